Source: an optimization exercise on an open RTL-to-GDS flow (aim: small area). Production flows keep margins and buffers that such runs may drop. At most, simulation tests tie the RTL to the original design; equivalence was not proved. The runs stand in the order in which they began. Some may have run side by side, so a run need not build on the results above it, and the first need not be the original design. The series may have gaps, and a smaller design here may also do less where the tests do not look. Function not checked in runs 9 and 15: the RTL went through the layout flow alone. The clock cells of runs 8 to 18 come from the design's own scripts or RTL, not from TritonCTS. The clock port is modelled as an ideal driver, which makes a skipped or thinned clock tree look cheaper than it is; a real chip needs a root buffer or a tree.

==> flow/design.v <==
`timescale 1ns / 1ps
module Elevator(input CLK,
					input rst,
					input [1:0] mode,
					input [3:0] request,
					output reg[3:0] currentFloor1,
					output reg[3:0] currentFloor2,
					output reg doorOpen1, 
					output reg doorOpen2, 
					output reg [3:0] listingLeds,
					output reg listBusy,
					output reg state);
integer taskCount; 
integer listIndex; 
integer i,j; 
reg [3:0]tasks[7:0]; 
integer task1,task2; 
integer isInList,deleted;
always@(posedge CLK)
begin
if(rst)
begin
	currentFloor1[3:0] = 1;
	currentFloor2[3:0] = 1;
	doorOpen1=1;
	doorOpen2=1;
	listingLeds=4'b0000;
	listBusy = 0;
	state = 0;
	for(i=0;i < 8;i=i+1) tasks[i]=4'b0000; 
	taskCount=0;
	task1=0;
	task2=0;
	listIndex=0;
end
else
begin
	if(mode==2'b00 && !listBusy) 
	begin
		isInList=0;
		if(taskCount!=8)
		begin
			for(j=0;j<8;j=j+1)
			begin
				if(tasks[j]==request)
				begin
					isInList=1;
				end
			end
			if(!isInList)
			begin
				tasks[taskCount]=request;
				taskCount=taskCount+1;
			end
		end
	end
	if(mode==2'b01 || listBusy) 
	begin
		listBusy=1; 
		if(listIndex==taskCount)
		begin
			listingLeds=4'b0000;
			listIndex=0;
			listBusy=0; 
		end
		else
		begin
			listingLeds=tasks[listIndex];
			listIndex=listIndex+1;
		end
	end
	if(mode==2'b10 && !listBusy) 
	begin
		j=0;
		deleted=0;
		for(i=0;i<8;i=i+1)  
		begin
			if(tasks[i]==request && request!=4'b0000)
			begin 
				j=i; 
				deleted=1;
				taskCount=taskCount-1;
			end
		end
		if(deleted)
		begin
		for(i=0;i<7;i=i+1)
		begin
				if(i>=j) tasks[i]=tasks[i+1];
		end
		tasks[7]=4'b0000;
		end
		i=0; 
	end
	if(mode==2'b11 && !listBusy) 
	begin
		state=1; 
		if(doorOpen1 && doorOpen2 && tasks[0]==0000)
		begin
			state=0;
		end
		else
		begin
			if(doorOpen1) 
			begin
				if(tasks[0]!=4'b0000) 
				begin
					task1=tasks[0];
					for(i=0;i<7;i=i+1) tasks[i]=tasks[i+1];
					tasks[7]=4'b0000;
					doorOpen1=0;
					taskCount=taskCount-1;
				end
			end
			if(!doorOpen1) 
			begin
				if(currentFloor1==task1 || currentFloor1==task1+1 || currentFloor1==task1-1) 
				begin
					doorOpen1=1;
				end
				if(currentFloor1!=task1) 
				begin
					currentFloor1=(task1>currentFloor1)? currentFloor1+1 : currentFloor1-1;
				end
			end
			if(doorOpen2) 
			begin
				if(tasks[0]!=4'b0000) 
				begin
					task2=tasks[0];
					for(i=0;i<7;i=i+1) tasks[i]=tasks[i+1];
					tasks[7]=4'b0000;
					doorOpen2=0;
					taskCount=taskCount-1;
				end
			end
			if(!doorOpen2) 
			begin
				if(currentFloor2==task2 || currentFloor2==task2+1 || currentFloor2==task2-1) 
				begin
					doorOpen2=1;
				end
				if(currentFloor2!=task2) 
				begin
					currentFloor2=(task2>currentFloor2)? currentFloor2+1 : currentFloor2-1;
				end
			end
		end
	end
end
end
endmodule
==> flow/run.sh <==
#!/bin/bash
# synth_recipe.tcl (not shown) runs the flow's synth.tcl, then flattens the netlist and writes it again
# the make line also repeats each setting of config.mk as NAME=value (left out here)
make -C /OpenROAD-flow-scripts/flow DESIGN_CONFIG=/design/flow/config.mk WORK_HOME=/design/flow/orfs CLKGATE_MAP_FILE= SYNTH_SCRIPT=/design/flow/synth_recipe.tcl finish
==> flow/config.mk <==
export PLATFORM = sky130hd
export DESIGN_NAME = Elevator
export DESIGN_NICKNAME = Elevator
export VERILOG_FILES = /design/flow/design.v
export SDC_FILE = /design/flow/constraint.sdc
export NUM_CORES = 4
export LEC_CHECK = 0
export CAP_MARGIN = 20
export CORE_MARGIN = 2
export CORE_UTILIZATION = 40
export SLEW_MARGIN = 20
==> flow/constraint.sdc <==
create_clock -name core_clock -period 18.0 [get_ports {CLK}]
set_input_delay 3.6000 -clock core_clock [delete_from_list [all_inputs] [get_ports {CLK}]]
set_output_delay 3.6000 -clock core_clock [all_outputs]
set_load 0.01 [all_outputs]
==> results of run 1 <==
-- state kept, by name (all words and copies together), names as in the netlist --
| register | count |
|---|---|
| currentFloor2 | 4 |
| listBusy | 1 |
| currentFloor1 | 4 |
| doorOpen2 | 1 |
| state | 1 |
| task1 | 32 |
| listingLeds | 4 |
| taskCount | 32 |
| listIndex | 32 |
| task2 | 32 |
| tasks | 32 |
| doorOpen1 | 1 |
-- metrics by stage --
stage / hold slack, ns / cells
floorplan: 0.460 / 3163
global placement: 0.440 / 3832
detailed placement: 0.447 / 3832
CTS: 0.465 / 3862
global route: 0.510 / 3862
finish: 0.464 / 3862
-- path summary, 6_finish.rpt --
kind / start / endpoint / depth (start not counted)
setup / recovery: request[3] / taskCount[28] / 47
hold / removal: listingLeds[3] / listingLeds[3] / 2
setup reg to reg: taskCount[0] / taskCount[28] / 49
hold reg to reg: listingLeds[3] / listingLeds[3] / 2
-- layer usage --
metal	track usage (%)	part of all wire, %
met5	0	0.014
met4	7.35	2.1
met3	3.95	6.6
met1	37.0	47
met2	42.1	45
-- critical path: cells and delay by family --
family	cells	cell delay [ns]
compound gates	16	4.50
xor+xnor	6	1.26
fa+ha+maj	4	1.23
buf+inv	5	1.58
mux	1	0.17
simple gates	15	5.05
-- area by class of cell --
class,count,area share [%]
clock inverters,11,0.353
clock buffers,19,1.80
repair buffers,53,1.89
flip-flops and latches,176,14.6
inverters,67,1.04
multi-input cells,2780,76.4
well taps,756,3.93
-- cell usage in the layout (no fill, tap or decap), drive strengths merged, types with 39 or more instances in the layout --
| cell type | instances |
|---|---|
| nand2 | 240 |
| nor4 | 106 |
| xnor2 | 272 |
| nor2 | 387 |
| a21oi | 149 |
| nor3 | 123 |
| o211ai | 39 |
| and3 | 52 |
| nand3 | 153 |
| o22ai | 41 |
| dfxtp | 176 |
| inv | 68 |
| and2 | 99 |
| nand4 | 86 |
| o21ai | 148 |
| or3 | 40 |
| a211oi | 52 |
| xor2 | 150 |
| mux2i | 62 |
-- logic make-up (layout without fill, tap and decap cells) --
family	after synthesis	in the layout
flip-flops	176	176
AND/OR/NAND/NOR	1502	1502
multiplexers	84	84
XOR/XNOR	427	427
buffers and inverters	207	150
adder cells (fa/ha/maj)	41	41
AO/OA/AOI/OAI	726	726
==> impl_metrics.py, run 1 <==
metrics = {
    "status": {
        "run_status": "no timing/DRC/antenna violations",
    },
    "placement": {
        "dpl.hpwl_um": 63200,
        "dp_slack_ns": 0.683,
        "gp_congestion": 0.974,
        "placed_area_mm2": 0.0235,
        "port_buffers": 23,
    },
    "worst_setup_path": {
        "cp_data_arrival_time_ns": 17.44,
        "slowest_delay_ns": 0.83,
        "critPathMaxFanout": 18,
        "crit_slowest_cell": "clkdlybuf4s50_1",
        "rrSetupSlack_ns": 4.21,
        "critical_path_class": "primary input to flop",
        "cpMostUsedCell": "a31oi_1",
        "required_ns": 18.33,
        "end_kind": "flop",
        "setup.worst_path.start_class": "primary input",
    },
    "clock_tree": {
        "htreeDepth": 4,
        "cts_setup_buffers": 0,
        "ctsResizeCount": 0,
        "clock_latency_ns": 0.48,
        "tritoncts": "done",
        "postCtsHoldBufs": 0,
        "path_clk_slew_ns": 0.07,
        "clock_path_buffers": 2,
        "root_buffer": "clkbuf_16",
        "numCtsBuffers": 17,
        "clock_sink_count": 176,
    },
    "floorplanning": {
        "dieArea_mm2": 0.0588,
        "die_h_um": 242,
        "rows": 87,
        "die_w_um": 242,
        "core_area_mm2": 0.0563,
        "floorplan.initialDensity_pct": 40.4,
        "io_pins": 24,
    },
    "synthesis": {
        "synthMuxAreaShare_pct": 3.82,
        "ys_seq_elements": 176,
        "ys_warn_count": 2,
        "synth_flop_cell": "dfxtp_1",
        "synth.area.top_cells": "dfxtp_1 (15%), xnor2_1 (10%), nor2_1 (6.4%), xor2_1 (5.7%), nand2_1 (3.9%)",
        "synth_simple_gate_area_share_pct": 35.4,
        "netlist_instances": 3163,
        "synth_compound_area_share_pct": 22.1,
        "yosysMostFrequentCell": "nor2_1",
        "syn-cell-area_mm2": 0.0228,
        "syn_nets": 3211,
        "synth_top_cell_area_share_pct": 15.5,
        "synth_edf_count": 0,
        "synthAdderAreaFrac_pct": 2.31,
        "synth_top_family_by_area": "simple AND/OR/NAND/NOR gates",
        "synth_common_cells": "nor2_1 (385), xnor2_1 (268), nand2_1 (239)",
        "yosysSeqAreaShare_pct": 15.5,
        "syn_area_per_cell_um2": 7.19,
        "yosys.area_share.xor_xnor_pct": 17.0,
        "synth.distinct_cells": 125,
        "async_reset_ff_share_pct": 0,
        "synth.largest_area_cell": "dfxtp_1",
    },
    "finish": {
        "area_growth_pct": 5.83,
        "layout-drive-gt1-share_pct": 6.15,
        "multi_input_area_mm2": 0.0184,
        "postLayoutCellArea_mm2": 0.0241,
        "fill_cells": 5791,
        "final_nets": 3143,
        "regArea_mm2": 0.00352,
        "antenna_cells": 0,
        "fin_util_pct": 42.8,
    },
    "sta": {
        "fin_ws_ns": 0.888,
        "hold_viol_final": 0,
        "drv_slew": 0,
        "rsz0062_at_grt": "false",
        "skew_ns": 0.0130,
        "setup_violations": 0,
        "setup_tns_ns": 0,
        "final.min_clock_period_ns": 17.11,
        "max_freq_mhz": 58.4,
        "fin_crit_sh_pct": 95.1,
        "max_slew_margin_pct": 23.2,
        "tightest_slew_ns": 1.15,
    },
    "global_route": {
        "grt_antenna_before_repair": 2,
        "grt_usage_pct": 26.5,
        "grt_max_degree": 86,
        "gr-total-overflow": 0,
        "grt_pass1_vias": 22500,
        "grt_first_pass_wirelength_um": 127000,
    },
    "route": {
        "routed_wl_um": 79700,
        "avgViaCountPerCell": 6.24,
        "drtIter0Drc": 2591,
        "route.detailed.wl_per_inst_um": 20.6,
        "post-route-drc-count": 0,
        "final_antenna_net_count": 0,
        "drtPass1Iterations": 6,
        "vias": 24100,
    },
    "min_path": {
        "hp-class": "flop to flop",
    },
    "job": {
        "cap_violations": 0,
    },
}
Power of run 1 is not shown: the default activity estimate is doubtful for this run.
==> inputs of run 2 (changes only) <==
==> flow/design.v (replaced) <==
`timescale 1ns / 1ps
module Elevator(input CLK,
					input rst,
					input [1:0] mode,
					input [3:0] request,
					output reg[3:0] currentFloor1,
					output reg[3:0] currentFloor2,
					output reg doorOpen1,
					output reg doorOpen2,
					output [3:0] listingLeds,
					output reg listBusy,
					output reg state);
reg [3:0] t0, t1, t2, t3, t4, t5, t6, t7;
reg [2:0] cur;
reg [3:0] tgt1, tgt2;
wire [7:0] e = {t7 == 0, t6 == 0, t5 == 0, t4 == 0,
                t3 == 0, t2 == 0, t1 == 0, t0 == 0};
wire [7:0] m = {t7 == request, t6 == request, t5 == request, t4 == request,
                t3 == request, t2 == request, t1 == request, t0 == request};
reg [3:0] shown;
always @* begin
	case (cur)
	3'd0: shown = t0; 3'd1: shown = t1; 3'd2: shown = t2; 3'd3: shown = t3;
	3'd4: shown = t4; 3'd5: shown = t5; 3'd6: shown = t6; default: shown = t7;
	endcase
end
assign listingLeds = listBusy ? shown : 4'd0;
wire [8:0] ex = {1'b1, e};
wire lastShown = ex[cur + 4'd1];
wire listAct = mode == 2'd1 || listBusy;
wire busyN = listBusy ? !lastShown : (mode == 2'd1 && !e[0]);
wire idle = !busyN;
wire addC = mode == 2'd0 && !listBusy && e[7] && m == 8'd0;
wire [7:0] fe = e & ~{e[6:0], 1'b0};
wire delC = mode == 2'd2 && idle && request != 4'd0;
wire [7:0] mp = {|m[7:0], |m[6:0], |m[5:0], |m[4:0], |m[3:0], |m[2:0], |m[1:0], m[0]};
wire [7:0] dsh = delC ? mp : 8'd0;
wire workC = mode == 2'd3 && idle;
wire stop = doorOpen1 && doorOpen2 && e[0];
wire take1 = workC && !stop && doorOpen1 && !e[0];
wire take2 = workC && !stop && doorOpen2 && (take1 ? !e[1] : !e[0]);
wire sh2 = take1 && take2;
wire sh1 = take1 ^ take2;
wire [3:0] tn1 = take1 ? t0 : tgt1;
wire [3:0] tn2 = take2 ? (take1 ? t1 : t0) : tgt2;
wire door1c = !doorOpen1 || take1;
wire door2c = !doorOpen2 || take2;
wire [4:0] d1 = {1'b0, tn1} - {1'b0, currentFloor1};
wire [4:0] d2 = {1'b0, tn2} - {1'b0, currentFloor2};
wire near1 = d1 == 5'd0 || d1 == 5'd1 || d1 == 5'h1f;
wire near2 = d2 == 5'd0 || d2 == 5'd1 || d2 == 5'h1f;
wire mv1 = workC && !stop && door1c && d1 != 5'd0;
wire mv2 = workC && !stop && door2c && d2 != 5'd0;
function [3:0] nxt;
	input [3:0] cur_, n1, n2;
	input s1, s2, add;
	begin
		nxt = s2 ? n2 : s1 ? n1 : add ? request : cur_;
	end
endfunction
always @(posedge CLK) begin
	if (rst) begin
		{t0, t1, t2, t3, t4, t5, t6, t7} <= 32'd0;
		cur <= 3'd0;
		listBusy <= 1'b0;
		tgt1 <= 4'd0;
		tgt2 <= 4'd0;
		currentFloor1 <= 4'd1;
		currentFloor2 <= 4'd1;
		doorOpen1 <= 1'b1;
		doorOpen2 <= 1'b1;
		state <= 1'b0;
	end else begin
		t0 <= nxt(t0, t1, t2, sh1 | dsh[0], sh2, addC & fe[0]);
		t1 <= nxt(t1, t2, t3, sh1 | dsh[1], sh2, addC & fe[1]);
		t2 <= nxt(t2, t3, t4, sh1 | dsh[2], sh2, addC & fe[2]);
		t3 <= nxt(t3, t4, t5, sh1 | dsh[3], sh2, addC & fe[3]);
		t4 <= nxt(t4, t5, t6, sh1 | dsh[4], sh2, addC & fe[4]);
		t5 <= nxt(t5, t6, t7, sh1 | dsh[5], sh2, addC & fe[5]);
		t6 <= nxt(t6, t7, 4'd0, sh1 | dsh[6], sh2, addC & fe[6]);
		t7 <= nxt(t7, 4'd0, 4'd0, sh1 | dsh[7], sh2, addC & fe[7]);
		listBusy <= busyN;
		if (listAct) cur <= listBusy ? cur + 3'd1 : 3'd0;
		if (workC) state <= !stop;
		if (take1) tgt1 <= t0;
		if (take2) tgt2 <= take1 ? t1 : t0;
		if (workC && !stop) begin
			doorOpen1 <= !door1c || near1;
			doorOpen2 <= !door2c || near2;
		end
		if (mv1) currentFloor1 <= d1[4] ? currentFloor1 - 4'd1 : currentFloor1 + 4'd1;
		if (mv2) currentFloor2 <= d2[4] ? currentFloor2 - 4'd1 : currentFloor2 + 4'd1;
	end
end
endmodule
==> impl_metrics.py, run 2 <==
metrics = {
    "clock_tree": {
        "root_buffer": "clkbuf_8",
        "clock_latency_ns": 0.32,
        "path_clk_slew_ns": 0.10,
        "tritoncts": "done",
        "postCtsHoldBufs": 0,
        "htreeDepth": 2,
        "clock_path_buffers": 2,
        "cts_setup_buffers": 0,
        "numCtsBuffers": 5,
        "clock_sink_count": 55,
        "ctsResizeCount": 0,
    },
    "floorplanning": {
        "core_area_mm2": 0.0104,
        "rows": 37,
        "io_pins": 24,
        "die_w_um": 108,
        "die_h_um": 108,
        "dieArea_mm2": 0.0116,
        "floorplan.initialDensity_pct": 41.5,
    },
    "synthesis": {
        "synth.distinct_cells": 66,
        "syn-cell-area_mm2": 0.00431,
        "synth_edf_count": 0,
        "ys_warn_count": 1,
        "synth_common_cells": "dfxtp_1 (55), nor2_1 (35), nand2_1 (34)",
        "yosysSeqAreaShare_pct": 25.6,
        "synth.area.top_cells": "dfxtp_1 (26%), ha_1 (5.2%), xnor2_1 (4.9%), xor2_1 (3.7%), nor2_1 (3.1%)",
        "syn_area_per_cell_um2": 8.41,
        "syn_nets": 542,
        "yosysMostFrequentCell": "dfxtp_1",
        "async_reset_ff_share_pct": 0,
        "synth.largest_area_cell": "dfxtp_1",
        "ys_seq_elements": 55,
        "synth_flop_cell": "dfxtp_1",
        "synth_top_cell_area_share_pct": 25.6,
        "netlist_instances": 512,
    },
    "finish": {
        "fin_util_pct": 44.9,
        "area_growth_pct": 8.20,
        "final_nets": 538,
        "mostFrequentLayoutCell": "dfxtp_1",
        "postLayoutCellArea_mm2": 0.00466,
        "antenna_cells": 0,
        "final_cell_mix": "dfxtp_1 (55), nor2_1 (35), nand2_1 (34)",
        "layout-drive-gt1-share_pct": 8.64,
    },
    "sta": {
        "drv_slew": 0,
        "setup_violations": 0,
        "tightest_slew_ns": 1.01,
        "hold_viol_final": 0,
        "setup_tns_ns": 0,
        "rsz0062_at_grt": "false",
        "skew_ns": 0.0124,
        "max_freq_mhz": 141,
        "final.min_clock_period_ns": 7.11,
        "timing.hold.ws_ns": 0.510,
        "max_slew_margin_pct": 32.8,
        "fin_crit_sh_pct": 39.5,
    },
    "worst_setup_path": {
        "critPathMaxFanout": 9,
        "required_ns": 18.25,
        "setup.worst_path.start_class": "primary input",
        "reg2reg_depth": 18,
        "rrSetupSlack_ns": 13.17,
        "critical_path_class": "primary input to flop",
        "end_kind": "flop",
        "rr_endpoint": "currentFloor2[3]",
        "reg2reg_from": "t3[1]",
        "cp_data_arrival_time_ns": 7.36,
    },
    "placement": {
        "port_buffers": 23,
        "placed_area_mm2": 0.00456,
        "gp_congestion": 0.837,
        "dpl.hpwl_um": 8660,
    },
    "min_path": {
        "hp-start": "currentFloor1[3]",
        "worstHoldPathCells": 2,
        "hp-class": "flop to flop",
        "holdPathEnd": "currentFloor1[3]",
    },
    "route": {
        "drtIter0Drc": 341,
        "vias": 3979,
        "final_antenna_net_count": 0,
        "post-route-drc-count": 0,
        "route.detailed.wl_per_inst_um": 19.1,
        "routed_wl_um": 12300,
        "avgViaCountPerCell": 6.17,
        "drtPass1Iterations": 8,
    },
    "global_route": {
        "grt_antenna_before_repair": 0,
        "top_usage_layer": "met2",
        "grt_pass1_vias": 3941,
        "grt_util_met1_pct": 28.7,
        "grt_usage_pct": 22.2,
        "use_met2_pct": 37.9,
        "grt_max_degree": 45,
        "globalRouteMet3Util_pct": 3.63,
        "grt_first_pass_wirelength_um": 20500,
        "gr-total-overflow": 0,
    },
    "job": {
        "cap_violations": 0,
    },
    "status": {
        "run_status": "no timing/DRC/antenna violations",
    },
}
==> run 2: changes by cell type in the layout (fill, tap and decap cells not counted), sizes merged, moves of 132 or more <==
cell / change
nor2: -351
xor2: -132
nand2: -206
xnor2: -248
o21ai: -138
nand3: -134
==> run 2: area by class of cell <==
class	instances	area (um^2)
fill	1039	5710
multi-input combinational	388	2920
sequential	55	1100
timing repair buffer	27	260
tap	136	170
inverter	31	116
clock buffer	7	86.3
clock inverter	1	8.76
==> run 2: cells by family after synthesis <==
logic type,after synthesis,share of synthesized area [%]
compound gates,117,21.7
xor+xnor,42,8.54
fa+ha+maj,22,7.09
buf+inv,69,6.71
flops,55,25.6
mux,22,5.52
simple gates,185,24.8
==> run 2: per-layer routing <==
layer / share of wire [%] / wire (um)
met1: 44 / 5460
met2: 47 / 5780
met3: 6.1 / 750
met4: 2.5 / 305
met5: 0 / 0
==> run 2: worst max-delay path by stage <==
stage | from | cells past startpoint | to
global placement | mode[0] | 17 | currentFloor2[3]
CTS | mode[0] | 17 | currentFloor2[3]
floorplan | mode[0] | 16 | currentFloor2[3]
finish | mode[0] | 17 | currentFloor2[3]
global route | mode[0] | 17 | currentFloor2[3]
detailed placement | mode[0] | 17 | currentFloor2[3]
==> run 2: through the flow <==
stage                     instances  setup WS, ns
after CTS                       645         10.90
after global placement          637         10.72
after floorplan                 512         11.51
after global routing            645         10.59
final                           645         10.89
after detailed placement        637         10.56
==> run 2: worst max-delay path, stage by stage <==
cell,delay [ns]
clkdlybuf4s50_1,0.52
nand2_1,0.10
a21oi_4,0.28
nand4_1,0.35
mux2i_1,0.22
ha_1,0.22
fa_1,0.40
nor2b_1,0.12
o21ai_0,0.08
nand2b_1,0.18
inv_1,0.10
ha_1,0.28
a21o_1,0.18
a21oi_1,0.17
xnor2_1,0.10
or3_1,0.31
a21oi_1,0.14
Power of run 2 is not shown: the default activity estimate is doubtful for this run.
==> inputs of run 3 (changes only) <==
--- a/flow/design.v
+++ b/flow/design.v
@@ -27,7 +27,6 @@
 assign listingLeds = listBusy ? shown : 4'd0;
 wire [8:0] ex = {1'b1, e};
 wire lastShown = ex[cur + 4'd1];
-wire listAct = mode == 2'd1 || listBusy;
 wire busyN = listBusy ? !lastShown : (mode == 2'd1 && !e[0]);
 wire idle = !busyN;
 wire addC = mode == 2'd0 && !listBusy && e[7] && m == 8'd0;
@@ -37,20 +36,18 @@
 wire [7:0] dsh = delC ? mp : 8'd0;
 wire workC = mode == 2'd3 && idle;
 wire stop = doorOpen1 && doorOpen2 && e[0];
-wire take1 = workC && !stop && doorOpen1 && !e[0];
-wire take2 = workC && !stop && doorOpen2 && (take1 ? !e[1] : !e[0]);
+wire take1 = workC && doorOpen1 && !e[0];
+wire take2 = workC && doorOpen2 && (doorOpen1 ? !e[1] : !e[0]);
 wire sh2 = take1 && take2;
 wire sh1 = take1 ^ take2;
-wire [3:0] tn1 = take1 ? t0 : tgt1;
-wire [3:0] tn2 = take2 ? (take1 ? t1 : t0) : tgt2;
-wire door1c = !doorOpen1 || take1;
-wire door2c = !doorOpen2 || take2;
-wire [4:0] d1 = {1'b0, tn1} - {1'b0, currentFloor1};
-wire [4:0] d2 = {1'b0, tn2} - {1'b0, currentFloor2};
-wire near1 = d1 == 5'd0 || d1 == 5'd1 || d1 == 5'h1f;
-wire near2 = d2 == 5'd0 || d2 == 5'd1 || d2 == 5'h1f;
-wire mv1 = workC && !stop && door1c && d1 != 5'd0;
-wire mv2 = workC && !stop && door2c && d2 != 5'd0;
+wire [3:0] tn1 = doorOpen1 ? t0 : tgt1;
+wire [3:0] tn2 = doorOpen2 ? (doorOpen1 ? t1 : t0) : tgt2;
+wire en1 = workC && !(doorOpen1 && e[0]);
+wire en2 = workC && !(doorOpen2 && (doorOpen1 ? e[1] : e[0]));
+wire up1 = tn1 > currentFloor1;
+wire up2 = tn2 > currentFloor2;
+wire [3:0] fn1 = tn1 == currentFloor1 ? currentFloor1 : up1 ? currentFloor1 + 4'd1 : currentFloor1 - 4'd1;
+wire [3:0] fn2 = tn2 == currentFloor2 ? currentFloor2 : up2 ? currentFloor2 + 4'd1 : currentFloor2 - 4'd1;
 function [3:0] nxt;
 	input [3:0] cur_, n1, n2;
 	input s1, s2, add;
@@ -59,12 +56,13 @@
 	end
 endfunction
 always @(posedge CLK) begin
+	tgt1 <= tn1;
+	tgt2 <= tn2;
+	if (!listBusy) cur <= 3'd0;
+	else cur <= cur + 3'd1;
 	if (rst) begin
 		{t0, t1, t2, t3, t4, t5, t6, t7} <= 32'd0;
-		cur <= 3'd0;
 		listBusy <= 1'b0;
-		tgt1 <= 4'd0;
-		tgt2 <= 4'd0;
 		currentFloor1 <= 4'd1;
 		currentFloor2 <= 4'd1;
 		doorOpen1 <= 1'b1;
@@ -80,16 +78,15 @@
 		t6 <= nxt(t6, t7, 4'd0, sh1 | dsh[6], sh2, addC & fe[6]);
 		t7 <= nxt(t7, 4'd0, 4'd0, sh1 | dsh[7], sh2, addC & fe[7]);
 		listBusy <= busyN;
-		if (listAct) cur <= listBusy ? cur + 3'd1 : 3'd0;
 		if (workC) state <= !stop;
-		if (take1) tgt1 <= t0;
-		if (take2) tgt2 <= take1 ? t1 : t0;
-		if (workC && !stop) begin
-			doorOpen1 <= !door1c || near1;
-			doorOpen2 <= !door2c || near2;
+		if (en1) begin
+			doorOpen1 <= fn1 == tn1;
+			currentFloor1 <= fn1;
 		end
-		if (mv1) currentFloor1 <= d1[4] ? currentFloor1 - 4'd1 : currentFloor1 + 4'd1;
-		if (mv2) currentFloor2 <= d2[4] ? currentFloor2 - 4'd1 : currentFloor2 + 4'd1;
+		if (en2) begin
+			doorOpen2 <= fn2 == tn2;
+			currentFloor2 <= fn2;
+		end
 	end
 end
 endmodule
==> flow/flow/run.sh (new file) <==
#!/bin/bash
# Standard ORFS flow, except that synthesis maps the logic with an
# area-oriented ABC script (flow/abc_area.script) and without the full-adder
# extraction; the synthesis script itself (synth_recipe.tcl) is unchanged.
set -euo pipefail
rm -rf scripts_area
cp -r "$FLOW_HOME/scripts" scripts_area
cp flow/abc_area.script scripts_area/abc_area.script
bash standard.sh SCRIPTS_DIR="$PWD/scripts_area" ABC_AREA=1 ADDER_MAP_FILE= synth > synth.log 2>&1
bash standard.sh > layout.log 2>&1
==> flow/flow/abc_area.script (new file) <==
strash
&get -n
&st
&deepsyn -T 60
&dch -f
&nf -a
&put
==> flow/standard.sh (new file) <==
#!/bin/bash
# synth_recipe.tcl (not shown) runs the flow's synth.tcl, then flattens the netlist and writes it again
# the make line also repeats each setting of config.mk as NAME=value (left out here)
make -C /OpenROAD-flow-scripts/flow DESIGN_CONFIG=/design/flow/config.mk WORK_HOME=/design/flow/orfs CLKGATE_MAP_FILE= SYNTH_SCRIPT=/design/flow/synth_recipe.tcl "${@:-finish}"
removed: flow/run.sh
==> impl_metrics.py, run 3 <==
metrics = {
    "synthesis": {
        "synth_top_cell_area_share_pct": 32.8,
        "syn_nets": 428,
        "synth.largest_area_cell": "dfxtp_1",
        "synth_edf_count": 0,
        "synth_common_cells": "dfxtp_1 (55), nand2_1 (47), nor2_1 (32)",
        "synth.area.top_cells": "dfxtp_1 (33%), xor2_1 (7.1%), nand2_1 (5.3%), a21oi_1 (4.3%), a22oi_1 (3.6%)",
        "syn_area_per_cell_um2": 7.98,
        "yosysSeqAreaShare_pct": 32.8,
        "ys_warn_count": 1,
        "synth_flop_cell": "dfxtp_1",
        "synth.distinct_cells": 51,
        "ys_seq_elements": 55,
        "syn-cell-area_mm2": 0.00335,
        "yosysMostFrequentCell": "dfxtp_1",
        "netlist_instances": 420,
        "async_reset_ff_share_pct": 0,
    },
    "sta": {
        "fin_ws_ns": 10.89,
        "final.min_clock_period_ns": 7.11,
        "setup_tns_ns": 0,
        "tightest_slew_ns": 1.11,
        "skew_ns": 0.00943,
        "drv_slew": 0,
        "max_slew_margin_pct": 25.2,
        "rsz0062_at_grt": "false",
        "hold_viol_final": 0,
        "fin_crit_sh_pct": 39.5,
        "setup_violations": 0,
        "max_freq_mhz": 141,
        "timing.hold.ws_ns": 0.499,
    },
    "finish": {
        "layout-drive-gt1-share_pct": 3.49,
        "antenna_cells": 0,
        "final_nets": 465,
        "mostFrequentLayoutCell": "dfxtp_1",
        "multi_input_area_mm2": 0.00220,
        "final_cell_mix": "dfxtp_1 (55), nand2_1 (47), nor2_1 (31)",
        "area_growth_pct": 15.5,
        "fill_cells": 840,
        "fin_util_pct": 47.3,
        "regArea_mm2": 0.00110,
    },
    "job": {
        "cap_violations": 0,
    },
    "clock_tree": {
        "clock_sink_count": 55,
        "numCtsBuffers": 5,
        "cts_setup_buffers": 0,
        "path_clk_slew_ns": 0.10,
        "postCtsHoldBufs": 0,
        "root_buffer": "clkbuf_8",
        "clock_latency_ns": 0.32,
        "ctsResizeCount": 0,
        "clock_path_buffers": 2,
        "htreeDepth": 2,
        "tritoncts": "done",
    },
    "worst_setup_path": {
        "critPathMaxFanout": 16,
        "setup.worst_path.start_class": "primary input",
        "required_ns": 18.25,
        "rrSetupSlack_ns": 13.77,
        "end_kind": "flop",
        "cp_data_arrival_time_ns": 7.35,
        "reg2reg_depth": 9,
        "critical_path_class": "primary input to flop",
    },
    "route": {
        "route.detailed.wl_per_inst_um": 19.4,
        "avgViaCountPerCell": 6.38,
        "routed_wl_um": 10900,
        "vias": 3590,
        "final_antenna_net_count": 0,
        "post-route-drc-count": 0,
        "drtPass1Iterations": 5,
        "drtIter0Drc": 396,
    },
    "global_route": {
        "grt_max_degree": 28,
        "grt_first_pass_wirelength_um": 17400,
        "grt_usage_pct": 24.4,
        "gr-total-overflow": 0,
        "grt_antenna_before_repair": 0,
        "grt_pass1_vias": 3302,
    },
    "floorplanning": {
        "die_h_um": 95.5,
        "io_pins": 24,
        "die_w_um": 95.5,
        "rows": 33,
        "core_area_mm2": 0.00818,
        "dieArea_mm2": 0.00913,
        "floorplan.initialDensity_pct": 41.0,
    },
    "min_path": {
        "hp-class": "flop to flop",
        "worstHoldPathCells": 2,
    },
    "placement": {
        "gp_congestion": 0.936,
        "dpl.hpwl_um": 7460,
        "port_buffers": 23,
        "dp_slack_ns": 10.70,
    },
    "status": {
        "run_status": "no timing/DRC/antenna violations",
    },
}
[run 3: cell types whose count changed in the layout (fill, tap and decap cells not counted), sizes merged, moves of 11 or more]
cell    delta
mux2      -14
a22oi     +11
xnor2     -13
inv       -31
ha        -18
clkinv    +17
nand2     +13
[run 3: per-layer routing]
| layer | vias to the layer above | global-route usage [%] | wire length, um |
|---|---|---|---|
| li1 | 1687 | - | - |
| met1 | 1714 | 32.1 | 4910 |
| met2 | 155 | 39.8 | 4950 |
| met3 | 34 | 3.95 | 736 |
| met4 | 0 | 9.88 | 341 |
| met5 | - | 0 | 0 |
[run 3: kinds of logic after synthesis]
| kind of cell | count (synthesis) | share of synthesized area, % |
|---|---|---|
| mux | 7 | 2.09 |
| compound gates | 132 | 27.6 |
| xor+xnor | 38 | 9.93 |
| flops | 55 | 32.8 |
| simple gates | 170 | 25.3 |
| fa+ha+maj | 1 | 0.299 |
| buf+inv | 17 | 1.90 |
[run 3: worst max-delay path, stage by stage]
cell and delay (ns):
clkdlybuf4s50_1 1.07, xor2_1 0.20, nor4_1 0.11, or3_1 0.43
nor3_1 0.34, nand3_1 0.21, nor4_1 0.76, nor2b_1 0.23
a2bb2oi_1 0.21, mux2i_1 0.19
[run 3: cell type report]
class | instances | share of cell area (%)
multi-input combinational | 348 | 56.7
sequential | 55 | 28.5
timing repair buffer | 30 | 7.31
tap | 105 | 3.39
clock buffer | 7 | 2.23
inverter | 17 | 1.65
clock inverter | 1 | 0.226
[run 3: final timing paths]
kind,from,end
worst max register to register,t3[0],t2[1]
worst min-delay path,tgt1[0],tgt1[0]
worst max-delay path,request[1],t1[1]
worst min register to register,tgt1[0],tgt1[0]
[run 3: metrics by stage]
step	area [um^2]	std cells
4_1_cts	3870	563
6_report	3870	563
3_5_place_dp	3770	555
2_1_floorplan	3350	420
3_3_place_gp	3770	555
5_1_grt	3870	563
Power of run 3 is not shown: the default activity estimate is doubtful for this run.
==> inputs of run 4 (changes only) <==
==> flow/flow/run.sh (replaced) <==
#!/bin/bash
# Standard ORFS flow (standard.sh) with three changes:
#  - synthesis maps the logic with an area-oriented ABC script
#    (flow/abc_area.script) and without full-adder extraction; the synthesis
#    script itself (synth_recipe.tcl) is unchanged, so are the registers;
#  - ports are buffered with the smallest buffer (buf_1);
#  - the clock tree is built from small clock buffers, without dummy loads.
set -euo pipefail
rm -rf scripts_area
cp -r "$FLOW_HOME/scripts" scripts_area
cp flow/abc_area.script scripts_area/abc_area.script
bash standard.sh SCRIPTS_DIR="$PWD/scripts_area" ABC_AREA=1 ADDER_MAP_FILE= synth > synth.log 2>&1
bash standard.sh \
  "BUFFER_PORTS_ARGS=-buffer_cell sky130_fd_sc_hd__buf_1" \
  "CTS_ARGS=-sink_clustering_enable -repair_clock_nets -dont_use_dummy_load -root_buf sky130_fd_sc_hd__clkbuf_8 -buf_list sky130_fd_sc_hd__clkbuf_8" \
  > layout.log 2>&1
--- a/flow/config.mk
+++ b/flow/config.mk
@@ -7,5 +7,6 @@
 export LEC_CHECK = 0
 export CAP_MARGIN = 20
 export CORE_MARGIN = 2
-export CORE_UTILIZATION = 40
+export CORE_UTILIZATION = 70
+export PLACE_DENSITY = 0.85
 export SLEW_MARGIN = 20
==> impl_metrics.py, run 4 <==
metrics = {
    "synthesis": {
        "synth_flop_cell": "dfxtp_1",
        "yosysSeqAreaShare_pct": 32.8,
        "synth_edf_count": 0,
        "yosysMostFrequentCell": "nand2_1",
        "synth.largest_area_cell": "dfxtp_1",
        "syn_nets": 439,
        "synth_common_cells": "nand2_1 (56), dfxtp_1 (55), nor2_1 (43)",
        "synth.distinct_cells": 52,
        "synth.area.top_cells": "dfxtp_1 (33%), nand2_1 (6.3%), xnor2_1 (5.2%), nor2_1 (4.8%), a32oi_1 (3.9%)",
        "ys_warn_count": 1,
        "async_reset_ff_share_pct": 0,
        "synth_top_cell_area_share_pct": 32.8,
        "syn_area_per_cell_um2": 7.80,
        "syn-cell-area_mm2": 0.00336,
        "ys_seq_elements": 55,
        "netlist_instances": 431,
    },
    "clock_tree": {
        "path_clk_slew_ns": 0.10,
        "postCtsHoldBufs": 0,
        "clock_path_buffers": 2,
        "tritoncts": "done",
        "root_buffer": "clkbuf_8",
        "numCtsBuffers": 5,
        "clock_latency_ns": 0.32,
        "cts_setup_buffers": 0,
        "ctsResizeCount": 0,
        "htreeDepth": 2,
        "clock_sink_count": 55,
    },
    "route": {
        "avgViaCountPerCell": 7.28,
        "final_antenna_net_count": 0,
        "vias": 3780,
        "routed_wl_um": 10700,
        "drtIter0Drc": 405,
        "drtPass1Iterations": 6,
        "route.detailed.wl_per_inst_um": 20.5,
        "post-route-drc-count": 0,
    },
    "global_route": {
        "grt_first_pass_wirelength_um": 17000,
        "top_usage_layer": "met2",
        "grt_usage_pct": 41.1,
        "globalRouteMet3Util_pct": 7.00,
        "grt_util_met1_pct": 53.3,
        "grt_antenna_before_repair": 0,
        "gr-total-overflow": 0,
        "grt_max_degree": 28,
        "use_met2_pct": 63.2,
        "grt_pass1_vias": 3488,
    },
    "floorplanning": {
        "core_area_mm2": 0.00466,
        "die_w_um": 73.3,
        "rows": 25,
        "io_pins": 24,
        "dieArea_mm2": 0.00537,
        "floorplan.initialDensity_pct": 72.1,
        "die_h_um": 73.3,
    },
    "sta": {
        "drv_slew": 0,
        "setup_violations": 0,
        "max_slew_margin_pct": 30.8,
        "setup_tns_ns": 0,
        "fin_crit_sh_pct": 37.4,
        "tightest_slew_ns": 1.03,
        "hold_viol_final": 0,
        "skew_ns": 0.0190,
        "rsz0062_at_grt": "false",
        "final.min_clock_period_ns": 6.73,
        "max_freq_mhz": 148,
    },
    "worst_setup_path": {
        "critPathMaxFanout": 15,
        "crit_slowest_cell": "nor3_1",
        "slowest_delay_ns": 0.83,
        "setup.worst_path.start_class": "primary input",
        "end_kind": "flop",
        "cp_data_arrival_time_ns": 6.98,
        "startpoint": "request[0]",
        "required_ns": 18.25,
        "reg2reg_from": "t6[3]",
        "critical_path_class": "primary input to flop",
        "crit_family": "simple AND/OR/NAND/NOR gates",
        "cpMostUsedCell": "nor3_1",
        "crit_chain": "buf_1, xor2_1, nor4_1, nor3_1, nand3_1, nand3b_1, nor3_1, buf_4, nor2b_1, a22o_1",
        "critical_path_buf_inv_count": 2,
    },
    "finish": {
        "regArea_mm2": 0.00110,
        "final_nets": 475,
        "mostFrequentLayoutCell": "nand2_1",
        "final_cell_mix": "nand2_1 (56), dfxtp_1 (55), nor2_1 (42)",
        "postLayoutCellArea_mm2": 0.00363,
        "area_growth_pct": 8.04,
        "fin_cells": 519,
        "fin_util_pct": 77.9,
        "fill_cells": 355,
        "multi_input_area_mm2": 0.00220,
        "layout-drive-gt1-share_pct": 2.58,
        "antenna_cells": 0,
    },
    "job": {
        "cap_violations": 0,
    },
    "min_path": {
        "hp-start": "state",
        "hp-class": "flop to flop",
    },
    "placement": {
        "gp_congestion": 0.967,
        "port_buffers": 23,
        "place_inst": 514,
        "placed_area_mm2": 0.00356,
        "dpl.hpwl_um": 7570,
    },
    "status": {
        "run_status": "no timing/DRC/antenna violations",
    },
}
[run 4: kinds of logic (layout without fill, tap and decap cells)]
logic type,count (synthesis),count (layout),share of synthesized area [%]
flops,55,55,32.8
mux,7,7,2.12
fa+ha+maj,1,1,0.298
simple gates,193,193,27.8
compound gates,125,125,26.3
xor+xnor,34,34,8.86
buf+inv,16,50,1.79
[run 4: final timing paths]
| path | cells after the start | to | slack [ns] |
|---|---|---|---|
| max | 10 | t7[0] | 11.27 |
| min | 2 | state | 0.47 |
| max reg2reg | 9 | t0[3] | 13.78 |
| min reg2reg | 2 | state | 0.47 |
[run 4: metrics by stage]
step | setup slack [ns] | hold slack, ns
3_5_place_dp | 11.13 | 0.447
5_1_grt | 11.07 | 0.502
2_1_floorplan | 12.08 | 0.455
4_1_cts | 11.31 | 0.470
3_3_place_gp | 11.38 | 0.437
6_report | 11.27 | 0.472
[run 4: final cells by class]
type | count | share of cell area, %
clock buffer | 5 | 1.90
multi-input combinational | 360 | 60.6
tap | 54 | 1.86
timing repair buffer | 29 | 3.62
sequential | 55 | 30.3
inverter | 16 | 1.65
[run 4: layer usage]
layer,vias up,part of all wire (%)
met5,-,0
met4,0,7.1
met3,81,11
met2,294,44
met1,1694,38
li1,1711,-
[run 4: worst register-to-register path: stages (launching register included)]
cell	delay, ns
dfxtp_1	0.41
nor4_1	0.66
o22ai_1	0.18
o21ai_0	0.56
o211ai_1	0.33
nor2_1	0.43
nand4_1	0.50
nor2_2	0.79
a22oi_1	0.20
nand2_1	0.11
Power of run 4 is not shown: the default activity estimate is doubtful for this run.
==> inputs of run 5 (changes only) <==
--- a/flow/config.mk
+++ b/flow/config.mk
@@ -5,8 +5,9 @@
 export SDC_FILE = /design/flow/constraint.sdc
 export NUM_CORES = 4
 export LEC_CHECK = 0
-export CAP_MARGIN = 20
+export CAP_MARGIN = 0
 export CORE_MARGIN = 2
 export CORE_UTILIZATION = 70
+export GPL_TIMING_DRIVEN = 0
 export PLACE_DENSITY = 0.85
-export SLEW_MARGIN = 20
+export SLEW_MARGIN = 0
==> impl_metrics.py, run 5 <==
metrics = {
    "status": {
        "run_status": "no timing/DRC/antenna violations",
    },
    "clock_tree": {
        "clock_sink_count": 55,
        "htreeDepth": 2,
        "clock_latency_ns": 0.31,
        "ctsResizeCount": 0,
        "root_buffer": "clkbuf_8",
        "cts_setup_buffers": 0,
        "clock_path_buffers": 2,
        "postCtsHoldBufs": 0,
        "numCtsBuffers": 5,
        "tritoncts": "done",
        "path_clk_slew_ns": 0.10,
    },
    "synthesis": {
        "synth_common_cells": "nand2_1 (56), dfxtp_1 (55), nor2_1 (43)",
        "syn_nets": 439,
        "synth_flop_cell": "dfxtp_1",
        "syn_area_per_cell_um2": 7.80,
        "synth.distinct_cells": 52,
        "synth.area.top_cells": "dfxtp_1 (33%), nand2_1 (6.3%), xnor2_1 (5.2%), nor2_1 (4.8%), a32oi_1 (3.9%)",
        "yosysMostFrequentCell": "nand2_1",
        "synth.largest_area_cell": "dfxtp_1",
        "async_reset_ff_share_pct": 0,
        "ys_seq_elements": 55,
        "synth_top_cell_area_share_pct": 32.8,
        "yosysSeqAreaShare_pct": 32.8,
        "syn-cell-area_mm2": 0.00336,
        "synth_edf_count": 0,
        "netlist_instances": 431,
        "ys_warn_count": 1,
    },
    "sta": {
        "hold_viol_final": 0,
        "setup_tns_ns": 0,
        "fin_crit_sh_pct": 37.9,
        "max_slew_margin_pct": 6.66,
        "setup_violations": 0,
        "max_freq_mhz": 147,
        "rsz0062_at_grt": "false",
        "tightest_slew_ns": 1.40,
        "final.min_clock_period_ns": 6.82,
        "skew_ns": 0.0150,
        "drv_slew": 0,
    },
    "floorplanning": {
        "die_w_um": 73.3,
        "dieArea_mm2": 0.00537,
        "rows": 25,
        "core_area_mm2": 0.00466,
        "die_h_um": 73.3,
        "io_pins": 24,
        "floorplan.initialDensity_pct": 72.1,
    },
    "finish": {
        "antenna_cells": 0,
        "mostFrequentLayoutCell": "nand2_1",
        "final_cell_mix": "nand2_1 (56), dfxtp_1 (55), nor2_1 (43)",
        "fill_cells": 365,
        "final_nets": 470,
        "area_growth_pct": 7.11,
        "fin_cells": 514,
        "postLayoutCellArea_mm2": 0.00360,
        "layout-drive-gt1-share_pct": 1.52,
    },
    "job": {
        "cap_violations": 0,
    },
    "worst_setup_path": {
        "critPathMaxFanout": 17,
        "required_ns": 18.24,
        "end_kind": "flop",
        "cp_data_arrival_time_ns": 7.06,
        "setup.worst_path.start_class": "primary input",
        "critical_path_class": "primary input to flop",
    },
    "global_route": {
        "globalRouteMet3Util_pct": 6.72,
        "grt_antenna_before_repair": 0,
        "grt_pass1_vias": 3374,
        "use_met2_pct": 62.3,
        "gr-total-overflow": 0,
        "top_usage_layer": "met2",
        "grt_max_degree": 28,
        "grt_util_met1_pct": 49.6,
        "grt_first_pass_wirelength_um": 16100,
        "grt_usage_pct": 38.3,
    },
    "route": {
        "final_antenna_net_count": 0,
        "vias": 3680,
        "route.detailed.wl_per_inst_um": 19.5,
        "drtPass1Iterations": 7,
        "post-route-drc-count": 0,
        "drtIter0Drc": 616,
        "routed_wl_um": 10000,
        "avgViaCountPerCell": 7.16,
    },
    "placement": {
        "port_buffers": 23,
        "dpl.hpwl_um": 6800,
        "gp_congestion": 0.959,
        "placed_area_mm2": 0.00353,
        "place_inst": 509,
    },
    "min_path": {
        "hp-class": "flop to flop",
    },
}
==> run 5: cell count changes in the layout (fill, tap and decap cells not counted), sizes merged <==
| cell | delta |
|---|---|
| buf | -5 |
==> run 5: cells by family (layout without fill, tap and decap cells) <==
kind of cell | count (synthesis) | count (layout) | share of synthesized area (%)
DFF | 55 | 55 | 32.8
buffers and inverters | 16 | 45 | 1.79
xor gates and xnor gates | 34 | 34 | 8.86
and+or+nand+nor | 193 | 193 | 27.8
adders and majority gates | 1 | 1 | 0.298
AOI/OAI and AO/OA | 125 | 125 | 26.3
muxes | 7 | 7 | 2.12
==> run 5: worst paths after layout <==
| kind | slack [ns] | cells past startpoint | start | endpoint |
|---|---|---|---|---|
| max | 11.18 | 11 | request[3] | t6[1] |
| min | 0.46 | 2 | state | state |
| max reg2reg | 13.62 | 9 | t2[1] | t0[3] |
| min reg2reg | 0.46 | 2 | state | state |
==> run 5: area by class of cell <==
class	count	area (um^2)	share of cell area [%]
flip-flops and latches	55	1100	30.6
repair buffers	24	97.6	2.71
well taps	54	67.6	1.88
clock buffers	5	68.8	1.91
inverters	16	60.1	1.67
multi-input cells	360	2200	61.2
==> run 5: stage by stage <==
step                      util (%)  worst slack, ns  hold slack, ns
after global routing          77.2            11.09           0.500
after global placement        75.4            10.36           0.439
final                         77.2            11.18           0.464
after detailed placement      75.8            11.14           0.445
after CTS                     77.2            11.43           0.467
after floorplan                  -            12.08           0.455
==> run 5: worst max-delay path: stages <==
cell and delay, ns:
buf_1 0.83, xor2_1 0.19, nor4_1 0.10, nor3_1 0.51
nand3_1 0.25, nand3b_1 0.32, nor3_2 0.57, buf_6 0.23
and3b_1 0.22, nand2_1 0.08, nand3_1 0.14
==> run 5: layer usage <==
layer	wire, um	vias to the layer above	share of wire (%)
li1	-	1695	-
met1	3860	1694	39
met2	4690	243	47
met3	1090	48	11
met4	378	0	3.8
met5	0	-	0
Power of run 5 is not shown: the default activity estimate is doubtful for this run.
==> inputs of run 6 (changes only) <==
==> flow/flow/abc_area.script (replaced) <==
strash
&get -n
&st
&deepsyn -T 60
&dch -f
&nf -a -R 1000 -C 32 -F 8 -A 8
&put
==> impl_metrics.py, run 6 <==
metrics = {
    "status": {
        "run_status": "no timing/DRC/antenna violations",
    },
    "worst_setup_path": {
        "cp_data_arrival_time_ns": 7.86,
        "required_ns": 18.23,
        "end_kind": "flop",
        "setup.worst_path.start_class": "primary input",
        "critical_path_class": "primary input to flop",
        "critPathMaxFanout": 17,
    },
    "sta": {
        "max_freq_mhz": 131,
        "tightest_slew_ns": 1.14,
        "rsz0062_at_grt": "false",
        "fin_crit_sh_pct": 42.4,
        "max_slew_margin_pct": 24.3,
        "setup_tns_ns": 0,
        "drv_slew": 0,
        "hold_viol_final": 0,
        "skew_ns": 0.0242,
        "final.min_clock_period_ns": 7.63,
        "setup_violations": 0,
    },
    "clock_tree": {
        "clock_sink_count": 55,
        "cts_setup_buffers": 0,
        "clock_path_buffers": 2,
        "root_buffer": "clkbuf_8",
        "path_clk_slew_ns": 0.11,
        "clock_latency_ns": 0.32,
        "numCtsBuffers": 5,
        "tritoncts": "done",
        "htreeDepth": 2,
        "postCtsHoldBufs": 0,
        "ctsResizeCount": 0,
    },
    "finish": {
        "postLayoutCellArea_mm2": 0.00349,
        "multi_input_area_mm2": 0.00209,
        "antenna_cells": 0,
        "final_nets": 454,
        "layout-drive-gt1-share_pct": 1.58,
        "final_cell_mix": "nand2_1 (55), dfxtp_1 (55), nor2_1 (46)",
        "fill_cells": 357,
        "regArea_mm2": 0.00110,
        "area_growth_pct": 6.94,
    },
    "route": {
        "vias": 3545,
        "final_antenna_net_count": 0,
        "post-route-drc-count": 0,
        "avgViaCountPerCell": 7.15,
        "drtPass1Iterations": 9,
        "route.detailed.wl_per_inst_um": 18.8,
        "routed_wl_um": 9320,
        "drtIter0Drc": 679,
    },
    "floorplanning": {
        "die_h_um": 72.3,
        "core_area_mm2": 0.00441,
        "die_w_um": 72.3,
        "dieArea_mm2": 0.00522,
        "io_pins": 24,
        "rows": 24,
        "floorplan.initialDensity_pct": 73.9,
    },
    "global_route": {
        "gr-total-overflow": 0,
        "grt_usage_pct": 36.2,
        "grt_first_pass_wirelength_um": 15000,
        "grt_pass1_vias": 3181,
        "grt_antenna_before_repair": 0,
        "grt_max_degree": 33,
    },
    "synthesis": {
        "synth_common_cells": "dfxtp_1 (55), nand2_1 (55), nor2_1 (46)",
        "synth.distinct_cells": 44,
        "synth.area.top_cells": "dfxtp_1 (34%), a222oi_1 (7.1%), xnor2_1 (7.0%), nand2_1 (6.3%), a21oi_1 (5.7%)",
        "ys_warn_count": 1,
        "ys_seq_elements": 55,
        "netlist_instances": 416,
        "syn_area_per_cell_um2": 7.84,
        "synth_edf_count": 0,
        "syn_nets": 424,
        "synth.largest_area_cell": "dfxtp_1",
        "synth_flop_cell": "dfxtp_1",
        "async_reset_ff_share_pct": 0,
        "yosysSeqAreaShare_pct": 33.8,
        "syn-cell-area_mm2": 0.00326,
        "synth_top_cell_area_share_pct": 33.8,
    },
    "placement": {
        "dpl.hpwl_um": 6430,
        "gp_congestion": 0.948,
        "port_buffers": 23,
        "placed_area_mm2": 0.00342,
    },
    "job": {
        "cap_violations": 0,
    },
    "min_path": {
        "hp-class": "flop to flop",
    },
}
-- run 6: metal layers --
metal / GRT usage [%] / vias up / share of wire [%]
met1: 48.4 / 1630 / 40
met4: 15.3 / 0 / 3.3
li1: - / 1635 / -
met5: 0 / - / 0
met3: 7.64 / 38 / 11
met2: 56.5 / 242 / 46
-- run 6: through the flow --
stage / hold WS [ns] / util, % / setup WS (ns) / cells
final: 0.506 / 79.0 / 10.37 / 496
after CTS: 0.504 / 79.0 / 10.59 / 496
after floorplan: 0.450 / - / 11.83 / 416
after detailed placement: 0.476 / 77.5 / 10.27 / 491
after global routing: 0.529 / 79.0 / 10.17 / 496
after global placement: 0.478 / 77.3 / 10.38 / 491
-- run 6: cells by family after synthesis --
logic type	synth area share, %
AO/OA/AOI/OAI	29.0
XOR/XNOR	9.93
adder cells (fa/ha/maj)	0.307
buffers and inverters	2.30
flip-flops	33.8
multiplexers	1.84
AND/OR/NAND/NOR	22.9
-- run 6: critical path: stages --
cell	delay, ns
buf_1	0.81
xor2_1	0.22
nor4_1	0.09
a41o_1	0.23
a41o_1	0.22
a41o_1	0.23
a41oi_1	0.26
o41ai_1	0.16
a41o_1	0.26
nor3_1	0.57
nor3b_1	0.65
a21oi_1	0.15
a21oi_1	0.21
nand3_1	0.10
o21ai_0	0.09
-- run 6: final timing paths --
path / start / end / slack [ns] / cells after the start
hold reg to reg: tgt1[0] / tgt1[0] / 0.51 / 2
setup / recovery: request[0] / t1[1] / 10.37 / 15
setup reg to reg: t3[3] / t5[0] / 13.32 / 12
hold / removal: tgt1[0] / tgt1[0] / 0.51 / 2
-- run 6: layout make-up --
cell class              instances  share of cell area [%]
clock buffers                   5                    1.97
well taps                      52                    1.87
repair buffers                 23                    2.51
multi-input cells             341                    59.9
inverters                      20                    2.15
flip-flops and latches         55                    31.6
Power of run 6 is not shown: the default activity estimate is doubtful for this run.
==> inputs of run 7 (changes only) <==
--- a/flow/design.v
+++ b/flow/design.v
@@ -49,19 +49,27 @@
 wire [3:0] fn1 = tn1 == currentFloor1 ? currentFloor1 : up1 ? currentFloor1 + 4'd1 : currentFloor1 - 4'd1;
 wire [3:0] fn2 = tn2 == currentFloor2 ? currentFloor2 : up2 ? currentFloor2 + 4'd1 : currentFloor2 - 4'd1;
 function [3:0] nxt;
+	input r;
 	input [3:0] cur_, n1, n2;
 	input s1, s2, add;
 	begin
-		nxt = s2 ? n2 : s1 ? n1 : add ? request : cur_;
+		nxt = {4{!r}} & (({4{!s1 && !s2}} & (cur_ | {4{add}} & request)) | ({4{s1}} & n1) | ({4{s2}} & n2));
 	end
 endfunction
 always @(posedge CLK) begin
 	tgt1 <= tn1;
+	t0 <= nxt(rst, t0, t1, t2, sh1 | dsh[0], sh2, addC & fe[0]);
+	t1 <= nxt(rst, t1, t2, t3, sh1 | dsh[1], sh2, addC & fe[1]);
+	t2 <= nxt(rst, t2, t3, t4, sh1 | dsh[2], sh2, addC & fe[2]);
+	t3 <= nxt(rst, t3, t4, t5, sh1 | dsh[3], sh2, addC & fe[3]);
+	t4 <= nxt(rst, t4, t5, t6, sh1 | dsh[4], sh2, addC & fe[4]);
+	t5 <= nxt(rst, t5, t6, t7, sh1 | dsh[5], sh2, addC & fe[5]);
+	t6 <= nxt(rst, t6, t7, 4'd0, sh1 | dsh[6], sh2, addC & fe[6]);
+	t7 <= nxt(rst, t7, 4'd0, 4'd0, sh1 | dsh[7], sh2, addC & fe[7]);
 	tgt2 <= tn2;
 	if (!listBusy) cur <= 3'd0;
 	else cur <= cur + 3'd1;
 	if (rst) begin
-		{t0, t1, t2, t3, t4, t5, t6, t7} <= 32'd0;
 		listBusy <= 1'b0;
 		currentFloor1 <= 4'd1;
 		currentFloor2 <= 4'd1;
@@ -69,14 +77,6 @@
 		doorOpen2 <= 1'b1;
 		state <= 1'b0;
 	end else begin
-		t0 <= nxt(t0, t1, t2, sh1 | dsh[0], sh2, addC & fe[0]);
-		t1 <= nxt(t1, t2, t3, sh1 | dsh[1], sh2, addC & fe[1]);
-		t2 <= nxt(t2, t3, t4, sh1 | dsh[2], sh2, addC & fe[2]);
-		t3 <= nxt(t3, t4, t5, sh1 | dsh[3], sh2, addC & fe[3]);
-		t4 <= nxt(t4, t5, t6, sh1 | dsh[4], sh2, addC & fe[4]);
-		t5 <= nxt(t5, t6, t7, sh1 | dsh[5], sh2, addC & fe[5]);
-		t6 <= nxt(t6, t7, 4'd0, sh1 | dsh[6], sh2, addC & fe[6]);
-		t7 <= nxt(t7, 4'd0, 4'd0, sh1 | dsh[7], sh2, addC & fe[7]);
 		listBusy <= busyN;
 		if (workC) state <= !stop;
 		if (en1) begin
==> impl_metrics.py, run 7 <==
metrics = {
    "route": {
        "routed_wl_um": 8950,
        "final_antenna_net_count": 0,
        "post-route-drc-count": 0,
        "drtPass1Iterations": 11,
        "avgViaCountPerCell": 7.17,
        "vias": 3399,
        "route.detailed.wl_per_inst_um": 18.9,
        "drtIter0Drc": 648,
    },
    "clock_tree": {
        "path_clk_slew_ns": 0.10,
        "tritoncts": "done",
        "clock_path_buffers": 2,
        "root_buffer": "clkbuf_8",
        "htreeDepth": 2,
        "numCtsBuffers": 5,
        "clock_latency_ns": 0.31,
        "postCtsHoldBufs": 0,
        "ctsResizeCount": 0,
        "cts_setup_buffers": 0,
        "clock_sink_count": 55,
    },
    "synthesis": {
        "synth.largest_area_cell": "dfxtp_1",
        "synth.area.top_cells": "dfxtp_1 (35%), a222oi_1 (11%), nand2_1 (8.9%), xor2_1 (7.2%), a21oi_1 (3.8%)",
        "synth_flop_cell": "dfxtp_1",
        "yosysMostFrequentCell": "nand2_1",
        "syn_nets": 402,
        "ys_seq_elements": 55,
        "netlist_instances": 394,
        "synth_edf_count": 0,
        "synth_common_cells": "nand2_1 (75), dfxtp_1 (55), a222oi_1 (36)",
        "yosysSeqAreaShare_pct": 34.8,
        "synth_top_cell_area_share_pct": 34.8,
        "syn_area_per_cell_um2": 8.03,
        "async_reset_ff_share_pct": 0,
        "synth.distinct_cells": 41,
        "syn-cell-area_mm2": 0.00317,
        "ys_warn_count": 1,
    },
    "job": {
        "cap_violations": 0,
    },
    "finish": {
        "final_nets": 432,
        "fin_util_pct": 77.8,
        "area_growth_pct": 7.04,
        "mostFrequentLayoutCell": "nand2_1",
        "regArea_mm2": 0.00110,
        "antenna_cells": 0,
        "fill_cells": 325,
        "multi_input_area_mm2": 0.00199,
        "final_cell_mix": "nand2_1 (75), dfxtp_1 (55), a222oi_1 (36)",
        "layout-drive-gt1-share_pct": 1.42,
    },
    "worst_setup_path": {
        "required_ns": 18.23,
        "critPathMaxFanout": 18,
        "end_kind": "flop",
        "setup.worst_path.start_class": "primary input",
        "cp_data_arrival_time_ns": 7.92,
        "critical_path_class": "primary input to flop",
    },
    "global_route": {
        "grt_first_pass_wirelength_um": 14700,
        "gr-total-overflow": 0,
        "grt_pass1_vias": 3071,
        "grt_antenna_before_repair": 0,
        "grt_usage_pct": 35.7,
        "grt_max_degree": 25,
    },
    "sta": {
        "final.min_clock_period_ns": 7.69,
        "drv_slew": 0,
        "setup_violations": 0,
        "max_slew_margin_pct": 15.5,
        "fin_ws_ns": 10.31,
        "setup_tns_ns": 0,
        "rsz0062_at_grt": "false",
        "fin_crit_sh_pct": 42.7,
        "tightest_slew_ns": 1.26,
        "max_freq_mhz": 130,
        "skew_ns": 0.0237,
        "hold_viol_final": 0,
    },
    "min_path": {
        "hp-class": "flop to flop",
    },
    "status": {
        "run_status": "no timing/DRC/antenna violations",
    },
    "placement": {
        "dpl.hpwl_um": 6010,
        "gp_congestion": 0.905,
        "dp_slack_ns": 10.42,
        "port_buffers": 23,
    },
    "floorplanning": {
        "die_w_um": 71.2,
        "floorplan.initialDensity_pct": 72.7,
        "core_area_mm2": 0.00435,
        "dieArea_mm2": 0.00508,
        "rows": 24,
        "io_pins": 24,
        "die_h_um": 71.2,
    },
}
[run 7: logic make-up after synthesis]
logic type	after synthesis	share of synthesized area (%)
multiplexers	4	1.26
AND/OR/NAND/NOR	157	22.7
XOR/XNOR	39	10.8
flip-flops	55	34.8
AO/OA/AOI/OAI	117	27.6
buffers and inverters	21	2.49
adder cells (fa/ha/maj)	1	0.316
[run 7: final timing paths]
check | startpoint | end | slack (ns) | cells past startpoint
worst max-delay path | request[1] | t2[1] | 10.31 | 13
worst min-delay path | state | state | 0.51 | 2
worst max register to register | t1[3] | t6[3] | 13.76 | 11
worst min register to register | state | state | 0.51 | 2
[run 7: layout make-up]
class / count / area share (%)
Multi-Input combinational cell: 318 / 58.7
Sequential cell: 55 / 32.5
Timing Repair Buffer: 23 / 2.55
Inverter: 21 / 2.33
Clock buffer: 5 / 2.03
Tap cell: 52 / 1.92
[run 7: stage by stage]
| stage | std cells | hold slack [ns] | area (um^2) |
|---|---|---|---|
| after floorplan | 394 | 0.453 | 3170 |
| after global placement | 469 | 0.485 | 3320 |
| after detailed placement | 469 | 0.494 | 3320 |
| after CTS | 474 | 0.514 | 3390 |
| after global routing | 474 | 0.540 | 3390 |
| final | 474 | 0.510 | 3390 |
[run 7: layer usage]
layer / GRT usage, % / routed length (um) / part of all wire (%)
met1: 52.0 / 3680 / 41
met2: 53.5 / 3950 / 44
met3: 5.77 / 1080 / 12
met4: 13.2 / 240 / 2.7
met5: 0 / 0 / 0
[run 7: critical path: stages]
cell and delay, ns:
buf_1 0.85, xnor2_1 0.14, nand4_1 0.17, o41a_1 0.20
o41a_1 0.19, o41a_1 0.17, o41ai_1 0.09, a41oi_1 0.39
o41ai_1 0.22, nor4_1 1.04, nor3b_1 0.55, a222oi_1 0.18
nand2_1 0.11
Power of run 7 is not shown: the default activity estimate is doubtful for this run.
==> inputs of run 8 (changes only) <==
==> flow/flow/run.sh (replaced) <==
#!/bin/bash
# Standard ORFS flow (standard.sh) with these changes:
#  - synthesis maps the logic with an area-oriented ABC script
#    (flow/abc_area.script) and without full-adder extraction; the synthesis
#    script itself (synth_recipe.tcl) is unchanged, so are the registers;
#  - ports are buffered with the smallest buffer (buf_1);
#  - the clock is distributed by two clkbuf_16, each fed by the clock port
#    and driving one half of the registers (flow/clock_tree.tcl, run after
#    CTS), in place of the tree that CTS builds.
set -euo pipefail
rm -rf scripts_area
cp -r "$FLOW_HOME/scripts" scripts_area
cp flow/abc_area.script scripts_area/abc_area.script
bash standard.sh SCRIPTS_DIR="$PWD/scripts_area" ABC_AREA=1 ADDER_MAP_FILE= synth > synth.log 2>&1
CLOCK_CLUSTERS=2 CLOCK_BUFFER=sky130_fd_sc_hd__clkbuf_16 bash standard.sh \
  "BUFFER_PORTS_ARGS=-buffer_cell sky130_fd_sc_hd__buf_1" \
  "CTS_ARGS=-sink_clustering_enable -repair_clock_nets -dont_use_dummy_load -root_buf sky130_fd_sc_hd__clkbuf_8 -buf_list sky130_fd_sc_hd__clkbuf_8" \
  "POST_CTS_TCL=$PWD/flow/clock_tree.tcl"  \
  > layout.log 2>&1
==> flow/flow/clock_tree.tcl (new file) <==
# Post-CTS hook: replace the clock tree that CTS built with CLOCK_CLUSTERS
# buffers of type CLOCK_BUFFER, each driven by the clock port and driving the
# clock pins of one cluster of registers.
set block [ord::get_db_block]
set db [ord::get_db]
set master [$db findMaster $::env(CLOCK_BUFFER)]
set root_net [[$block findBTerm CLK] getNet]

proc is_clock_buffer { inst } {
  return [string match "sky130_fd_sc_hd__clkbuf_*" [[$inst getMaster] getName]]
}

# Walk the clock tree from the port: collect its buffers, nets and sinks.
set nets [list $root_net]
set bufs {}
set tree_nets {}
set sinks {}
while { [llength $nets] > 0 } {
  set net [lindex $nets 0]
  set nets [lrange $nets 1 end]
  foreach it [$net getITerms] {
    if { [$it isOutputSignal] } { continue }
    set inst [$it getInst]
    if { [is_clock_buffer $inst] } {
      lappend bufs $inst
      foreach o [$inst getITerms] {
        if { [$o isOutputSignal] && [$o getNet] != "NULL" } {
          lappend nets [$o getNet]
          lappend tree_nets [$o getNet]
        }
      }
    } else {
      lappend sinks $it
    }
  }
}
puts "clock_single: [llength $bufs] clock buffers, [llength $sinks] sinks"

# Split the sinks into clusters by position (k-means on x), one buffer each.
set pts {}
foreach it $sinks {
  set box [[$it getInst] getBBox]
  lappend pts [list $it [expr { ([$box xMin] + [$box xMax]) / 2 }] [expr { ([$box yMin] + [$box yMax]) / 2 }]]
}
set K $::env(CLOCK_CLUSTERS)
set cx {}
set cy {}
set sorted [lsort -real -index 1 $pts]
for { set k 0 } { $k < $K } { incr k } {
  set p [lindex $sorted [expr { int(($k + 0.5) * [llength $sorted] / $K) }]]
  lappend cx [lindex $p 1]
  lappend cy [lindex $p 2]
}
for { set iter 0 } { $iter < 20 } { incr iter } {
  set members {}
  for { set k 0 } { $k < $K } { incr k } { lappend members {} }
  foreach p $pts {
    set best 0
    set bd 1e30
    for { set k 0 } { $k < $K } { incr k } {
      set d [expr { abs([lindex $p 1] - [lindex $cx $k]) + abs([lindex $p 2] - [lindex $cy $k]) }]
      if { $d < $bd } { set bd $d; set best $k }
    }
    lset members $best [concat [lindex $members $best] [list $p]]
  }
  for { set k 0 } { $k < $K } { incr k } {
    set m [lindex $members $k]
    if { [llength $m] == 0 } { continue }
    set sx 0
    set sy 0
    foreach p $m { set sx [expr { $sx + [lindex $p 1] }]; set sy [expr { $sy + [lindex $p 2] }] }
    lset cx $k [expr { $sx / [llength $m] }]
    lset cy $k [expr { $sy / [llength $m] }]
  }
}
foreach b $bufs {
  odb::dbInst_destroy $b
}
foreach n $tree_nets {
  if { [llength [$n getITerms]] == 0 } {
    odb::dbNet_destroy $n
  }
}
for { set k 0 } { $k < $K } { incr k } {
  set m [lindex $members $k]
  if { [llength $m] == 0 } { continue }
  set leaf [odb::dbNet_create $block clknet_leaf_$k]
  $leaf setSigType CLOCK
  foreach p $m {
    set it [lindex $p 0]
    $it disconnect
    $it connect $leaf
  }
  set nb [odb::dbInst_create $block $master clkbuf_leaf_$k]
  [$nb findITerm A] connect $root_net
  [$nb findITerm X] connect $leaf
  $nb setLocation [expr { int([lindex $cx $k]) }] [expr { int([lindex $cy $k]) }]
  $nb setPlacementStatus PLACED
  puts "clock_single: buffer $k drives [llength $m] sinks"
}
global_connect
detailed_placement
check_placement -verbose
estimate_parasitics -placement
==> impl_metrics.py, run 8 <==
metrics = {
    "min_path": {
        "hp-class": "flop to flop",
        "hp-start": "state",
    },
    "synthesis": {
        "synth.largest_area_cell": "dfxtp_1",
        "async_reset_ff_share_pct": 0,
        "yosysSeqAreaShare_pct": 34.8,
        "synth_flop_cell": "dfxtp_1",
        "netlist_instances": 394,
        "ys_seq_elements": 55,
        "ys_warn_count": 1,
        "syn-cell-area_mm2": 0.00317,
        "syn_area_per_cell_um2": 8.03,
        "yosysMostFrequentCell": "nand2_1",
        "synth.distinct_cells": 41,
        "synth_edf_count": 0,
        "synth.area.top_cells": "dfxtp_1 (35%), a222oi_1 (11%), nand2_1 (8.9%), xor2_1 (7.2%), a21oi_1 (3.8%)",
        "synth_common_cells": "nand2_1 (75), dfxtp_1 (55), a222oi_1 (36)",
        "synth_top_cell_area_share_pct": 34.8,
        "syn_nets": 402,
    },
    "clock_tree": {
        "clock_latency_ns": 0.17,
        "clock_sink_count": 55,
        "path_clk_slew_ns": 0.10,
    },
    "route": {
        "drtPass1Iterations": 12,
        "route.detailed.wl_per_inst_um": 19.2,
        "routed_wl_um": 9040,
        "post-route-drc-count": 0,
        "final_antenna_net_count": 0,
        "drtIter0Drc": 636,
        "avgViaCountPerCell": 7.19,
        "vias": 3386,
    },
    "worst_setup_path": {
        "slowest_delay_ns": 1.02,
        "crit_slowest_cell": "nor4_1",
        "cpMostUsedCell": "o41a_1",
        "critical_path_buf_inv_count": 1,
        "required_ns": 18.11,
        "crit_chain": "buf_1, xnor2_1, nand4_1, o41a_1, o41a_1, o41a_1, o41ai_1, a41oi_1, o41ai_1, nor4_1, nor3b_1, a222oi_1, nand2_1",
        "cp_data_arrival_time_ns": 7.82,
        "end_kind": "flop",
        "critical_path_class": "primary input to flop",
        "critPathMaxFanout": 18,
        "crit_family": "simple AND/OR/NAND/NOR gates",
        "setup.worst_path.start_class": "primary input",
        "startpoint": "request[1]",
        "reg2reg_from": "t1[3]",
    },
    "finish": {
        "mostFrequentLayoutCell": "nand2_1",
        "antenna_cells": 0,
        "final_nets": 433,
        "multi_input_area_mm2": 0.00199,
        "fill_cells": 326,
        "regArea_mm2": 0.00110,
        "final_cell_mix": "nand2_1 (75), dfxtp_1 (55), a222oi_1 (36)",
        "area_growth_pct": 6.44,
        "layout-drive-gt1-share_pct": 0.716,
    },
    "global_route": {
        "gr-total-overflow": 0,
        "grt_first_pass_wirelength_um": 14800,
        "grt_usage_pct": 35.7,
        "grt_pass1_vias": 3081,
        "grt_antenna_before_repair": 0,
        "grt_max_degree": 29,
    },
    "sta": {
        "setup_tns_ns": 0,
        "rsz0062_at_grt": "false",
        "fin_crit_sh_pct": 42.8,
        "max_slew_margin_pct": 17.0,
        "max_freq_mhz": 130,
        "tightest_slew_ns": 1.23,
        "skew_ns": 0.00813,
        "hold_viol_final": 0,
        "drv_slew": 0,
        "setup_violations": 0,
        "final.min_clock_period_ns": 7.71,
    },
    "floorplanning": {
        "die_w_um": 71.2,
        "die_h_um": 71.2,
        "rows": 24,
        "core_area_mm2": 0.00435,
        "io_pins": 24,
        "floorplan.initialDensity_pct": 72.7,
        "dieArea_mm2": 0.00508,
    },
    "job": {
        "cap_violations": 0,
    },
    "placement": {
        "port_buffers": 23,
        "dpl.hpwl_um": 6010,
        "gp_congestion": 0.905,
    },
    "status": {
        "run_status": "no timing/DRC/antenna violations",
    },
}
-- run 8: cell counts after synthesis --
No cell type changed its count.
-- run 8: stage by stage --
step | setup slack, ns | utilization [%] | hold WS, ns | cells | cell area [um^2]
floorplan | 12.13 | - | 0.453 | 394 | 3170
global placement | 10.43 | 76.2 | 0.485 | 469 | 3320
detailed placement | 10.42 | 76.2 | 0.494 | 469 | 3320
global route | 10.15 | 77.4 | 0.555 | 471 | 3370
finish | 10.29 | 77.4 | 0.511 | 471 | 3370
-- run 8: routing by layer --
layer,global-route usage [%],part of all wire [%]
met5,0,0
met4,11.9,2.0
met3,6.33,12
met2,53.6,45
met1,52.1,41
-- run 8: worst register-to-register path, delay by kind of cell (launching register included) --
| kind | cells | cell delay, ns |
|---|---|---|
| and+or+nand+nor | 6 | 2.16 |
| DFF | 1 | 0.40 |
| AOI/OAI and AO/OA | 4 | 1.58 |
| buffers and inverters | 1 | 0.12 |
-- run 8: logic make-up (layout without fill, tap and decap cells) --
family                   after synthesis  count (layout)  synth area share, %
AO/OA/AOI/OAI                        117             117                 27.6
XOR/XNOR                              39              39                 10.8
adder cells (fa/ha/maj)                1               1                0.316
buffers and inverters                 21              46                 2.49
flip-flops                            55              55                 34.8
multiplexers                           4               4                 1.26
AND/OR/NAND/NOR                      157             157                 22.7
-- run 8: worst paths after layout --
kind | to | slack [ns] | cells after the start
worst min register to register | state | 0.51 | 2
worst max register to register | t6[1] | 13.63 | 11
worst min-delay path | state | 0.51 | 2
worst max-delay path | t2[3] | 10.29 | 13
-- run 8: cell type report --
type                            count  area share, %
Buffer                              2           1.49
Inverter                           21           2.34
Multi-Input combinational cell    318           59.0
Sequential cell                    55           32.7
Tap cell                           52           1.93
Timing Repair Buffer               23           2.56
Power of run 8 is not shown: the default activity estimate is doubtful for this run.
==> inputs of run 9 (changes only) <==
--- a/flow/design.v
+++ b/flow/design.v
@@ -29,9 +29,9 @@
 wire lastShown = ex[cur + 4'd1];
 wire busyN = listBusy ? !lastShown : (mode == 2'd1 && !e[0]);
 wire idle = !busyN;
-wire addC = mode == 2'd0 && !listBusy && e[7] && m == 8'd0;
+wire addC = mode == 2'd0 && !listBusy && m == 8'd0;
 wire [7:0] fe = e & ~{e[6:0], 1'b0};
-wire delC = mode == 2'd2 && idle && request != 4'd0;
+wire delC = mode == 2'd2 && idle;
 wire [7:0] mp = {|m[7:0], |m[6:0], |m[5:0], |m[4:0], |m[3:0], |m[2:0], |m[1:0], m[0]};
 wire [7:0] dsh = delC ? mp : 8'd0;
 wire workC = mode == 2'd3 && idle;
==> flow/flow/run.sh (replaced) <==
#!/bin/bash
# Standard ORFS flow (standard.sh) with these changes:
#  - synthesis maps the logic with an area-oriented ABC script (deepsyn, then
#    amap or nf) and without full-adder extraction. Several ABC random seeds
#    are tried, each in a synthesis run of its own (cand/N), and the seed with
#    the smallest cell area is used for the layout. The synthesis script
#    itself (synth_recipe.tcl) is unchanged, and so are the registers;
#  - ports are buffered with the smallest buffer (buf_1);
#  - the clock is distributed by two clkbuf_16, each fed by the clock port
#    and driving one half of the registers (flow/clock_tree.tcl, run after
#    CTS), in place of the tree that CTS builds.
set -euo pipefail

abc_script() {  # abc_script SEED MAPPER
  printf 'strash\n&get -n\n&st\n&deepsyn -T 60 -S %s\n' "$1"
  if [[ $2 == amap ]]; then
    printf '&put\namap\n'
  else
    printf '&dch -f\n&nf -a -R 1000 -C 32 -F 8 -A 8\n&put\n'
  fi
}

candidates=("0 amap" "1 amap" "2 amap" "3 amap" "4 amap" "5 amap" "0 nf" "1 nf")
rm -rf cand
mkdir -p cand
run_candidate() {
  local i=$1 d=$PWD/cand/$1
  mkdir -p "$d"
  cp -r "$FLOW_HOME/scripts" "$d/scripts"
  abc_script ${candidates[$i]} > "$d/scripts/abc_area.script"
  sed "s#WORK_HOME=[^ ]*#WORK_HOME=$d/orfs#" standard.sh > "$d/standard.sh"
  bash "$d/standard.sh" SCRIPTS_DIR="$d/scripts" ABC_AREA=1 ADDER_MAP_FILE= synth > "$d/synth.log" 2>&1 || true
}
for i in "${!candidates[@]}"; do
  run_candidate "$i" &
  if (( i % 4 == 3 )); then wait; fi
done
wait

best=""
best_area=""
for i in "${!candidates[@]}"; do
  stat=cand/$i/orfs/reports/sky130hd/Elevator/base/synth_stat.txt
  [[ -f $stat ]] || continue
  area=$(awk '/Chip area/ {print $NF}' "$stat")
  echo "candidate $i (${candidates[$i]}): $area" >> candidates.log
  if [[ -z $best ]] || awk -v a="$area" -v b="$best_area" 'BEGIN {exit !(a < b)}'; then
    best=$i
    best_area=$area
  fi
done
echo "best: candidate $best (${candidates[$best]}): $best_area" >> candidates.log

rm -rf scripts_area
cp -r "$FLOW_HOME/scripts" scripts_area
abc_script ${candidates[$best]} > scripts_area/abc_area.script
bash standard.sh SCRIPTS_DIR="$PWD/scripts_area" ABC_AREA=1 ADDER_MAP_FILE= synth > synth.log 2>&1
echo "layout synthesis: $(awk '/Chip area/ {print $NF}' orfs/reports/sky130hd/Elevator/base/synth_stat.txt)" >> candidates.log
rm -rf cand/*/scripts

CLOCK_CLUSTERS=2 CLOCK_BUFFER=sky130_fd_sc_hd__clkbuf_16 bash standard.sh \
  "BUFFER_PORTS_ARGS=-buffer_cell sky130_fd_sc_hd__buf_1" \
  "CTS_ARGS=-sink_clustering_enable -repair_clock_nets -dont_use_dummy_load -root_buf sky130_fd_sc_hd__clkbuf_8 -buf_list sky130_fd_sc_hd__clkbuf_8" \
  "POST_CTS_TCL=$PWD/flow/clock_tree.tcl" \
  > layout.log 2>&1
removed: flow/flow/abc_area.script
==> impl_metrics.py, run 9 <==
metrics = {
    "status": {
        "run_status": "no timing/DRC/antenna violations",
    },
    "global_route": {
        "grt_usage_pct": 39.7,
        "gr-total-overflow": 0,
        "grt_first_pass_wirelength_um": 16100,
        "grt_antenna_before_repair": 0,
        "grt_pass1_vias": 3450,
        "grt_max_degree": 34,
    },
    "worst_setup_path": {
        "critPathMaxFanout": 16,
        "cp_data_arrival_time_ns": 7.91,
        "end_kind": "flop",
        "critical_path_class": "primary input to flop",
        "reg2reg_depth": 12,
        "required_ns": 18.09,
        "setup.worst_path.start_class": "primary input",
    },
    "floorplanning": {
        "dieArea_mm2": 0.00502,
        "die_w_um": 70.9,
        "die_h_um": 70.9,
        "core_area_mm2": 0.00432,
        "floorplan.initialDensity_pct": 72.4,
        "rows": 24,
        "io_pins": 24,
    },
    "job": {
        "cap_violations": 0,
    },
    "placement": {
        "port_buffers": 23,
        "gp_congestion": 1.04,
        "dpl.hpwl_um": 7480,
    },
    "sta": {
        "final.min_clock_period_ns": 7.82,
        "skew_ns": 0.0196,
        "timing.hold.ws_ns": 0.470,
        "tightest_slew_ns": 0.995,
        "max_freq_mhz": 128,
        "rsz0062_at_grt": "false",
        "setup_tns_ns": 0,
        "max_slew_margin_pct": 33.6,
        "fin_crit_sh_pct": 43.5,
        "hold_viol_final": 0,
        "drv_slew": 0,
        "setup_violations": 0,
    },
    "synthesis": {
        "synth.area.top_cells": "dfxtp_1 (35%), a222oi_1 (10%), clkinv_1 (9.7%), o21ai_0 (8.2%), nor2_1 (6.4%)",
        "synth_edf_count": 0,
        "synth.distinct_cells": 31,
        "synth_common_cells": "clkinv_1 (81), dfxtp_1 (55), nor2_1 (53)",
        "syn-cell-area_mm2": 0.00313,
        "async_reset_ff_share_pct": 0,
        "syn_nets": 431,
        "syn_area_per_cell_um2": 7.40,
        "yosysMostFrequentCell": "clkinv_1",
        "synth_flop_cell": "dfxtp_1",
        "synth_top_cell_area_share_pct": 35.2,
        "netlist_instances": 423,
        "synth.largest_area_cell": "dfxtp_1",
        "ys_seq_elements": 55,
        "yosysSeqAreaShare_pct": 35.2,
        "ys_warn_count": 1,
    },
    "clock_tree": {
        "clock_latency_ns": 0.18,
        "clock_sink_count": 55,
        "path_clk_slew_ns": 0.10,
    },
    "route": {
        "routed_wl_um": 10200,
        "drtIter0Drc": 917,
        "vias": 3780,
        "post-route-drc-count": 0,
        "final_antenna_net_count": 0,
        "avgViaCountPerCell": 7.56,
        "route.detailed.wl_per_inst_um": 20.3,
        "drtPass1Iterations": 7,
    },
    "min_path": {
        "hp-class": "flop to flop",
        "worstHoldPathCells": 1,
    },
    "finish": {
        "antenna_cells": 0,
        "mostFrequentLayoutCell": "clkinv_1",
        "final_nets": 462,
        "layout-drive-gt1-share_pct": 0.670,
        "area_growth_pct": 6.52,
        "final_cell_mix": "clkinv_1 (81), dfxtp_1 (55), nor2_1 (52)",
    },
}
## run 9: changes by cell type after synthesis, sizes merged, moves of 25 or more
cell	before	now
nor2	28	53
nand2	75	23
o21ai	23	51
o22ai	1	28
xor2	26	0
clkinv	21	81
## run 9: cell type report
| cell class | instances | area (um^2) |
|---|---|---|
| timing repair buffer | 23 | 86.3 |
| sequential | 55 | 1100 |
| tap | 52 | 65.1 |
| inverter | 81 | 304 |
| buffer | 2 | 50.0 |
| fill | 327 | 991 |
| multi-input combinational | 287 | 1730 |
## run 9: kinds of logic after synthesis
kind of cell           after synthesis  synth area share (%)
and+or+nand+nor                    113                  16.2
buffers and inverters               81                  9.72
AOI/OAI and AO/OA                  174                  38.9
DFF                                 55                  35.2
## run 9: path summary, 6_finish.rpt
kind	start	to	slack, ns
setup / recovery	request[1]	t5[0]	10.18
hold / removal	cur[0]	cur[0]	0.47
setup reg to reg	t1[3]	t6[0]	13.97
hold reg to reg	cur[0]	cur[0]	0.47
## run 9: layer usage
| metal | vias to the layer above | share of wire (%) | GRT usage (%) | wire length (um) |
|---|---|---|---|---|
| li1 | 1682 | - | - | - |
| met1 | 1684 | 36 | 48.9 | 3690 |
| met2 | 332 | 46 | 65.7 | 4670 |
| met3 | 82 | 13 | 8.40 | 1300 |
| met4 | 0 | 5.1 | 19.9 | 518 |
| met5 | - | 0 | 0 | 0 |
## run 9: through the flow
| step | cell area [um^2] | worst slack [ns] | cells | utilization (%) |
|---|---|---|---|---|
| finish | 3330 | 10.18 | 500 | 77.1 |
| global route | 3330 | 10.04 | 500 | 77.1 |
| detailed placement | 3280 | 10.29 | 498 | 75.9 |
| global placement | 3280 | 10.44 | 498 | 75.9 |
| floorplan | 3130 | 12.02 | 423 | - |
## run 9: critical path, stage by stage
cell	delay (ns)
buf_1	0.64
clkinv_1	0.59
a22oi_1	0.30
or4_1	0.17
o41ai_1	0.11
a31oi_1	0.26
nand2_1	0.14
a31oi_1	0.26
o41ai_1	0.16
a31oi_1	0.22
nand2_1	0.11
or3_1	0.47
nor3b_1	0.54
a222oi_1	0.21
o21ai_0	0.12
Power of run 9 is not shown: the default activity estimate is doubtful for this run.
==> inputs of run 10 (changes only) <==
--- a/flow/design.v
+++ b/flow/design.v
@@ -5,14 +5,16 @@
 					input [3:0] request,
 					output reg[3:0] currentFloor1,
 					output reg[3:0] currentFloor2,
-					output reg doorOpen1,
-					output reg doorOpen2,
+					output doorOpen1,
+					output doorOpen2,
 					output [3:0] listingLeds,
 					output reg listBusy,
 					output reg state);
 reg [3:0] t0, t1, t2, t3, t4, t5, t6, t7;
 reg [2:0] cur;
 reg [3:0] tgt1, tgt2;
+assign doorOpen1 = currentFloor1 == tgt1;
+assign doorOpen2 = currentFloor2 == tgt2;
 wire [7:0] e = {t7 == 0, t6 == 0, t5 == 0, t4 == 0,
                 t3 == 0, t2 == 0, t1 == 0, t0 == 0};
 wire [7:0] m = {t7 == request, t6 == request, t5 == request, t4 == request,
@@ -57,7 +59,6 @@
 	end
 endfunction
 always @(posedge CLK) begin
-	tgt1 <= tn1;
 	t0 <= nxt(rst, t0, t1, t2, sh1 | dsh[0], sh2, addC & fe[0]);
 	t1 <= nxt(rst, t1, t2, t3, sh1 | dsh[1], sh2, addC & fe[1]);
 	t2 <= nxt(rst, t2, t3, t4, sh1 | dsh[2], sh2, addC & fe[2]);
@@ -66,25 +67,24 @@
 	t5 <= nxt(rst, t5, t6, t7, sh1 | dsh[5], sh2, addC & fe[5]);
 	t6 <= nxt(rst, t6, t7, 4'd0, sh1 | dsh[6], sh2, addC & fe[6]);
 	t7 <= nxt(rst, t7, 4'd0, 4'd0, sh1 | dsh[7], sh2, addC & fe[7]);
-	tgt2 <= tn2;
 	if (!listBusy) cur <= 3'd0;
 	else cur <= cur + 3'd1;
 	if (rst) begin
 		listBusy <= 1'b0;
 		currentFloor1 <= 4'd1;
 		currentFloor2 <= 4'd1;
-		doorOpen1 <= 1'b1;
-		doorOpen2 <= 1'b1;
+		tgt1 <= 4'd1;
+		tgt2 <= 4'd1;
 		state <= 1'b0;
 	end else begin
 		listBusy <= busyN;
 		if (workC) state <= !stop;
 		if (en1) begin
-			doorOpen1 <= fn1 == tn1;
+			tgt1 <= tn1;
 			currentFloor1 <= fn1;
 		end
 		if (en2) begin
-			doorOpen2 <= fn2 == tn2;
+			tgt2 <= tn2;
 			currentFloor2 <= fn2;
 		end
 	end
--- a/flow/flow/run.sh
+++ b/flow/flow/run.sh
@@ -20,7 +20,7 @@
   fi
 }
 
-candidates=("0 amap" "1 amap" "2 amap" "3 amap" "4 amap" "5 amap" "0 nf" "1 nf")
+candidates=("1 amap" "2 amap" "3 amap" "4 amap" "5 amap" "6 amap" "7 amap" "8 amap" "1 nf" "2 nf" "3 nf" "4 nf")
 rm -rf cand
 mkdir -p cand
 run_candidate() {
==> impl_metrics.py, run 10 <==
metrics = {
    "floorplanning": {
        "die_w_um": 70.6,
        "io_pins": 24,
        "dieArea_mm2": 0.00499,
        "core_area_mm2": 0.00432,
        "die_h_um": 70.6,
        "rows": 24,
        "floorplan.initialDensity_pct": 71.9,
    },
    "finish": {
        "multi_input_area_mm2": 0.00177,
        "mostFrequentLayoutCell": "clkinv_1",
        "antenna_cells": 0,
        "area_growth_pct": 7.20,
        "final_nets": 446,
        "regArea_mm2": 0.00106,
        "layout-drive-gt1-share_pct": 1.16,
        "final_cell_mix": "clkinv_1 (76), dfxtp_1 (53), o21ai_0 (46)",
        "fill_cells": 322,
    },
    "synthesis": {
        "synth_top_cell_area_share_pct": 34.1,
        "synth_flop_cell": "dfxtp_1",
        "syn_area_per_cell_um2": 7.66,
        "netlist_instances": 406,
        "synth.area.top_cells": "dfxtp_1 (34%), a222oi_1 (11%), clkinv_1 (9.2%), o21ai_0 (7.4%), o22ai_1 (6.4%)",
        "synth_common_cells": "clkinv_1 (76), dfxtp_1 (53), o21ai_0 (46)",
        "synth.largest_area_cell": "dfxtp_1",
        "yosysSeqAreaShare_pct": 34.1,
        "syn_nets": 414,
        "ys_seq_elements": 53,
        "yosysMostFrequentCell": "clkinv_1",
        "synth.distinct_cells": 40,
        "syn-cell-area_mm2": 0.00311,
        "async_reset_ff_share_pct": 0,
        "synth_edf_count": 0,
        "ys_warn_count": 1,
    },
    "global_route": {
        "use_met2_pct": 66.5,
        "grt_antenna_before_repair": 0,
        "grt_usage_pct": 42.2,
        "top_usage_layer": "met2",
        "grt_first_pass_wirelength_um": 17100,
        "globalRouteMet3Util_pct": 6.84,
        "grt_max_degree": 31,
        "gr-total-overflow": 0,
        "grt_util_met1_pct": 54.7,
        "grt_pass1_vias": 3560,
    },
    "route": {
        "avgViaCountPerCell": 7.84,
        "post-route-drc-count": 0,
        "vias": 3794,
        "final_antenna_net_count": 0,
        "drtPass1Iterations": 10,
        "route.detailed.wl_per_inst_um": 21.6,
        "drtIter0Drc": 658,
        "routed_wl_um": 10500,
    },
    "worst_setup_path": {
        "required_ns": 18.07,
        "slowest_delay_ns": 0.66,
        "critical_path_class": "primary input to flop",
        "crit_family": "compound AO/OA/AOI/OAI gates",
        "critPathMaxFanout": 17,
        "cp_data_arrival_time_ns": 8.19,
        "end_kind": "flop",
        "crit_chain": "buf_1, clkinv_1, a22oi_1, or4_1, o41ai_1, a31o_1, a31oi_1, o41a_1, o41ai_1, a31oi_1, nand2_1, or3_1, nor3b_1, a222oi_1, o21ai_0",
        "setup.worst_path.start_class": "primary input",
        "critical_path_buf_inv_count": 2,
        "crit_slowest_cell": "buf_1",
    },
    "placement": {
        "port_buffers": 23,
        "gp_congestion": 0.988,
        "dpl.hpwl_um": 7300,
    },
    "sta": {
        "rsz0062_at_grt": "false",
        "skew_ns": 0.0145,
        "drv_slew": 0,
        "hold_viol_final": 0,
        "max_slew_margin_pct": 28.2,
        "setup_tns_ns": 0,
        "final.min_clock_period_ns": 8.12,
        "max_freq_mhz": 123,
        "fin_crit_sh_pct": 45.1,
        "tightest_slew_ns": 1.07,
        "setup_violations": 0,
    },
    "status": {
        "run_status": "no timing/DRC/antenna violations",
    },
    "min_path": {
        "hp-class": "flop to flop",
    },
    "clock_tree": {
        "clock_sink_count": 53,
        "path_clk_slew_ns": 0.11,
        "clock_latency_ns": 0.17,
    },
    "job": {
        "cap_violations": 0,
    },
}
run 10: cell count changes after synthesis, sizes merged, moves of 3 or more:
cell    delta
a21oi      -4
a22oi      +9
a221oi     -3
a211oi     +3
o21ai      -5
o22ai      +4
clkinv     -5
nor3       -3
nand3      -4
nor3b      +4
nor2      -18
run 10: cell type report:
type,count,area share (%)
timing repair buffer,24,2.93
tap,52,1.95
sequential,53,31.8
buffer,2,1.50
inverter,76,8.56
multi-input combinational,277,53.2
run 10: layer usage:
metal	routed length, um	part of all wire [%]
met2	4540	43
met1	3800	36
met4	687	6.6
met5	0	0
met3	1440	14
run 10: through the flow:
stage          std cells  area [um^2]  setup slack [ns]  hold slack, ns  util, %
6_report             484         3330              9.88           0.482     77.1
3_5_place_dp         482         3280             10.16           0.456     75.8
3_3_place_gp         481         3260             10.24           0.449     75.4
5_1_grt              484         3330              9.79           0.501     77.1
2_1_floorplan        406         3110             11.90           0.430        -
run 10: final timing paths:
check	from	to	slack, ns	cells past startpoint
hold / removal	cur[0]	cur[0]	0.48	1
setup reg to reg	currentFloor1[2]	t6[1]	13.35	15
setup / recovery	request[3]	t2[0]	9.88	15
hold reg to reg	cur[0]	cur[0]	0.48	1
run 10: cells by family (layout without fill, tap and decap cells):
kind of cell           after synthesis  in the layout  synth area share, %
AO/OA/AOI/OAI                      187            187                 43.2
AND/OR/NAND/NOR                     90             90                 13.5
buffers and inverters               76            102                 9.17
flip-flops                          53             53                 34.1
Power of run 10 is not shown: the default activity estimate is doubtful for this run.
==> inputs of run 11 (changes only) <==
--- a/flow/flow/run.sh
+++ b/flow/flow/run.sh
@@ -6,8 +6,8 @@
 #    the smallest cell area is used for the layout. The synthesis script
 #    itself (synth_recipe.tcl) is unchanged, and so are the registers;
 #  - ports are buffered with the smallest buffer (buf_1);
-#  - the clock is distributed by two clkbuf_16, each fed by the clock port
-#    and driving one half of the registers (flow/clock_tree.tcl, run after
+#  - the clock is distributed by four clkbuf_8, each fed by the clock port
+#    and driving a quarter of the registers (flow/clock_tree.tcl, run after
 #    CTS), in place of the tree that CTS builds.
 set -euo pipefail
 
@@ -58,7 +58,7 @@
 echo "layout synthesis: $(awk '/Chip area/ {print $NF}' orfs/reports/sky130hd/Elevator/base/synth_stat.txt)" >> candidates.log
 rm -rf cand/*/scripts
 
-CLOCK_CLUSTERS=2 CLOCK_BUFFER=sky130_fd_sc_hd__clkbuf_16 bash standard.sh \
+CLOCK_CLUSTERS=4 CLOCK_BUFFER=sky130_fd_sc_hd__clkbuf_8 bash standard.sh \
   "BUFFER_PORTS_ARGS=-buffer_cell sky130_fd_sc_hd__buf_1" \
   "CTS_ARGS=-sink_clustering_enable -repair_clock_nets -dont_use_dummy_load -root_buf sky130_fd_sc_hd__clkbuf_8 -buf_list sky130_fd_sc_hd__clkbuf_8" \
   "POST_CTS_TCL=$PWD/flow/clock_tree.tcl" \
==> impl_metrics.py, run 11 <==
metrics = {
    "floorplanning": {
        "die_h_um": 70.6,
        "core_area_mm2": 0.00432,
        "rows": 24,
        "die_w_um": 70.6,
        "floorplan.initialDensity_pct": 71.9,
        "dieArea_mm2": 0.00499,
        "io_pins": 24,
    },
    "worst_setup_path": {
        "setup.worst_path.start_class": "primary input",
        "reg2reg_depth": 15,
        "slowest_delay_ns": 0.63,
        "required_ns": 18.06,
        "reg2reg_from": "currentFloor1[2]",
        "cp_data_arrival_time_ns": 8.11,
        "rrSetupSlack_ns": 13.38,
        "crit_chain": "buf_1, clkinv_1, o22ai_1, or4_1, o41ai_1, a31o_1, a31oi_1, o41a_1, o41ai_1, a31oi_1, nand2_1, or3_1, nor3b_1, a222oi_1, o21ai_0",
        "critical_path_class": "primary input to flop",
        "critPathMaxFanout": 15,
        "rr_endpoint": "t6[3]",
        "crit_slowest_cell": "clkinv_1",
        "end_kind": "flop",
    },
    "finish": {
        "final_cell_mix": "clkinv_1 (76), dfxtp_1 (53), o21ai_0 (46)",
        "mostFrequentLayoutCell": "clkinv_1",
        "area_growth_pct": 7.36,
        "fin_util_pct": 77.2,
        "fill_cells": 322,
        "regArea_mm2": 0.00106,
        "layout-drive-gt1-share_pct": 1.61,
        "multi_input_area_mm2": 0.00177,
        "antenna_cells": 0,
        "final_nets": 448,
    },
    "synthesis": {
        "synth.largest_area_cell": "dfxtp_1",
        "syn_nets": 414,
        "synth_top_cell_area_share_pct": 34.1,
        "async_reset_ff_share_pct": 0,
        "syn-cell-area_mm2": 0.00311,
        "yosysMostFrequentCell": "clkinv_1",
        "synth_edf_count": 0,
        "synth.area.top_cells": "dfxtp_1 (34%), a222oi_1 (11%), clkinv_1 (9.2%), o21ai_0 (7.4%), o22ai_1 (6.4%)",
        "syn_area_per_cell_um2": 7.66,
        "synth.distinct_cells": 40,
        "synth_common_cells": "clkinv_1 (76), dfxtp_1 (53), o21ai_0 (46)",
        "ys_seq_elements": 53,
        "synth_flop_cell": "dfxtp_1",
        "netlist_instances": 406,
        "ys_warn_count": 1,
        "yosysSeqAreaShare_pct": 34.1,
    },
    "clock_tree": {
        "clock_sink_count": 53,
        "clock_latency_ns": 0.16,
        "path_clk_slew_ns": 0.07,
    },
    "min_path": {
        "holdPathEnd": "cur[0]",
        "hp-class": "flop to flop",
        "hp-start": "cur[0]",
        "worstHoldPathCells": 1,
    },
    "sta": {
        "tightest_slew_ns": 1.08,
        "skew_ns": 0.0265,
        "max_slew_margin_pct": 27.5,
        "setup_tns_ns": 0,
        "rsz0062_at_grt": "false",
        "final.min_clock_period_ns": 8.06,
        "drv_slew": 0,
        "fin_crit_sh_pct": 44.8,
        "hold_viol_final": 0,
        "max_freq_mhz": 124,
        "setup_violations": 0,
    },
    "placement": {
        "port_buffers": 23,
        "dpl.hpwl_um": 7300,
        "gp_congestion": 0.988,
    },
    "route": {
        "highest_layer": "met4",
        "vias": 3764,
        "routed_wl_um": 10500,
        "wl_met3_um": 1400,
        "drtIter0Drc": 719,
        "avgViaCountPerCell": 7.74,
        "route.detailed.wl_per_inst_um": 21.6,
        "final_antenna_net_count": 0,
        "wl_met1_um": 3850,
        "post-route-drc-count": 0,
        "wl_met2_um": 4560,
        "drtPass1Iterations": 8,
    },
    "status": {
        "run_status": "no timing/DRC/antenna violations",
    },
    "job": {
        "cap_violations": 0,
    },
    "global_route": {
        "grt_usage_pct": 42.5,
        "grt_max_degree": 19,
        "grt_pass1_vias": 3568,
        "gr-total-overflow": 0,
        "grt_antenna_before_repair": 0,
        "grt_first_pass_wirelength_um": 17000,
    },
}
run 11: how the worst max path moves through the flow:
stage,startpoint,to,slack [ns],cells past startpoint
after detailed placement,request[2],t1[1],10.16,15
final,request[0],t3[0],9.94,15
after global placement,request[3],t3[1],10.24,15
after floorplan,mode[0],t0[1],11.90,7
after global routing,request[2],t5[0],9.81,15
run 11: layout make-up:
| cell class | count | area share [%] |
|---|---|---|
| timing repair buffer | 24 | 2.92 |
| sequential | 53 | 31.8 |
| tap | 52 | 1.95 |
| inverter | 76 | 8.55 |
| buffer | 4 | 1.65 |
| multi-input combinational | 277 | 53.1 |
run 11: cells by family (layout without fill, tap and decap cells):
family	count (synthesis)	in the layout	share of synthesized area, %
flip-flops	53	53	34.1
buffers and inverters	76	104	9.17
AND/OR/NAND/NOR	90	90	13.5
AO/OA/AOI/OAI	187	187	43.2
run 11: stage by stage:
step	cell area (um^2)	hold slack [ns]	setup WS [ns]	cells
finish	3340	0.476	9.94	486
global placement	3260	0.449	10.24	481
detailed placement	3280	0.456	10.16	482
global route	3340	0.497	9.81	486
floorplan	3110	0.430	11.90	406
run 11: critical path, delay by kind of cell:
family	cells	cell delay [ns]
buffers and inverters	2	1.25
and+or+nand+nor	4	1.35
AOI/OAI and AO/OA	9	1.92
run 11: per-layer routing:
| metal | vias to the layer above | global-route usage, % |
|---|---|---|
| met3 | 81 | 9.69 |
| met4 | 0 | 28.5 |
| li1 | 1674 | - |
| met2 | 339 | 65.3 |
| met5 | - | 0 |
| met1 | 1670 | 53.4 |
Power of run 11 is not shown: the default activity estimate is doubtful for this run.
==> inputs of run 12 (changes only) <==
--- a/flow/design.v
+++ b/flow/design.v
@@ -48,8 +48,10 @@
 wire en2 = workC && !(doorOpen2 && (doorOpen1 ? e[1] : e[0]));
 wire up1 = tn1 > currentFloor1;
 wire up2 = tn2 > currentFloor2;
-wire [3:0] fn1 = tn1 == currentFloor1 ? currentFloor1 : up1 ? currentFloor1 + 4'd1 : currentFloor1 - 4'd1;
-wire [3:0] fn2 = tn2 == currentFloor2 ? currentFloor2 : up2 ? currentFloor2 + 4'd1 : currentFloor2 - 4'd1;
+wire stay1 = doorOpen1 && t0 == currentFloor1;
+wire stay2 = doorOpen2 && (doorOpen1 ? t1 : t0) == currentFloor2;
+wire [3:0] fn1 = stay1 ? currentFloor1 : up1 ? currentFloor1 + 4'd1 : currentFloor1 - 4'd1;
+wire [3:0] fn2 = stay2 ? currentFloor2 : up2 ? currentFloor2 + 4'd1 : currentFloor2 - 4'd1;
 function [3:0] nxt;
 	input r;
 	input [3:0] cur_, n1, n2;
--- a/flow/flow/run.sh
+++ b/flow/flow/run.sh
@@ -6,8 +6,8 @@
 #    the smallest cell area is used for the layout. The synthesis script
 #    itself (synth_recipe.tcl) is unchanged, and so are the registers;
 #  - ports are buffered with the smallest buffer (buf_1);
-#  - the clock is distributed by four clkbuf_8, each fed by the clock port
-#    and driving a quarter of the registers (flow/clock_tree.tcl, run after
+#  - the clock is distributed by two clkbuf_16, each fed by the clock port
+#    and driving one half of the registers (flow/clock_tree.tcl, run after
 #    CTS), in place of the tree that CTS builds.
 set -euo pipefail
 
@@ -20,7 +20,7 @@
   fi
 }
 
-candidates=("1 amap" "2 amap" "3 amap" "4 amap" "5 amap" "6 amap" "7 amap" "8 amap" "1 nf" "2 nf" "3 nf" "4 nf")
+candidates=("1 amap" "2 amap" "3 amap" "4 amap" "5 amap" "6 amap" "7 amap" "8 amap" "9 amap" "10 amap" "1 nf" "2 nf" "3 nf" "4 nf" "5 nf" "6 nf")
 rm -rf cand
 mkdir -p cand
 run_candidate() {
@@ -58,7 +58,7 @@
 echo "layout synthesis: $(awk '/Chip area/ {print $NF}' orfs/reports/sky130hd/Elevator/base/synth_stat.txt)" >> candidates.log
 rm -rf cand/*/scripts
 
-CLOCK_CLUSTERS=4 CLOCK_BUFFER=sky130_fd_sc_hd__clkbuf_8 bash standard.sh \
+CLOCK_CLUSTERS=2 CLOCK_BUFFER=sky130_fd_sc_hd__clkbuf_16 bash standard.sh \
   "BUFFER_PORTS_ARGS=-buffer_cell sky130_fd_sc_hd__buf_1" \
   "CTS_ARGS=-sink_clustering_enable -repair_clock_nets -dont_use_dummy_load -root_buf sky130_fd_sc_hd__clkbuf_8 -buf_list sky130_fd_sc_hd__clkbuf_8" \
   "POST_CTS_TCL=$PWD/flow/clock_tree.tcl" \
==> impl_metrics.py, run 12 <==
metrics = {
    "status": {
        "run_status": "no timing/DRC/antenna violations",
    },
    "route": {
        "drtIter0Drc": 792,
        "post-route-drc-count": 0,
        "avgViaCountPerCell": 7.62,
        "vias": 3765,
        "final_antenna_net_count": 0,
        "route.detailed.wl_per_inst_um": 20.7,
        "routed_wl_um": 10200,
        "drtPass1Iterations": 10,
    },
    "synthesis": {
        "ys_warn_count": 1,
        "syn_nets": 424,
        "synth.largest_area_cell": "dfxtp_1",
        "async_reset_ff_share_pct": 0,
        "netlist_instances": 416,
        "yosysSeqAreaShare_pct": 34.2,
        "syn-cell-area_mm2": 0.00310,
        "synth.area.top_cells": "dfxtp_1 (34%), a222oi_1 (11%), clkinv_1 (10%), o21ai_0 (8.9%), o22ai_1 (6.5%)",
        "synth_common_cells": "clkinv_1 (85), o21ai_0 (55), dfxtp_1 (53)",
        "ys_seq_elements": 53,
        "synth_edf_count": 0,
        "syn_area_per_cell_um2": 7.45,
        "synth_flop_cell": "dfxtp_1",
        "synth_top_cell_area_share_pct": 34.2,
        "yosysMostFrequentCell": "clkinv_1",
        "synth.distinct_cells": 29,
    },
    "sta": {
        "setup_violations": 0,
        "hold_viol_final": 0,
        "max_freq_mhz": 130,
        "fin_ws_ns": 10.28,
        "fin_crit_sh_pct": 42.9,
        "setup_tns_ns": 0,
        "rsz0062_at_grt": "false",
        "skew_ns": 0.00748,
        "final.min_clock_period_ns": 7.72,
        "tightest_slew_ns": 1.30,
        "max_slew_margin_pct": 12.8,
        "drv_slew": 0,
    },
    "placement": {
        "port_buffers": 23,
        "gp_congestion": 0.979,
        "dp_slack_ns": 10.54,
        "dpl.hpwl_um": 7180,
    },
    "floorplanning": {
        "floorplan.initialDensity_pct": 72.1,
        "rows": 24,
        "die_h_um": 70.5,
        "io_pins": 24,
        "die_w_um": 70.5,
        "dieArea_mm2": 0.00497,
        "core_area_mm2": 0.00429,
    },
    "worst_setup_path": {
        "crit_slowest_cell": "buf_1",
        "slowest_delay_ns": 0.67,
        "critPathMaxFanout": 16,
        "end_kind": "flop",
        "crit_chain": "buf_1, clkinv_1, a22oi_1, nor4_1, a31oi_1, nand2_1, a31oi_1, nand2_1, a31oi_1, nand2_1, a31oi_1, nand2_1, nor3_1, a222oi_1, o21ai_0",
        "critical_path_class": "primary input to flop",
        "cp_data_arrival_time_ns": 7.81,
        "required_ns": 18.09,
        "reg2reg_depth": 14,
        "setup.worst_path.start_class": "primary input",
    },
    "finish": {
        "final_nets": 456,
        "multi_input_area_mm2": 0.00172,
        "final_cell_mix": "clkinv_1 (85), o21ai_0 (55), dfxtp_1 (53)",
        "antenna_cells": 0,
        "regArea_mm2": 0.00106,
        "mostFrequentLayoutCell": "clkinv_1",
        "fill_cells": 327,
        "fin_util_pct": 77.2,
        "area_growth_pct": 7.03,
        "layout-drive-gt1-share_pct": 0.905,
    },
    "min_path": {
        "worstHoldPathCells": 2,
        "hp-class": "flop to flop",
    },
    "global_route": {
        "grt_first_pass_wirelength_um": 16200,
        "gr-total-overflow": 0,
        "grt_antenna_before_repair": 0,
        "grt_pass1_vias": 3303,
        "grt_usage_pct": 40.6,
        "grt_max_degree": 28,
    },
    "clock_tree": {
        "clock_sink_count": 53,
        "clock_latency_ns": 0.16,
        "path_clk_slew_ns": 0.10,
    },
    "job": {
        "cap_violations": 0,
    },
}
run 12: cell count changes after synthesis, moves of 6 or more:
cell / change
a21oi_1: -7
nand2_1: +7
clkinv_1: +9
o21ai_0: +9
a22oi_1: -10
o221ai_1: +7
a221oi_1: +6
run 12: cell type report:
type,instances,area share (%)
tap,52,1.96
timing repair buffer,24,2.94
buffer,2,1.51
multi-input combinational,278,52.0
inverter,85,9.62
sequential,53,32.0
run 12: worst max-delay path, delay by kind of cell:
family / cells / cell delay, ns
and+or+nand+nor: 6 / 1.26
AOI/OAI and AO/OA: 7 / 1.65
buffers and inverters: 2 / 1.28
run 12: metrics by stage:
| stage | cells | area, um^2 | hold WS, ns |
|---|---|---|---|
| detailed placement | 492 | 3270 | 0.451 |
| finish | 494 | 3320 | 0.484 |
| global route | 494 | 3320 | 0.495 |
| global placement | 491 | 3250 | 0.432 |
| floorplan | 416 | 3100 | 0.417 |
run 12: per-layer routing:
layer | global-route usage [%] | vias to the layer above | part of all wire [%]
met2 | 59.6 | 345 | 42
met3 | 10.7 | 70 | 15
met4 | 13.7 | 0 | 4.4
met1 | 58.0 | 1662 | 38
li1 | - | 1688 | -
met5 | 0 | - | 0
run 12: worst paths after layout:
check | startpoint | end | slack [ns]
setup / recovery | request[2] | t4[1] | 10.28
setup reg to reg | tgt1[1] | t0[3] | 13.46
hold reg to reg | tgt1[3] | tgt1[3] | 0.48
hold / removal | tgt1[3] | tgt1[3] | 0.48
run 12: logic make-up (layout without fill, tap and decap cells):
logic type / Yosys count / after routing / share of synthesized area [%]
and+or+nand+nor: 97 / 97 / 13.7
buffers and inverters: 85 / 111 / 10.3
DFF: 53 / 53 / 34.2
AOI/OAI and AO/OA: 181 / 181 / 41.8
Power of run 12 is not shown: the default activity estimate is doubtful for this run.
==> inputs of run 13 (changes only) <==
--- a/flow/design.v
+++ b/flow/design.v
@@ -52,23 +52,24 @@
 wire stay2 = doorOpen2 && (doorOpen1 ? t1 : t0) == currentFloor2;
 wire [3:0] fn1 = stay1 ? currentFloor1 : up1 ? currentFloor1 + 4'd1 : currentFloor1 - 4'd1;
 wire [3:0] fn2 = stay2 ? currentFloor2 : up2 ? currentFloor2 + 4'd1 : currentFloor2 - 4'd1;
+wire [3:0] addReq = addC ? request : 4'd0;
 function [3:0] nxt;
 	input r;
 	input [3:0] cur_, n1, n2;
-	input s1, s2, add;
+	input s1, s2;
 	begin
-		nxt = {4{!r}} & (({4{!s1 && !s2}} & (cur_ | {4{add}} & request)) | ({4{s1}} & n1) | ({4{s2}} & n2));
+		nxt = {4{!r}} & (({4{!s1 && !s2}} & cur_) | ({4{s1}} & (n1 | addReq)) | ({4{s2}} & n2));
 	end
 endfunction
 always @(posedge CLK) begin
-	t0 <= nxt(rst, t0, t1, t2, sh1 | dsh[0], sh2, addC & fe[0]);
-	t1 <= nxt(rst, t1, t2, t3, sh1 | dsh[1], sh2, addC & fe[1]);
-	t2 <= nxt(rst, t2, t3, t4, sh1 | dsh[2], sh2, addC & fe[2]);
-	t3 <= nxt(rst, t3, t4, t5, sh1 | dsh[3], sh2, addC & fe[3]);
-	t4 <= nxt(rst, t4, t5, t6, sh1 | dsh[4], sh2, addC & fe[4]);
-	t5 <= nxt(rst, t5, t6, t7, sh1 | dsh[5], sh2, addC & fe[5]);
-	t6 <= nxt(rst, t6, t7, 4'd0, sh1 | dsh[6], sh2, addC & fe[6]);
-	t7 <= nxt(rst, t7, 4'd0, 4'd0, sh1 | dsh[7], sh2, addC & fe[7]);
+	t0 <= nxt(rst, t0, t1, t2, sh1 | dsh[0] | addC & fe[0], sh2);
+	t1 <= nxt(rst, t1, t2, t3, sh1 | dsh[1] | addC & fe[1], sh2);
+	t2 <= nxt(rst, t2, t3, t4, sh1 | dsh[2] | addC & fe[2], sh2);
+	t3 <= nxt(rst, t3, t4, t5, sh1 | dsh[3] | addC & fe[3], sh2);
+	t4 <= nxt(rst, t4, t5, t6, sh1 | dsh[4] | addC & fe[4], sh2);
+	t5 <= nxt(rst, t5, t6, t7, sh1 | dsh[5] | addC & fe[5], sh2);
+	t6 <= nxt(rst, t6, t7, 4'd0, sh1 | dsh[6] | addC & fe[6], sh2);
+	t7 <= nxt(rst, t7, 4'd0, 4'd0, sh1 | dsh[7] | addC & fe[7], sh2);
 	if (!listBusy) cur <= 3'd0;
 	else cur <= cur + 3'd1;
 	if (rst) begin
==> impl_metrics.py, run 13 <==
metrics = {
    "placement": {
        "dpl.hpwl_um": 7380,
        "port_buffers": 23,
        "gp_congestion": 1.04,
    },
    "synthesis": {
        "netlist_instances": 417,
        "ys_seq_elements": 53,
        "syn_nets": 425,
        "synth.distinct_cells": 27,
        "synth.area.top_cells": "dfxtp_1 (34%), clkinv_1 (10%), o21ai_0 (8.6%), o221ai_1 (8.5%), o22ai_1 (5.9%)",
        "async_reset_ff_share_pct": 0,
        "synth.largest_area_cell": "dfxtp_1",
        "synth_common_cells": "clkinv_1 (82), dfxtp_1 (53), o21ai_0 (53)",
        "yosys.area_share.xor_xnor_pct": 0,
        "syn-cell-area_mm2": 0.00308,
        "yosysSeqAreaShare_pct": 34.4,
        "synth_top_cell_area_share_pct": 34.4,
        "yosysMostFrequentCell": "clkinv_1",
        "synth_edf_count": 0,
        "synthAdderAreaFrac_pct": 0,
        "syn_area_per_cell_um2": 7.40,
        "synth_top_family_by_area": "compound AO/OA/AOI/OAI gates",
        "synth_simple_gate_area_share_pct": 12.4,
        "synthMuxAreaShare_pct": 0,
        "synth_compound_area_share_pct": 43.2,
        "synth_flop_cell": "dfxtp_1",
        "ys_warn_count": 1,
    },
    "route": {
        "drtPass1Iterations": 8,
        "drtIter0Drc": 565,
        "routed_wl_um": 10400,
        "avgViaCountPerCell": 7.62,
        "post-route-drc-count": 0,
        "route.detailed.wl_per_inst_um": 21.0,
        "final_antenna_net_count": 0,
        "vias": 3762,
    },
    "worst_setup_path": {
        "crit_slowest_cell": "nor2_1",
        "cpMostUsedCell": "a31oi_1",
        "reg2reg_from": "currentFloor1[0]",
        "slowest_delay_ns": 0.66,
        "setup.worst_path.start_class": "primary input",
        "critPathMaxFanout": 11,
        "critical_path_class": "primary input to flop",
        "end_kind": "flop",
        "startpoint": "request[2]",
        "required_ns": 18.06,
        "cp_data_arrival_time_ns": 7.81,
        "crit_chain": "buf_1, clkinv_1, o22ai_1, nor4_1, a31oi_1, nand2_1, a31oi_1, nand2_1, a31oi_1, nand2_1, a31oi_1, nand3_1, nor2_1, o21ai_0, o221ai_1",
    },
    "global_route": {
        "grt_pass1_vias": 3390,
        "grt_usage_pct": 42.2,
        "gr-total-overflow": 0,
        "grt_first_pass_wirelength_um": 16700,
        "grt_max_degree": 28,
        "grt_antenna_before_repair": 0,
    },
    "finish": {
        "fill_cells": 328,
        "layout-drive-gt1-share_pct": 0.452,
        "final_nets": 456,
        "antenna_cells": 0,
        "final_cell_mix": "clkinv_1 (82), o21ai_0 (53), dfxtp_1 (53)",
        "fin_util_pct": 76.5,
        "mostFrequentLayoutCell": "clkinv_1",
        "area_growth_pct": 6.53,
    },
    "sta": {
        "drv_slew": 0,
        "setup_violations": 0,
        "setup_tns_ns": 0,
        "final.min_clock_period_ns": 7.74,
        "max_freq_mhz": 129,
        "tightest_slew_ns": 1.03,
        "fin_crit_sh_pct": 43.0,
        "max_slew_margin_pct": 31.3,
        "rsz0062_at_grt": "false",
        "skew_ns": 0.00821,
        "hold_viol_final": 0,
    },
    "floorplanning": {
        "die_h_um": 70.4,
        "dieArea_mm2": 0.00495,
        "core_area_mm2": 0.00429,
        "rows": 24,
        "floorplan.initialDensity_pct": 71.8,
        "io_pins": 24,
        "die_w_um": 70.4,
    },
    "clock_tree": {
        "clock_sink_count": 53,
        "path_clk_slew_ns": 0.11,
        "clock_latency_ns": 0.17,
    },
    "job": {
        "cap_violations": 0,
    },
    "status": {
        "run_status": "no timing/DRC/antenna violations",
    },
    "min_path": {
        "hp-start": "cur[0]",
        "hp-class": "flop to flop",
    },
}
-- run 13: cell types whose count changed after synthesis, moves of 4 or more --
cell / previous run / this run
nand4_1: 4 / 0
nand2_1: 29 / 13
a21oi_1: 4 / 18
nor3_1: 7 / 2
or2_0: 0 / 4
a22oi_1: 11 / 15
a222oi_1: 33 / 8
o221ai_1: 12 / 30
o32ai_1: 2 / 8
a31oi_1: 9 / 13
nand3_1: 5 / 12
a221oi_1: 7 / 11
-- run 13: path summary, 6_finish.rpt --
path	endpoint	slack, ns	depth (start not counted)
min reg2reg	cur[0]	0.49	1
max	t5[2]	10.26	15
min	cur[0]	0.49	1
max reg2reg	t0[2]	12.69	13
-- run 13: critical path: cells and delay by family --
family                 cells  cell delay (ns)
AND/OR/NAND/NOR            6             1.60
AO/OA/AOI/OAI              7             1.54
buffers and inverters      2             1.07
-- run 13: layout make-up --
type,instances,area [um^2],area share (%)
Buffer,2,50.0,1.52
Multi-Input combinational cell,282,1720,52.2
Sequential cell,53,1060,32.3
Timing Repair Buffer,23,86.3,2.63
Tap cell,52,65.1,1.98
Inverter,82,308,9.37
-- run 13: routing by layer --
layer,global-route usage [%],vias to the layer above,wire (um)
li1,-,1688,-
met1,56.4,1672,3850
met2,65.1,336,4520
met3,8.23,66,1480
met4,20.7,0,547
met5,0,-,0
-- run 13: cell families after synthesis --
family,Yosys count
compound gates,196
buf+inv,82
flops,53
simple gates,86
-- run 13: through the flow --
step | cells | setup slack, ns | hold WS, ns | instance area [um^2]
final | 494 | 10.26 | 0.489 | 3290
after global routing | 494 | 10.06 | 0.495 | 3290
after detailed placement | 492 | 10.53 | 0.449 | 3240
after global placement | 492 | 10.54 | 0.437 | 3240
after floorplan | 417 | 11.97 | 0.430 | 3080
Power of run 13 is not shown: the default activity estimate is doubtful for this run.
==> inputs of run 14 (changes only) <==
--- a/flow/design.v
+++ b/flow/design.v
@@ -22,11 +22,11 @@
 reg [3:0] shown;
 always @* begin
 	case (cur)
-	3'd0: shown = t0; 3'd1: shown = t1; 3'd2: shown = t2; 3'd3: shown = t3;
+	3'd0: shown = listBusy ? t0 : 4'd0; 3'd1: shown = t1; 3'd2: shown = t2; 3'd3: shown = t3;
 	3'd4: shown = t4; 3'd5: shown = t5; 3'd6: shown = t6; default: shown = t7;
 	endcase
 end
-assign listingLeds = listBusy ? shown : 4'd0;
+assign listingLeds = shown;
 wire [8:0] ex = {1'b1, e};
 wire lastShown = ex[cur + 4'd1];
 wire busyN = listBusy ? !lastShown : (mode == 2'd1 && !e[0]);
@@ -70,7 +70,7 @@
 	t5 <= nxt(rst, t5, t6, t7, sh1 | dsh[5] | addC & fe[5], sh2);
 	t6 <= nxt(rst, t6, t7, 4'd0, sh1 | dsh[6] | addC & fe[6], sh2);
 	t7 <= nxt(rst, t7, 4'd0, 4'd0, sh1 | dsh[7] | addC & fe[7], sh2);
-	if (!listBusy) cur <= 3'd0;
+	if (rst || !listBusy || !busyN) cur <= 3'd0;
 	else cur <= cur + 3'd1;
 	if (rst) begin
 		listBusy <= 1'b0;
==> impl_metrics.py, run 14 <==
metrics = {
    "placement": {
        "port_buffers": 23,
        "place_inst": 486,
        "dp_slack_ns": 10.64,
        "gp_congestion": 1.02,
        "dpl.hpwl_um": 7300,
    },
    "synthesis": {
        "ys_seq_elements": 53,
        "yosysSeqAreaShare_pct": 34.8,
        "synth_top_cell_area_share_pct": 34.8,
        "ys_warn_count": 1,
        "synth_flop_cell": "dfxtp_1",
        "yosysMostFrequentCell": "clkinv_1",
        "synth.area.top_cells": "dfxtp_1 (35%), o22ai_1 (9.0%), clkinv_1 (8.5%), o221ai_1 (8.0%), o21ai_0 (6.4%)",
        "synth.largest_area_cell": "dfxtp_1",
        "syn_nets": 419,
        "synth_edf_count": 0,
        "synth.distinct_cells": 26,
        "netlist_instances": 411,
        "synth_common_cells": "clkinv_1 (69), dfxtp_1 (53), nor2_1 (50)",
        "async_reset_ff_share_pct": 0,
        "syn-cell-area_mm2": 0.00305,
        "syn_area_per_cell_um2": 7.43,
    },
    "finish": {
        "layout-drive-gt1-share_pct": 0.459,
        "area_growth_pct": 6.60,
        "fin_cells": 488,
        "final_nets": 450,
        "fin_util_pct": 76.3,
        "mostFrequentLayoutCell": "clkinv_1",
        "final_cell_mix": "clkinv_1 (69), dfxtp_1 (53), nor2_1 (50)",
        "antenna_cells": 0,
    },
    "job": {
        "cap_violations": 0,
    },
    "sta": {
        "fin_ws_ns": 10.48,
        "final.min_clock_period_ns": 7.52,
        "setup_tns_ns": 0,
        "max_freq_mhz": 133,
        "setup_violations": 0,
        "hold_viol_final": 0,
        "max_slew_margin_pct": 34.7,
        "fin_crit_sh_pct": 41.8,
        "rsz0062_at_grt": "false",
        "tightest_slew_ns": 0.979,
        "skew_ns": 0.0300,
        "drv_slew": 0,
    },
    "floorplanning": {
        "rows": 24,
        "io_pins": 24,
        "core_area_mm2": 0.00426,
        "die_w_um": 70.0,
        "dieArea_mm2": 0.00491,
        "floorplan.initialDensity_pct": 71.6,
        "die_h_um": 70.0,
    },
    "global_route": {
        "grt_first_pass_wirelength_um": 16700,
        "grt_antenna_before_repair": 0,
        "grt_max_degree": 31,
        "gr-total-overflow": 0,
        "grt_usage_pct": 42.7,
        "grt_pass1_vias": 3472,
    },
    "worst_setup_path": {
        "critical_path_class": "primary input to flop",
        "cp.depth": 17,
        "crit_chain": "buf_1, clkinv_1, o22ai_1, nor4_1, a31oi_1, nand2_1, a31oi_1, nand2_1, a31oi_1, nand2_1, a31oi_1, nand3_1, clkinv_1, a311oi_1, nor2_1, o21ai_0, o221ai_1",
        "critPathMaxFanout": 10,
        "setup.worst_path.start_class": "primary input",
        "crit_slowest_cell": "clkinv_1",
        "rrSetupSlack_ns": 13.05,
        "end_kind": "flop",
        "crit_family": "compound AO/OA/AOI/OAI gates",
        "critical_path_buf_inv_count": 3,
        "cp_data_arrival_time_ns": 7.60,
        "required_ns": 18.08,
        "reg2reg_depth": 13,
        "slowest_delay_ns": 0.57,
        "cpMostUsedCell": "a31oi_1",
    },
    "route": {
        "route.detailed.wl_per_inst_um": 21.9,
        "final_antenna_net_count": 0,
        "avgViaCountPerCell": 7.83,
        "vias": 3819,
        "routed_wl_um": 10700,
        "drtIter0Drc": 605,
        "drtPass1Iterations": 12,
        "post-route-drc-count": 0,
    },
    "min_path": {
        "hp-class": "flop to flop",
        "worstHoldPathCells": 1,
    },
    "clock_tree": {
        "clock_latency_ns": 0.18,
        "clock_sink_count": 53,
        "path_clk_slew_ns": 0.12,
    },
    "status": {
        "run_status": "no timing/DRC/antenna violations",
    },
}
run 14: changes by cell type in the layout (fill, tap and decap cells not counted), sizes merged, moves of 3 or more:
cell	change
o22ai	+15
o21ai	-14
clkinv	-13
a21oi	-10
nand2	+9
nor2	+8
a31oi	-7
a311oi	+4
nand3	+4
or4	+4
o32ai	-3
run 14: metrics by stage:
stage                     cell area (um^2)  hold slack (ns)
final                                 3250            0.473
after floorplan                       3050            0.429
after global placement                3200            0.446
after global routing                  3250            0.503
after detailed placement              3200            0.454
run 14: path summary, 6_finish.rpt:
| kind | to | start |
|---|---|---|
| worst max-delay path | t1[2] | request[0] |
| worst min-delay path | cur[0] | cur[0] |
| worst max register to register | t1[2] | t1[1] |
| worst min register to register | cur[0] | cur[0] |
run 14: logic make-up (layout without fill, tap and decap cells):
logic type,Yosys count,count (layout),synth area share [%]
AO/OA/AOI/OAI,176,176,40.1
buffers and inverters,69,94,8.48
flip-flops,53,53,34.8
AND/OR/NAND/NOR,113,113,16.6
run 14: layout make-up:
type	instances	area [um^2]
Inverter	69	259
Buffer	2	50.0
Multi-Input combinational cell	289	1730
Timing Repair Buffer	23	86.3
Sequential cell	53	1060
Fill cell	328	1010
Tap cell	52	65.1
run 14: worst reg2reg max path, stage by stage (launching register included):
cell and delay [ns]:
dfxtp_1 0.39, nor4_1 0.83, a222oi_1 0.17, a222oi_1 0.55, nand3_1 0.32, a221oi_1 0.53
clkinv_1 0.21, nor2_1 0.27, nor2_1 0.14, a31oi_1 0.67, a311oi_1 0.16, nor2_1 0.28
o21ai_0 0.19, o221ai_1 0.14
run 14: routing by layer:
| metal | vias to the layer above | track usage, % | part of all wire [%] | wire length, um |
|---|---|---|---|---|
| li1 | 1660 | - | - | - |
| met1 | 1677 | 53.5 | 35 | 3730 |
| met3 | 106 | 9.67 | 14 | 1480 |
| met4 | 0 | 23.5 | 7.2 | 770 |
| met5 | - | 0 | 0 | 0 |
| met2 | 376 | 67.9 | 44 | 4690 |
Power of run 14 is not shown: the default activity estimate is doubtful for this run.
==> inputs of run 15 (changes only) <==
--- a/flow/design.v
+++ b/flow/design.v
@@ -40,8 +40,8 @@
 wire stop = doorOpen1 && doorOpen2 && e[0];
 wire take1 = workC && doorOpen1 && !e[0];
 wire take2 = workC && doorOpen2 && (doorOpen1 ? !e[1] : !e[0]);
-wire sh2 = take1 && take2;
-wire sh1 = take1 ^ take2;
+wire sh2 = workC && doorOpen1 && doorOpen2;
+wire sh1 = workC && (doorOpen1 ^ doorOpen2);
 wire [3:0] tn1 = doorOpen1 ? t0 : tgt1;
 wire [3:0] tn2 = doorOpen2 ? (doorOpen1 ? t1 : t0) : tgt2;
 wire en1 = workC && !(doorOpen1 && e[0]);
==> flow/flow/run.sh (replaced) <==
#!/bin/bash
# Standard ORFS flow (standard.sh) with these changes:
#  - synthesis maps the logic with an area-oriented ABC script (deepsyn, then
#    amap or nf) and without full-adder extraction. Several ABC random seeds
#    are tried, each in a synthesis run of its own (cand/N, all with the standard flow's
#    synthesis script synth_recipe.tcl, so with the same registers), and the
#    results of the run with the smallest cell area are used for the layout;
#  - ports are buffered with the smallest buffer (buf_1);
#  - the clock is distributed by two clkbuf_16, each fed by the clock port
#    and driving one half of the registers (flow/clock_tree.tcl, run after
#    CTS), in place of the tree that CTS builds.
set -euo pipefail

abc_script() {  # abc_script SEED MAPPER
  printf 'strash\n&get -n\n&st\n&deepsyn -T 60 -S %s\n' "$1"
  if [[ $2 == amap ]]; then
    printf '&put\namap\n'
  else
    printf '&dch -f\n&nf -a -R 1000 -C 32 -F 8 -A 8\n&put\n'
  fi
}

candidates=()
for s in $(seq 1 20); do candidates+=("$s amap"); done
for s in $(seq 1 4); do candidates+=("$s nf"); done
rm -rf cand
mkdir -p cand
run_candidate() {
  local i=$1 d=$PWD/cand/$1
  mkdir -p "$d"
  cp -r "$FLOW_HOME/scripts" "$d/scripts"
  abc_script ${candidates[$i]} > "$d/scripts/abc_area.script"
  sed "s#WORK_HOME=[^ ]*#WORK_HOME=$d/orfs#" standard.sh > "$d/standard.sh"
  bash "$d/standard.sh" SCRIPTS_DIR="$d/scripts" ABC_AREA=1 ADDER_MAP_FILE= synth > "$d/synth.log" 2>&1 || true
}
for i in "${!candidates[@]}"; do
  run_candidate "$i" &
  if (( i % 4 == 3 )); then wait; fi
done
wait

best=""
best_area=""
for i in "${!candidates[@]}"; do
  stat=cand/$i/orfs/reports/sky130hd/Elevator/base/synth_stat.txt
  [[ -f $stat && -f cand/$i/orfs/results/sky130hd/Elevator/base/1_synth.odb ]] || continue
  area=$(awk '/Chip area/ {print $NF}' "$stat")
  echo "candidate $i (${candidates[$i]}): $area" >> candidates.log
  if [[ -z $best ]] || awk -v a="$area" -v b="$best_area" 'BEGIN {exit !(a < b)}'; then
    best=$i
    best_area=$area
  fi
done
echo "best: candidate $best (${candidates[$best]}): $best_area" >> candidates.log

# Use the best run's synthesis as the layout's, timestamps kept so that make
# treats it as up to date.
mkdir -p orfs
for sub in results logs reports objects; do
  rm -rf "orfs/$sub"
  cp -a "cand/$best/orfs/$sub" "orfs/$sub"
done
cp "cand/$best/scripts/abc_area.script" abc_area_used.script
rm -rf cand/*/scripts

CLOCK_CLUSTERS=2 CLOCK_BUFFER=sky130_fd_sc_hd__clkbuf_16 bash standard.sh \
  "BUFFER_PORTS_ARGS=-buffer_cell sky130_fd_sc_hd__buf_1" \
  "CTS_ARGS=-sink_clustering_enable -repair_clock_nets -dont_use_dummy_load -root_buf sky130_fd_sc_hd__clkbuf_8 -buf_list sky130_fd_sc_hd__clkbuf_8" \
  "POST_CTS_TCL=$PWD/flow/clock_tree.tcl" \
  > layout.log 2>&1
echo "layout synthesis: $(awk '/Chip area/ {print $NF}' orfs/reports/sky130hd/Elevator/base/synth_stat.txt)" >> candidates.log
==> impl_metrics.py, run 15 <==
metrics = {
    "floorplanning": {
        "io_pins": 24,
        "floorplan.initialDensity_pct": 71.5,
        "die_w_um": 70.0,
        "dieArea_mm2": 0.00490,
        "core_area_mm2": 0.00426,
        "rows": 24,
        "die_h_um": 70.0,
    },
    "route": {
        "routed_wl_um": 10400,
        "final_antenna_net_count": 0,
        "post-route-drc-count": 0,
        "drtPass1Iterations": 5,
        "route.detailed.wl_per_inst_um": 21.2,
        "avgViaCountPerCell": 7.58,
        "drtIter0Drc": 514,
        "vias": 3724,
    },
    "finish": {
        "postLayoutCellArea_mm2": 0.00326,
        "final_cell_mix": "clkinv_1 (72), dfxtp_1 (53), o21ai_0 (51)",
        "antenna_cells": 0,
        "fill_cells": 308,
        "area_growth_pct": 6.81,
        "final_nets": 453,
        "layout-drive-gt1-share_pct": 0.683,
        "mostFrequentLayoutCell": "clkinv_1",
    },
    "worst_setup_path": {
        "setup.worst_path.start_class": "primary input",
        "critical_path_class": "primary input to flop",
        "crit_family": "compound AO/OA/AOI/OAI gates",
        "end_kind": "flop",
        "slowest_delay_ns": 0.73,
        "cp_data_arrival_time_ns": 8.94,
        "critical_path_buf_inv_count": 4,
        "critPathMaxFanout": 10,
        "cpMostUsedCell": "a31oi_1",
        "reg2reg_from": "t0[0]",
        "crit_chain": "buf_1, clkinv_1, o221a_1, a31oi_1, clkinv_1, a31oi_1, o41ai_1, a31oi_1, o41ai_1, a31oi_1, nand2_1, nor4_2, clkinv_1, nor2_1, o21ai_0, o221ai_1",
        "required_ns": 18.06,
        "crit_slowest_cell": "nor4_2",
        "startpoint": "request[0]",
    },
    "sta": {
        "fin_crit_sh_pct": 49.4,
        "skew_ns": 0.0290,
        "max_freq_mhz": 113,
        "max_slew_margin_pct": 35.7,
        "fin_ws_ns": 9.12,
        "hold_viol_final": 0,
        "setup_tns_ns": 0,
        "drv_slew": 0,
        "final.min_clock_period_ns": 8.88,
        "tightest_slew_ns": 0.957,
        "setup_violations": 0,
        "rsz0062_at_grt": "false",
    },
    "placement": {
        "placed_area_mm2": 0.00320,
        "dp_slack_ns": 8.97,
        "gp_congestion": 1.03,
        "port_buffers": 23,
        "dpl.hpwl_um": 7300,
    },
    "synthesis": {
        "yosysMostFrequentCell": "clkinv_1",
        "syn_area_per_cell_um2": 7.37,
        "netlist_instances": 414,
        "synth_edf_count": 0,
        "syn_nets": 422,
        "synth.area.top_cells": "dfxtp_1 (35%), o22ai_1 (9.6%), clkinv_1 (8.9%), o21ai_0 (8.4%), o221ai_1 (8.0%)",
        "synth_common_cells": "clkinv_1 (72), dfxtp_1 (53), o21ai_0 (51)",
        "yosysSeqAreaShare_pct": 34.8,
        "syn-cell-area_mm2": 0.00305,
        "ys_seq_elements": 53,
        "synth_top_cell_area_share_pct": 34.8,
        "ys_warn_count": 1,
        "synth_flop_cell": "dfxtp_1",
        "synth.largest_area_cell": "dfxtp_1",
        "synth.distinct_cells": 31,
        "async_reset_ff_share_pct": 0,
    },
    "global_route": {
        "grt_usage_pct": 42.8,
        "gr-total-overflow": 0,
        "grt_antenna_before_repair": 0,
        "grt_pass1_vias": 3356,
        "grt_first_pass_wirelength_um": 16900,
        "grt_max_degree": 32,
    },
    "clock_tree": {
        "clock_sink_count": 53,
        "path_clk_slew_ns": 0.12,
        "clock_latency_ns": 0.18,
    },
    "min_path": {
        "hp-class": "flop to flop",
        "hp-start": "state",
    },
    "status": {
        "run_status": "no timing/DRC/antenna violations",
    },
    "job": {
        "cap_violations": 0,
    },
}
-- run 15: area by class of cell --
class                      instances  area [um^2]  share of cell area [%]
multi-input combinational        289         1730                    53.0
sequential                        53         1060                    32.6
inverter                          72          270                    8.29
timing repair buffer              23         86.3                    2.65
tap                               52         65.1                    2.00
buffer                             2         50.0                    1.54
-- run 15: cell families after synthesis --
| logic type | synth area share, % |
|---|---|
| AO/OA/AOI/OAI | 41.4 |
| buffers and inverters | 8.86 |
| flip-flops | 34.8 |
| AND/OR/NAND/NOR | 14.9 |
-- run 15: through the flow --
step / cells / hold WS, ns / utilization [%]
3_5_place_dp: 489 / 0.481 / 75.1
3_3_place_gp: 489 / 0.466 / 75.1
6_report: 491 / 0.521 / 76.4
5_1_grt: 491 / 0.518 / 76.4
2_1_floorplan: 414 / 0.460 / -
-- run 15: worst paths after layout --
| kind | end | slack (ns) | cells after the start |
|---|---|---|---|
| worst min-delay path | state | 0.52 | 1 |
| worst max register to register | t3[0] | 13.03 | 16 |
| worst min register to register | state | 0.52 | 1 |
| worst max-delay path | t3[0] | 9.12 | 16 |
-- run 15: routing by layer --
metal | vias to the layer above | global-route usage, % | wire length [um] | share of wire (%)
met5 | - | 0 | 0 | 0
met4 | 0 | 25.2 | 697 | 6.7
met3 | 73 | 9.24 | 1460 | 14
met2 | 341 | 65.4 | 4490 | 43
met1 | 1636 | 55.7 | 3780 | 36
li1 | 1674 | - | - | -
Power of run 15 is not shown: the default activity estimate is doubtful for this run.
==> inputs of run 16 (changes only) <==
--- a/flow/design.v
+++ b/flow/design.v
@@ -40,8 +40,8 @@
 wire stop = doorOpen1 && doorOpen2 && e[0];
 wire take1 = workC && doorOpen1 && !e[0];
 wire take2 = workC && doorOpen2 && (doorOpen1 ? !e[1] : !e[0]);
-wire sh2 = workC && doorOpen1 && doorOpen2;
-wire sh1 = workC && (doorOpen1 ^ doorOpen2);
+wire sh2 = take1 && take2;
+wire sh1 = take1 ^ take2;
 wire [3:0] tn1 = doorOpen1 ? t0 : tgt1;
 wire [3:0] tn2 = doorOpen2 ? (doorOpen1 ? t1 : t0) : tgt2;
 wire en1 = workC && !(doorOpen1 && e[0]);
--- a/flow/flow/run.sh
+++ b/flow/flow/run.sh
@@ -1,13 +1,13 @@
 #!/bin/bash
 # Standard ORFS flow (standard.sh) with these changes:
 #  - synthesis maps the logic with an area-oriented ABC script (deepsyn, then
-#    amap or nf) and without full-adder extraction. Several ABC random seeds
+#    amap) and without full-adder extraction. Several ABC random seeds
 #    are tried, each in a synthesis run of its own (cand/N, all with the standard flow's
 #    synthesis script synth_recipe.tcl, so with the same registers), and the
 #    results of the run with the smallest cell area are used for the layout;
 #  - ports are buffered with the smallest buffer (buf_1);
-#  - the clock is distributed by two clkbuf_16, each fed by the clock port
-#    and driving one half of the registers (flow/clock_tree.tcl, run after
+#  - the clock is distributed by four clkbuf_8, each fed by the clock port
+#    and driving a quarter of the registers (flow/clock_tree.tcl, run after
 #    CTS), in place of the tree that CTS builds.
 set -euo pipefail
 
@@ -21,8 +21,7 @@
 }
 
 candidates=()
-for s in $(seq 1 20); do candidates+=("$s amap"); done
-for s in $(seq 1 4); do candidates+=("$s nf"); done
+for s in $(seq 1 32); do candidates+=("$s amap"); done
 rm -rf cand
 mkdir -p cand
 run_candidate() {
@@ -63,7 +62,7 @@
 cp "cand/$best/scripts/abc_area.script" abc_area_used.script
 rm -rf cand/*/scripts
 
-CLOCK_CLUSTERS=2 CLOCK_BUFFER=sky130_fd_sc_hd__clkbuf_16 bash standard.sh \
+CLOCK_CLUSTERS=4 CLOCK_BUFFER=sky130_fd_sc_hd__clkbuf_8 bash standard.sh \
   "BUFFER_PORTS_ARGS=-buffer_cell sky130_fd_sc_hd__buf_1" \
   "CTS_ARGS=-sink_clustering_enable -repair_clock_nets -dont_use_dummy_load -root_buf sky130_fd_sc_hd__clkbuf_8 -buf_list sky130_fd_sc_hd__clkbuf_8" \
   "POST_CTS_TCL=$PWD/flow/clock_tree.tcl" \
==> impl_metrics.py, run 16 <==
metrics = {
    "worst_setup_path": {
        "startpoint": "request[1]",
        "slowest_delay_ns": 0.70,
        "reg2reg_depth": 14,
        "cp.depth": 15,
        "critical_path_buf_inv_count": 2,
        "required_ns": 18.04,
        "crit_family": "compound AO/OA/AOI/OAI gates",
        "end_kind": "flop",
        "rrSetupSlack_ns": 13.50,
        "crit_slowest_cell": "nor2_1",
        "rr_endpoint": "t4[2]",
        "crit_chain": "buf_1, clkinv_1, a22oi_1, nor4_1, a31oi_1, nand2_1, a31oi_1, nand2_1, a31oi_1, nand2_1, a31oi_1, nand2_1, nor2_1, o21ai_0, o221ai_1",
        "cp_data_arrival_time_ns": 7.74,
        "reg2reg_from": "t1[3]",
        "critical_path_class": "primary input to flop",
        "setup.worst_path.start_class": "primary input",
        "critPathMaxFanout": 10,
    },
    "route": {
        "final_antenna_net_count": 0,
        "avgViaCountPerCell": 7.82,
        "vias": 3826,
        "drtPass1Iterations": 9,
        "post-route-drc-count": 0,
        "drtIter0Drc": 780,
        "route.detailed.wl_per_inst_um": 21.7,
        "routed_wl_um": 10600,
    },
    "synthesis": {
        "yosysMostFrequentCell": "clkinv_1",
        "ys_seq_elements": 53,
        "synth_compound_area_share_pct": 42.1,
        "syn_area_per_cell_um2": 7.38,
        "syn-cell-area_mm2": 0.00304,
        "yosysSeqAreaShare_pct": 34.9,
        "yosys.area_share.xor_xnor_pct": 0,
        "netlist_instances": 412,
        "ys_warn_count": 1,
        "synthMuxAreaShare_pct": 0,
        "synthAdderAreaFrac_pct": 0,
        "synth_flop_cell": "dfxtp_1",
        "synth_top_cell_area_share_pct": 34.9,
        "synth_simple_gate_area_share_pct": 14.0,
        "synth_top_family_by_area": "compound AO/OA/AOI/OAI gates",
        "synth.area.top_cells": "dfxtp_1 (35%), clkinv_1 (9.0%), o21ai_0 (8.7%), o22ai_1 (8.0%), o221ai_1 (7.8%)",
        "syn_nets": 420,
        "synth_common_cells": "clkinv_1 (73), dfxtp_1 (53), o21ai_0 (53)",
        "synth_edf_count": 0,
        "async_reset_ff_share_pct": 0,
        "synth.distinct_cells": 28,
        "synth.largest_area_cell": "dfxtp_1",
    },
    "floorplanning": {
        "die_w_um": 69.9,
        "floorplan.initialDensity_pct": 74.4,
        "rows": 23,
        "die_h_um": 69.9,
        "core_area_mm2": 0.00409,
        "dieArea_mm2": 0.00488,
        "io_pins": 24,
    },
    "finish": {
        "regArea_mm2": 0.00106,
        "antenna_cells": 0,
        "final_nets": 453,
        "final_cell_mix": "clkinv_1 (73), o21ai_0 (53), dfxtp_1 (53)",
        "fill_cells": 314,
        "multi_input_area_mm2": 0.00170,
        "mostFrequentLayoutCell": "clkinv_1",
        "area_growth_pct": 6.71,
        "layout-drive-gt1-share_pct": 0.911,
    },
    "global_route": {
        "grt_usage_pct": 44.0,
        "grt_pass1_vias": 3526,
        "grt_first_pass_wirelength_um": 17200,
        "gr-total-overflow": 0,
        "grt_max_degree": 25,
        "grt_antenna_before_repair": 0,
    },
    "sta": {
        "fin_crit_sh_pct": 42.8,
        "final.min_clock_period_ns": 7.70,
        "setup_tns_ns": 0,
        "max_slew_margin_pct": 33.1,
        "skew_ns": 0.0218,
        "hold_viol_final": 0,
        "tightest_slew_ns": 1.00,
        "drv_slew": 0,
        "rsz0062_at_grt": "false",
        "setup_violations": 0,
        "max_freq_mhz": 130,
    },
    "status": {
        "run_status": "no timing/DRC/antenna violations",
    },
    "min_path": {
        "hp-start": "cur[0]",
        "worstHoldPathCells": 1,
        "hp-class": "flop to flop",
        "holdPathEnd": "cur[0]",
    },
    "placement": {
        "gp_congestion": 1.03,
        "port_buffers": 23,
        "dpl.hpwl_um": 7350,
    },
    "clock_tree": {
        "clock_latency_ns": 0.15,
        "clock_sink_count": 53,
        "path_clk_slew_ns": 0.10,
    },
    "job": {
        "cap_violations": 0,
    },
}
## run 16: per-layer routing
metal | part of all wire [%] | GRT usage (%) | up-vias | routed length [um]
li1 | - | - | 1667 | -
met1 | 35 | 54.7 | 1657 | 3690
met2 | 44 | 68.1 | 393 | 4650
met3 | 14 | 11.0 | 109 | 1530
met4 | 7.2 | 27.4 | 0 | 767
met5 | 0 | 0 | - | 0
## run 16: worst max path at each step
stage | to | slack, ns
2_1_floorplan | t3[1] | 12.16
3_3_place_gp | t4[1] | 10.65
3_5_place_dp | t1[1] | 10.59
5_1_grt | t4[1] | 10.19
6_report | t1[1] | 10.30
## run 16: area by class of cell
type	instances	area share, %
multi-input combinational	286	52.5
timing repair buffer	23	2.66
tap	50	1.93
inverter	73	8.45
buffer	4	1.70
sequential	53	32.7
## run 16: cells by family (layout without fill, tap and decap cells)
group           Yosys count  after routing
compound gates          188            188
flops                    53             53
buf+inv                  73            100
simple gates             98             98
## run 16: through the flow
step / utilization, % / cells / setup WS [ns] / hold WS (ns) / cell area (um^2)
after global routing: 79.4 / 489 / 10.19 / 0.502 / 3240
after global placement: 78.0 / 485 / 10.65 / 0.451 / 3190
after floorplan: - / 412 / 12.16 / 0.429 / 3040
after detailed placement: 78.0 / 485 / 10.59 / 0.463 / 3190
final: 79.4 / 489 / 10.30 / 0.490 / 3240
Power of run 16 is not shown: the default activity estimate is doubtful for this run.
==> inputs of run 17 (changes only) <==
--- a/flow/flow/run.sh
+++ b/flow/flow/run.sh
@@ -21,7 +21,7 @@
 }
 
 candidates=()
-for s in $(seq 1 32); do candidates+=("$s amap"); done
+for s in $(seq 1 48); do candidates+=("$s amap"); done
 rm -rf cand
 mkdir -p cand
 run_candidate() {
@@ -34,7 +34,7 @@
 }
 for i in "${!candidates[@]}"; do
   run_candidate "$i" &
-  if (( i % 4 == 3 )); then wait; fi
+  if (( i % 6 == 5 )); then wait; fi
 done
 wait
 
==> impl_metrics.py, run 17 <==
metrics = {
    "global_route": {
        "grt_antenna_before_repair": 0,
        "grt_usage_pct": 43.9,
        "grt_first_pass_wirelength_um": 17200,
        "gr-total-overflow": 0,
        "grt_pass1_vias": 3642,
        "grt_max_degree": 25,
    },
    "sta": {
        "skew_ns": 0.0321,
        "hold_viol_final": 0,
        "setup_tns_ns": 0,
        "setup_violations": 0,
        "max_slew_margin_pct": 32.6,
        "rsz0062_at_grt": "false",
        "fin_ws_ns": 10.37,
        "max_freq_mhz": 131,
        "drv_slew": 0,
        "final.min_clock_period_ns": 7.63,
        "fin_crit_sh_pct": 42.4,
        "tightest_slew_ns": 1.01,
    },
    "worst_setup_path": {
        "crit_chain": "buf_1, clkinv_1, o22ai_1, nor4_1, a31oi_1, nand2_1, a31oi_1, nand2_1, a31oi_1, nand2_1, a31oi_1, nand3_1, clkinv_1, a221oi_1, nor2_1, o21ai_0, o221ai_1",
        "crit_slowest_cell": "clkinv_1",
        "reg2reg_from": "t0[1]",
        "crit_family": "compound AO/OA/AOI/OAI gates",
        "critical_path_buf_inv_count": 3,
        "setup.worst_path.start_class": "primary input",
        "critical_path_class": "primary input to flop",
        "rrSetupSlack_ns": 13.04,
        "rr_endpoint": "t0[0]",
        "cp_data_arrival_time_ns": 7.70,
        "critPathMaxFanout": 10,
        "required_ns": 18.07,
        "reg2reg_depth": 13,
        "slowest_delay_ns": 0.58,
        "cpMostUsedCell": "a31oi_1",
        "end_kind": "flop",
    },
    "synthesis": {
        "yosysSeqAreaShare_pct": 34.9,
        "syn-cell-area_mm2": 0.00304,
        "syn_area_per_cell_um2": 7.51,
        "ys_warn_count": 1,
        "syn_nets": 413,
        "synth.largest_area_cell": "dfxtp_1",
        "synth.area.top_cells": "dfxtp_1 (35%), o22ai_1 (9.7%), o221ai_1 (9.2%), clkinv_1 (9.1%), o21ai_0 (6.3%)",
        "yosysMostFrequentCell": "clkinv_1",
        "netlist_instances": 405,
        "synth.distinct_cells": 27,
        "synth_edf_count": 0,
        "synth_flop_cell": "dfxtp_1",
        "ys_seq_elements": 53,
        "async_reset_ff_share_pct": 0,
        "synth_common_cells": "clkinv_1 (74), dfxtp_1 (53), o22ai_1 (47)",
        "synth_top_cell_area_share_pct": 34.9,
    },
    "min_path": {
        "hp-start": "cur[0]",
        "worstHoldPathCells": 1,
        "holdPathEnd": "cur[0]",
        "hp-class": "flop to flop",
    },
    "clock_tree": {
        "clock_sink_count": 53,
        "path_clk_slew_ns": 0.11,
        "clock_latency_ns": 0.16,
    },
    "placement": {
        "dp_slack_ns": 10.55,
        "port_buffers": 23,
        "gp_congestion": 1.05,
        "place_inst": 479,
        "dpl.hpwl_um": 7380,
    },
    "floorplanning": {
        "dieArea_mm2": 0.00489,
        "die_w_um": 69.9,
        "core_area_mm2": 0.00409,
        "io_pins": 24,
        "floorplan.initialDensity_pct": 74.5,
        "die_h_um": 69.9,
        "rows": 23,
    },
    "route": {
        "route.detailed.wl_per_inst_um": 22.2,
        "vias": 3857,
        "drtPass1Iterations": 9,
        "post-route-drc-count": 0,
        "drtIter0Drc": 666,
        "avgViaCountPerCell": 7.99,
        "final_antenna_net_count": 0,
        "routed_wl_um": 10700,
    },
    "finish": {
        "fin_cells": 483,
        "final_nets": 447,
        "mostFrequentLayoutCell": "clkinv_1",
        "layout-drive-gt1-share_pct": 1.15,
        "final_cell_mix": "clkinv_1 (74), dfxtp_1 (53), o22ai_1 (47)",
        "area_growth_pct": 6.91,
        "fin_util_pct": 79.6,
        "antenna_cells": 0,
    },
    "job": {
        "cap_violations": 0,
    },
    "status": {
        "run_status": "no timing/DRC/antenna violations",
    },
}
run 17: kinds of logic after synthesis:
logic type,synth area share [%]
compound gates,41.0
buf+inv,9.13
flops,34.9
simple gates,15.0
run 17: how the worst max path moves through the flow:
stage,start,end,slack [ns],cells after the start
after floorplan,mode[0],t0[1],12.05,12
after global placement,request[2],t4[0],10.64,15
after detailed placement,request[1],t4[1],10.55,15
after global routing,request[0],t4[1],10.11,15
final,request[0],t0[0],10.37,17
run 17: area by class of cell:
type / count / area, um^2
repair buffers: 24 / 91.3
plain buffers: 4 / 55.1
inverters: 74 / 278
fillers: 301 / 833
well taps: 50 / 62.6
multi-input cells: 278 / 1710
flip-flops and latches: 53 / 1060
run 17: metrics by stage:
step | cell area [um^2] | hold slack (ns)
floorplan | 3040 | 0.429
global route | 3250 | 0.515
finish | 3250 | 0.496
global placement | 3190 | 0.451
detailed placement | 3200 | 0.475
run 17: layer usage:
layer  wire length [um]  vias to the layer above  GRT usage [%]
met4                758                        0           27.4
met5                  0                        -              0
met3               1580                      121           9.24
met1               3710                     1694           53.8
met2               4690                      380           70.2
li1                   -                     1662              -
Power of run 17 is not shown: the default activity estimate is doubtful for this run.
==> inputs of run 18 (changes only) <==
--- a/flow/flow/run.sh
+++ b/flow/flow/run.sh
@@ -34,7 +34,7 @@
 }
 for i in "${!candidates[@]}"; do
   run_candidate "$i" &
-  if (( i % 6 == 5 )); then wait; fi
+  if (( i % 4 == 3 )); then wait; fi
 done
 wait
 
==> impl_metrics.py, run 18 <==
metrics = {
    "synthesis": {
        "ys_warn_count": 1,
        "synth.area.top_cells": "dfxtp_1 (35%), clkinv_1 (9.0%), o21ai_0 (8.7%), o22ai_1 (8.0%), o221ai_1 (7.8%)",
        "yosys.area_share.xor_xnor_pct": 0,
        "async_reset_ff_share_pct": 0,
        "synth_edf_count": 0,
        "syn-cell-area_mm2": 0.00304,
        "netlist_instances": 412,
        "syn_area_per_cell_um2": 7.38,
        "yosysSeqAreaShare_pct": 34.9,
        "synthAdderAreaFrac_pct": 0,
        "yosysMostFrequentCell": "clkinv_1",
        "synth_compound_area_share_pct": 42.1,
        "syn_nets": 420,
        "synth_top_cell_area_share_pct": 34.9,
        "synth.distinct_cells": 28,
        "synth.largest_area_cell": "dfxtp_1",
        "synth_top_family_by_area": "compound AO/OA/AOI/OAI gates",
        "ys_seq_elements": 53,
        "synth_common_cells": "clkinv_1 (73), dfxtp_1 (53), o21ai_0 (53)",
        "synthMuxAreaShare_pct": 0,
        "synth_simple_gate_area_share_pct": 14.0,
        "synth_flop_cell": "dfxtp_1",
    },
    "floorplanning": {
        "die_w_um": 69.9,
        "io_pins": 24,
        "rows": 23,
        "floorplan.initialDensity_pct": 74.4,
        "die_h_um": 69.9,
        "core_area_mm2": 0.00409,
        "dieArea_mm2": 0.00488,
    },
    "worst_setup_path": {
        "reg2reg_from": "t1[3]",
        "slowest_delay_ns": 0.70,
        "required_ns": 18.04,
        "reg2reg_depth": 14,
        "cp_data_arrival_time_ns": 7.74,
        "critical_path_class": "primary input to flop",
        "crit_slowest_cell": "nor2_1",
        "setup.worst_path.start_class": "primary input",
        "crit_chain": "buf_1, clkinv_1, a22oi_1, nor4_1, a31oi_1, nand2_1, a31oi_1, nand2_1, a31oi_1, nand2_1, a31oi_1, nand2_1, nor2_1, o21ai_0, o221ai_1",
        "rrSetupSlack_ns": 13.50,
        "end_kind": "flop",
        "startpoint": "request[1]",
        "critPathMaxFanout": 10,
    },
    "route": {
        "final_antenna_net_count": 0,
        "post-route-drc-count": 0,
        "drtPass1Iterations": 9,
        "drtIter0Drc": 780,
        "routed_wl_um": 10600,
        "avgViaCountPerCell": 7.82,
        "route.detailed.wl_per_inst_um": 21.7,
        "vias": 3826,
    },
    "placement": {
        "placed_area_mm2": 0.00319,
        "port_buffers": 23,
        "gp_congestion": 1.03,
        "dpl.hpwl_um": 7350,
    },
    "clock_tree": {
        "path_clk_slew_ns": 0.10,
        "clock_latency_ns": 0.15,
        "clock_sink_count": 53,
    },
    "global_route": {
        "grt_pass1_vias": 3526,
        "gr-total-overflow": 0,
        "grt_antenna_before_repair": 0,
        "grt_usage_pct": 44.0,
        "grt_max_degree": 25,
        "grt_first_pass_wirelength_um": 17200,
    },
    "sta": {
        "hold_viol_final": 0,
        "final.min_clock_period_ns": 7.70,
        "rsz0062_at_grt": "false",
        "skew_ns": 0.0218,
        "setup_violations": 0,
        "max_slew_margin_pct": 33.1,
        "setup_tns_ns": 0,
        "tightest_slew_ns": 1.00,
        "fin_crit_sh_pct": 42.8,
        "max_freq_mhz": 130,
        "drv_slew": 0,
    },
    "min_path": {
        "hp-start": "cur[0]",
        "hp-class": "flop to flop",
        "worstHoldPathCells": 1,
    },
    "finish": {
        "antenna_cells": 0,
        "final_nets": 453,
        "layout-drive-gt1-share_pct": 0.911,
        "final_cell_mix": "clkinv_1 (73), o21ai_0 (53), dfxtp_1 (53)",
        "area_growth_pct": 6.71,
        "postLayoutCellArea_mm2": 0.00324,
        "mostFrequentLayoutCell": "clkinv_1",
        "fin_util_pct": 79.4,
    },
    "job": {
        "cap_violations": 0,
    },
    "status": {
        "run_status": "no timing/DRC/antenna violations",
    },
}
-- run 18: logic make-up after synthesis --
logic type             Yosys count
buffers and inverters           73
AO/OA/AOI/OAI                  188
flip-flops                      53
AND/OR/NAND/NOR                 98
-- run 18: cell type report --
cell class,instances,area (um^2)
multi-input combinational,286,1700
sequential,53,1060
fill,314,843
inverter,73,274
timing repair buffer,23,86.3
tap,50,62.6
buffer,4,55.1
-- run 18: critical path: cells and delay by family --
family | cells | cell delay (ns)
buf+inv | 2 | 1.12
compound gates | 7 | 1.61
simple gates | 6 | 1.40
-- run 18: per-stage QoR --
step	std cells	setup WS (ns)	hold slack (ns)
2_1_floorplan	412	12.16	0.429
3_3_place_gp	485	10.65	0.451
3_5_place_dp	485	10.59	0.463
5_1_grt	489	10.19	0.502
6_report	489	10.30	0.490
-- run 18: routing by layer --
layer | vias up | part of all wire (%) | GRT usage (%)
met1 | 1657 | 35 | 54.7
li1 | 1667 | - | -
met3 | 109 | 14 | 11.0
met4 | 0 | 7.2 | 27.4
met2 | 393 | 44 | 68.1
met5 | - | 0 | 0
-- run 18: worst paths after layout --
check,endpoint
hold / removal,cur[0]
setup reg to reg,t4[2]
setup / recovery,t1[1]
hold reg to reg,cur[0]
Power of run 18 is not shown: the default activity estimate is doubtful for this run.

afterwards: timing with drivers on the ports:
The results above use ideal ports. As a check the final layouts listed here were re-extracted and re-timed, cells and wires unchanged.
Step 1: set_driving_cell puts a clkbuf_16 on CLK and a buf_2 on each other input, an assumption about the parent block.
Step 2 also shifts input and output timing later by t, the mid clock arrival at the registers, as if the neighbouring blocks saw the same clock.
Slacks: ideal ports / drivers / drivers and shift; pairs: ideal ports / drivers.
run | t (ns) | setup WS [ns] | worst setup path at the end | worst register clock-pin slew, ns
run 1 | 0.536 | 0.888 / 0.920 / 0.384 | input to register | 0.07 / 0.07
run 2 | 0.353 | 10.886 / 10.899 / 10.545 | input to register | 0.11 / 0.11
run 3 | 0.348 | 10.892 / 10.897 / 10.550 | input to register | 0.10 / 0.10
run 4 | 0.340 | 11.265 / 11.267 / 10.927 | input to register | 0.10 / 0.10
run 5 | 0.338 | 11.185 / 11.181 / 10.844 | input to register | 0.10 / 0.10
run 6 | 0.336 | 10.366 / 10.365 / 10.029 | input to register | 0.11 / 0.11
run 7 | 0.324 | 10.314 / 10.313 / 9.989 | input to register | 0.10 / 0.10
run 8 | 0.211 | 10.292 / 10.310 / 10.099 | input to register | 0.10 / 0.10
run 9 | 0.214 | 10.179 / 10.199 / 9.984 | input to register | 0.12 / 0.12
run 10 | 0.211 | 9.881 / 9.904 / 9.693 | input to register | 0.11 / 0.11
run 11 | 0.210 | 9.942 / 9.977 / 9.767 | input to register | 0.10 / 0.10
run 12 | 0.207 | 10.279 / 10.301 / 10.094 | input to register | 0.10 / 0.10
run 13 | 0.211 | 10.255 / 10.277 / 10.066 | input to register | 0.11 / 0.11
run 14 | 0.212 | 10.476 / 10.503 / 10.291 | input to register | 0.12 / 0.12
run 15 | 0.215 | 9.116 / 9.144 / 8.930 | input to register | 0.12 / 0.12
run 16 | 0.202 | 10.297 / 10.324 / 10.122 | input to register | 0.10 / 0.10
run 17 | 0.206 | 10.367 / 10.402 / 10.196 | input to register | 0.11 / 0.11
run 18 | 0.202 | 10.297 / 10.324 / 10.122 | input to register | 0.10 / 0.10
After both steps setup and hold are still met in every run listed. The setup slack of run 1, which loses most, moves by +0.032 ns with the drivers and by -0.504 ns with both steps.
